Context: an optimization exercise on an open-source flow, tuned for a short achievable clock period and few clock cycles. The choices shown serve that exercise and are no tape-out recipe.
RTL that was checked went through simulation tests only; none was proved equivalent to the original.
The runs stand in the order in which they began. Some may have run side by side, so a run need not build on the results above it, and the first need not be the original design.
Not every run is shown, and edits may drop behaviour that the tests do not exercise.
The RTL of runs 2, 3, 5 and 6 was laid out without a check of its function.
Power figures rest on the tool's default switching activity, not on a simulated workload.

--- flow/config.mk ---
export PLATFORM = sky130hd
export DESIGN_NAME = cpu_pl
export DESIGN_NICKNAME = cpu_pl
export VERILOG_FILES = /design/flow/design.v
export SDC_FILE = /design/flow/constraint.sdc
export NUM_CORES = 4
export LEC_CHECK = 0
export CAP_MARGIN = 20
export CORE_MARGIN = 2
export CORE_UTILIZATION = 40
export PLACE_DENSITY = 0.6
export SLEW_MARGIN = 20
--- flow/constraint.sdc ---
create_clock -name core_clock -period 6.6 [get_ports {clk}]
set_input_delay 1.3200 -clock core_clock [delete_from_list [all_inputs] [get_ports {clk}]]
set_output_delay 1.3200 -clock core_clock [all_outputs]
set_load 0.01 [all_outputs]
--- flow/design.v ---
`timescale 1ns / 1ps
module MUX3_1(
    input [31:0] in0,
    input [31:0] in1,
    input [31:0] in2,
    input [1:0] sel,
    output reg [31:0] in
    );
    always @(*)
        begin
            if(sel==0)
                in = in0;
            else if(sel==2'b01)
                in = in1;
            else if(sel==2'b10)
                in = in2;
            else
                in = 0;
        end
endmodule
`timescale 1ns / 1ps
module regfile(
    input clk,we,
    input [4:0] wa, 
    input [31:0] wd, 
    input [4:0] ra1,ra2, 
    output reg [31:0] rd1,rd2 
    );
    reg [31:0] reg_file [31:0];
    always @(*)
        begin
            if(ra1 == wa && wa != 0 && we==1)
                rd1 = wd;
            else if(ra1==0)
                rd1 = 0;
            else
                rd1 = reg_file[ra1];
            if(ra2 == wa && wa != 0 && we==1)
                rd2 = wd;
            else if(ra2==0)
                rd2 = 0;
            else
                rd2 = reg_file[ra2];
        end
    always @(posedge clk)
        begin
            if(we==1 && wa !=0)
                reg_file[wa] <= wd;
        end
endmodule
`timescale 1ns / 1ps
module ALU(
    input clk,
    input rst,
    input flush,
    input [31:0] a,
    input [31:0] b,
    input [3: 0] ALUop,
    input branch,
    input jal,
    output reg [31:0] y,
    output reg pcsrc
    );
always @(posedge clk)
    begin
        if(rst==1)
            begin
                y <= 0;
                pcsrc <= 0;
            end
        else if(ALUop[1]==1) 
            begin
                y <= a + b;
                pcsrc <= jal & ~flush;
            end
        else if(ALUop[0]==1) 
            begin
                y <= a - b;
                pcsrc <= (branch | jal) & ((a - b) == 0) & ~flush;
            end
        else
            begin
                y <= 0;
                pcsrc <= jal & ~flush;
            end
    end
endmodule
`timescale 1ns / 1ps
module control(
    input clk,
    input rst,
    input [6:0] opcode,
    input [31:0] instruction,
    input stall, 
    input pcsrc,
    output reg [31:0] ctrl,
    output reg [31:0] Immediate
);
always @(posedge clk)
    begin
        if( pcsrc==1 || rst==1 || stall==1)
            begin
                 ctrl <= 0;
                 Immediate <= 0;
            end   
        else
            begin
                    begin
                        ctrl[31:30]<=0; 
                        ctrl[29:28]<=0; 
                        ctrl[27:26]<=0;
                        ctrl[25:24]<=0;
                        ctrl[23:22]<=0;
                        ctrl[21:20] <= 2'b00;
                        ctrl[19]<=0;
                        ctrl[18] <= (opcode == 7'b0110011 
                                        || opcode == 7'b0010011 
                                            || opcode == 7'b0000011 
                                                || opcode == 7'b1101111) ? 1:0; 
                        ctrl[17] <= 0;
                        ctrl[16] <= (opcode == 7'b0000011)?1:0; 
                        ctrl[15:14] <=0;
                        ctrl[13] <= (opcode ==7'b0000011)?1:0; 
                        ctrl[12] <= (opcode == 7'b0100011)?1:0; 
                        ctrl[11:10] <= 0;
                        ctrl[9] <= (opcode == 7'b1101111)?1:0; 
                        ctrl[8] <= (opcode == 7'b1100011)? 1:0; 
                        ctrl[7:6] <= 0;
                        ctrl[5] <= (opcode == 7'b0110011 || opcode ==7'b0010011 || opcode==7'b0000011)?1:0;
                        ctrl[4] <= (opcode == 7'b0110011 || opcode ==7'b1100011)? 0:1; 
                        ctrl[3:2] <= 0; 
                        ctrl[1] <= (opcode == 7'b0110011 
                                        || opcode ==7'b0010011 
                                            || opcode ==7'b0000011 
                                                ||opcode == 7'b0100011)?1:0; 
                        ctrl[0] <= (opcode == 7'b1100011)?1:0; 
                        if(opcode == 7'b1101111) 
                            begin
                                Immediate[19]     <= instruction[31];
                                Immediate[9:0]    <= instruction[30:21];
                                Immediate[10]     <= instruction[20];
                                Immediate[18:11]  <= instruction[19:12];
                                if(instruction[31] == 1)
                                    Immediate[31:20] <= 11'h7ff;
                                else 
                                    Immediate[31:20] <= 11'h000;
                            end
                        else if(opcode ==7'b1100011) 
                            begin
                                Immediate[11]   <= instruction[31];
                                Immediate[9:4]  <= instruction[30:25];
                                Immediate[3:0]  <= instruction[11:8];
                                Immediate[10]   <= instruction[7];
                                if(instruction[31] == 1)
                                    Immediate[31:12] <= 19'h7ffff;
                                else 
                                    Immediate[31:12] <= 19'h00000;
                            end
                        else if(opcode == 7'b0100011) 
                            begin
                                Immediate[11:5] <= instruction[31:25];
                                Immediate[4:0]  <= instruction[11:7];
                                if(instruction[31] == 1)
                                    Immediate[31:12] <= 20'hfffff;
                                else Immediate[31:12] <= 20'h00000;
                            end
                        else if(opcode ==7'b0010011 || opcode == 7'b0000011) 
                            begin
                                Immediate[11:0] <= instruction[31:20];
                                if(instruction[31] == 1)
                                    Immediate[31:12] <= 20'hfffff;
                                else Immediate[31:12] <= 20'h00000;
                            end
                        else
                            Immediate <= 0;
                    end   
            end                     
    end
endmodule
`timescale 1ns / 1ps
module cpu_pl(
    input clk,
    input rst, 
    output [7:0] imem_addr,
    input [31:0] imem_data,
    output [7:0] dmem_addr,
    output [31:0] dmem_wdata,
    output dmem_we,
    input [31:0] dmem_rdata,
    output [7:0] io_addr,
    output [31:0] io_dout,
    output io_we,
    input [31:0] io_din
    );
    reg [31:0] pc;
    reg [31:0] pcd;
    reg [31:0] ir;
    reg stall;
    reg [31:0] pce;
    reg [31:0] a;
    reg [31:0] b;
    wire [31:0] imm;
    reg [4:0] rd;
    wire [31:0] ctrl;
    reg [4:0] rs1_address;
    reg [4:0] rs2_address;
    wire [31:0] a_in, b_in;
    wire [31:0] y;
    reg [31:0] bm;
    reg [4:0] rdm;
    reg [31:0] ctrlm;
    reg [31:0] pcm;
    reg [31:0] imm_m;
    wire pcsrc;
    reg [31:0] yw;
    reg [31:0] mdr;
    reg [4:0] rdw;
    reg [31:0] ctrlw;
    reg [31:0] pcw;
    wire we;
    wire [31:0] wd1;
    reg [1:0] forwardA, forwardB;
    always @(posedge clk)
        begin
            if(rst == 1)
                begin
                   pc <= 0;
                end
            else if(pcsrc==1)
                begin
                    pc <= pcm + (imm_m<<1);
                    pcd <= 0;
                end
            else if(stall!=1)
                begin
                    pc <= pc+4;
                    pcd <= pc;
                end
        end
    wire [31:0] ir_out;
    assign imem_addr = pc[9:2];
    assign ir_out = imem_data;
    always @(posedge clk)
        begin
            if(pcsrc==1 || rst == 1)
                ir <= 0;
            else if(stall!=1)
                ir <= ir_out;
        end
    control my_instance_ctrl(
        .clk(clk),
        .rst(rst),
        .opcode(ir[6:0]),
        .instruction(ir),
        .stall(stall),
        .pcsrc(pcsrc),
        .ctrl(ctrl),
        .Immediate(imm)
    );
    wire [31:0] wd;
    assign wd = (ctrlw[16]==1)?mdr:yw;
    assign wd1 = (ctrlw[9]==1)?(pcw+32'b0100):wd;
    assign we = (ctrlw[9]==1)?1:ctrlw[18];
    wire [31:0] read_data1,read_data2;
    regfile my_instance_regfile(
        .clk(clk),
        .we(we),
        .wa(rdw),
        .wd(wd1),
        .ra1(ir[19:15]),
        .ra2(ir[24:20]),
        .rd1(read_data1),
        .rd2(read_data2)
    );
    always @(posedge clk)
        begin
            if(pcsrc == 1 || rst == 1)
                begin
                    pce <= 0;
                    rd <= 0;
                    a <= 0;
                    b <= 0;
                    rs1_address <= 0;
                    rs2_address <= 0;
                end
            else if(stall!=1)
                begin
                    pce <= pcd;
                    rd <= ir[11:7];
                    a <= read_data1;
                    b <= read_data2;
                    rs1_address <= ir[19:15];
                    rs2_address <= ir[24:20];
                end
        end
    always @(*)
        begin
            if(ctrl[13]==1 && (ir[19:15]==rd || ir[24:20]==rd) && rd !=0)
                stall = 1;
            else
                stall = 0;
        end
    always @(*)
        begin
            if(pcsrc==1 || rst==1)
                forwardA = 2'b00;
            else if(ctrlm[5]==1 && rs1_address==rdm[4:0] && rdm!=0)
                forwardA = 2'b10;
            else if(ctrlw[5]==1 && rs1_address==rdw[4:0] && rdw !=0)
                forwardA = 2'b01;
            else
                forwardA = 2'b00;
        end
    always @(*)
        begin
            if(pcsrc==1 || rst==1)
                forwardB = 2'b00;
            else if(ctrlm[5]==1 && rs2_address==rdm[4:0] && rdm!=0)
                forwardB = 2'b10;
            else if(ctrlw[5]==1 && rs2_address==rdw[4:0] && rdw !=0)
                forwardB = 2'b01;
            else
                forwardB = 2'b00;
        end
    wire [31:0] b_in_in;
    MUX3_1 mux_a(
        .in0(a),
        .in1(wd),
        .in2(y),
        .sel(forwardA),
        .in(a_in)
    );
    MUX3_1 mux_b(
        .in0(b),
        .in1(wd),
        .in2(y),
        .sel(forwardB),
        .in(b_in)
    );
    assign b_in_in = (ctrl[4]==1)?imm:b_in;
    ALU my_instance_ALU(
        .clk(clk),
        .rst(rst),
        .flush(pcsrc),
        .a(a_in),
        .b(b_in_in),
        .ALUop(ctrl[3:0]),
        .branch(ctrl[8]),
        .jal(ctrl[9]),
        .y(y),
        .pcsrc(pcsrc)
    );
    always @(posedge clk)
        begin
            if(pcsrc==1 || rst == 1)
                begin
                    pcm <= 0;
                    imm_m <= 0;
                end
            else
                begin
                    pcm <= pce; 
                    imm_m <= imm;
                end
        end
    always @(posedge clk)
        begin
            if(pcsrc==1 || rst == 1)
                begin
                    ctrlm <= 0;
                    bm <= 0;
                    rdm <= 0;
                end
            else
                begin
                    ctrlm <= ctrl;
                    bm <= b_in;
                    rdm <= rd;
                end
        end
    always @(posedge clk)
        begin
            if(rst == 1)
                begin
                    yw <= 0;
                    rdw <= 0;
                    ctrlw <= 0;
                    pcw <= 0;
                end
            else
                begin
                    yw <= y;
                    rdw <= rdm;
                    ctrlw <= ctrlm;
                    pcw <= pcm;
                end
        end
    wire [31:0] mdr_out;
    assign dmem_addr = y[9:2];
    assign dmem_wdata = bm;
    assign dmem_we = ctrlm[12] & (~y[10]);
    assign mdr_out = dmem_rdata;
    always @(posedge clk)
        begin
            if(rst == 1)
                mdr <= 0;
            else if(y[10]==0)
                mdr <= mdr_out;
            else
                mdr <= io_din;
        end
    assign io_addr = y[7:0];
    assign io_dout = bm;
    assign io_we = ctrlm[12] & y[10];
endmodule
--- flow/run.sh ---
#!/bin/bash
# synth_recipe.tcl (not shown) runs the flow's synth.tcl, then flattens the netlist and writes it again
# the make line also repeats each setting of config.mk as NAME=value (left out here)
make -C /OpenROAD-flow-scripts/flow DESIGN_CONFIG=/design/flow/config.mk WORK_HOME=/design/flow/orfs CLKGATE_MAP_FILE= SYNTH_SCRIPT=/design/flow/synth_recipe.tcl finish
==> metrics.cfg, run 1 <==
[cts]
insertion_delay_ps=830
tritoncts=done
h-tree-depth=4
clockBufferDepth=3
cts_buffers=158
path_clk_slew_ps=60
clock-root-buffer=clkbuf_16
cts_sinks=1502

[detailed_routing]
wl_mm=221.0
drt-vias-per-instance=5.939
drtIter0Drc=4931
wire_per_inst_um=28.69
num_vias=45760
dr.pass1.iters=6
drcViolationCount=0
ant_nets=0

[timing]
tns_ps=0
fin_ws_ps=179.8
setup_viol=0
hold_violations=0
relSlewSlack_pct=21.15
max_freq_mhz=155.8
worst_pin_slew_ps=1183
drv_slew=0
skew_ps=37.84
period_share_pct=97.28
layout_min_cycle_time_ps=6420

[layout]
layout_commonest_cell=edfxtp_1
finalInstanceArea_um2=83130
synthToLayoutAreaGrowth_pct=16.20
layout.nets=5410
multi_input_area_um2=29340
largest_reg_flops=1024
utilization_pct=46.69
nFillCells=15500
regArea_um2=40680
final_cell_mix=1056 x edfxtp_1, 640 x mux4_2, 431 x dfxtp_1
largest_register=my_instance_regfile.reg_file
drive_gt1_share_pct=26.09

[synth]
synth_area_um2=71540
synth_edf_count=1056
yosys_warnings=5
synthFlopType=edfxtp_1
syn_inst=4947
synth_cell_types=102
syn-mean-instance-area_um2=14.46
ys_seq_area_share_pct=56.81
yosys_register_bits=1502
synthArstFlopShare_pct=0

[outcome]
status=no timing/DRC/antenna violations

[floorplanning]
io_pins=188
die-width_um=426.9
start_util_pct=40.18
core-area_um2=178000
row_count=155
die_h_um=426.9
die-area_um2=182200

[grt]
antenna_found_initial=2
grt_pass1_vias=45700
grt_first_pass_wirelength_mm=319.5
overflow=0
grt_max_degree=153
grt_use_total_pct=24.20

[placement]
dp_hpwl_mm=141.7
dpl_cell_area_um2=77640
port_buffers=187
post-place-ws_ps=-407.0
gp_congestion=0.9584

[setup_path]
crit_required_ps=7340
cp_data_arrival_time_ps=7160
cp_max_fo=4
start_kind=flip-flop
worstSetupEndpointType=flip-flop
r2r_cells=21
worst-setup-path-type=flip-flop to flip-flop

[power_and_ir_drop]
ir_drop_mv=0.3007
power_density_nw_per_um2=263.3
p_total_mw=21.89
p_leak_nw=27.63

[run]
cap_violations=0

[hold_path]
whs_path_depth=1
hp-class=flip-flop to flip-flop

## cell type report
class | instances | share of cell area [%]
Sequential cell | 1502 | 48.94
Antenna cell | 3 | 0.009031
Clock buffer | 200 | 5.047
Multi-Input combinational cell | 2961 | 35.30
Inverter | 100 | 0.4515
Clock inverter | 93 | 1.383
Timing Repair Buffer | 491 | 5.330
Tap cell | 2355 | 3.545
## through the flow
step / hold slack, ps / cells
CTS: 432.1 / 7700
global placement: 407.7 / 7404
finish: 431.7 / 7705
floorplan: 405.7 / 4978
global route: 443.2 / 7702
detailed placement: 421.2 / 7407
## cell families (layout without fill, tap and decap cells)
group / after synthesis / count (layout) / synth area share (%)
mux: 778 / 778 / 22.21
compound gates: 713 / 713 / 6.630
xor+xnor: 135 / 135 / 1.653
flops: 1502 / 1502 / 56.81
other cells: 1 / 35 / 0.005242
buf+inv: 515 / 884 / 3.045
simple gates: 1205 / 1205 / 7.902
fa+ha+maj: 98 / 98 / 1.745
## metal layers
metal	up-vias	track usage [%]	wire length, um
li1	19760	-	-
met1	23860	31.80	89280
met2	1787	40.17	108000
met3	354	4.186	15130
met4	2	9.155	8623
met5	-	0	9
## what timing repair did
item | CTS | global route
buffers inserted | 0 | 0
pin swaps | 0 | 5
gates resized for setup | 1 | 31
hold buffers | 0 | 0
endpoints found under the setup margin | 1 | 3
## where the power goes
part / internal, mW / total [mW] / leakage, nW / switching (mW)
sequential: 10.2 / 10.3 / 13.1 / 0.171
combinational: 1.08 / 2.33 / 11.9 / 1.25
clock: 5.34 / 9.22 / 2.62 / 3.87
total: 16.6 / 21.9 / 27.6 / 5.29
## cell usage after synthesis (all sizes together) (17+ instances only)
library cell / count / area (um^2)
a211oi: 48 / 395.4
a21o: 41 / 307.8
a21oi: 214 / 1071
a221oi: 58 / 514.2
a22oi: 36 / 270.3
and2: 72 / 450.4
and3: 18 / 112.6
buf: 161 / 848.3
clkbuf: 254 / 954.7
dfxtp: 446 / 8929
edfxtp: 1056 / 31710
ha: 95 / 1189
inv: 100 / 375.4
mux2: 77 / 867.1
mux2i: 61 / 610.6
mux4: 640 / 14410
nand2: 351 / 1318
nand3: 74 / 370.4
nand4: 24 / 150.1
nor2: 368 / 1391
nor2b: 122 / 768.2
nor3: 92 / 460.4
o211ai: 18 / 158.9
o21ai: 127 / 639.4
o21bai: 17 / 127.6
o22ai: 46 / 287.8
o31ai: 18 / 140.1
xnor2: 82 / 718.2
xor2: 53 / 464.2
## critical path: stages (launching register included)
cell       delay, ps
dfxtp_1          300
or4_1            560
o211ai_1         330
nor3_1           110
or4_2            720
o21ai_1          200
o21ai_0          110
buf_4            210
ha_1             220
fa_2             430
nor2_4           140
o211ai_4         140
buf_4            190
a211oi_4         310
nor4_1           100
a2111oi_2        450
o211ai_1         160
or4_4            600
nor4b_4          370
nand4_1          170
a2111o_1         340
o31ai_2          160
## worst paths after layout
check	start	end	slack (ps)
setup reg to reg	rdm[3]$_SDFF_PP0_	my_instance_ALU.pcsrc$_SDFF_PP0_	180
hold reg to reg	my_instance_ctrl.ctrl[5]$_SDFF_PP0_	ctrlm[5]$_SDFF_PP0_	430
setup / recovery	rdm[3]$_SDFF_PP0_	my_instance_ALU.pcsrc$_SDFF_PP0_	180
hold / removal	my_instance_ctrl.ctrl[5]$_SDFF_PP0_	ctrlm[5]$_SDFF_PP0_	430
Testbench counts, summed over its fixed seeds: cycles 22,147.
==> run 2, diff against run 1 <==
==> flow/design.v (replaced) <==
`timescale 1ns / 1ps
`timescale 1ns / 1ps
module regfile(
    input clk,
    input we,
    input [4:0] wa,
    input [31:0] wd,
    input [4:0] ra1, ra2,
    output [31:0] rd1, rd2
    );
    reg [31:0] rf [1:31];
    always @(posedge clk)
        if (we && wa != 5'd0)
            rf[wa] <= wd;
    assign rd1 = (we && wa == ra1 && ra1 != 5'd0) ? wd : (ra1 == 5'd0) ? 32'd0 : rf[ra1];
    assign rd2 = (we && wa == ra2 && ra2 != 5'd0) ? wd : (ra2 == 5'd0) ? 32'd0 : rf[ra2];
endmodule
`timescale 1ns / 1ps
module ALU(
    input [31:0] a,
    input [31:0] b,
    output [31:0] y
    );
    assign y = a + b;
endmodule
`timescale 1ns / 1ps
`timescale 1ns / 1ps
module cpu_pl(
    input clk,
    input rst,
    output [7:0] imem_addr,
    input [31:0] imem_data,
    output [7:0] dmem_addr,
    output [31:0] dmem_wdata,
    output dmem_we,
    input [31:0] dmem_rdata,
    output [7:0] io_addr,
    output [31:0] io_dout,
    output io_we,
    input [31:0] io_din
    );
    localparam OP_ADD  = 7'b0110011;
    localparam OP_ADDI = 7'b0010011;
    localparam OP_LW   = 7'b0000011;
    localparam OP_SW   = 7'b0100011;
    localparam OP_BEQ  = 7'b1100011;
    localparam OP_JAL  = 7'b1101111;
    wire stall;       
    wire redirect;    
    wire [31:0] redirect_pc;
    reg  [9:0]  f_pc_lo;     
    reg  [21:0] f_pend_hi;   
    reg         f_pend_c;    
    reg  [31:0] d_ir;
    reg         d_valid;
    reg  [9:0]  d_pc_lo;
    reg  [21:0] d_pc_hi;     
    wire [31:0] inst = imem_data;
    wire        f_is_jal = inst[6:0] == OP_JAL;
    wire        f_is_beq = inst[6:0] == OP_BEQ;
    wire        f_take   = f_is_jal | (f_is_beq & (inst[19:15] == inst[24:20]));
    wire [9:0]  f_imm_lo = {inst[29:25], (inst[3] ? inst[24:21] : inst[11:8]), 1'b0};
    wire [21:0] f_imm_hi = inst[3] ? {{11{inst[31]}}, inst[31], inst[19:12], inst[20], inst[30]}
                                   : {{19{inst[31]}}, inst[31], inst[7], inst[30]};
    wire [10:0] f_tgt_lo = {1'b0, f_pc_lo} + {1'b0, f_imm_lo};
    wire [10:0] f_seq_lo = {1'b0, f_pc_lo} + 11'd4;
    wire [21:0] f_pc_hi  = d_pc_hi + f_pend_hi + {21'd0, f_pend_c};
    assign imem_addr = f_pc_lo[9:2];
    always @(posedge clk) begin
        if (rst) begin
            f_pc_lo   <= 10'd0;
            f_pend_hi <= 22'd0;
            f_pend_c  <= 1'b0;
            d_pc_hi   <= 22'd0;
            d_valid   <= 1'b0;
        end else if (redirect) begin
            f_pc_lo   <= redirect_pc[9:0];
            f_pend_hi <= 22'd0;
            f_pend_c  <= 1'b0;
            d_pc_hi   <= redirect_pc[31:10];
            d_valid   <= 1'b0;
        end else if (!stall) begin
            f_pc_lo   <= f_take ? f_tgt_lo[9:0] : f_seq_lo[9:0];
            f_pend_hi <= f_take ? f_imm_hi : 22'd0;
            f_pend_c  <= f_take ? f_tgt_lo[10] : f_seq_lo[10];
            d_pc_hi   <= f_pc_hi;
            d_valid   <= 1'b1;
        end
    end
    always @(posedge clk) begin
        if (!stall) begin
            d_ir    <= inst;
            d_pc_lo <= f_pc_lo;
        end
    end
    wire [6:0]  d_op  = d_ir[6:0];
    wire [4:0]  d_rd  = d_ir[11:7];
    wire [4:0]  d_rs1 = d_ir[19:15];
    wire [4:0]  d_rs2 = d_ir[24:20];
    wire [31:0] d_pc  = {d_pc_hi, d_pc_lo};
    wire d_add  = d_valid & (d_op == OP_ADD);
    wire d_addi = d_valid & (d_op == OP_ADDI);
    wire d_lw   = d_valid & (d_op == OP_LW);
    wire d_sw   = d_valid & (d_op == OP_SW);
    wire d_jal  = d_valid & (d_op == OP_JAL);
    wire d_beq  = d_valid & (d_op == OP_BEQ) & (d_rs1 != d_rs2);   
    wire d_use1 = d_add | d_addi | d_lw | d_sw | d_beq;
    wire d_use2 = d_add | d_beq;           
    wire d_wr   = (d_add | d_addi | d_lw | d_jal) & (d_rd != 5'd0);
    wire [31:0] d_imm_i = {{20{d_ir[31]}}, d_ir[31:20]};
    wire [31:0] d_imm_s = {{20{d_ir[31]}}, d_ir[31:25], d_ir[11:7]};
    wire [31:0] d_imm_b = {{20{d_ir[31]}}, d_ir[7], d_ir[30:25], d_ir[11:8], 1'b0};
    reg         e_wr, e_lw, e_sw, e_beq;
    reg  [4:0]  e_rd;
    reg         m_wr, m_lw, m_sw;
    reg  [4:0]  m_rd;
    reg  [31:0] m_y, m_sd;
    reg         w_wr;
    reg  [4:0]  w_rd;
    reg  [31:0] w_val;
    wire [31:0] rf_rd1, rf_rd2;
    regfile u_rf(
        .clk(clk),
        .we(w_wr),
        .wa(w_rd),
        .wd(w_val),
        .ra1(d_rs1),
        .ra2(d_rs2),
        .rd1(rf_rd1),
        .rd2(rf_rd2)
    );
    wire d_e1 = e_wr & (e_rd == d_rs1);
    wire d_e2 = e_wr & (e_rd == d_rs2);
    wire d_m1 = m_wr & (m_rd == d_rs1);
    wire d_m2 = m_wr & (m_rd == d_rs2);
    assign stall = e_lw & ((d_use1 & d_e1) | ((d_use2 | d_sw) & d_e2));
    wire [31:0] d_tgt = d_pc + d_imm_b;
    reg  [31:0] e_a, e_b, e_sd, e_tgt;
    reg         e_fa1, e_fa2, e_fb1, e_fb2, e_fs1, e_fs2;
    always @(posedge clk) begin
        if (rst | redirect | stall) begin
            e_wr  <= 1'b0;
            e_lw  <= 1'b0;
            e_sw  <= 1'b0;
            e_beq <= 1'b0;
        end else begin
            e_wr  <= d_wr;
            e_lw  <= d_lw & d_wr;
            e_sw  <= d_sw;
            e_beq <= d_beq;
        end
    end
    always @(posedge clk) begin
        e_rd  <= d_rd;
        e_a   <= d_jal ? d_pc : rf_rd1;
        e_b   <= d_jal ? 32'd4 : (d_addi | d_lw) ? d_imm_i : d_sw ? d_imm_s : rf_rd2;
        e_sd  <= rf_rd2;
        e_tgt <= d_tgt;
        e_fa1 <= d_use1 & d_e1;
        e_fa2 <= d_use1 & ~d_e1 & d_m1;
        e_fb1 <= d_use2 & d_e2;
        e_fb2 <= d_use2 & ~d_e2 & d_m2;
        e_fs1 <= d_e2;
        e_fs2 <= ~d_e2 & d_m2;
    end
    wire [31:0] x_a  = e_fa1 ? m_y : e_fa2 ? w_val : e_a;
    wire [31:0] x_b  = e_fb1 ? m_y : e_fb2 ? w_val : e_b;
    wire [31:0] x_sd = e_fs1 ? m_y : e_fs2 ? w_val : e_sd;
    wire [31:0] x_sum;
    ALU u_alu(.a(x_a), .b(x_b), .y(x_sum));
    assign redirect    = e_beq & (x_a == x_b);
    assign redirect_pc = e_tgt;
    always @(posedge clk) begin
        if (rst) begin
            m_wr <= 1'b0;
            m_lw <= 1'b0;
            m_sw <= 1'b0;
        end else begin
            m_wr <= e_wr;
            m_lw <= e_lw;
            m_sw <= e_sw;
        end
        m_rd <= e_rd;
        m_y  <= x_sum;
        m_sd <= x_sd;
    end
    assign dmem_addr  = m_y[9:2];
    assign dmem_wdata = m_sd;
    assign dmem_we    = m_sw & ~m_y[10];
    assign io_addr    = m_y[7:0];
    assign io_dout    = m_sd;
    assign io_we      = m_sw & m_y[10];
    wire [31:0] m_ld = m_y[10] ? io_din : dmem_rdata;
    always @(posedge clk) begin
        if (rst)
            w_wr <= 1'b0;
        else
            w_wr <= m_wr;
        w_rd  <= m_rd;
        w_val <= m_lw ? m_ld : m_y;
    end
endmodule
--- a/flow/config.mk
+++ b/flow/config.mk
@@ -7,2 +7,3 @@
 export LEC_CHECK = 0
+export ABC_CLOCK_PERIOD_IN_PS = 2500
 export CAP_MARGIN = 20
@@ -11,2 +12,4 @@
 export PLACE_DENSITY = 0.6
+export SETUP_SLACK_MARGIN = 4.0
 export SLEW_MARGIN = 20
+export TNS_END_PERCENT = 100
==> metrics.cfg, run 2 <==
[setup_path]
worst-setup-path-type=flip-flop to flip-flop  ; unchanged
crit_required_ps=7260  ; was 7340 ps
cp_data_arrival_time_ps=3910  ; was 7160 ps
crit_start=e_fa2$_DFF_P_  ; was rdm[3]$_SDFF_PP0_
r2r_start=e_fa2$_DFF_P_  ; was rdm[3]$_SDFF_PP0_
start_kind=flip-flop  ; unchanged
cp_slowest_stage_delay_ps=520  ; was 720 ps
r2r_cells=12  ; was 21
r2r_slack_ps=3350  ; was 180 ps
crit_path_top_delay_cell=or3_4  ; was or4_2
cp_max_fo=8  ; was 4
worstSetupEndpointType=flip-flop  ; unchanged
crit_path_cell_trace=buf_6 > buf_16 > mux2i_1 > o21ai_1 > ha_2 > nor4_4 > nand4_1 > or3_4 > nand2b_4 > clkinvlp_4 > nand3_4 > o2bb2ai_1  ; was or4_1 > o211ai_1 > nor3_1 > or4_2 > o21ai_1 > o21ai_0 > buf_4 > ha_1 > fa_2 > nor2_4 > o211ai_4 > buf_4 > a211oi_4 > nor4_1 > a2111oi_2 > o211ai_1 > or4_4 > nor4b_4 > nand4_1 > a2111o_1 > o31ai_2

[power_and_ir_drop]
power_density_nw_per_um2=288.5  ; was 263.3 nW/um^2
ir_drop_mv=0.2130  ; was 0.3007 mV
p_total_mw=23.21  ; was 21.89 mW
p_leak_nw=27.67  ; was 27.63 nW

[detailed_routing]
drt-vias-per-instance=6.313  ; was 5.939
drcViolationCount=0  ; unchanged
dr.pass1.iters=5  ; was 6
wire_per_inst_um=32.64  ; was 28.69 um
drtIter0Drc=6022  ; was 4931
num_vias=43230  ; was 45760
wl_mm=223.5  ; was 221.0 mm
ant_nets=0  ; unchanged

[synth]
synth-xor-area-share_pct=1.525  ; was 1.653%
synth_top_area_share_pct=48.56  ; was 44.33%
syn-mean-instance-area_um2=15.28  ; was 14.46 um^2
synth_compound_area_share_pct=6.614  ; was 6.630%
synthAdderAreaFrac_pct=1.943  ; was 1.745%
synth_most_common_cell=edfxtp_1  ; unchanged
synthTopCellsByArea=edfxtp_1 49%, mux4_2 20%, dfxtp_1 9.7%  ; was edfxtp_1 44%, mux4_2 20%, dfxtp_1 12%
yosys_register_bits=1339  ; was 1502
syn_inst=4172  ; was 4947
ys_seq_area_share_pct=58.23  ; was 56.81%
synth_top_family_by_area=multiplexers  ; unchanged
yosysTopAreaCell=edfxtp_1  ; unchanged
synthFlopType=edfxtp_1  ; unchanged
synth_edf_count=1031  ; was 1056
yosys-top-cells-count=1031 x edfxtp_1, 553 x mux4_2, 330 x nor2_1  ; was 1056 x edfxtp_1, 640 x mux4_2, 446 x dfxtp_1
synthArstFlopShare_pct=0  ; unchanged
muxShareOfSynthArea_pct=23.69  ; was 22.21%
synth_cell_types=75  ; was 102
yosys_warnings=2  ; was 5
synth_area_um2=63750  ; was 71540 um^2
synth-simple-area-share_pct=5.159  ; was 7.902%

[grt]
grt_use_met1_pct=36.93  ; was 31.80%
busiest_layer=met2  ; unchanged
grt_max_degree=78  ; was 153
antenna_found_initial=6  ; was 2
grt_first_pass_wirelength_mm=305.2  ; was 319.5 mm
grt_use_total_pct=26.41  ; was 24.20%
overflow=0  ; unchanged
grtUsageMet2_pct=40.21  ; was 40.17%
globalRouteMet3Util_pct=5.677  ; was 4.186%
grt_pass1_vias=41480  ; was 45700

[layout]
finalInstanceArea_um2=80430  ; was 83130 um^2
drive_gt1_share_pct=38.36  ; was 26.09%
nFillCells=12970  ; was 15500
largest_reg_flops=992  ; was 1024
regArea_um2=37420  ; was 40680 um^2
multi_input_area_um2=27450  ; was 29340 um^2
layout.nets=4851  ; was 5410
largest_register=u_rf.rf  ; was my_instance_regfile.reg_file
utilization_pct=50.78  ; was 46.69%
final_cell_mix=1031 x edfxtp_1, 553 x mux4_2, 262 x nor2_1  ; was 1056 x edfxtp_1, 640 x mux4_2, 431 x dfxtp_1
layout_commonest_cell=edfxtp_1  ; unchanged
synthToLayoutAreaGrowth_pct=26.16  ; was 16.20%

[timing]
max_freq_mhz=308.0  ; was 155.8 MHz
whs_ps=392.0  ; was 431.7 ps
layout_min_cycle_time_ps=3246  ; was 6420 ps
drv_slew=0  ; unchanged
hold_violations=0  ; unchanged
skew_ps=35.83  ; was 37.84 ps
relSlewSlack_pct=25.21  ; was 21.15%
tns_ps=0  ; unchanged
worst_pin_slew_ps=1113  ; was 1183 ps
period_share_pct=49.19  ; was 97.28%
setup_viol=0  ; unchanged
rsz0062_at_grt=true

[cts]
path_clk_slew_ps=60  ; about the same
insertion_delay_ps=800  ; was 830 ps
clockBufferDepth=3  ; unchanged
postCtsHoldBufs=0  ; unchanged
h-tree-depth=4  ; unchanged
clock-root-buffer=clkbuf_16  ; unchanged
tritoncts=done  ; unchanged
cts_sinks=1339  ; was 1502
cts_buffers=141  ; was 158

[placement]
dpl_cell_area_um2=67800  ; was 77640 um^2
port_buffers=187  ; unchanged
gp_congestion=0.9031  ; was 0.9584
dp_hpwl_mm=112.0  ; was 141.7 mm

[run]
cap_violations=0  ; unchanged

[floorplanning]
die-area_um2=162600  ; was 182200 um^2
core-area_um2=158400  ; was 178000 um^2
row_count=146  ; was 155
die_h_um=403.2  ; was 426.9 um
die-width_um=403.2  ; was 426.9 um
io_pins=188  ; unchanged
start_util_pct=40.25  ; was 40.18%

[hold_path]
min_from=m_rd[0]$_DFF_P_  ; was my_instance_ctrl.ctrl[5]$_SDFF_PP0_
hp-class=flip-flop to flip-flop  ; unchanged
whs_path_depth=0  ; was 1

[outcome]
status=no timing/DRC/antenna violations  ; unchanged

-- run 2: changes by cell type in the layout (fill, tap and decap cells not counted), moves of 87 or more --
cell / previous run / this run
mux2i_1: 61 / 215
mux4_2: 640 / 553
nand2_1: 351 / 230
dfxtp_1: 431 / 212
nor2b_1: 119 / 20
clkdlybuf4s50_1: 186 / 86
-- run 2: where the power goes --
group	switching (mW)	total (mW)	internal (mW)
logic	1.80	3.41	1.61
clock network	3.42	8.10	4.68
registers	1.29	11.7	10.4
total	6.52	23.2	16.7
-- run 2: what timing repair did --
action / CTS / global route
gates cloned: 52 / 22
setup endpoints to repair: 500 / 233
endpoints found under the hold margin: 0 / 0
resized for setup: 926 / 276
buffers inserted: 215 / 129
pin swaps: 101 / 166
-- run 2: layout make-up --
class | count | area share (%)
sequential | 1339 | 46.52
multi-input combinational | 2472 | 34.13
timing repair buffer | 673 | 10.20
clock buffer | 185 | 4.958
tap | 2072 | 3.223
clock inverter | 72 | 0.7965
inverter | 30 | 0.1602
antenna | 4 | 0.01244
-- run 2: layer usage --
metal	vias to the layer above	share of wire, %	wire, um
li1	17620	-	-
met5	-	0.037	82
met1	22340	39	87780
met3	495	11	24820
met4	6	4.4	9912
met2	2763	45	100900
-- run 2: cell families after synthesis --
group,Yosys count
compound gates,679
xor+xnor,111
fa+ha+maj,96
buf+inv,371
flops,1339
mux,817
simple gates,759
-- run 2: critical path: cells and delay by family, from the launching register on --
family                     cells  cell delay, ps
muxes                          1             200
buffers and inverters          3             530
DFF                            1             450
and+or+nand+nor                5            1430
adders and majority gates      1             300
AOI/OAI and AO/OA              2             190
-- run 2: metrics by stage --
stage | worst slack, ps | instances
final | 3354 | 6847
after global routing | 3292 | 6844
after CTS | 3512 | 6692
after detailed placement | 1849 | 6168
after floorplan | 3030 | 4172
after global placement | 1863 | 6166
-- run 2: final timing paths --
check	to
setup reg to reg	f_pend_hi[8]$_SDFFE_PP0N_
setup / recovery	f_pend_hi[8]$_SDFFE_PP0N_
hold reg to reg	w_rd[0]$_DFF_P_
hold / removal	w_rd[0]$_DFF_P_
==> run 3, diff against run 2 <==
--- a/flow/design.v
+++ b/flow/design.v
@@ -48,7 +48,8 @@
     wire stall;       
-    wire redirect;    
-    wire [31:0] redirect_pc;
+    reg  redirect;    
+    reg  [31:0] redirect_pc;
     reg  [9:0]  f_pc_lo;     
-    reg  [21:0] f_pend_hi;   
-    reg         f_pend_c;    
+    reg         f_took;      
+    reg  [21:0] f_imm_hi_q;  
+    reg         f_tgt_c, f_seq_c;  
     reg  [31:0] d_ir;
@@ -66,2 +67,4 @@
     wire [10:0] f_seq_lo = {1'b0, f_pc_lo} + 11'd4;
+    wire [21:0] f_pend_hi = f_took ? f_imm_hi_q : 22'd0;
+    wire        f_pend_c  = f_took ? f_tgt_c : f_seq_c;
     wire [21:0] f_pc_hi  = d_pc_hi + f_pend_hi + {21'd0, f_pend_c};
@@ -71,4 +74,4 @@
             f_pc_lo   <= 10'd0;
-            f_pend_hi <= 22'd0;
-            f_pend_c  <= 1'b0;
+            f_took    <= 1'b0;
+            f_seq_c   <= 1'b0;
             d_pc_hi   <= 22'd0;
@@ -77,4 +80,4 @@
             f_pc_lo   <= redirect_pc[9:0];
-            f_pend_hi <= 22'd0;
-            f_pend_c  <= 1'b0;
+            f_took    <= 1'b0;
+            f_seq_c   <= 1'b0;
             d_pc_hi   <= redirect_pc[31:10];
@@ -83,6 +86,12 @@
             f_pc_lo   <= f_take ? f_tgt_lo[9:0] : f_seq_lo[9:0];
-            f_pend_hi <= f_take ? f_imm_hi : 22'd0;
-            f_pend_c  <= f_take ? f_tgt_lo[10] : f_seq_lo[10];
+            f_took    <= f_take;
+            f_seq_c   <= f_seq_lo[10];
             d_pc_hi   <= f_pc_hi;
             d_valid   <= 1'b1;
+        end
+    end
+    always @(posedge clk) begin
+        if (!stall) begin
+            f_imm_hi_q <= f_imm_hi;
+            f_tgt_c    <= f_tgt_lo[10];
         end
@@ -114,3 +123,3 @@
     reg  [4:0]  e_rd;
-    reg         m_wr, m_lw, m_sw;
+    reg         m_wr, m_lw, m_dwe, m_iowe;
     reg  [4:0]  m_rd;
@@ -131,2 +140,3 @@
     );
+    wire [31:0] m_ld, w_next;
     wire d_e1 = e_wr & (e_rd == d_rs1);
@@ -138,3 +148,3 @@
     reg  [31:0] e_a, e_b, e_sd, e_tgt;
-    reg         e_fa1, e_fa2, e_fb1, e_fb2, e_fs1, e_fs2;
+    reg         e_fa1, e_fb1, e_fs1;
     always @(posedge clk) begin
@@ -154,29 +164,34 @@
         e_rd  <= d_rd;
-        e_a   <= d_jal ? d_pc : rf_rd1;
-        e_b   <= d_jal ? 32'd4 : (d_addi | d_lw) ? d_imm_i : d_sw ? d_imm_s : rf_rd2;
-        e_sd  <= rf_rd2;
+        e_a   <= d_jal ? d_pc : d_m1 ? w_next : rf_rd1;
+        e_b   <= d_jal ? 32'd4 : (d_addi | d_lw) ? d_imm_i : d_sw ? d_imm_s : d_m2 ? w_next : rf_rd2;
+        e_sd  <= d_m2 ? w_next : rf_rd2;
         e_tgt <= d_tgt;
         e_fa1 <= d_use1 & d_e1;
-        e_fa2 <= d_use1 & ~d_e1 & d_m1;
         e_fb1 <= d_use2 & d_e2;
-        e_fb2 <= d_use2 & ~d_e2 & d_m2;
         e_fs1 <= d_e2;
-        e_fs2 <= ~d_e2 & d_m2;
-    end
-    wire [31:0] x_a  = e_fa1 ? m_y : e_fa2 ? w_val : e_a;
-    wire [31:0] x_b  = e_fb1 ? m_y : e_fb2 ? w_val : e_b;
-    wire [31:0] x_sd = e_fs1 ? m_y : e_fs2 ? w_val : e_sd;
+    end
+    wire [31:0] x_a  = e_fa1 ? m_y : e_a;
+    wire [31:0] x_b  = e_fb1 ? m_y : e_b;
+    wire [31:0] x_sd = e_fs1 ? m_y : e_sd;
     wire [31:0] x_sum;
     ALU u_alu(.a(x_a), .b(x_b), .y(x_sum));
-    assign redirect    = e_beq & (x_a == x_b);
-    assign redirect_pc = e_tgt;
-    always @(posedge clk) begin
-        if (rst) begin
-            m_wr <= 1'b0;
-            m_lw <= 1'b0;
-            m_sw <= 1'b0;
+    wire x_taken = e_beq & (x_a == x_b);
+    always @(posedge clk) begin
+        if (rst)
+            redirect <= 1'b0;
+        else
+            redirect <= x_taken & ~redirect;
+        redirect_pc <= e_tgt;
+    end
+    always @(posedge clk) begin
+        if (rst | redirect) begin
+            m_wr   <= 1'b0;
+            m_lw   <= 1'b0;
+            m_dwe  <= 1'b0;
+            m_iowe <= 1'b0;
         end else begin
-            m_wr <= e_wr;
-            m_lw <= e_lw;
-            m_sw <= e_sw;
+            m_wr   <= e_wr;
+            m_lw   <= e_lw;
+            m_dwe  <= e_sw & ~x_sum[10];
+            m_iowe <= e_sw & x_sum[10];
         end
@@ -188,7 +203,8 @@
     assign dmem_wdata = m_sd;
-    assign dmem_we    = m_sw & ~m_y[10];
+    assign dmem_we    = m_dwe;
     assign io_addr    = m_y[7:0];
     assign io_dout    = m_sd;
-    assign io_we      = m_sw & m_y[10];
-    wire [31:0] m_ld = m_y[10] ? io_din : dmem_rdata;
+    assign io_we      = m_iowe;
+    assign m_ld   = m_y[10] ? io_din : dmem_rdata;
+    assign w_next = m_lw ? m_ld : m_y;
     always @(posedge clk) begin
@@ -199,3 +215,3 @@
         w_rd  <= m_rd;
-        w_val <= m_lw ? m_ld : m_y;
+        w_val <= w_next;
     end
--- a/flow/config.mk
+++ b/flow/config.mk
@@ -7,3 +7,3 @@
 export LEC_CHECK = 0
-export ABC_CLOCK_PERIOD_IN_PS = 2500
+export ABC_CLOCK_PERIOD_IN_PS = 2000
 export CAP_MARGIN = 20
@@ -12,3 +12,3 @@
 export PLACE_DENSITY = 0.6
-export SETUP_SLACK_MARGIN = 4.0
+export SETUP_SLACK_MARGIN = 4.2
 export SLEW_MARGIN = 20
==> metrics.cfg, run 3 <==
[timing]
drv_slew=0  ; unchanged
relSlewSlack_pct=24.66  ; was 25.21%
rsz0062_at_grt=true  ; unchanged
period_share_pct=49.06  ; was 49.19%
worst_pin_slew_ps=1129  ; was 1113 ps
setup_viol=0  ; unchanged
skew_ps=32.76  ; was 35.83 ps
hold_violations=0  ; unchanged
max_freq_mhz=308.9  ; was 308.0 MHz
layout_min_cycle_time_ps=3238  ; was 3246 ps
whs_ps=306.6  ; was 392.0 ps
tns_ps=0  ; unchanged

[layout]
largest_reg_flops=992  ; unchanged
num_antenna_cells=0  ; was 4
drive_gt1_share_pct=44.27  ; was 38.36%
largest_register=u_rf.rf  ; unchanged
final_cells=6782  ; was 6847
nFillCells=12510  ; was 12970
utilization_pct=51.98  ; was 50.78%
layout.nets=4789  ; was 4851
finalInstanceArea_um2=82520  ; was 80430 um^2
layout_commonest_cell=edfxtp_1  ; unchanged
final_cell_mix=1041 x edfxtp_1, 551 x mux4_2, 283 x buf_4  ; was 1031 x edfxtp_1, 553 x mux4_2, 262 x nor2_1
synthToLayoutAreaGrowth_pct=28.69  ; was 26.16%

[floorplanning]
die-width_um=404.4  ; was 403.2 um
start_util_pct=40.39  ; was 40.25%
io_pins=188  ; unchanged
die_h_um=404.4  ; was 403.2 um
row_count=146  ; unchanged
die-area_um2=163500  ; was 162600 um^2
core-area_um2=158700  ; was 158400 um^2

[setup_path]
start_kind=input pin  ; was flip-flop
crit_required_ps=7270  ; was 7260 ps
worstSetupEndpointType=flip-flop  ; unchanged
cp_data_arrival_time_ps=3910  ; about the same
crit_start=imem_data[3]  ; was e_fa2$_DFF_P_
r2r_start=e_fa1$_DFF_P_  ; was e_fa2$_DFF_P_
worst-setup-path-type=input pin to flip-flop  ; was flip-flop to flip-flop
cp_max_fo=3  ; was 8

[detailed_routing]
met1_length_mm=82.96  ; was 87.78 mm
wl_mm=221.0  ; was 223.5 mm
drtIter0Drc=5312  ; was 6022
ant_nets=0  ; unchanged
drt-vias-per-instance=6.242  ; was 6.313
dr.pass1.iters=6  ; was 5
met2WireLength_mm=107.4  ; was 100.9 mm
met3WireLength_mm=19.72  ; was 24.82 mm
drcViolationCount=0  ; unchanged
top_layer_used=met5  ; unchanged
wire_per_inst_um=32.58  ; was 32.64 um
num_vias=42340  ; was 43230

[synth]
syn_inst=4025  ; was 4172
ys_seq_area_share_pct=59.02  ; was 58.23%
yosys-top-cells-count=1041 x edfxtp_1, 551 x mux4_2, 329 x dfxtp_1  ; was 1031 x edfxtp_1, 553 x mux4_2, 330 x nor2_1
yosys_warnings=2  ; unchanged
synthTopCellsByArea=edfxtp_1 49%, mux4_2 19%, dfxtp_1 10%  ; was edfxtp_1 49%, mux4_2 20%, dfxtp_1 9.7%
syn-mean-instance-area_um2=15.93  ; was 15.28 um^2
yosys_register_bits=1370  ; was 1339
synth_top_area_share_pct=48.75  ; was 48.56%
synth_edf_count=1041  ; was 1031
synth_area_um2=64120  ; was 63750 um^2
synthArstFlopShare_pct=0  ; unchanged
synth_cell_types=71  ; was 75
synth_most_common_cell=edfxtp_1  ; unchanged
yosysTopAreaCell=edfxtp_1  ; unchanged
synthFlopType=edfxtp_1  ; unchanged

[cts]
clock-root-buffer=clkbuf_16  ; unchanged
h-tree-depth=4  ; unchanged
tritoncts=done  ; unchanged
postCtsHoldBufs=0  ; unchanged
path_clk_slew_ps=60  ; about the same
insertion_delay_ps=810  ; was 800 ps
clockBufferDepth=3  ; unchanged
cts_buffers=144  ; was 141
cts_sinks=1370  ; was 1339

[hold_path]
hp-class=flip-flop to flip-flop  ; unchanged
min_from=e_tgt[4]$_DFF_P_  ; was m_rd[0]$_DFF_P_

[grt]
antenna_found_initial=5  ; was 6
grt_max_degree=83  ; was 78
grt_first_pass_wirelength_mm=307.4  ; was 305.2 mm
overflow=0  ; unchanged
grt_pass1_vias=41650  ; was 41480
grt_use_total_pct=26.58  ; was 26.41%

[placement]
placedCellCount=6037  ; was 6168
gp_congestion=0.9223  ; was 0.9031
dpl_cell_area_um2=68880  ; was 67800 um^2
dp_hpwl_mm=115.4  ; was 112.0 mm
port_buffers=187  ; unchanged

[power_and_ir_drop]
p_leak_nw=28.87  ; was 27.67 nW
power_density_nw_per_um2=279.9  ; was 288.5 nW/um^2
ir_drop_mv=0.2965  ; was 0.2130 mV

[run]
cap_violations=0  ; unchanged

[outcome]
status=no timing/DRC/antenna violations  ; unchanged

-- run 3: changes by cell type in the layout (fill, tap and decap cells not counted), moves of 50 or more --
cell	previous run	this run
buf_2	56	6
buf_6	82	173
mux2_2	1	82
mux2_4	3	58
mux2i_1	215	122
nand2_1	230	125
nor2_1	262	197
o21ai_0	101	28
-- run 3: power breakdown --
part / switching [mW] / leakage (nW) / internal [mW]
Clock: 3.49 / 2.20 / 4.37
Sequential: 1.14 / 12.2 / 10.6
Combinational: 1.77 / 14.4 / 1.74
-- run 3: worst paths after layout --
path | cells past startpoint | to | slack, ps
worst max-delay path | 13 | f_pc_lo[9]$_SDFFE_PP0P_ | 3360
worst min-delay path | 0 | redirect_pc[4]$_DFF_P_ | 310
worst max register to register | 13 | m_y[31]$_DFF_P_ | 3370
worst min register to register | 0 | redirect_pc[4]$_DFF_P_ | 310
-- run 3: per-layer routing --
layer	up-vias	track usage, %
met2	2346	43.80
met4	2	11.94
li1	17360	-
met5	-	0
met3	482	5.039
met1	22150	34.16
-- run 3: area by class of cell --
type,instances,area (um^2),area share (%)
clock buffer,190,3969,4.810
sequential,1370,38040,46.09
tap,2072,2592,3.142
timing repair inverter,7,168.9,0.2047
timing repair buffer,743,9484,11.49
multi-input combinational,2274,27510,33.33
inverter,55,232.7,0.2820
clock inverter,71,529.3,0.6414
-- run 3: worst max-delay path: stages --
cell and delay [ps]:
buf_12 100, mux2_4 300, ha_4 170, fa_2 350, a21o_1 190, a21oi_4 180
o21bai_4 80, a2111oi_2 390, nor3_1 160, xor2_1 170, mux2_4 280, o221ai_2 120
a21oi_1 80
-- run 3: cells by family after synthesis --
| kind of cell | count (synthesis) | synth area share (%) |
|---|---|---|
| muxes | 819 | 23.81 |
| DFF | 1370 | 59.02 |
| xor gates and xnor gates | 111 | 1.516 |
| buffers and inverters | 386 | 2.892 |
| adders and majority gates | 96 | 1.932 |
| and+or+nand+nor | 594 | 4.131 |
| AOI/OAI and AO/OA | 649 | 6.697 |
-- run 3: metrics by stage --
| step | total power, mW | worst slack (ps) |
|---|---|---|
| after global routing | 23.79 | 3270 |
| after floorplan | 13.12 | 2776 |
| after detailed placement | 14.43 | 1843 |
| after CTS | 22.87 | 3400 |
| final | 23.10 | 3362 |
| after global placement | 14.38 | 1794 |
-- run 3: timing repair --
| item | 4_1_cts | 5_1_grt |
|---|---|---|
| setup endpoints to repair | 971 | 399 |
| pin swaps | 195 | 157 |
| gates cloned | 76 | 8 |
| resized for setup | 1087 | 183 |
| setup buffers | 304 | 96 |
==> run 4, diff against run 3 <==
--- a/flow/design.v
+++ b/flow/design.v
@@ -23,3 +23,43 @@
     );
-    assign y = a + b;
+    wire [31:0] p0 = a ^ b;
+    wire [31:0] g0 = a & b;
+    wire [31:0] g1, p1, g2, p2, g3, p3, g4, p4, g5;
+    genvar i;
+    generate
+        for (i = 0; i < 32; i = i + 1) begin : ks
+            if (i >= 1) begin
+                assign g1[i] = g0[i] | (p0[i] & g0[i-1]);
+                assign p1[i] = p0[i] & p0[i-1];
+            end else begin
+                assign g1[i] = g0[i];
+                assign p1[i] = p0[i];
+            end
+            if (i >= 2) begin
+                assign g2[i] = g1[i] | (p1[i] & g1[i-2]);
+                assign p2[i] = p1[i] & p1[i-2];
+            end else begin
+                assign g2[i] = g1[i];
+                assign p2[i] = p1[i];
+            end
+            if (i >= 4) begin
+                assign g3[i] = g2[i] | (p2[i] & g2[i-4]);
+                assign p3[i] = p2[i] & p2[i-4];
+            end else begin
+                assign g3[i] = g2[i];
+                assign p3[i] = p2[i];
+            end
+            if (i >= 8) begin
+                assign g4[i] = g3[i] | (p3[i] & g3[i-8]);
+                assign p4[i] = p3[i] & p3[i-8];
+            end else begin
+                assign g4[i] = g3[i];
+                assign p4[i] = p3[i];
+            end
+            if (i >= 16)
+                assign g5[i] = g4[i] | (p4[i] & g4[i-16]);
+            else
+                assign g5[i] = g4[i];
+        end
+    endgenerate
+    assign y = p0 ^ {g5[30:0], 1'b0};
 endmodule
==> metrics.cfg, run 4 <==
[cts]
h-tree-depth=4  ; unchanged
clockBufferDepth=3  ; unchanged
cts_sinks=1370  ; unchanged
insertion_delay_ps=800  ; was 810 ps
clock-root-buffer=clkbuf_16  ; unchanged
path_clk_slew_ps=70  ; was 60 ps
cts_buffers=147  ; was 144
tritoncts=done  ; unchanged
postCtsHoldBufs=0  ; unchanged

[grt]
antenna_found_initial=4  ; was 5
grt_use_total_pct=26.20  ; was 26.58%
grt_max_degree=97  ; was 83
overflow=0  ; unchanged
grt_pass1_vias=41120  ; was 41650
grt_first_pass_wirelength_mm=304.9  ; was 307.4 mm

[floorplanning]
die_h_um=405.4  ; was 404.4 um
row_count=147  ; was 146
die-area_um2=164300  ; was 163500 um^2
start_util_pct=40.22  ; was 40.39%
die-width_um=405.4  ; was 404.4 um
io_pins=188  ; unchanged
core-area_um2=160200  ; was 158700 um^2

[detailed_routing]
drcViolationCount=0  ; unchanged
wl_mm=220.8  ; was 221.0 mm
drt-vias-per-instance=6.133  ; was 6.242
wire_per_inst_um=31.90  ; was 32.58 um
dr.pass1.iters=5  ; was 6
ant_nets=0  ; unchanged
num_vias=42460  ; was 42340
drtIter0Drc=5388  ; was 5312

[hold_path]
min_from=e_tgt[26]$_DFF_P_  ; was e_tgt[4]$_DFF_P_
whs_path_depth=0  ; unchanged
hp-class=flip-flop to flip-flop  ; unchanged
whs_endpoint=redirect_pc[26]$_DFF_P_  ; was redirect_pc[4]$_DFF_P_

[layout]
nFillCells=12620  ; was 12510
synthToLayoutAreaGrowth_pct=29.90  ; was 28.69%
multi_input_area_um2=28030  ; was 27510 um^2
layout_commonest_cell=edfxtp_1  ; unchanged
final_cell_mix=1041 x edfxtp_1, 552 x mux4_2, 283 x buf_4  ; was 1041 x edfxtp_1, 551 x mux4_2, 283 x buf_4
layout.nets=4833  ; was 4789
regArea_um2=38050  ; was 38040 um^2
largest_reg_flops=992  ; unchanged
drive_gt1_share_pct=44.96  ; was 44.27%
largest_register=u_rf.rf  ; unchanged

[outcome]
status=no timing/DRC/antenna violations  ; unchanged

[synth]
synth_area_um2=64430  ; was 64120 um^2
synth_top_area_share_pct=48.52  ; was 48.75%
syn_inst=4051  ; was 4025
synthTopCellsByArea=edfxtp_1 49%, mux4_2 19%, dfxtp_1 10%  ; unchanged
synth_most_common_cell=edfxtp_1  ; unchanged
synth_edf_count=1041  ; unchanged
synthFlopType=edfxtp_1  ; unchanged
synth_cell_types=74  ; was 71
yosysTopAreaCell=edfxtp_1  ; unchanged
yosys_register_bits=1370  ; unchanged
syn-mean-instance-area_um2=15.91  ; was 15.93 um^2
synthArstFlopShare_pct=0  ; unchanged
yosys-top-cells-count=1041 x edfxtp_1, 552 x mux4_2, 329 x dfxtp_1  ; was 1041 x edfxtp_1, 551 x mux4_2, 329 x dfxtp_1
ys_seq_area_share_pct=58.74  ; was 59.02%
yosys_warnings=2  ; unchanged

[placement]
port_buffers=187  ; unchanged
post-place-ws_ps=1926  ; was 1843 ps
gp_congestion=0.8655  ; was 0.9223
dp_hpwl_mm=116.2  ; was 115.4 mm

[timing]
hold_violations=0  ; unchanged
tns_ps=0  ; unchanged
max_freq_mhz=319.3  ; was 308.9 MHz
setup_viol=0  ; unchanged
worst_pin_slew_ps=1135  ; was 1129 ps
period_share_pct=47.45  ; was 49.06%
fin_ws_ps=3468  ; was 3362 ps
relSlewSlack_pct=23.51  ; was 24.66%
layout_min_cycle_time_ps=3132  ; was 3238 ps
rsz0062_at_grt=true  ; unchanged
drv_slew=0  ; unchanged
skew_ps=45.65  ; was 32.76 ps

[setup_path]
worstSetupEndpointType=flip-flop  ; unchanged
r2r_slack_ps=3470  ; was 3370 ps
worst-setup-path-type=flip-flop to flip-flop  ; was input pin to flip-flop
r2r_start=e_fa1$_DFF_P_  ; unchanged
reg2reg_to=m_y[28]$_DFF_P_  ; was m_y[31]$_DFF_P_
r2r_cells=13  ; unchanged
cp_num_buf_inv=2  ; was 1
crit_required_ps=7300  ; was 7270 ps
cpMostUsedCell=a211o_1  ; was mux2_4
cp_data_arrival_time_ps=3830  ; was 3910 ps
cp_max_fo=6  ; was 3
cp_slowest_stage_delay_ps=390  ; about the same
critPathTopFamily=compound AO/OA/AOI/OAI gates  ; unchanged
start_kind=flip-flop  ; was input pin
crit_path_cell_trace=buf_12 > mux2_4 > ha_4 > inv_2 > fa_2 > nand2b_4 > a21o_1 > a211o_1 > a211o_1 > a31oi_4 > o31ai_4 > a311o_1 > xnor2_1  ; was buf_12 > mux2_4 > ha_4 > fa_2 > a21o_1 > a21oi_4 > o21bai_4 > a2111oi_2 > nor3_1 > xor2_1 > mux2_4 > o221ai_2 > a21oi_1
crit_path_top_delay_cell=fa_2  ; was a2111oi_2

[power_and_ir_drop]
ir_drop_mv=0.2531  ; was 0.2965 mV
power_density_nw_per_um2=283.7  ; was 279.9 nW/um^2
p_leak_nw=29.31  ; was 28.87 nW

[run]
cap_violations=0  ; unchanged

-- run 4: changes by cell type after synthesis, moves of 13 or more --
| cell | before | now |
|---|---|---|
| buf_4 | 66 | 88 |
| inv_1 | 54 | 39 |
| nand2_1 | 152 | 183 |
| nor2_1 | 255 | 235 |
| o21ai_0 | 71 | 58 |
| o21a_1 | 16 | 38 |
| a221o_1 | 43 | 21 |
| a22oi_1 | 7 | 20 |
| xnor2_1 | 67 | 54 |
-- run 4: report_power, final --
part,leakage (nW),switching [mW],internal [mW]
combinational,14.7,1.84,1.80
clock,2.37,3.56,4.81
sequential,12.2,1.15,10.6
total,29.3,6.55,17.2
-- run 4: final cells by class --
| type | instances | area share [%] |
|---|---|---|
| Timing Repair inverter | 1 | 0.01345 |
| Clock inverter | 83 | 0.9253 |
| Timing Repair Buffer | 774 | 11.81 |
| Tap cell | 2160 | 3.229 |
| Sequential cell | 1370 | 45.46 |
| Multi-Input combinational cell | 2304 | 33.49 |
| Clock buffer | 189 | 4.864 |
| Antenna cell | 1 | 0.002990 |
| Inverter | 41 | 0.2078 |
-- run 4: logic make-up after synthesis --
family,count (synthesis),synth area share [%]
compound gates,663,6.853
xor+xnor,106,1.441
fa+ha+maj,96,1.922
buf+inv,381,2.987
flops,1370,58.74
mux,824,23.79
simple gates,611,4.266
-- run 4: routing by layer --
layer  wire length, um  global-route usage (%)  vias to the layer above
li1                  -                       -                    17560
met1             85590                   34.91                    22140
met2            104900                   41.93                     2321
met3             20920                   5.479                      437
met4              9400                   10.59                        4
met5                18                       0                        -
-- run 4: worst max-delay path by stage --
| stage | slack (ps) | endpoint | cells after the start | startpoint |
|---|---|---|---|---|
| 2_1_floorplan | 2990 | f_pc_lo[9]$_SDFFE_PP0P_ | 12 | imem_data[3] |
| 6_report | 3470 | m_y[28]$_DFF_P_ | 13 | e_fa1$_DFF_P_ |
| 3_5_place_dp | 1930 | f_pc_lo[9]$_SDFFE_PP0P_ | 12 | imem_data[3] |
| 4_1_cts | 3510 | m_y[28]$_DFF_P_ | 12 | e_fb1$_DFF_P_ |
| 5_1_grt | 3410 | m_y[28]$_DFF_P_ | 13 | e_fa1$_DFF_P_ |
| 3_3_place_gp | 1850 | f_pc_lo[9]$_SDFFE_PP0P_ | 12 | imem_data[3] |
-- run 4: metrics by stage --
stage / hold WS [ps] / std cells / total power [mW] / utilization, % / area, um^2
3_5_place_dp: 312.1 / 6145 / 14.45 / 43.24 / 69280
3_3_place_gp: 310.9 / 6143 / 14.41 / 43.22 / 69240
6_report: 323.0 / 6923 / 23.74 / 52.25 / 83700
4_1_cts: 313.1 / 6791 / 23.49 / 50.68 / 81190
2_1_floorplan: 309.6 / 4051 / 13.17 / - / 66210
5_1_grt: 320.7 / 6922 / 24.41 / 52.24 / 83700
-- run 4: what timing repair did --
action / in CTS / in global routing
setup buffers: 303 / 114
gates cloned: 71 / 16
gates resized for setup: 1075 / 247
pin swaps: 168 / 182
setup endpoints to repair: 1219 / 359
Testbench counts for the RTL of run 4, summed over its fixed seeds: cycles 16,171.
==> run 5, diff against run 4 <==
--- a/flow/design.v
+++ b/flow/design.v
@@ -4,14 +4,21 @@
     input clk,
-    input we,
-    input [4:0] wa,
+    input [31:1] we,
     input [31:0] wd,
-    input [4:0] ra1, ra2,
-    output [31:0] rd1, rd2
+    input [31:1] rs1, rs2,
+    output reg [31:0] rd1, rd2
     );
     reg [31:0] rf [1:31];
+    integer i;
     always @(posedge clk)
-        if (we && wa != 5'd0)
-            rf[wa] <= wd;
-    assign rd1 = (we && wa == ra1 && ra1 != 5'd0) ? wd : (ra1 == 5'd0) ? 32'd0 : rf[ra1];
-    assign rd2 = (we && wa == ra2 && ra2 != 5'd0) ? wd : (ra2 == 5'd0) ? 32'd0 : rf[ra2];
+        for (i = 1; i < 32; i = i + 1)
+            if (we[i])
+                rf[i] <= wd;
+    always @(*) begin
+        rd1 = 32'd0;
+        rd2 = 32'd0;
+        for (i = 1; i < 32; i = i + 1) begin
+            rd1 = rd1 | (rf[i] & {32{rs1[i]}});
+            rd2 = rd2 | (rf[i] & {32{rs2[i]}});
+        end
+    end
 endmodule
@@ -87,3 +94,3 @@
     localparam OP_JAL  = 7'b1101111;
-    wire stall;       
+    reg  stall;       
     reg  redirect;    
@@ -95,2 +102,3 @@
     reg  [31:0] d_ir;
+    reg  [31:1] d_sel1, d_sel2;   
     reg         d_valid;
@@ -99,2 +107,7 @@
     wire [31:0] inst = imem_data;
+    function [31:1] onehot(input [4:0] r);
+        integer k;
+        for (k = 1; k < 32; k = k + 1)
+            onehot[k] = (r == k);
+    endfunction
     wire        f_is_jal = inst[6:0] == OP_JAL;
@@ -102,6 +115,7 @@
     wire        f_take   = f_is_jal | (f_is_beq & (inst[19:15] == inst[24:20]));
-    wire [9:0]  f_imm_lo = {inst[29:25], (inst[3] ? inst[24:21] : inst[11:8]), 1'b0};
     wire [21:0] f_imm_hi = inst[3] ? {{11{inst[31]}}, inst[31], inst[19:12], inst[20], inst[30]}
                                    : {{19{inst[31]}}, inst[31], inst[7], inst[30]};
-    wire [10:0] f_tgt_lo = {1'b0, f_pc_lo} + {1'b0, f_imm_lo};
+    wire [10:0] f_tgt_j  = {1'b0, f_pc_lo} + {1'b0, inst[29:21], 1'b0};
+    wire [10:0] f_tgt_b  = {1'b0, f_pc_lo} + {1'b0, inst[29:25], inst[11:8], 1'b0};
+    wire [10:0] f_tgt_lo = (f_tgt_j & {11{inst[3]}}) | (f_tgt_b & {11{~inst[3]}});
     wire [10:0] f_seq_lo = {1'b0, f_pc_lo} + 11'd4;
@@ -142,2 +156,4 @@
             d_pc_lo <= f_pc_lo;
+            d_sel1  <= onehot(inst[19:15]);
+            d_sel2  <= onehot(inst[24:20]);
         end
@@ -170,9 +186,9 @@
     wire [31:0] rf_rd1, rf_rd2;
+    reg  [31:1] w_sel;    
     regfile u_rf(
         .clk(clk),
-        .we(w_wr),
-        .wa(w_rd),
+        .we(w_sel),
         .wd(w_val),
-        .ra1(d_rs1),
-        .ra2(d_rs2),
+        .rs1(d_sel1),
+        .rs2(d_sel2),
         .rd1(rf_rd1),
@@ -181,2 +197,6 @@
     wire [31:0] m_ld, w_next;
+    wire d_w1 = w_wr & (w_rd == d_rs1);
+    wire d_w2 = w_wr & (w_rd == d_rs2);
+    wire [31:0] d_v1 = d_w1 ? w_val : rf_rd1;
+    wire [31:0] d_v2 = d_w2 ? w_val : rf_rd2;
     wire d_e1 = e_wr & (e_rd == d_rs1);
@@ -185,3 +205,12 @@
     wire d_m2 = m_wr & (m_rd == d_rs2);
-    assign stall = e_lw & ((d_use1 & d_e1) | ((d_use2 | d_sw) & d_e2));
+    wire [6:0] f_op   = inst[6:0];
+    wire       f_bc   = (f_op == OP_BEQ) & (inst[19:15] != inst[24:20]);
+    wire       f_use1 = (f_op == OP_ADD) | (f_op == OP_ADDI) | (f_op == OP_LW) | (f_op == OP_SW) | f_bc;
+    wire       f_use2 = (f_op == OP_ADD) | (f_op == OP_SW) | f_bc;
+    always @(posedge clk) begin
+        if (rst | redirect | stall)
+            stall <= 1'b0;
+        else
+            stall <= d_lw & d_wr & ((f_use1 & (inst[19:15] == d_rd)) | (f_use2 & (inst[24:20] == d_rd)));
+    end
     wire [31:0] d_tgt = d_pc + d_imm_b;
@@ -204,5 +233,5 @@
         e_rd  <= d_rd;
-        e_a   <= d_jal ? d_pc : d_m1 ? w_next : rf_rd1;
-        e_b   <= d_jal ? 32'd4 : (d_addi | d_lw) ? d_imm_i : d_sw ? d_imm_s : d_m2 ? w_next : rf_rd2;
-        e_sd  <= d_m2 ? w_next : rf_rd2;
+        e_a   <= d_jal ? d_pc : d_m1 ? w_next : d_v1;
+        e_b   <= d_jal ? 32'd4 : (d_addi | d_lw) ? d_imm_i : d_sw ? d_imm_s : d_m2 ? w_next : d_v2;
+        e_sd  <= d_m2 ? w_next : d_v2;
         e_tgt <= d_tgt;
@@ -250,6 +279,9 @@
     always @(posedge clk) begin
-        if (rst)
-            w_wr <= 1'b0;
-        else
-            w_wr <= m_wr;
+        if (rst) begin
+            w_wr  <= 1'b0;
+            w_sel <= 31'd0;
+        end else begin
+            w_wr  <= m_wr;
+            w_sel <= m_wr ? onehot(m_rd) : 31'd0;
+        end
         w_rd  <= m_rd;
==> metrics.cfg, run 5 <==
[synth]
synth-simple-area-share_pct=7.099  ; was 4.266%
synth-xor-area-share_pct=1.800  ; was 1.441%
yosys-top-cells-count=1103 x edfxtp_1, 351 x dfxtp_1, 320 x a22oi_1  ; was 1041 x edfxtp_1, 552 x mux4_2, 329 x dfxtp_1
syn_inst=4618  ; was 4051
synth_area_um2=61800  ; was 64430 um^2
synth_compound_area_share_pct=18.47  ; was 6.853%
yosys_register_bits=1454  ; was 1370
muxShareOfSynthArea_pct=2.636  ; was 23.79%
synth_edf_count=1103  ; was 1041
synth_cell_types=80  ; was 74
syn-mean-instance-area_um2=13.38  ; was 15.91 um^2
synth_most_common_cell=edfxtp_1  ; unchanged
synth_top_area_share_pct=53.60  ; was 48.52%
synthFlopType=edfxtp_1  ; unchanged
yosysTopAreaCell=edfxtp_1  ; unchanged
synthAdderAreaFrac_pct=2.118  ; was 1.922%
synthTopCellsByArea=edfxtp_1 54%, dfxtp_1 11%, a221oi_1 4.2%  ; was edfxtp_1 49%, mux4_2 19%, dfxtp_1 10%
synth_top_family_by_area=compound AO/OA/AOI/OAI gates  ; was multiplexers
ys_seq_area_share_pct=64.97  ; was 58.74%
synthArstFlopShare_pct=0  ; unchanged
yosys_warnings=3  ; was 2

[timing]
skew_ps=49.03  ; was 45.65 ps
drv_slew=0  ; unchanged
setup_viol=0  ; unchanged
worst_pin_slew_ps=1224  ; was 1135 ps
hold_violations=0  ; unchanged
layout_min_cycle_time_ps=3163  ; was 3132 ps
relSlewSlack_pct=18.29  ; was 23.51%
period_share_pct=47.92  ; was 47.45%
tns_ps=0  ; unchanged
max_freq_mhz=316.2  ; was 319.3 MHz
rsz0062_at_grt=true  ; unchanged

[hold_path]
min_from=e_tgt[2]$_DFF_P_  ; was e_tgt[26]$_DFF_P_
hp-class=flip-flop to flip-flop  ; unchanged

[grt]
grt_first_pass_wirelength_mm=380.1  ; was 304.9 mm
antenna_found_initial=14  ; was 4
grt_pass1_vias=48330  ; was 41120
grt_max_degree=89  ; was 97
grt_use_total_pct=34.68  ; was 26.20%
overflow=0  ; unchanged

[cts]
tritoncts=done  ; unchanged
cts_buffers=152  ; was 147
cts_sinks=1454  ; was 1370
clock-root-buffer=clkbuf_16  ; unchanged
clockBufferDepth=3  ; unchanged
h-tree-depth=4  ; unchanged
path_clk_slew_ps=60  ; was 70 ps
insertion_delay_ps=830  ; was 800 ps
postCtsHoldBufs=0  ; unchanged

[power_and_ir_drop]
p_leak_nw=27.78  ; was 29.31 nW
ir_drop_mv=0.2963  ; was 0.2531 mV
power_density_nw_per_um2=305.8  ; was 283.7 nW/um^2

[detailed_routing]
wl_mm=293.0  ; was 220.8 mm
ant_nets=0  ; unchanged
drt-vias-per-instance=7.234  ; was 6.133
drcViolationCount=0  ; unchanged
drtIter0Drc=13000  ; was 5388
dr.pass1.iters=12  ; was 5
num_vias=52900  ; was 42460
wire_per_inst_um=40.07  ; was 31.90 um

[setup_path]
cpMostUsedCell=a211oi_2  ; was a211o_1
start_kind=flip-flop  ; unchanged
worstSetupEndpointType=flip-flop  ; unchanged
cp_slowest_stage_delay_ps=380  ; was 390 ps
crit_path_top_delay_cell=mux2_2  ; was fa_2
worst-setup-path-type=flip-flop to flip-flop  ; unchanged
crit_path_cell_trace=buf_12 > mux2_2 > ha_4 > nand3_2 > a211oi_2 > a21bo_4 > a2111oi_4 > buf_4 > o2111ai_4 > a21boi_2 > o21ai_2 > a211oi_2  ; was buf_12 > mux2_4 > ha_4 > inv_2 > fa_2 > nand2b_4 > a21o_1 > a211o_1 > a211o_1 > a31oi_4 > o31ai_4 > a311o_1 > xnor2_1
cp_max_fo=10  ; was 6
r2r_start=e_fa1$_DFF_P_  ; unchanged
crit_start=e_fa1$_DFF_P_  ; unchanged
cp_data_arrival_time_ps=3880  ; was 3830 ps
crit_required_ps=7310  ; was 7300 ps

[floorplanning]
start_util_pct=40.21  ; was 40.22%
die-width_um=397.1  ; was 405.4 um
core-area_um2=153700  ; was 160200 um^2
row_count=144  ; was 147
die_h_um=397.1  ; was 405.4 um
io_pins=188  ; unchanged
die-area_um2=157600  ; was 164300 um^2

[outcome]
status=no timing/DRC/antenna violations  ; unchanged

[layout]
layout_commonest_cell=edfxtp_1  ; unchanged
drive_gt1_share_pct=29.25  ; was 44.96%
finalInstanceArea_um2=79550  ; was 83700 um^2
largest_register=u_rf.rf  ; unchanged
largest_reg_flops=992  ; unchanged
nFillCells=12590  ; was 12620
layout.nets=5331  ; was 4833
synthToLayoutAreaGrowth_pct=28.73  ; was 29.90%
final_cell_mix=1103 x edfxtp_1, 317 x a22oi_1, 305 x buf_4  ; was 1041 x edfxtp_1, 552 x mux4_2, 283 x buf_4

[placement]
dp_hpwl_mm=150.8  ; was 116.2 mm
dpl_cell_area_um2=66550  ; was 69280 um^2
gp_congestion=0.9603  ; was 0.8655
port_buffers=187  ; unchanged

[run]
cap_violations=0  ; unchanged

==> run 5: cell types whose count changed after synthesis, moves of 56 or more <==
cell and delta:
a22oi_1 +300, a221oi_1 +283, nand4_1 +126, mux2i_1 -74, clkbuf_1 +82, mux4_2 -552
a22o_1 +280, a222oi_1 +64, edfxtp_1 +62, nor3_1 +56
==> run 5: cell families after synthesis <==
family          count (synthesis)
compound gates               1471
xor+xnor                      127
fa+ha+maj                     101
buf+inv                       414
flops                        1454
mux                           151
simple gates                  900
==> run 5: layout make-up <==
type	instances	area, um^2	area share [%]
Sequential cell	1454	40360	50.73
Inverter	51	196.4	0.2469
Clock buffer	197	4230	5.318
Clock inverter	80	855.8	1.076
Multi-Input combinational cell	2754	23170	29.13
Antenna cell	14	35.03	0.04404
Timing Repair Buffer	719	8143	10.24
Tap cell	2044	2557	3.215
==> run 5: timing repair <==
action | in CTS | in global routing
buffers inserted | 189 | 160
endpoints found under the setup margin | 352 | 240
pin swaps | 164 | 208
gates resized for setup | 1079 | 415
gates cloned | 10 | 15
==> run 5: stage by stage <==
| stage | total power, mW | hold WS [ps] | utilization (%) | setup slack [ps] | instances |
|---|---|---|---|---|---|
| finish | 24.33 | 323.1 | 51.76 | 3437 | 7313 |
| detailed placement | 14.74 | 312.1 | 43.30 | 1976 | 6648 |
| global placement | 14.69 | 310.4 | 43.30 | 2027 | 6648 |
| global route | 24.82 | 328.3 | 51.74 | 3382 | 7301 |
| floorplan | 13.38 | 309.6 | - | 3527 | 4618 |
| CTS | 23.82 | 322.2 | 49.40 | 3553 | 7124 |
==> run 5: worst paths after layout <==
kind	to	slack [ps]	cells after the start
max	m_y[28]$_DFF_P_	3440	12
min	redirect_pc[2]$_DFF_P_	320	0
max reg2reg	m_y[28]$_DFF_P_	3440	12
min reg2reg	redirect_pc[2]$_DFF_P_	320	0
==> run 5: report_power, final <==
part           switching, mW  internal (mW)  total, mW
clock network           3.78           5.16       8.93
logic                   1.76           1.31       3.07
registers               1.12           11.2       12.3
==> run 5: layer usage <==
layer  share of wire (%)  global-route usage, %  up-vias
met1                  34                  45.15    25460
met2                  39                  46.79     5967
met5                0.12                 0.6053        -
met4                 8.4                  20.84       26
li1                    -                      -    19780
met3                  18                  15.78     1660
==> run 5: critical path: cells and delay by family (launching register included) <==
family	cells	cell delay, ps
AND/OR/NAND/NOR	1	90
multiplexers	1	380
adder cells (fa/ha/maj)	1	330
flip-flops	1	370
AO/OA/AOI/OAI	7	1540
buffers and inverters	2	360
==> run 6, diff against run 5 <==
==> flow/design.v (replaced) <==
`timescale 1ns / 1ps
`timescale 1ns / 1ps
module regfile(
    input clk,
    input [31:1] we,
    input [31:0] wd,
    input [31:1] rs1, rs2,
    output reg [31:0] rd1, rd2
    );
    reg [31:0] rf [1:31];
    integer i;
    always @(posedge clk)
        for (i = 1; i < 32; i = i + 1)
            if (we[i])
                rf[i] <= wd;
    always @(*) begin
        rd1 = 32'd0;
        rd2 = 32'd0;
        for (i = 1; i < 32; i = i + 1) begin
            rd1 = rd1 | (rf[i] & {32{rs1[i]}});
            rd2 = rd2 | (rf[i] & {32{rs2[i]}});
        end
    end
endmodule
`timescale 1ns / 1ps
module ALU #(parameter W = 16) (
    input [W-1:0] a,
    input [W-1:0] b,
    input ci,
    output [W-1:0] y,
    output co
    );
    wire [W-1:0] p0 = a ^ b;
    wire [6*W-1:0] g, p;
    assign g[W-1:0] = {a[W-1:1] & b[W-1:1], (a[0] & b[0]) | (p0[0] & ci)};
    assign p[W-1:0] = p0;
    genvar l, i;
    generate
        for (l = 0; l < 5; l = l + 1) begin : lvl
            for (i = 0; i < W; i = i + 1) begin : col
                if (i >= (1 << l)) begin : merge
                    assign g[(l+1)*W+i] = g[l*W+i] | (p[l*W+i] & g[l*W+i-(1<<l)]);
                    assign p[(l+1)*W+i] = p[l*W+i] & p[l*W+i-(1<<l)];
                end else begin : pass
                    assign g[(l+1)*W+i] = g[l*W+i];
                    assign p[(l+1)*W+i] = p[l*W+i];
                end
            end
        end
    endgenerate
    assign y  = p0 ^ {g[5*W +: W-1], ci};
    assign co = g[5*W+W-1];
endmodule
`timescale 1ns / 1ps
`timescale 1ns / 1ps
module cpu_pl(
    input clk,
    input rst,
    output [7:0] imem_addr,
    input [31:0] imem_data,
    output [7:0] dmem_addr,
    output [31:0] dmem_wdata,
    output dmem_we,
    input [31:0] dmem_rdata,
    output [7:0] io_addr,
    output [31:0] io_dout,
    output io_we,
    input [31:0] io_din
    );
    localparam OP_ADD  = 7'b0110011;
    localparam OP_ADDI = 7'b0010011;
    localparam OP_LW   = 7'b0000011;
    localparam OP_SW   = 7'b0100011;
    localparam OP_BEQ  = 7'b1100011;
    localparam OP_JAL  = 7'b1101111;
    reg  stall;       
    reg  redirect;    
    reg  [31:0] redirect_pc;
    function [31:1] onehot(input [4:0] r);
        integer k;
        for (k = 1; k < 32; k = k + 1)
            onehot[k] = (r == k);
    endfunction
    reg  [9:0]  f_pc_lo;     
    reg         f_took;      
    reg  [21:0] f_imm_hi_q;  
    reg         f_tgt_c, f_seq_c;  
    reg  [31:0] d_ir;
    reg  [31:1] d_sel1, d_sel2;   
    reg         d_valid;
    reg  [9:0]  d_pc_lo;
    reg  [21:0] d_pc_hi;     
    wire [31:0] inst = imem_data;
    wire [6:0]  f_op     = inst[6:0];
    wire        f_is_jal = f_op == OP_JAL;
    wire        f_is_beq = f_op == OP_BEQ;
    wire        f_take   = f_is_jal | (f_is_beq & (inst[19:15] == inst[24:20]));
    wire [21:0] f_imm_hi = inst[3] ? {{11{inst[31]}}, inst[31], inst[19:12], inst[20], inst[30]}
                                   : {{19{inst[31]}}, inst[31], inst[7], inst[30]};
    wire [10:0] f_tgt_j, f_tgt_b;
    ALU #(10) u_tgt_j(.a(f_pc_lo), .b({inst[29:21], 1'b0}), .ci(1'b0), .y(f_tgt_j[9:0]), .co(f_tgt_j[10]));
    ALU #(10) u_tgt_b(.a(f_pc_lo), .b({inst[29:25], inst[11:8], 1'b0}), .ci(1'b0), .y(f_tgt_b[9:0]), .co(f_tgt_b[10]));
    wire [10:0] f_tgt_lo = (f_tgt_j & {11{inst[3]}}) | (f_tgt_b & {11{~inst[3]}});
    wire [10:0] f_seq_lo = {1'b0, f_pc_lo} + 11'd4;
    wire [21:0] f_hi_t, f_hi_s;
    ALU #(22) u_hi_t(.a(d_pc_hi), .b(f_imm_hi_q), .ci(f_tgt_c), .y(f_hi_t), .co());
    ALU #(22) u_hi_s(.a(d_pc_hi), .b(22'd0), .ci(f_seq_c), .y(f_hi_s), .co());
    wire [21:0] f_pc_hi = (f_hi_t & {22{f_took}}) | (f_hi_s & {22{~f_took}});
    assign imem_addr = f_pc_lo[9:2];
    always @(posedge clk) begin
        if (rst) begin
            f_pc_lo   <= 10'd0;
            f_took    <= 1'b0;
            f_seq_c   <= 1'b0;
            d_pc_hi   <= 22'd0;
            d_valid   <= 1'b0;
        end else if (redirect) begin
            f_pc_lo   <= redirect_pc[9:0];
            f_took    <= 1'b0;
            f_seq_c   <= 1'b0;
            d_pc_hi   <= redirect_pc[31:10];
            d_valid   <= 1'b0;
        end else if (!stall) begin
            f_pc_lo   <= f_take ? f_tgt_lo[9:0] : f_seq_lo[9:0];
            f_took    <= f_take;
            f_seq_c   <= f_seq_lo[10];
            d_pc_hi   <= f_pc_hi;
            d_valid   <= 1'b1;
        end
    end
    always @(posedge clk) begin
        if (!stall) begin
            f_imm_hi_q <= f_imm_hi;
            f_tgt_c    <= f_tgt_lo[10];
            d_ir       <= inst;
            d_sel1     <= onehot(inst[19:15]);
            d_sel2     <= onehot(inst[24:20]);
            d_pc_lo    <= f_pc_lo;
        end
    end
    wire [6:0]  d_op  = d_ir[6:0];
    wire [4:0]  d_rd  = d_ir[11:7];
    wire [4:0]  d_rs1 = d_ir[19:15];
    wire [4:0]  d_rs2 = d_ir[24:20];
    wire [31:0] d_pc  = {d_pc_hi, d_pc_lo};
    wire d_add  = d_valid & (d_op == OP_ADD);
    wire d_addi = d_valid & (d_op == OP_ADDI);
    wire d_lw   = d_valid & (d_op == OP_LW);
    wire d_sw   = d_valid & (d_op == OP_SW);
    wire d_jal  = d_valid & (d_op == OP_JAL);
    wire d_beq  = d_valid & (d_op == OP_BEQ) & (d_rs1 != d_rs2);   
    wire d_use1 = d_add | d_addi | d_lw | d_sw | d_beq;
    wire d_use2 = d_add | d_beq;           
    wire d_wr   = (d_add | d_addi | d_lw | d_jal) & (d_rd != 5'd0);
    wire [31:0] d_imm_i = {{20{d_ir[31]}}, d_ir[31:20]};
    wire [31:0] d_imm_s = {{20{d_ir[31]}}, d_ir[31:25], d_ir[11:7]};
    wire [31:0] d_imm_b = {{20{d_ir[31]}}, d_ir[7], d_ir[30:25], d_ir[11:8], 1'b0};
    reg         e_wr, e_lw, e_sw, e_beq;
    reg  [4:0]  e_rd;
    reg         m_wr, m_lw, m_dwe, m_iowe, m_beq;
    reg  [4:0]  m_rd;
    reg  [15:0] m_lo;
    reg  [31:0] m_sd;
    reg         w_wr;
    reg  [4:0]  w_rd;
    reg  [31:0] w_val;
    reg  [31:1] w_sel;    
    wire [31:0] w_next;
    wire [31:0] rf_rd1, rf_rd2;
    regfile u_rf(
        .clk(clk),
        .we(w_sel),
        .wd(w_val),
        .rs1(d_sel1),
        .rs2(d_sel2),
        .rd1(rf_rd1),
        .rd2(rf_rd2)
    );
    wire d_w1 = w_wr & (w_rd == d_rs1);
    wire d_w2 = w_wr & (w_rd == d_rs2);
    wire [31:0] d_v1 = d_w1 ? w_val : rf_rd1;
    wire [31:0] d_v2 = d_w2 ? w_val : rf_rd2;
    wire d_e1 = e_wr & (e_rd == d_rs1);
    wire d_e2 = e_wr & (e_rd == d_rs2);
    wire d_m1 = m_wr & (m_rd == d_rs1);
    wire d_m2 = m_wr & (m_rd == d_rs2);
    wire       f_bc   = f_is_beq & (inst[19:15] != inst[24:20]);
    wire       f_is_sw = f_op == OP_SW;
    wire       f_use1 = (f_op == OP_ADD) | (f_op == OP_ADDI) | (f_op == OP_LW) | f_is_sw | f_bc;
    wire       f_use2 = (f_op == OP_ADD) | f_bc;
    wire       f_m1   = inst[19:15] == d_rd;
    wire       f_m2   = inst[24:20] == d_rd;
    always @(posedge clk) begin
        if (rst | redirect | stall)
            stall <= 1'b0;
        else
            stall <= d_wr & ((d_lw & ((f_use1 & f_m1) | ((f_use2 | f_is_sw) & f_m2))) | (f_is_sw & f_m2));
    end
    wire [15:0] d_tgt_lo;
    wire        d_tgt_c;
    ALU #(16) u_tgt_lo(.a(d_pc[15:0]), .b(d_imm_b[15:0]), .ci(1'b0), .y(d_tgt_lo), .co(d_tgt_c));
    reg  [15:0] e_a_lo, e_b_lo;
    reg  [15:0] e_a_hi, e_b_hi;
    reg  [31:0] e_sd;
    reg  [15:0] e_tgt_lo, e_pc_hi;
    reg         e_tgt_c, e_tgt_s;
    reg         e_fa1, e_fb1;     
    reg         e_s00, e_s10, e_s01, e_s11;   
    reg         e_fa2, e_fb2;     
    reg         e_fs2;            
    wire kill;    
    always @(posedge clk) begin
        if (rst | redirect | stall) begin
            e_wr  <= 1'b0;
            e_lw  <= 1'b0;
            e_sw  <= 1'b0;
            e_beq <= 1'b0;
        end else begin
            e_wr  <= d_wr;
            e_lw  <= d_lw & d_wr;
            e_sw  <= d_sw;
            e_beq <= d_beq;
        end
    end
    wire [31:0] d_b = (d_addi | d_lw) ? d_imm_i : d_sw ? d_imm_s : d_v2;
    always @(posedge clk) begin
        e_rd   <= d_rd;
        e_a_lo <= d_jal ? d_pc[15:0] : (d_use1 & d_m1) ? w_next[15:0] : d_v1[15:0];
        e_b_lo <= d_jal ? 16'd4 : (d_use2 & d_m2) ? w_next[15:0] : d_b[15:0];
        e_a_hi <= d_jal ? d_pc[31:16] : d_v1[31:16];
        e_b_hi <= d_jal ? 16'd0 : d_b[31:16];
        e_sd   <= d_v2;
        e_tgt_lo <= d_tgt_lo;
        e_tgt_c  <= d_tgt_c;
        e_tgt_s  <= d_ir[31];
        e_pc_hi  <= d_pc[31:16];
        e_fa1  <= d_use1 & d_e1;
        e_fb1  <= d_use2 & d_e2;
        e_s00  <= ~(d_use1 & d_e1) & ~(d_use2 & d_e2);
        e_s10  <=  (d_use1 & d_e1) & ~(d_use2 & d_e2);
        e_s01  <= ~(d_use1 & d_e1) &  (d_use2 & d_e2);
        e_s11  <=  (d_use1 & d_e1) &  (d_use2 & d_e2);
        e_fa2  <= d_use1 & ~d_e1 & d_m1;
        e_fb2  <= d_use2 & ~d_e2 & d_m2;
        e_fs2  <= ~d_e2 & d_m2;
    end
    wire [15:0] s00, s10, s01;
    wire        c00, c10, c01;
    ALU #(16) u_lo00(.a(e_a_lo), .b(e_b_lo), .ci(1'b0), .y(s00), .co(c00));
    ALU #(16) u_lo10(.a(m_lo),   .b(e_b_lo), .ci(1'b0), .y(s10), .co(c10));
    ALU #(16) u_lo01(.a(e_a_lo), .b(m_lo),   .ci(1'b0), .y(s01), .co(c01));
    wire [15:0] s11 = {m_lo[14:0], 1'b0};
    wire        c11 = m_lo[15];
    wire [15:0] x_lo = (s00 & {16{e_s00}}) | (s10 & {16{e_s10}}) | (s01 & {16{e_s01}}) | (s11 & {16{e_s11}});
    wire        x_c  = (c00 & e_s00) | (c10 & e_s10) | (c01 & e_s01) | (c11 & e_s11);
    wire [15:0] x_tgt_hi;
    ALU #(16) u_tgt_hi(.a(e_pc_hi), .b({16{e_tgt_s}}), .ci(e_tgt_c), .y(x_tgt_hi), .co());
    wire        x_eq = e_fa1 ? (e_fb1 | (m_lo == e_b_lo)) : (e_fb1 ? (e_a_lo == m_lo) : (e_a_lo == e_b_lo));
    reg  [15:0] m_a_hi, m_b_hi;
    reg         m_fa1, m_fb1;     
    reg         m_h00, m_h10, m_h01, m_h11;   
    reg         m_c, m_eq;
    reg  [31:0] m_tgt;
    always @(posedge clk) begin
        if (rst | kill) begin
            m_wr   <= 1'b0;
            m_lw   <= 1'b0;
            m_dwe  <= 1'b0;
            m_iowe <= 1'b0;
            m_beq  <= 1'b0;
        end else begin
            m_wr   <= e_wr;
            m_lw   <= e_lw;
            m_dwe  <= e_sw & ~x_lo[10];
            m_iowe <= e_sw & x_lo[10];
            m_beq  <= e_beq;
        end
        m_rd   <= e_rd;
        m_lo   <= x_lo;
        m_c    <= x_c;
        m_eq   <= x_eq;
        m_a_hi <= e_fa2 ? w_val[31:16] : e_a_hi;
        m_b_hi <= e_fb2 ? w_val[31:16] : e_b_hi;
        m_fa1  <= e_fa1;
        m_fb1  <= e_fb1;
        m_h00  <= e_s00 & ~e_lw;
        m_h10  <= e_s10 & ~e_lw;
        m_h01  <= e_s01 & ~e_lw;
        m_h11  <= e_s11 & ~e_lw;
        m_sd   <= e_fs2 ? w_val : e_sd;
        m_tgt  <= {x_tgt_hi, e_tgt_lo};
    end
    assign dmem_addr  = m_lo[9:2];
    assign dmem_wdata = m_sd;
    assign dmem_we    = m_dwe;
    assign io_addr    = m_lo[7:0];
    assign io_dout    = m_sd;
    assign io_we      = m_iowe;
    wire [15:0] w_hi = w_val[31:16];
    wire [15:0] h00, h10, h01;
    wire        hc00, hc10, hc01;
    ALU #(16) u_hi00(.a(m_a_hi), .b(m_b_hi), .ci(m_c), .y(h00), .co(hc00));
    ALU #(16) u_hi10(.a(w_hi),   .b(m_b_hi), .ci(m_c), .y(h10), .co(hc10));
    ALU #(16) u_hi01(.a(m_a_hi), .b(w_hi),   .ci(m_c), .y(h01), .co(hc01));
    wire [15:0] h11 = {w_hi[14:0], m_c};
    wire        y_eq = m_fa1 ? (m_fb1 | (w_hi == m_b_hi)) : (m_fb1 ? (m_a_hi == w_hi) : (m_a_hi == m_b_hi));
    wire        taken = m_beq & m_eq & y_eq;
    assign kill = taken | redirect;
    always @(posedge clk) begin
        if (rst)
            redirect <= 1'b0;
        else
            redirect <= taken;
        redirect_pc <= m_tgt;
    end
    wire [31:0] m_ld = m_lo[10] ? io_din : dmem_rdata;
    assign w_next = {(h00 & {16{m_h00}}) | (h10 & {16{m_h10}}) | (h01 & {16{m_h01}}) | (h11 & {16{m_h11}}) | (m_ld[31:16] & {16{m_lw}}),
                     m_lw ? m_ld[15:0] : m_lo};
    always @(posedge clk) begin
        if (rst | redirect) begin
            w_wr  <= 1'b0;
            w_sel <= 31'd0;
        end else begin
            w_wr  <= m_wr;
            w_sel <= m_wr ? onehot(m_rd) : 31'd0;
        end
        w_rd  <= m_rd;
        w_val <= w_next;
    end
endmodule
--- a/flow/config.mk
+++ b/flow/config.mk
@@ -10,4 +10,4 @@
 export CORE_MARGIN = 2
-export CORE_UTILIZATION = 40
-export PLACE_DENSITY = 0.6
+export CORE_UTILIZATION = 35
+export PLACE_DENSITY = 0.55
 export SETUP_SLACK_MARGIN = 4.2
==> metrics.cfg, run 6 <==
[layout]
utilization_pct=43.91  ; was 51.76%
largest_reg_flops=992  ; unchanged
layout_commonest_cell=edfxtp_1  ; unchanged
drive_gt1_share_pct=24.01  ; was 29.25%
multi_input_area_um2=25810  ; was 23170 um^2
largest_register=u_rf.rf  ; unchanged
regArea_um2=41720  ; was 40360 um^2
nFillCells=17090  ; was 12590
final_cell_mix=1103 x edfxtp_1, 333 x a22oi_1, 292 x dfxtp_1  ; was 1103 x edfxtp_1, 317 x a22oi_1, 305 x buf_4
synthToLayoutAreaGrowth_pct=24.93  ; was 28.73%
layout.nets=5896  ; was 5331
finalInstanceArea_um2=83330  ; was 79550 um^2

[cts]
h-tree-depth=4  ; unchanged
postCtsHoldBufs=0  ; unchanged
insertion_delay_ps=840  ; was 830 ps
cts_sinks=1519  ; was 1454
clock-root-buffer=clkbuf_16  ; unchanged
path_clk_slew_ps=60  ; about the same
cts_buffers=156  ; was 152
tritoncts=done  ; unchanged
clockBufferDepth=3  ; unchanged

[timing]
relSlewSlack_pct=20.95  ; was 18.29%
setup_viol=0  ; unchanged
rsz0062_at_grt=true  ; unchanged
tns_ps=0  ; unchanged
skew_ps=41.53  ; was 49.03 ps
period_share_pct=45.41  ; was 47.92%
layout_min_cycle_time_ps=2997  ; was 3163 ps
hold_violations=0  ; unchanged
worst_pin_slew_ps=1184  ; was 1224 ps
fin_ws_ps=3603  ; was 3437 ps
max_freq_mhz=333.7  ; was 316.2 MHz
drv_slew=0  ; unchanged

[synth]
yosys-top-cells-count=1103 x edfxtp_1, 416 x dfxtp_1, 336 x a22oi_1  ; was 1103 x edfxtp_1, 351 x dfxtp_1, 320 x a22oi_1
synth_cell_types=73  ; was 80
synth_top_family_by_area=compound AO/OA/AOI/OAI gates  ; unchanged
synth_top_area_share_pct=49.66  ; was 53.60%
synth-simple-area-share_pct=7.855  ; was 7.099%
synthFlopType=edfxtp_1  ; unchanged
syn-mean-instance-area_um2=12.88  ; was 13.38 um^2
synth-xor-area-share_pct=2.600  ; was 1.800%
synth_edf_count=1103  ; unchanged
syn_inst=5177  ; was 4618
synth_area_um2=66700  ; was 61800 um^2
synth_compound_area_share_pct=18.51  ; was 18.47%
yosys_warnings=3  ; unchanged
yosysTopAreaCell=edfxtp_1  ; unchanged
yosys_register_bits=1519  ; was 1454
synthTopCellsByArea=edfxtp_1 50%, dfxtp_1 12%, a22o_1 3.8%  ; was edfxtp_1 54%, dfxtp_1 11%, a221oi_1 4.2%
synthArstFlopShare_pct=0  ; unchanged
synth_most_common_cell=edfxtp_1  ; unchanged
muxShareOfSynthArea_pct=2.707  ; was 2.636%
synthAdderAreaFrac_pct=3.407  ; was 2.118%
ys_seq_area_share_pct=62.15  ; was 64.97%

[hold_path]
hp-class=flip-flop to flip-flop  ; unchanged

[floorplanning]
io_pins=188  ; unchanged
die_h_um=440.5  ; was 397.1 um
die-area_um2=194100  ; was 157600 um^2
start_util_pct=35.14  ; was 40.21%
core-area_um2=189800  ; was 153700 um^2
die-width_um=440.5  ; was 397.1 um
row_count=160  ; was 144

[detailed_routing]
wl_mm=314.5  ; was 293.0 mm
drt-vias-per-instance=6.809  ; was 7.234
num_vias=56300  ; was 52900
drcViolationCount=0  ; unchanged
dr.pass1.iters=11  ; was 12
drtIter0Drc=12290  ; was 13000
ant_nets=0  ; unchanged
wire_per_inst_um=38.04  ; was 40.07 um

[outcome]
status=no timing/DRC/antenna violations  ; unchanged

[power_and_ir_drop]
switching_share_pct=30.42  ; was 27.34%
pwr-share-seq_pct=45.1  ; was 50.7%
power_frac_comb_pct=23.0  ; was 12.6%
p_clk_share_pct=31.9  ; was 36.7%
p_int_mw=18.96  ; was 17.67 mW
p_total_mw=27.25  ; was 24.33 mW
p_sw_mw=8.289  ; was 6.652 mW
ir_drop_mv=0.1882  ; was 0.2963 mV
power_density_nw_per_um2=327.1  ; was 305.8 nW/um^2
p_leak_nw=29.36  ; was 27.78 nW

[setup_path]
worstSetupEndpointType=flip-flop  ; unchanged
crit_path_cell_trace=ha_4 > fa_2 > a21o_1 > a21o_1 > a2111oi_4 > buf_4 > nor4_2 > o31a_1 > or3_1 > a32o_1 > a211o_1  ; was buf_12 > mux2_2 > ha_4 > nand3_2 > a211oi_2 > a21bo_4 > a2111oi_4 > buf_4 > o2111ai_4 > a21boi_2 > o21ai_2 > a211oi_2
crit_required_ps=7290  ; was 7310 ps
cp_slowest_stage_delay_ps=350  ; was 380 ps
crit_path_top_delay_cell=dfxtp_4  ; was mux2_2
cpMostUsedCell=a21o_1  ; was a211oi_2
cp_data_arrival_time_ps=3680  ; was 3880 ps
cp_num_buf_inv=1  ; was 2
start_kind=flip-flop  ; unchanged
critPathTopFamily=compound AO/OA/AOI/OAI gates  ; unchanged
cp_max_fo=4  ; was 10
worst-setup-path-type=flip-flop to flip-flop  ; unchanged

[grt]
grt_first_pass_wirelength_mm=410.1  ; was 380.1 mm
grt_use_total_pct=30.22  ; was 34.68%
antenna_found_initial=6  ; was 14
overflow=0  ; unchanged
grt_max_degree=84  ; was 89
grt_pass1_vias=51600  ; was 48330

[placement]
gp_congestion=0.9188  ; was 0.9603
dpl_cell_area_um2=71660  ; was 66550 um^2
dp_hpwl_mm=167.7  ; was 150.8 mm
port_buffers=187  ; unchanged
post-place-ws_ps=2369  ; was 1976 ps

[run]
cap_violations=0  ; unchanged

[run 6: changes by cell type in the layout (fill, tap and decap cells not counted), sizes merged, moves of 21 or more]
cell    before  now
xnor2       64   97
nand3       83  105
buf        616  539
ha          95  156
nand2b      24   45
a21oi      163  222
nor3        94  132
nor2       237  291
mux2i       57   87
xor2        63  101
dfxtp      351  416
[run 6: path summary, 6_finish.rpt]
check,slack (ps),end,startpoint,cells after the start
setup / recovery,3600,m_lo[14]$_DFF_P_,m_lo[0]$_DFF_P_,11
hold / removal,320,redirect_pc[23]$_DFF_P_,m_tgt[23]$_DFF_P_,0
setup reg to reg,3600,m_lo[14]$_DFF_P_,m_lo[0]$_DFF_P_,11
hold reg to reg,320,redirect_pc[23]$_DFF_P_,m_tgt[23]$_DFF_P_,0
[run 6: kinds of logic after synthesis]
logic type,after synthesis
buffers and inverters,434
AO/OA/AOI/OAI,1618
AND/OR/NAND/NOR,1066
multiplexers,170
flip-flops,1519
XOR/XNOR,198
adder cells (fa/ha/maj),172
[run 6: layout make-up]
cell class                 instances  share of cell area (%)
inverter                          65                  0.2958
multi-input combinational       3227                   30.98
tap                             2511                   3.770
antenna                            6                 0.01802
timing repair buffer             657                   9.029
clock buffer                     209                   5.113
clock inverter                    74                  0.7357
sequential                      1519                   50.06
[run 6: power by group through the flow]
stage	logic [mW]	clock network, mW	registers (mW)
detailed placement	4.46	0	12.6
global placement	4.42	0	12.6
CTS	5.66	8.69	12.3
global route	6.60	9.05	12.3
floorplan	2.72	0	12.5
finish	6.26	8.69	12.3
[run 6: what timing repair did]
item                                    4_1_cts  5_1_grt
endpoints found under the setup margin      340      301
cloned                                       15       21
setup buffers                               177       96
pin swaps                                   145      217
gates resized for setup                    1038      368
[run 6: metal layers]
metal  wire length (um)  track usage [%]
met5                495                0
met4              23610            16.17
met3              51480            11.64
met2             126300            42.22
met1             112600            40.15
[run 6: metrics by stage]
step | hold slack [ps] | cells
after floorplan | 309.6 | 5177
after CTS | 325.5 | 8145
after global routing | 328.2 | 8262
after global placement | 309.9 | 7670
final | 321.9 | 8268
after detailed placement | 312.1 | 7670
==> run 7, diff against run 6 <==
--- a/flow/design.v
+++ b/flow/design.v
@@ -77,3 +77,6 @@
     reg  redirect;    
-    reg  [31:0] redirect_pc;
+    reg  undo;        
+    reg  [31:0] undo_pc;
+    wire [31:0] redirect_pc;
+    wire f_redirect = redirect | undo;
     function [31:1] onehot(input [4:0] r);
@@ -116,3 +119,3 @@
             d_valid   <= 1'b0;
-        end else if (redirect) begin
+        end else if (f_redirect) begin
             f_pc_lo   <= redirect_pc[9:0];
@@ -193,3 +196,3 @@
     always @(posedge clk) begin
-        if (rst | redirect | stall)
+        if (rst | f_redirect | stall)
             stall <= 1'b0;
@@ -203,3 +206,3 @@
     reg  [15:0] e_a_hi, e_b_hi;
-    reg  [31:0] e_sd;
+    reg  [31:0] e_sd, e_pc4;
     reg  [15:0] e_tgt_lo, e_pc_hi;
@@ -212,3 +215,3 @@
     always @(posedge clk) begin
-        if (rst | redirect | stall) begin
+        if (rst | f_redirect | stall) begin
             e_wr  <= 1'b0;
@@ -236,2 +239,3 @@
         e_pc_hi  <= d_pc[31:16];
+        e_pc4    <= d_pc + 32'd4;
         e_fa1  <= d_use1 & d_e1;
@@ -262,3 +266,3 @@
     reg         m_c, m_eq;
-    reg  [31:0] m_tgt;
+    reg  [31:0] m_tgt, m_pc4;
     always @(posedge clk) begin
@@ -291,2 +295,3 @@
         m_tgt  <= {x_tgt_hi, e_tgt_lo};
+        m_pc4  <= e_pc4;
     end
@@ -306,10 +311,13 @@
     wire        y_eq = m_fa1 ? (m_fb1 | (w_hi == m_b_hi)) : (m_fb1 ? (m_a_hi == w_hi) : (m_a_hi == m_b_hi));
-    wire        taken = m_beq & m_eq & y_eq;
-    assign kill = taken | redirect;
+    assign kill = f_redirect;
+    assign redirect_pc = undo ? undo_pc : m_tgt;
     always @(posedge clk) begin
-        if (rst)
+        if (rst) begin
             redirect <= 1'b0;
-        else
-            redirect <= taken;
-        redirect_pc <= m_tgt;
+            undo     <= 1'b0;
+        end else begin
+            redirect <= e_beq & x_eq & ~kill;
+            undo     <= m_beq & m_eq & ~y_eq;
+        end
+        undo_pc <= m_pc4;
     end
@@ -319,3 +327,3 @@
     always @(posedge clk) begin
-        if (rst | redirect) begin
+        if (rst) begin
             w_wr  <= 1'b0;
--- a/flow/config.mk
+++ b/flow/config.mk
@@ -10,4 +10,4 @@
 export CORE_MARGIN = 2
-export CORE_UTILIZATION = 35
-export PLACE_DENSITY = 0.55
+export CORE_UTILIZATION = 40
+export PLACE_DENSITY = 0.6
 export SETUP_SLACK_MARGIN = 4.2
==> metrics.cfg, run 7 <==
[outcome]
status=no timing/DRC/antenna violations  ; unchanged

[layout]
layout.nets=6041  ; was 5896
layout_commonest_cell=edfxtp_1  ; unchanged
synthToLayoutAreaGrowth_pct=24.09  ; was 24.93%
largest_register=u_rf.rf  ; unchanged
largest_reg_flops=992  ; unchanged
nFillCells=14470  ; was 17090
final_cell_mix=1103 x edfxtp_1, 358 x dfxtp_1, 346 x a22oi_1  ; was 1103 x edfxtp_1, 333 x a22oi_1, 292 x dfxtp_1
drive_gt1_share_pct=24.39  ; was 24.01%

[setup_path]
r2r_slack_ps=3710  ; was 3600 ps
cp_max_fo=3  ; was 4
worstSetupEndpointType=flip-flop  ; unchanged
worst-setup-path-type=flip-flop to flip-flop  ; unchanged
start_kind=flip-flop  ; unchanged
cp_data_arrival_time_ps=3610  ; was 3680 ps
crit_required_ps=7310  ; was 7290 ps
r2r_cells=9  ; was 11

[floorplanning]
io_pins=188  ; unchanged
die-width_um=417.7  ; was 440.5 um
start_util_pct=40.34  ; was 35.14%
row_count=151  ; was 160
die_h_um=417.7  ; was 440.5 um
core-area_um2=169700  ; was 189800 um^2
die-area_um2=174400  ; was 194100 um^2

[grt]
grt_use_total_pct=33.47  ; was 30.22%
grt_first_pass_wirelength_mm=409.9  ; was 410.1 mm
grt_max_degree=73  ; was 84
overflow=0  ; unchanged
antenna_found_initial=17  ; was 6
grt_pass1_vias=53120  ; was 51600

[cts]
insertion_delay_ps=830  ; was 840 ps
cts_sinks=1582  ; was 1519
clock-root-buffer=clkbuf_16  ; unchanged
h-tree-depth=4  ; unchanged
cts_buffers=159  ; was 156
tritoncts=done  ; unchanged
postCtsHoldBufs=0  ; unchanged
clockBufferDepth=3  ; unchanged
path_clk_slew_ps=60  ; about the same

[synth]
synthTopCellsByArea=edfxtp_1 48%, dfxtp_1 14%, a22oi_1 3.8%  ; was edfxtp_1 50%, dfxtp_1 12%, a22o_1 3.8%
syn_inst=5314  ; was 5177
yosys_warnings=3  ; unchanged
synth_cell_types=74  ; was 73
yosysTopAreaCell=edfxtp_1  ; unchanged
synth_most_common_cell=edfxtp_1  ; unchanged
synth_edf_count=1103  ; unchanged
ys_seq_area_share_pct=62.40  ; was 62.15%
synthArstFlopShare_pct=0  ; unchanged
synth_area_um2=68440  ; was 66700 um^2
syn-mean-instance-area_um2=12.88  ; about the same
yosys_register_bits=1582  ; was 1519
synthFlopType=edfxtp_1  ; unchanged
synth_top_area_share_pct=48.39  ; was 49.66%
yosys-top-cells-count=1103 x edfxtp_1, 479 x dfxtp_1, 347 x a22oi_1  ; was 1103 x edfxtp_1, 416 x dfxtp_1, 336 x a22oi_1

[timing]
relSlewSlack_pct=22.67  ; was 20.95%
skew_ps=42.50  ; was 41.53 ps
whs_ps=313.4  ; was 321.9 ps
tns_ps=0  ; unchanged
setup_viol=0  ; unchanged
max_freq_mhz=345.6  ; was 333.7 MHz
layout_min_cycle_time_ps=2893  ; was 2997 ps
worst_pin_slew_ps=1160  ; was 1184 ps
drv_slew=0  ; unchanged
hold_violations=0  ; unchanged
period_share_pct=43.84  ; was 45.41%
rsz0062_at_grt=true  ; unchanged

[detailed_routing]
wire_per_inst_um=38.28  ; was 38.04 um
drcViolationCount=0  ; unchanged
num_vias=58090  ; was 56300
dr.pass1.iters=17  ; was 11
drt-vias-per-instance=7.139  ; was 6.809
drtIter0Drc=13290  ; was 12290
wl_mm=311.5  ; was 314.5 mm
ant_nets=0  ; unchanged

[power_and_ir_drop]
ir_drop_mv=0.2100  ; was 0.1882 mV
power_density_nw_per_um2=328.8  ; was 327.1 nW/um^2
p_leak_nw=30.24  ; was 29.36 nW

[run]
cap_violations=0  ; unchanged

[placement]
dp_hpwl_mm=165.7  ; was 167.7 mm
port_buffers=187  ; unchanged
gp_congestion=0.9496  ; was 0.9188

[hold_path]
hp-class=flip-flop to flip-flop  ; unchanged
whs_path_depth=0  ; unchanged

[run 7: cell types whose count changed after synthesis, moves of 12 or more]
cell,previous run,this run
xnor2_1,97,150
nand2_1,184,208
nor2_1,291,277
o21a_1,34,22
dfxtp_1,416,479
nand3_1,104,121
[run 7: layer usage]
layer / GRT usage [%] / up-vias / wire (um)
met4: 19.83 / 26 / 26490
met2: 45.62 / 6018 / 121500
met3: 15.19 / 1698 / 54920
met5: 0.3334 / - / 717
met1: 43.30 / 28140 / 107900
li1: - / 22210 / -
[run 7: metrics by stage]
step / area, um^2 / setup WS [ps] / power [mW] / util, % / cells
floorplan: 68790 / 3463 / 15.64 / - / 5314
global placement: 72960 / 2357 / 17.36 / 43.01 / 7494
detailed placement: 72970 / 2240 / 17.45 / 43.01 / 7494
CTS: 81870 / 3676 / 27.27 / 48.25 / 7980
global route: 84880 / 3622 / 28.66 / 50.03 / 8116
finish: 84930 / 3707 / 27.92 / 50.06 / 8137
[run 7: kinds of logic after synthesis]
family,synth area share [%]
flip-flops,62.40
adder cells (fa/ha/maj),3.338
XOR/XNOR,3.212
AO/OA/AOI/OAI,17.74
buffers and inverters,2.841
multiplexers,2.636
AND/OR/NAND/NOR,7.826
[run 7: what timing repair did]
item / CTS / global route
gates cloned: 2 / 17
resized for setup: 993 / 388
buffers inserted: 197 / 115
setup endpoints to repair: 271 / 232
pin swaps: 151 / 208
[run 7: cell type report]
cell class              count  area, um^2  share of cell area, %
inverters                  74       292.8                 0.3447
diodes                     23       57.56                0.06777
clock inverters            83       872.1                  1.027
clock buffers             204        4431                  5.217
flip-flops and latches   1582       42970                  50.60
repair buffers            679        7274                  8.565
multi-input cells        3274       26260                  30.91
well taps                2218        2775                  3.268
[run 7: final timing paths]
kind / to / startpoint
setup / recovery: w_val[31]$_DFF_P_ / m_b_hi[0]$_DFF_P_
hold / removal: undo_pc[9]$_DFF_P_ / m_pc4[9]$_DFF_P_
setup reg to reg: w_val[31]$_DFF_P_ / m_b_hi[0]$_DFF_P_
hold reg to reg: undo_pc[9]$_DFF_P_ / m_pc4[9]$_DFF_P_
[run 7: critical path: stages, from the launching register on]
cell and delay, ps:
dfxtp_4 360, fa_2 410, a21o_1 190, a41o_1 210
or4b_4 590, a2111oi_4 370, nor3_2 100, a211oi_4 220
mux2i_1 120, a211o_1 230
[run 7: power breakdown]
group	switching, mW	internal (mW)
Sequential	0.600	11.9
Clock	3.99	5.38
Combinational	3.59	2.43
Total	8.17	19.8
Testbench counts for the RTL of run 7, summed over its fixed seeds: cycles 16,190.
==> run 8, diff against run 7 <==
--- a/flow/design.v
+++ b/flow/design.v
@@ -81,2 +81,12 @@
     wire f_redirect = redirect | undo;
+    function [15:0] inc16(input [15:0] x);
+        integer k;
+        for (k = 0; k < 16; k = k + 1)
+            inc16[k] = x[k] ^ (&(x | ~((16'd1 << k) - 16'd1)));
+    endfunction
+    function [15:0] dec16(input [15:0] x);
+        integer k;
+        for (k = 0; k < 16; k = k + 1)
+            dec16[k] = x[k] ^ ~(|(x & ((16'd1 << k) - 16'd1)));
+    endfunction
     function [31:1] onehot(input [4:0] r);
@@ -107,6 +117,18 @@
     wire [10:0] f_seq_lo = {1'b0, f_pc_lo} + 11'd4;
-    wire [21:0] f_hi_t, f_hi_s;
-    ALU #(22) u_hi_t(.a(d_pc_hi), .b(f_imm_hi_q), .ci(f_tgt_c), .y(f_hi_t), .co());
-    ALU #(22) u_hi_s(.a(d_pc_hi), .b(22'd0), .ci(f_seq_c), .y(f_hi_s), .co());
-    wire [21:0] f_pc_hi = (f_hi_t & {22{f_took}}) | (f_hi_s & {22{~f_took}});
+    wire [10:0] f_hl_t, f_hl_s;
+    wire        f_hc_t, f_hc_s;
+    ALU #(11) u_hi_t(.a(d_pc_hi[10:0]), .b(f_imm_hi_q[10:0]), .ci(f_tgt_c), .y(f_hl_t), .co(f_hc_t));
+    ALU #(11) u_hi_s(.a(d_pc_hi[10:0]), .b(11'd0), .ci(f_seq_c), .y(f_hl_s), .co(f_hc_s));
+    wire [15:0] f_hu_inc16 = inc16({5'd0, d_pc_hi[21:11]});
+    wire [15:0] f_hu_dec16 = dec16({5'd0, d_pc_hi[21:11]});
+    wire [10:0] f_hu_inc = f_hu_inc16[10:0];
+    wire [10:0] f_hu_dec = f_hu_dec16[10:0];
+    wire        f_t_inc  = f_hc_t & ~f_imm_hi_q[21];
+    wire        f_t_dec  = ~f_hc_t & f_imm_hi_q[21];
+    wire        f_up_inc = f_took ? f_t_inc : f_hc_s;
+    wire        f_up_dec = f_took & f_t_dec;
+    wire [10:0] f_hu = (f_hu_inc & {11{f_up_inc}}) | (f_hu_dec & {11{f_up_dec}})
+                     | (d_pc_hi[21:11] & {11{~f_up_inc & ~f_up_dec}});
+    wire [10:0] f_hl = (f_hl_t & {11{f_took}}) | (f_hl_s & {11{~f_took}});
+    wire [21:0] f_pc_hi = {f_hu, f_hl};
     assign imem_addr = f_pc_lo[9:2];
@@ -165,2 +187,3 @@
     reg  [15:0] m_lo;
+    reg  [9:0]  m_oaddr;    
     reg  [31:0] m_sd;
@@ -283,2 +306,4 @@
         m_lo   <= x_lo;
+        if (e_lw | e_sw)
+            m_oaddr <= x_lo[9:0];
         m_c    <= x_c;
@@ -297,6 +322,6 @@
     end
-    assign dmem_addr  = m_lo[9:2];
+    assign dmem_addr  = m_oaddr[9:2];
     assign dmem_wdata = m_sd;
     assign dmem_we    = m_dwe;
-    assign io_addr    = m_lo[7:0];
+    assign io_addr    = m_oaddr[7:0];
     assign io_dout    = m_sd;
==> metrics.cfg, run 8 <==
[outcome]
status=no timing/DRC/antenna violations  ; unchanged

[cts]
cts_sinks=1592  ; was 1582
clock-root-buffer=clkbuf_16  ; unchanged
tritoncts=done  ; unchanged
h-tree-depth=4  ; unchanged
path_clk_slew_ps=70  ; was 60 ps
postCtsHoldBufs=0  ; unchanged
insertion_delay_ps=840  ; was 830 ps
clockBufferDepth=3  ; unchanged
cts_buffers=158  ; was 159

[placement]
post-place-ws_ps=2432  ; was 2240 ps
port_buffers=187  ; unchanged
dp_hpwl_mm=164.6  ; was 165.7 mm
gp_congestion=0.9427  ; was 0.9496

[detailed_routing]
wire_per_inst_um=38.62  ; was 38.28 um
drcViolationCount=0  ; unchanged
drt-vias-per-instance=7.168  ; was 7.139
ant_nets=0  ; unchanged
wl_mm=312.7  ; was 311.5 mm
num_vias=58050  ; was 58090
dr.pass1.iters=13  ; was 17
drtIter0Drc=12980  ; was 13290

[synth]
yosys-top-cells-count=1113 x edfxtp_1, 479 x dfxtp_1, 351 x a22oi_1  ; was 1103 x edfxtp_1, 479 x dfxtp_1, 347 x a22oi_1
synth_most_common_cell=edfxtp_1  ; unchanged
yosys_warnings=3  ; unchanged
yosys_register_bits=1592  ; was 1582
syn_inst=5277  ; was 5314
synthTopCellsByArea=edfxtp_1 49%, dfxtp_1 14%, a22oi_1 3.8%  ; was edfxtp_1 48%, dfxtp_1 14%, a22oi_1 3.8%
yosysTopAreaCell=edfxtp_1  ; unchanged
synthFlopType=edfxtp_1  ; unchanged
syn-mean-instance-area_um2=12.97  ; was 12.88 um^2
ys_seq_area_share_pct=62.82  ; was 62.40%
synth_area_um2=68470  ; was 68440 um^2
synthArstFlopShare_pct=0  ; unchanged
synth_top_area_share_pct=48.81  ; was 48.39%
synth_edf_count=1113  ; was 1103
synth_cell_types=87  ; was 74

[setup_path]
crit_required_ps=7330  ; was 7310 ps
worstSetupEndpointType=flip-flop  ; unchanged
reg2reg_to=d_pc_hi[20]$_SDFFE_PP0P_  ; was w_val[31]$_DFF_P_
cp_data_arrival_time_ps=3500  ; was 3610 ps
cp_max_fo=4  ; was 3
worst-setup-path-type=flip-flop to flip-flop  ; unchanged
r2r_slack_ps=3830  ; was 3710 ps
r2r_start=d_ir[30]$_DFFE_PN_  ; was m_b_hi[0]$_DFF_P_
start_kind=flip-flop  ; unchanged
r2r_cells=11  ; was 9

[layout]
largest_reg_flops=992  ; unchanged
drive_gt1_share_pct=23.46  ; was 24.39%
layout.nets=6000  ; was 6041
nFillCells=14520  ; was 14470
largest_register=u_rf.rf  ; unchanged
layout_commonest_cell=edfxtp_1  ; unchanged
synthToLayoutAreaGrowth_pct=23.26  ; was 24.09%
final_cell_mix=1113 x edfxtp_1, 360 x dfxtp_1, 346 x a22oi_1  ; was 1103 x edfxtp_1, 358 x dfxtp_1, 346 x a22oi_1

[power_and_ir_drop]
power_density_nw_per_um2=329.7  ; was 328.8 nW/um^2
ir_drop_mv=0.2373  ; was 0.2100 mV
p_leak_nw=30.09  ; was 30.24 nW

[grt]
grt_pass1_vias=52990  ; was 53120
antenna_found_initial=7  ; was 17
grt_max_degree=79  ; was 73
overflow=0  ; unchanged
grt_use_total_pct=33.58  ; was 33.47%
grt_first_pass_wirelength_mm=410.3  ; was 409.9 mm

[hold_path]
hp-class=flip-flop to flip-flop  ; unchanged
min_from=m_pc4[6]$_DFF_P_  ; was m_pc4[9]$_DFF_P_
whs_endpoint=undo_pc[6]$_DFF_P_  ; was undo_pc[9]$_DFF_P_
whs_path_depth=0  ; unchanged

[floorplanning]
start_util_pct=40.36  ; was 40.34%
die_h_um=417.7  ; about the same
io_pins=188  ; unchanged
core-area_um2=169700  ; unchanged
die-area_um2=174500  ; was 174400 um^2
row_count=151  ; unchanged
die-width_um=417.7  ; about the same

[timing]
max_freq_mhz=361.3  ; was 345.6 MHz
drv_slew=0  ; unchanged
skew_ps=42.19  ; was 42.50 ps
fin_ws_ps=3832  ; was 3707 ps
layout_min_cycle_time_ps=2768  ; was 2893 ps
hold_violations=0  ; unchanged
rsz0062_at_grt=true  ; unchanged
tns_ps=0  ; unchanged
period_share_pct=41.93  ; was 43.84%
setup_viol=0  ; unchanged
relSlewSlack_pct=20.19  ; was 22.67%
whs_ps=319.9  ; was 313.4 ps
worst_pin_slew_ps=1197  ; was 1160 ps

[run]
cap_violations=0  ; unchanged

[run 8: cell types whose count changed in the layout (fill, tap and decap cells not counted), sizes merged, moves of 8 or more]
cell	change
a21oi	-10
and3	+8
buf	-21
clkbuf	+11
diode	-8
edfxtp	+10
nand2	-15
nand3	-11
nor2	+17
nor4	-8
o21ai	+9
xnor2	-22
[run 8: through the flow]
stage               instances  power (mW)  area [um^2]  utilization (%)
floorplan                5277       15.56        68730                -
global placement         7465       17.22        72920            42.98
detailed placement       7466       17.30        72940            42.99
CTS                      7919       27.22        81190            47.86
global route             8083       28.57        84350            49.72
finish                   8098       27.82        84390            49.74
[run 8: cell families (layout without fill, tap and decap cells)]
logic type	after synthesis	after routing	share of synthesized area, %
compound gates	1607	1607	17.95
xor+xnor	230	230	2.942
fa+ha+maj	171	171	3.300
buf+inv	444	1032	2.748
flops	1592	1592	62.82
mux	167	167	2.591
other cells	0	15	0
simple gates	1066	1066	7.648
[run 8: what timing repair did]
item / 4_1_cts / 5_1_grt
setup buffers: 158 / 142
setup endpoints to repair: 331 / 269
pin swaps: 126 / 189
gates resized for setup: 904 / 380
gates cloned: 1 / 22
[run 8: worst max path at each step]
| stage | startpoint | end | slack [ps] | cells past startpoint |
|---|---|---|---|---|
| 2_1_floorplan | imem_data[21] | f_pc_lo[7]$_SDFFE_PP0P_ | 3620 | 11 |
| 3_3_place_gp | imem_data[21] | f_pc_lo[7]$_SDFFE_PP0P_ | 2440 | 12 |
| 3_5_place_dp | imem_data[21] | f_pc_lo[7]$_SDFFE_PP0P_ | 2430 | 12 |
| 4_1_cts | d_ir[30]$_DFFE_PN_ | d_pc_hi[20]$_SDFFE_PP0P_ | 3850 | 11 |
| 5_1_grt | d_ir[30]$_DFFE_PN_ | d_pc_hi[13]$_SDFFE_PP0P_ | 3740 | 12 |
| 6_report | d_ir[30]$_DFFE_PN_ | d_pc_hi[20]$_SDFFE_PP0P_ | 3830 | 11 |
[run 8: routing by layer]
metal,vias to the layer above,global-route usage [%],share of wire (%)
met1,28120,43.85,34
met5,-,0.3890,0.15
met2,6138,46.57,40
met3,1677,13.72,18
li1,22100,-,-
met4,12,19.61,8.3
[run 8: final cells by class]
| cell class | count | area (um^2) | share of cell area (%) |
|---|---|---|---|
| clock buffer | 210 | 4333 | 5.134 |
| sequential | 1592 | 43250 | 51.25 |
| antenna | 15 | 37.54 | 0.04448 |
| tap | 2218 | 2775 | 3.289 |
| multi-input combinational | 3241 | 25890 | 30.68 |
| clock inverter | 84 | 919.6 | 1.090 |
| inverter | 76 | 296.5 | 0.3514 |
| timing repair buffer | 662 | 6890 | 8.165 |
[run 8: critical path, stage by stage, from the launching register on]
cell	delay [ps]
edfxtp_1	430
inv_2	60
fa_2	360
nor2b_2	130
o2111a_2	270
nor3_4	60
or3_4	360
buf_4	170
a2111oi_4	340
a211oi_2	90
a221o_1	330
o211ai_1	80
[run 8: power by group]
group          leakage, nW  total, mW  internal (mW)  switching [mW]
sequential            14.3       12.7           12.0           0.687
combinational         13.2       5.77           2.25            3.52
clock                 2.55       9.33           5.27            4.05
Testbench counts for the RTL of run 8, summed over its fixed seeds: cycles 16,190.
==> run 9, diff against run 8 <==
--- a/flow/config.mk
+++ b/flow/config.mk
@@ -12,3 +12,3 @@
 export PLACE_DENSITY = 0.6
-export SETUP_SLACK_MARGIN = 4.2
+export SETUP_SLACK_MARGIN = 4.6
 export SLEW_MARGIN = 20
==> metrics.cfg, run 9 <==
[placement]
port_buffers=187  ; unchanged
dp_hpwl_mm=166.0  ; was 164.6 mm
gp_congestion=0.9307  ; was 0.9427
placedCellCount=7473  ; was 7466

[detailed_routing]
drcViolationCount=0  ; unchanged
wire_per_inst_um=39.97  ; was 38.62 um
ant_nets=0  ; unchanged
dr.pass1.iters=17  ; was 13
num_vias=61000  ; was 58050
drt-vias-per-instance=7.288  ; was 7.168
drtIter0Drc=14820  ; was 12980
wl_mm=334.6  ; was 312.7 mm

[synth]
synth_most_common_cell=edfxtp_1  ; unchanged
synth_area_um2=68470  ; unchanged
syn-mean-instance-area_um2=12.97  ; unchanged
synth_cell_types=87  ; unchanged
synthTopCellsByArea=edfxtp_1 49%, dfxtp_1 14%, a22oi_1 3.8%  ; unchanged
yosys-top-cells-count=1113 x edfxtp_1, 479 x dfxtp_1, 351 x a22oi_1  ; unchanged
ys_seq_area_share_pct=62.82  ; unchanged
synth_edf_count=1113  ; unchanged
synthArstFlopShare_pct=0  ; unchanged
yosysTopAreaCell=edfxtp_1  ; unchanged
yosys_register_bits=1592  ; unchanged
synthFlopType=edfxtp_1  ; unchanged
synth_top_area_share_pct=48.81  ; unchanged
syn_inst=5277  ; unchanged
yosys_warnings=3  ; unchanged

[grt]
antenna_found_initial=14  ; was 7
grt_max_degree=61  ; was 79
grt_first_pass_wirelength_mm=435.6  ; was 410.3 mm
overflow=0  ; unchanged
grt_pass1_vias=55110  ; was 52990
grt_use_total_pct=35.80  ; was 33.58%

[floorplanning]
die-area_um2=174500  ; unchanged
die_h_um=417.7  ; unchanged
start_util_pct=40.36  ; unchanged
row_count=151  ; unchanged
io_pins=188  ; unchanged
core-area_um2=169700  ; unchanged
die-width_um=417.7  ; unchanged

[layout]
layout_commonest_cell=edfxtp_1  ; unchanged
synthToLayoutAreaGrowth_pct=32.15  ; was 23.26%
largest_register=u_rf.rf  ; unchanged
final_cells=8370  ; was 8098
final_cell_mix=1113 x edfxtp_1, 386 x buf_4, 349 x dfxtp_1  ; was 1113 x edfxtp_1, 360 x dfxtp_1, 346 x a22oi_1
largest_reg_flops=992  ; unchanged
drive_gt1_share_pct=31.12  ; was 23.46%
layout.nets=6270  ; was 6000

[timing]
relSlewSlack_pct=17.86  ; was 20.19%
max_freq_mhz=360.5  ; was 361.3 MHz
rsz0062_at_grt=true  ; unchanged
layout_min_cycle_time_ps=2774  ; was 2768 ps
period_share_pct=42.03  ; was 41.93%
whs_ps=319.3  ; was 319.9 ps
drv_slew=0  ; unchanged
worst_pin_slew_ps=1232  ; was 1197 ps
tns_ps=0  ; unchanged
skew_ps=56.20  ; was 42.19 ps
setup_viol=0  ; unchanged
hold_violations=0  ; unchanged

[setup_path]
crit_required_ps=5280  ; was 7330 ps
cpMostUsedCell=buf_6
cp_num_buf_inv=2  ; unchanged
critPathTopFamily=flip-flops  ; was compound AO/OA/AOI/OAI gates
cp_slowest_stage_delay_ps=360  ; was 430 ps
cp_max_fo=2  ; was 4
worstSetupEndpointType=output pin  ; was flip-flop
worst-setup-path-type=flip-flop to output pin  ; was flip-flop to flip-flop
crit_path_cell_trace=buf_6 > buf_6  ; was inv_2 > fa_2 > nor2b_2 > o2111a_2 > nor3_4 > or3_4 > buf_4 > a2111oi_4 > a211oi_2 > a221o_1 > o211ai_1
cp_data_arrival_time_ps=1450  ; was 3500 ps
start_kind=flip-flop  ; unchanged
crit_path_top_delay_cell=dfxtp_4  ; was edfxtp_1

[cts]
path_clk_slew_ps=60  ; was 70 ps
cts_buffers=159  ; was 158
cts_sinks=1592  ; unchanged
insertion_delay_ps=880  ; was 840 ps
clockBufferDepth=3  ; unchanged
h-tree-depth=4  ; unchanged
clock-root-buffer=clkbuf_16  ; unchanged
tritoncts=done  ; unchanged

[power_and_ir_drop]
power_density_nw_per_um2=314.6  ; was 329.7 nW/um^2
switching_share_pct=30.35  ; was 29.68%
pwr-share-seq_pct=44.4  ; was 45.7%
p_clk_share_pct=32.7  ; was 33.5%
power_frac_comb_pct=22.9  ; was 20.7%
p_int_mw=19.83  ; was 19.56 mW
p_total_mw=28.47  ; was 27.82 mW
p_sw_mw=8.640  ; was 8.256 mW
p_leak_nw=32.64  ; was 30.09 nW
ir_drop_mv=0.2057  ; was 0.2373 mV

[run]
cap_violations=0  ; unchanged

[hold_path]
hp-class=flip-flop to flip-flop  ; unchanged

[outcome]
status=no timing/DRC/antenna violations  ; unchanged

-- run 9: cell counts after synthesis --
No cell type changed its count.
-- run 9: logic make-up after synthesis --
kind of cell | Yosys count | share of synthesized area (%)
AND/OR/NAND/NOR | 1066 | 7.648
flip-flops | 1592 | 62.82
multiplexers | 167 | 2.591
buffers and inverters | 444 | 2.748
adder cells (fa/ha/maj) | 171 | 3.300
XOR/XNOR | 230 | 2.942
AO/OA/AOI/OAI | 1607 | 17.95
-- run 9: final timing paths --
path,startpoint,to,slack [ps],cells after the start
min,e_tgt_lo[6]$_DFF_P_,m_tgt[6]$_DFF_P_,320,0
min reg2reg,e_tgt_lo[6]$_DFF_P_,m_tgt[6]$_DFF_P_,320,0
max reg2reg,d_ir[30]$_DFFE_PN_,d_pc_hi[18]$_SDFFE_PP0P_,3830,10
max,m_sd[10]$_DFF_P_,dmem_wdata[10],3830,2
-- run 9: through the flow --
step / util [%] / area (um^2) / setup WS [ps]
floorplan: - / 69390 / 3631
global placement: 43.28 / 73430 / 2439
detailed placement: 43.28 / 73430 / 2476
CTS: 51.06 / 86630 / 3791
global route: 53.31 / 90440 / 3775
finish: 53.33 / 90480 / 3826
-- run 9: power groups by stage --
stage	Combinational, mW	Clock, mW	Sequential [mW]
final	6.52	9.31	12.6
after global routing	6.79	9.66	12.7
after CTS	5.87	9.25	12.6
after detailed placement	4.31	0	13.2
after global placement	4.24	0	13.1
after floorplan	2.70	0	13.0
-- run 9: timing repair --
action	4_1_cts	5_1_grt
hold buffers	0	0
pin swaps	309	329
cloned	36	19
setup endpoints to repair	450	322
buffers inserted	326	204
resized for setup	1502	388
-- run 9: layout make-up --
class	count	area, um^2
Inverter	76	319.1
Tap cell	2218	2775
Sequential cell	1592	43290
Antenna cell	20	50.05
Clock buffer	215	4419
Timing Repair Buffer	930	11160
Fill cell	13720	79180
Clock inverter	77	794.5
Multi-Input combinational cell	3242	27670
-- run 9: routing by layer --
| metal | global-route usage, % | share of wire [%] | vias to the layer above |
|---|---|---|---|
| met2 | 48.56 | 39 | 6778 |
| met5 | 0.3612 | 0.35 | - |
| met3 | 17.51 | 18 | 2085 |
| met1 | 45.37 | 34 | 29420 |
| met4 | 21.98 | 9.0 | 30 |
| li1 | - | - | 22690 |
==> run 10, diff against run 9 <==
--- a/flow/design.v
+++ b/flow/design.v
@@ -96,5 +96,5 @@
     endfunction
-    reg  [9:0]  f_pc_lo;     
+    reg  [15:0] f_pc_lo;     
     reg         f_took;      
-    reg  [21:0] f_imm_hi_q;  
+    reg  [15:0] f_imm_hi_q;  
     reg         f_tgt_c, f_seq_c;  
@@ -103,4 +103,4 @@
     reg         d_valid;
-    reg  [9:0]  d_pc_lo;
-    reg  [21:0] d_pc_hi;     
+    reg  [15:0] d_pc_lo;
+    reg  [15:0] d_pc_hi;     
     wire [31:0] inst = imem_data;
@@ -110,25 +110,24 @@
     wire        f_take   = f_is_jal | (f_is_beq & (inst[19:15] == inst[24:20]));
-    wire [21:0] f_imm_hi = inst[3] ? {{11{inst[31]}}, inst[31], inst[19:12], inst[20], inst[30]}
-                                   : {{19{inst[31]}}, inst[31], inst[7], inst[30]};
-    wire [10:0] f_tgt_j, f_tgt_b;
-    ALU #(10) u_tgt_j(.a(f_pc_lo), .b({inst[29:21], 1'b0}), .ci(1'b0), .y(f_tgt_j[9:0]), .co(f_tgt_j[10]));
-    ALU #(10) u_tgt_b(.a(f_pc_lo), .b({inst[29:25], inst[11:8], 1'b0}), .ci(1'b0), .y(f_tgt_b[9:0]), .co(f_tgt_b[10]));
-    wire [10:0] f_tgt_lo = (f_tgt_j & {11{inst[3]}}) | (f_tgt_b & {11{~inst[3]}});
-    wire [10:0] f_seq_lo = {1'b0, f_pc_lo} + 11'd4;
-    wire [10:0] f_hl_t, f_hl_s;
+    wire [15:0] f_imm_hi = inst[3] ? {{11{inst[31]}}, inst[31], inst[19:16]} : {16{inst[31]}};
+    wire [16:0] f_tgt_j, f_tgt_b;
+    ALU #(16) u_tgt_j(.a(f_pc_lo), .b({inst[15:12], inst[20], inst[30:21], 1'b0}), .ci(1'b0),
+                      .y(f_tgt_j[15:0]), .co(f_tgt_j[16]));
+    ALU #(16) u_tgt_b(.a(f_pc_lo), .b({{4{inst[31]}}, inst[7], inst[30:25], inst[11:8], 1'b0}), .ci(1'b0),
+                      .y(f_tgt_b[15:0]), .co(f_tgt_b[16]));
+    wire [16:0] f_tgt_lo = (f_tgt_j & {17{inst[3]}}) | (f_tgt_b & {17{~inst[3]}});
+    wire [16:0] f_seq_lo = {1'b0, f_pc_lo} + 17'd4;
+    wire [4:0]  f_hl_t, f_hl_s;
     wire        f_hc_t, f_hc_s;
-    ALU #(11) u_hi_t(.a(d_pc_hi[10:0]), .b(f_imm_hi_q[10:0]), .ci(f_tgt_c), .y(f_hl_t), .co(f_hc_t));
-    ALU #(11) u_hi_s(.a(d_pc_hi[10:0]), .b(11'd0), .ci(f_seq_c), .y(f_hl_s), .co(f_hc_s));
-    wire [15:0] f_hu_inc16 = inc16({5'd0, d_pc_hi[21:11]});
-    wire [15:0] f_hu_dec16 = dec16({5'd0, d_pc_hi[21:11]});
-    wire [10:0] f_hu_inc = f_hu_inc16[10:0];
-    wire [10:0] f_hu_dec = f_hu_dec16[10:0];
-    wire        f_t_inc  = f_hc_t & ~f_imm_hi_q[21];
-    wire        f_t_dec  = ~f_hc_t & f_imm_hi_q[21];
+    ALU #(5) u_hi_t(.a(d_pc_hi[4:0]), .b(f_imm_hi_q[4:0]), .ci(f_tgt_c), .y(f_hl_t), .co(f_hc_t));
+    ALU #(5) u_hi_s(.a(d_pc_hi[4:0]), .b(5'd0), .ci(f_seq_c), .y(f_hl_s), .co(f_hc_s));
+    wire [15:0] f_hu_inc16 = inc16({5'd0, d_pc_hi[15:5]});
+    wire [15:0] f_hu_dec16 = dec16({5'd0, d_pc_hi[15:5]});
+    wire        f_t_inc  = f_hc_t & ~f_imm_hi_q[15];
+    wire        f_t_dec  = ~f_hc_t & f_imm_hi_q[15];
     wire        f_up_inc = f_took ? f_t_inc : f_hc_s;
     wire        f_up_dec = f_took & f_t_dec;
-    wire [10:0] f_hu = (f_hu_inc & {11{f_up_inc}}) | (f_hu_dec & {11{f_up_dec}})
-                     | (d_pc_hi[21:11] & {11{~f_up_inc & ~f_up_dec}});
-    wire [10:0] f_hl = (f_hl_t & {11{f_took}}) | (f_hl_s & {11{~f_took}});
-    wire [21:0] f_pc_hi = {f_hu, f_hl};
+    wire [10:0] f_hu = (f_hu_inc16[10:0] & {11{f_up_inc}}) | (f_hu_dec16[10:0] & {11{f_up_dec}})
+                     | (d_pc_hi[15:5] & {11{~f_up_inc & ~f_up_dec}});
+    wire [4:0]  f_hl = (f_hl_t & {5{f_took}}) | (f_hl_s & {5{~f_took}});
+    wire [15:0] f_pc_hi = {f_hu, f_hl};
     assign imem_addr = f_pc_lo[9:2];
@@ -136,17 +135,17 @@
         if (rst) begin
-            f_pc_lo   <= 10'd0;
+            f_pc_lo   <= 16'd0;
             f_took    <= 1'b0;
             f_seq_c   <= 1'b0;
-            d_pc_hi   <= 22'd0;
+            d_pc_hi   <= 16'd0;
             d_valid   <= 1'b0;
         end else if (f_redirect) begin
-            f_pc_lo   <= redirect_pc[9:0];
+            f_pc_lo   <= redirect_pc[15:0];
             f_took    <= 1'b0;
             f_seq_c   <= 1'b0;
-            d_pc_hi   <= redirect_pc[31:10];
+            d_pc_hi   <= redirect_pc[31:16];
             d_valid   <= 1'b0;
         end else if (!stall) begin
-            f_pc_lo   <= f_take ? f_tgt_lo[9:0] : f_seq_lo[9:0];
+            f_pc_lo   <= f_take ? f_tgt_lo[15:0] : f_seq_lo[15:0];
             f_took    <= f_take;
-            f_seq_c   <= f_seq_lo[10];
+            f_seq_c   <= f_seq_lo[16];
             d_pc_hi   <= f_pc_hi;
@@ -158,3 +157,3 @@
             f_imm_hi_q <= f_imm_hi;
-            f_tgt_c    <= f_tgt_lo[10];
+            f_tgt_c    <= f_tgt_lo[16];
             d_ir       <= inst;
@@ -230,3 +229,3 @@
     reg  [31:0] e_sd, e_pc4;
-    reg  [15:0] e_tgt_lo, e_pc_hi;
+    reg  [15:0] e_tgt_lo, e_pc_hi, e_pc_hi_inc, e_pc_hi_dec;
     reg         e_tgt_c, e_tgt_s;
@@ -262,2 +261,4 @@
         e_pc_hi  <= d_pc[31:16];
+        e_pc_hi_inc <= inc16(d_pc[31:16]);
+        e_pc_hi_dec <= dec16(d_pc[31:16]);
         e_pc4    <= d_pc + 32'd4;
@@ -282,4 +283,6 @@
     wire        x_c  = (c00 & e_s00) | (c10 & e_s10) | (c01 & e_s01) | (c11 & e_s11);
-    wire [15:0] x_tgt_hi;
-    ALU #(16) u_tgt_hi(.a(e_pc_hi), .b({16{e_tgt_s}}), .ci(e_tgt_c), .y(x_tgt_hi), .co());
+    wire        x_tinc = e_tgt_c & ~e_tgt_s;
+    wire        x_tdec = ~e_tgt_c & e_tgt_s;
+    wire [15:0] x_tgt_hi = (e_pc_hi_inc & {16{x_tinc}}) | (e_pc_hi_dec & {16{x_tdec}})
+                         | (e_pc_hi & {16{~x_tinc & ~x_tdec}});
     wire        x_eq = e_fa1 ? (e_fb1 | (m_lo == e_b_lo)) : (e_fb1 ? (e_a_lo == m_lo) : (e_a_lo == e_b_lo));
==> metrics.cfg, run 10 <==
[outcome]
status=no timing/DRC/antenna violations  ; unchanged

[placement]
port_buffers=187  ; unchanged
gp_congestion=0.9685  ; was 0.9307
dp_hpwl_mm=170.2  ; was 166.0 mm
dpl_cell_area_um2=74060  ; was 73430 um^2

[cts]
insertion_delay_ps=890  ; was 880 ps
tritoncts=done  ; unchanged
cts_sinks=1624  ; was 1592
clockBufferDepth=3  ; unchanged
cts_buffers=161  ; was 159
h-tree-depth=4  ; unchanged
path_clk_slew_ps=60  ; about the same
postCtsHoldBufs=0  ; unchanged
clock-root-buffer=clkbuf_16  ; unchanged

[floorplanning]
row_count=152  ; was 151
io_pins=188  ; unchanged
die_h_um=419.4  ; was 417.7 um
die-width_um=419.4  ; was 417.7 um
start_util_pct=40.24  ; was 40.36%
die-area_um2=175900  ; was 174500 um^2
core-area_um2=171500  ; was 169700 um^2

[synth]
yosys_register_bits=1624  ; was 1592
yosys_warnings=3  ; unchanged
syn-mean-instance-area_um2=13.09  ; was 12.97 um^2
ys_seq_area_share_pct=63.25  ; was 62.82%
synthArstFlopShare_pct=0  ; unchanged
synthFlopType=edfxtp_1  ; unchanged
synth_area_um2=69030  ; was 68470 um^2
yosys-top-cells-count=1114 x edfxtp_1, 510 x dfxtp_1, 334 x a22oi_1  ; was 1113 x edfxtp_1, 479 x dfxtp_1, 351 x a22oi_1
yosysTopAreaCell=edfxtp_1  ; unchanged
synth_most_common_cell=edfxtp_1  ; unchanged
synth_edf_count=1114  ; was 1113
synth_top_area_share_pct=48.46  ; was 48.81%
synth_cell_types=89  ; was 87
syn_inst=5273  ; was 5277
synthTopCellsByArea=edfxtp_1 48%, dfxtp_1 15%, a221oi_1 3.7%  ; was edfxtp_1 49%, dfxtp_1 14%, a22oi_1 3.8%

[grt]
grt_pass1_vias=56450  ; was 55110
grt_use_total_pct=36.91  ; was 35.80%
grtUsageMet2_pct=48.06  ; was 48.56%
grt_first_pass_wirelength_mm=448.7  ; was 435.6 mm
busiest_layer=met2  ; unchanged
overflow=0  ; unchanged
antenna_found_initial=32  ; was 14
grt_max_degree=121  ; was 61
globalRouteMet3Util_pct=21.93  ; was 17.51%
grt_use_met1_pct=44.29  ; was 45.37%

[setup_path]
cp_max_fo=4  ; was 2
reg2reg_to=w_val[28]$_DFF_P_  ; was d_pc_hi[18]$_SDFFE_PP0P_
worstSetupEndpointType=flip-flop  ; was output pin
r2r_slack_ps=3750  ; was 3830 ps
r2r_cells=13  ; was 10
start_kind=flip-flop  ; unchanged
worst-setup-path-type=flip-flop to flip-flop  ; was flip-flop to output pin
r2r_start=m_c$_DFF_P_  ; was d_ir[30]$_DFFE_PN_
cp_data_arrival_time_ps=3540  ; was 1450 ps
crit_required_ps=7290  ; was 5280 ps

[timing]
relSlewSlack_pct=19.26  ; was 17.86%
drv_slew=0  ; unchanged
max_freq_mhz=350.4  ; was 360.5 MHz
rsz0062_at_grt=true  ; unchanged
hold_violations=0  ; unchanged
tns_ps=0  ; unchanged
period_share_pct=43.24  ; was 42.03%
layout_min_cycle_time_ps=2854  ; was 2774 ps
worst_pin_slew_ps=1211  ; was 1232 ps
setup_viol=0  ; unchanged
skew_ps=103.7  ; was 56.20 ps

[detailed_routing]
ant_nets=0  ; unchanged
num_vias=62220  ; was 61000
drcViolationCount=0  ; unchanged
wire_per_inst_um=39.60  ; was 39.97 um
wl_mm=341.9  ; was 334.6 mm
drtIter0Drc=14650  ; was 14820
dr.pass1.iters=14  ; was 17
drt-vias-per-instance=7.206  ; was 7.288

[layout]
largest_reg_flops=992  ; unchanged
layout.nets=6414  ; was 6270
layout_commonest_cell=edfxtp_1  ; unchanged
synthToLayoutAreaGrowth_pct=35.26  ; was 32.15%
final_cell_mix=1114 x edfxtp_1, 488 x buf_4, 378 x dfxtp_1  ; was 1113 x edfxtp_1, 386 x buf_4, 349 x dfxtp_1
drive_gt1_share_pct=34.22  ; was 31.12%
finalInstanceArea_um2=93370  ; was 90480 um^2
largest_register=u_rf.rf  ; unchanged

[hold_path]
hp-class=flip-flop to flip-flop  ; unchanged
min_from=e_pc4[31]$_DFF_P_  ; was e_tgt_lo[6]$_DFF_P_
whs_endpoint=m_pc4[31]$_DFF_P_  ; was m_tgt[6]$_DFF_P_
whs_path_depth=0  ; unchanged

[power_and_ir_drop]
p_leak_nw=33.98  ; was 32.64 nW
p_total_mw=28.52  ; was 28.47 mW
ir_drop_mv=0.2860  ; was 0.2057 mV
power_density_nw_per_um2=305.4  ; was 314.6 nW/um^2

[run]
cap_violations=0  ; unchanged

-- run 10: changes by cell type in the layout (fill, tap and decap cells not counted), moves of 15 or more --
cell      before  now
a21oi_1      119  102
a221oi_1     168  130
a221oi_2     119  164
a222oi_1      86  101
a22oi_1      335  315
buf_12       110  129
buf_16        48   63
buf_4        386  488
dfxtp_1      349  378
diode_2       20   42
inv_1         57   85
nand3_1       99   82
nor2_1       270  246
nor3_1        67   51
-- run 10: area by class of cell --
| cell class | instances | area (um^2) |
|---|---|---|
| multi-input combinational | 3194 | 27970 |
| tap | 2310 | 2890 |
| sequential | 1624 | 43940 |
| fill | 13670 | 78170 |
| clock buffer | 224 | 4546 |
| timing repair buffer | 1065 | 12700 |
| antenna | 42 | 105.1 |
| inverter | 100 | 421.7 |
| clock inverter | 75 | 795.8 |
-- run 10: logic make-up after synthesis --
family,count (synthesis),share of synthesized area [%]
compound gates,1583,17.69
fa+ha+maj,170,3.234
simple gates,1010,7.156
mux,173,2.655
flops,1624,63.25
buf+inv,465,2.866
xor+xnor,248,3.147
-- run 10: power breakdown --
group / switching (mW) / internal (mW) / total (mW)
sequential: 0.876 / 12.2 / 13.1
combinational: 3.37 / 2.52 / 5.89
clock: 4.17 / 5.35 / 9.52
-- run 10: metal layers --
| metal | vias to the layer above | share of wire [%] | wire, um |
|---|---|---|---|
| li1 | 22960 | - | - |
| met1 | 29970 | 33 | 114500 |
| met2 | 6956 | 38 | 128900 |
| met3 | 2261 | 19 | 63270 |
| met4 | 66 | 9.7 | 33290 |
| met5 | - | 0.56 | 1904 |
-- run 10: how the worst max path moves through the flow --
stage | from | endpoint | cells past startpoint
after floorplan | imem_data[9] | f_tgt_c$_DFFE_PN_ | 9
after global placement | imem_data[24] | f_tgt_c$_DFFE_PN_ | 10
after detailed placement | imem_data[24] | f_tgt_c$_DFFE_PN_ | 10
after CTS | w_val[16]$_DFF_P_ | w_val[30]$_DFF_P_ | 13
after global routing | m_c$_DFF_P_ | w_val[28]$_DFF_P_ | 13
final | m_c$_DFF_P_ | w_val[28]$_DFF_P_ | 13
-- run 10: metrics by stage --
step / cells / hold WS, ps / setup slack [ps] / util, %
final: 8634 / 318.3 / 3746 / 54.43
after global routing: 8608 / 325.3 / 3647 / 54.39
after CTS: 8406 / 325.8 / 3799 / 52.40
after floorplan: 5273 / 309.6 / 3380 / -
after global placement: 7564 / 310.2 / 2062 / 43.17
after detailed placement: 7564 / 312.1 / 2037 / 43.17
-- run 10: critical path, stage by stage (launching register included) --
cell and delay (ps):
dfxtp_4 360, buf_6 110, fa_2 430, inv_2 80, fa_2 210, nor2b_2 50
o31a_1 350, o21a_1 260, a21oi_2 140, nand2b_4 140, nand2b_1 70, xnor2_1 190
o21ai_1 90, a221o_1 270
-- run 10: repair_timing --
| item | 4_1_cts | 5_1_grt |
|---|---|---|
| gates cloned | 60 | 7 |
| setup buffers | 483 | 179 |
| endpoints found under the setup margin | 364 | 293 |
| gates resized for setup | 1647 | 368 |
| hold endpoints to repair | 0 | 0 |
| pin swaps | 438 | 313 |
Testbench counts for the RTL of run 10, summed over its fixed seeds: cycles 16,190.

==> re-timing with driven ports <==
No port has a modelled driver above. Below, the same layouts with a new extraction and two added sets of constraints. Step 1, drivers: a clkbuf_16 drives clk and a buf_2 each remaining input, both assumed. Step 2, shift: input delay + t, output delay - t, t = (earliest + latest rising clock arrival at the registers) / 2. This alone moves slack from input paths to output paths. Three values: ideal ports, drivers, drivers and shift; two values: the first two.
run | t, ns | slack for setup (ns) | worst setup path at the end | worst slew at a driven data input, ns
run 1 | 0.897 | 0.180 / 0.180 / -0.213 | input to register | 0.06
run 2 | 0.863 | 3.354 / 3.354 / 2.843 | input to register | 0.10
run 3 | 0.878 | 3.362 / 3.375 / 2.520 | input to register | 0.06
run 4 | 0.875 | 3.468 / 3.468 / 2.790 | input to register | 0.06
run 5 | 0.887 | 3.437 / 3.437 / 3.211 | input to register | 0.08
run 6 | 0.909 | 3.603 / 3.603 / 3.331 | input to register | 0.08
run 7 | 0.905 | 3.707 / 3.707 / 3.205 | input to register | 0.15
run 8 | 0.893 | 3.832 / 3.832 / 3.354 | input to register | 0.06
run 9 | 0.925 | 3.826 / 3.746 / 3.412 | input to register | 0.10
run 10 | 0.920 | 3.746 / 3.746 / 3.025 | input to register | 0.16
Met with ideal ports but missed after step 2: setup timing in run 1. The setup slack of run 3, which loses most, moves by +0.013 ns with the drivers and by -0.842 ns with both steps.
